Background: an optimization exercise with open tools, aiming at small area. Do not read the settings as production practice. Where RTL was checked, it was by simulation tests only, not by an equivalence proof against the original. Runs are listed by start time; runs that overlapped did not see each other's results, and the first one shown may already differ from the original design. Not every run is shown, and edits may drop behaviour that the tests do not exercise. Function not checked in runs 2 to 8: the RTL went through the layout flow alone.

## flow/design.v

```verilog
module AHBDCD(
  input wire [31:0] HADDR,
  output wire HSEL_S0,
  output wire HSEL_S1,
  output wire HSEL_S2,
  output wire HSEL_S3,
  output wire HSEL_S4,
  output wire HSEL_S5,
  output wire HSEL_S6,
  output wire HSEL_S7,
  output wire HSEL_S8,
  output wire HSEL_S9,
  output wire HSEL_NOMAP,
  output reg [3:0] MUX_SEL
    );
reg [15:0] dec;
assign HSEL_S0 = dec[0];    
assign HSEL_S1 = dec[1];    
assign HSEL_S2 = dec[2];    
assign HSEL_S3 = dec[3];    
assign HSEL_S4 = dec[4];    
assign HSEL_S5 = dec[5];    
assign HSEL_S6 = dec[6];    
assign HSEL_S7 = dec[7];    
assign HSEL_S8 = dec[8];    
assign HSEL_S9 = dec[9];    
assign HSEL_NOMAP = dec[15];  
always@*
begin
  case(HADDR[31:24])
    8'h00: 						 
      begin
        dec = 16'b0000_0000_00000001;
        MUX_SEL = 4'b0000;
      end
    8'h50: 						 
      begin
        dec = 16'b0000_0000_0000_0010;
        MUX_SEL = 4'b0001;
      end
    8'h51: 						 
      begin
        dec =16'b0000_0000_0000_0100;
        MUX_SEL = 4'b0010;
      end   
    8'h52:  					 
      begin
        dec = 16'b0000_0000_0000_1000;
        MUX_SEL = 4'b0011;
      end
    8'h53: 						 
      begin
        dec = 16'b0000_0000_0001_0000;
        MUX_SEL = 4'b0100;
      end
    8'h54:						 
      begin
        dec = 16'b0000_0000_0010_0000;
        MUX_SEL = 4'b0101;
      end
    8'h55:						 
      begin
        dec = 16'b0000_0000_0100_0000;
        MUX_SEL = 4'b0110;
      end
    8'h56:						 
      begin
        dec = 16'b0000_0000_1000_0000;
        MUX_SEL = 4'b0111;
      end
    8'h57: 						 
      begin
        dec = 16'b0000_0001_0000_0000;
        MUX_SEL = 4'b1000;
      end
    8'h58:						 
      begin
        dec = 16'b0000_0010_0000_0000;
        MUX_SEL = 4'b1001;
      end
    default:  
      begin
        dec = 16'b1000_0000_00000000;
        MUX_SEL = 4'b1111;
      end
  endcase
end
endmodule
module AHBMUX(
  input wire HCLK,
  input wire HRESETn,
  input wire [3:0] MUX_SEL,
  input wire [31:0] HRDATA_S0,		
  input wire [31:0] HRDATA_S1,
  input wire [31:0] HRDATA_S2,
  input wire [31:0] HRDATA_S3,
  input wire [31:0] HRDATA_S4,
  input wire [31:0] HRDATA_S5,
  input wire [31:0] HRDATA_S6,
  input wire [31:0] HRDATA_S7,
  input wire [31:0] HRDATA_S8,
  input wire [31:0] HRDATA_S9,
  input wire [31:0] HRDATA_NOMAP,
  input wire HREADYOUT_S0,
  input wire HREADYOUT_S1,
  input wire HREADYOUT_S2,
  input wire HREADYOUT_S3,
  input wire HREADYOUT_S4,
  input wire HREADYOUT_S5,
  input wire HREADYOUT_S6,
  input wire HREADYOUT_S7,
  input wire HREADYOUT_S8,
  input wire HREADYOUT_S9,
  input wire HREADYOUT_NOMAP,
  output reg HREADY,
  output reg [31:0] HRDATA
);
  reg [3:0] APHASE_MUX_SEL;			 
  always@ (posedge HCLK or negedge HRESETn)
  begin
    if(!HRESETn)
      APHASE_MUX_SEL <= 4'h0;
    else if(HREADY)						 
      APHASE_MUX_SEL <= MUX_SEL;
  end
  always@*
  begin
    case(APHASE_MUX_SEL)
      4'b0000: begin						 
        HRDATA = HRDATA_S0;
        HREADY = HREADYOUT_S0;
      end
      4'b0001: begin
        HRDATA = HRDATA_S1;
        HREADY = HREADYOUT_S1;
      end
      4'b0010: begin
        HRDATA = HRDATA_S2;
        HREADY = HREADYOUT_S2;
      end
      4'b0011: begin
        HRDATA = HRDATA_S3;
        HREADY = HREADYOUT_S3;
      end
      4'b0100: begin
        HRDATA = HRDATA_S4;
        HREADY = HREADYOUT_S4;
      end
      4'b0101: begin
        HRDATA = HRDATA_S5;
        HREADY = HREADYOUT_S5;
      end
      4'b0110: begin
        HRDATA = HRDATA_S6;
        HREADY = HREADYOUT_S6;
      end
      4'b0111: begin
        HRDATA = HRDATA_S7;
        HREADY = HREADYOUT_S7;
      end
      4'b1000: begin
        HRDATA = HRDATA_S8;
        HREADY = HREADYOUT_S8;
      end
      4'b1001: begin
        HRDATA = HRDATA_S9;
        HREADY = HREADYOUT_S9;
      end
      default: begin            
        HRDATA = HRDATA_NOMAP;
        HREADY = HREADYOUT_NOMAP;
      end
    endcase
  end
endmodule
module BAUDGEN
(
  input wire clk,
  input wire resetn,
  input wire write_enable,
  input wire [15:0] divisor,
  output wire baudtick
);
reg [21:0] count_reg;
wire [21:0] count_next;
reg [15:0] count_div;
always @ (posedge clk, negedge resetn)
  begin
    if(!resetn) begin
      count_reg <= 0;
      count_div <= 16'd162;
    end 
    else if (write_enable) begin
      count_div <= (divisor == 16'd326) ? {16'd326} :
                   (divisor == 16'd162) ? {16'd162} :
                   (divisor == 16'd81) ?  {16'd81} :
                   (divisor == 16'd54) ?  {16'd54} :
                   (divisor == 16'd27) ?  {16'd27} :
                                          {16'd162} ;
      count_reg  <= 0;
    end                                         
    else
      count_reg <= count_next;
end
assign count_next = ((count_reg == count_div) ? 0 : count_reg + 1'b1);
assign baudtick = ((count_reg == count_div) ? 1'b1 : 1'b0);
endmodule
module FIFO #(parameter DWIDTH=8, AWIDTH=1)
(
  input wire clk,
  input wire resetn,
  input wire rd,
  input wire wr,
  input wire [DWIDTH-1:0] w_data,
  output wire empty,
  output wire full,
  output wire [DWIDTH-1:0] r_data
);
  reg [DWIDTH-1:0] array_reg [2**AWIDTH-1:0];
  reg [AWIDTH-1:0] w_ptr_reg;
  reg [AWIDTH-1:0] w_ptr_next;
  reg [AWIDTH-1:0] w_ptr_succ;
  reg [AWIDTH-1:0] r_ptr_reg;
  reg [AWIDTH-1:0] r_ptr_next;
  reg [AWIDTH-1:0] r_ptr_succ;
  reg full_reg;
  reg empty_reg;
  reg full_next;
  reg empty_next;
  wire w_en;
  always @ (posedge clk)
    if(w_en)
    begin
      array_reg[w_ptr_reg] <= w_data;
    end
  assign r_data = array_reg[r_ptr_reg];   
  assign w_en = wr & ~full_reg;           
  always @ (posedge clk, negedge resetn)
  begin
    if(!resetn)
      begin
        w_ptr_reg <= 0;
        r_ptr_reg <= 0;
        full_reg <= 1'b0;
        empty_reg <= 1'b1;
      end
    else
      begin
        w_ptr_reg <= w_ptr_next;
        r_ptr_reg <= r_ptr_next;
        full_reg <= full_next;
        empty_reg <= empty_next;
      end
  end
  always @*
  begin
    w_ptr_succ = w_ptr_reg + 1;
    r_ptr_succ = r_ptr_reg + 1;
    w_ptr_next = w_ptr_reg;
    r_ptr_next = r_ptr_reg;
    full_next = full_reg;
    empty_next = empty_reg;
    case({w_en,rd})
      2'b01:
        if(~empty_reg)
          begin
            r_ptr_next = r_ptr_succ;
            full_next = 1'b0;
            if (r_ptr_succ == w_ptr_reg)
              empty_next = 1'b1;
          end
      2'b10:
        if(~full_reg)
          begin
            w_ptr_next = w_ptr_succ;
            empty_next = 1'b0;
            if (w_ptr_succ == r_ptr_reg)
              full_next = 1'b1;
          end
      2'b11:
        begin
          w_ptr_next = w_ptr_succ;
          r_ptr_next = r_ptr_succ;
        end
    endcase
  end
  assign full = full_reg;
  assign empty = empty_reg;
endmodule
module UART_TX(
  input wire clk,
  input wire resetn,
  input wire tx_start,        
  input wire b_tick,           
  input wire [7:0] d_in,       
  input wire parity_en,
  input wire parity_odd,
  output reg tx_done,          
  output wire tx               
  );
  localparam [2:0] idle_st   = 3'b000;
  localparam [2:0] start_st  = 3'b001;
  localparam [2:0] data_st   = 3'b010;
  localparam [2:0] parity_st = 3'b011;
  localparam [2:0] stop_st   = 3'b100;
  reg [2:0] current_state;
  reg [2:0] next_state;
  reg [3:0] b_reg;           
  reg [3:0] b_next;
  reg [2:0] count_reg;       
  reg [2:0] count_next;
  reg [7:0] data_reg;        
  reg [7:0] data_next;
  reg tx_reg;                
  reg tx_next;
  reg parity_reg;
  reg parity_next;
  always @(posedge clk, negedge resetn)
  begin
    if(!resetn)
      begin
        current_state <= idle_st;
        b_reg <= 0;
        count_reg <= 0;
        data_reg <= 0;
        tx_reg <= 1'b1;
        parity_reg <= 1'b0;
      end
    else
      begin
        current_state <= next_state;
        b_reg <= b_next;
        count_reg <= count_next;
        data_reg <= data_next;
        tx_reg <= tx_next;
        parity_reg <= parity_next;
      end
  end
  always @*
  begin
    next_state = current_state;
    tx_done = 1'b0;
    b_next = b_reg;
    count_next = count_reg;
    data_next = data_reg;
    tx_next = tx_reg;
    parity_next = parity_reg;
    case(current_state)
      idle_st:
      begin
        tx_next = 1'b1;
        if(tx_start)
        begin
          next_state = start_st;
          b_next = 0;
          data_next = d_in;
          parity_next = parity_en ? (parity_odd ? ~(^d_in) : ^d_in) : 1'b0;
        end
      end
      start_st:  
      begin
        tx_next = 1'b0;
        if(b_tick)
          if(b_reg==15)
            begin
              next_state = data_st;
              b_next = 0;
              count_next = 0;
            end
          else
            b_next = b_reg + 1;
      end
      data_st:  
      begin
        tx_next = data_reg[0];
        if(b_tick)
          if(b_reg == 15)
            begin
              b_next = 0;
              data_next = data_reg >> 1;
              if(count_reg == 7)     
                next_state = parity_en ? parity_st : stop_st;
              else
                count_next = count_reg + 1;
            end
          else
            b_next = b_reg + 1;
      end
      parity_st:  
      begin
        tx_next = parity_reg;
        if(b_tick)
          if(b_reg == 15)
            begin
              next_state = stop_st;
              b_next = 0;
            end
          else
            b_next = b_reg + 1;
      end
      stop_st:  
      begin
        tx_next = 1'b1;
        if(b_tick)
          if(b_reg == 15)    
            begin
              next_state = idle_st;
              tx_done = 1'b1;
            end
          else
            b_next = b_reg + 1;
      end
    endcase
  end
  assign tx = tx_reg;
endmodule
module UART_RX(
  input wire clk,
  input wire resetn,
  input wire b_tick,         
  input wire rx,             
  input wire parity_en,
  input wire parity_odd,
  output reg parity_err,
  output reg rx_done,        
  output wire [7:0] dout     
  );
  localparam [2:0] idle_st   = 3'b000;
  localparam [2:0] start_st  = 3'b001;
  localparam [2:0] data_st   = 3'b010;
  localparam [2:0] parity_st = 3'b011;
  localparam [2:0] stop_st   = 3'b100;
  reg [2:0] current_state;
  reg [2:0] next_state;
  reg [3:0] b_reg;  
  reg [3:0] b_next;
  reg [2:0] count_reg;  
  reg [2:0] count_next;
  reg [7:0] data_reg;  
  reg [7:0] data_next;
  reg parity_err_next;
  always @ (posedge clk, negedge resetn)
  begin
    if(!resetn)
      begin
        current_state <= idle_st;
        b_reg <= 0;
        count_reg <= 0;
        data_reg <=0;
        parity_err <= 1'b0;
      end
    else
      begin
        current_state <= next_state;
        b_reg <= b_next;
        count_reg <= count_next;
        data_reg <= data_next;
        parity_err <= parity_err_next;
      end
  end
  always @*
  begin
    next_state = current_state;
    b_next = b_reg;
    count_next = count_reg;
    data_next = data_reg;
    rx_done = 1'b0;
    parity_err_next = parity_err;
    case(current_state)
      idle_st:
        if(~rx)
          begin
            next_state = start_st;
            b_next = 0;
          end
      start_st:
        if(b_tick)
          if(b_reg == 7)
            begin
              next_state = data_st;
              b_next = 0;
              count_next = 0;
            end
          else
            b_next = b_reg + 1'b1;
      data_st:
        if(b_tick)
          if(b_reg == 15)
            begin
              b_next = 0;
              data_next = {rx, data_reg [7:1]};
              if(count_next == 7)  
                next_state = parity_en ? parity_st : stop_st;
              else
                count_next = count_reg + 1'b1;
            end
          else
            b_next = b_reg + 1;
      parity_st:
        if (b_tick)
          if (b_reg == 15)
            begin
              b_next = 0;
              if (parity_odd)
              begin
                if (rx == ^data_reg)  
                  parity_err_next = 1'b1;
                else
                  parity_err_next = 1'b0;
              end 
              else
              begin
                if (rx == ^data_reg)
                  parity_err_next = 1'b0;
                else
                  parity_err_next = 1'b1;
              end
              next_state = stop_st;
            end 
          else 
            b_next = b_reg + 1;
      stop_st:
        if(b_tick)
          if(b_reg == 15)  
            begin
              next_state = idle_st;
              rx_done = 1'b1;
            end
          else
           b_next = b_reg + 1;
    endcase
  end
  assign dout = data_reg;
endmodule
module AHBUART(
  input wire         HCLK,
  input wire         HRESETn,
  input wire  [31:0] HADDR,
  input wire  [1:0]  HTRANS,
  input wire  [31:0] HWDATA,
  input wire         HWRITE,
  input wire         HREADY,
  output wire        HREADYOUT,
  output wire [31:0] HRDATA,
  input wire         HSEL,
  input wire         RsRx,   
  output wire        RsTx,   
  output wire uart_irq   
);
  localparam DATA_ADDR = 8'h00;
  localparam BAUD_ADDR = 8'h04;
  localparam PARITY_ADDR = 8'h08;
  localparam STATUS_ADDR = 8'h0C;
  wire [7:0] uart_wdata;  
  wire [7:0] uart_rdata;
  wire uart_wr;
  wire uart_rd;
  wire [7:0] tx_data;
  wire [7:0] rx_data;
  wire [7:0] status;
  wire tx_full;
  wire tx_empty;
  wire rx_full;
  wire rx_empty;
  wire tx_done;
  wire rx_done;
  wire b_tick;
  reg [1:0] last_HTRANS;
  reg [31:0] last_HADDR;
  reg last_HWRITE;
  reg last_HSEL;
  reg [15:0] BAUD_DIVISOR;
  reg w_baudgen;
  reg [7:0] PARITY_REGISTER;
  wire uart_parity_err;
  always@ (posedge HCLK)
  begin
    if(HREADY)
    begin
      last_HTRANS <= HTRANS;
      last_HWRITE <= HWRITE;
      last_HSEL <= HSEL;
      last_HADDR <= HADDR;
    end
  end
  assign HREADYOUT = ~tx_full;
  assign uart_wr = last_HTRANS[1] & last_HWRITE & last_HSEL & (last_HADDR[7:0]==8'h00);
  assign uart_rd = last_HTRANS[1] & ~last_HWRITE & last_HSEL & (last_HADDR[7:0]==8'h00);
  always @(posedge HCLK, negedge HRESETn)
  begin
    if(!HRESETn)
      begin
        BAUD_DIVISOR <= 16'd326;  
        PARITY_REGISTER <= 16'd0;
        w_baudgen <= 1'b0;
      end
    else if(last_HTRANS[1] & last_HWRITE & last_HSEL &  last_HADDR[7:0] == BAUD_ADDR & HREADYOUT)
      begin
        BAUD_DIVISOR <= HWDATA[15:0];
        w_baudgen <= 1'b1;
      end
    else if(last_HTRANS[1] & last_HWRITE & last_HSEL &  last_HADDR[7:0] == PARITY_ADDR)
      begin
        PARITY_REGISTER <= HWDATA[15:0];
      end
    else
      begin
        w_baudgen <= 1'b0;
      end
  end
  assign uart_wdata = HWDATA[7:0];
  assign HRDATA = (last_HADDR[7:0] == DATA_ADDR) ? {24'h000000, uart_rdata} :
                  (last_HADDR[7:0] == BAUD_ADDR) ? {16'h0000, BAUD_DIVISOR} :
                  (last_HADDR[7:0] == PARITY_ADDR) ? {16'h0000, PARITY_REGISTER} :
                  (last_HADDR[7:0] == STATUS_ADDR) ? {24'h000000, status} :
                  32'h00000000;
  assign status = {5'b00000, tx_full, rx_empty, uart_parity_err};  
  assign uart_irq = ~rx_empty; 
  BAUDGEN uBAUDGEN(
    .clk(HCLK),
    .resetn(HRESETn),
    .write_enable(w_baudgen),
    .divisor(BAUD_DIVISOR),
    .baudtick(b_tick)
  );
  FIFO  
   #(.DWIDTH(8), .AWIDTH(4))
	uFIFO_TX 
  (
    .clk(HCLK),
    .resetn(HRESETn),
    .rd(tx_done),
    .wr(uart_wr),
    .w_data(uart_wdata[7:0]),
    .empty(tx_empty),
    .full(tx_full),
    .r_data(tx_data[7:0])
  );
  FIFO 
   #(.DWIDTH(8), .AWIDTH(4))
	uFIFO_RX(
    .clk(HCLK),
    .resetn(HRESETn),
    .rd(uart_rd),
    .wr(rx_done),
    .w_data(rx_data[7:0]),
    .empty(rx_empty),
    .full(rx_full),
    .r_data(uart_rdata[7:0])
  );
  UART_RX uUART_RX(
    .clk(HCLK),
    .resetn(HRESETn),
    .b_tick(b_tick),
    .rx(RsRx),
    .parity_en(PARITY_REGISTER[1]),
    .parity_odd(PARITY_REGISTER[0]),
    .parity_err(uart_parity_err),
    .rx_done(rx_done),
    .dout(rx_data[7:0])
  );
  UART_TX uUART_TX(
    .clk(HCLK),
    .resetn(HRESETn),
    .tx_start(!tx_empty),
    .b_tick(b_tick),
    .d_in(tx_data[7:0]),
    .parity_en(PARITY_REGISTER[1]),
    .parity_odd(PARITY_REGISTER[0]),
    .tx_done(tx_done),
    .tx(RsTx)
  );
endmodule
module prescaler(
  input wire inclk,
  input wire resetn,
  output wire outclk
    );
reg [3:0] counter;
always @(posedge inclk, negedge resetn)
  if (!resetn)
    counter <= 4'b0000;
  else
    counter <= counter + 1'b1;
assign outclk = counter == 4'b1111;
endmodule
module AHBTIMER(
	input wire HCLK,
	input wire HRESETn,
  input wire [31:0] HADDR,
  input wire [31:0] HWDATA,
  input wire [1:0] HTRANS,
  input wire HWRITE,
  input wire HSEL,
  input wire HREADY,
  input wire capture_event,
  output wire [31:0] HRDATA,
	output wire HREADYOUT,
	output wire PWM_OUT,
  output reg timer_irq
);
  localparam [7:0] LDADDR = 8'h00;    
  localparam [7:0] VALADDR = 8'h04;   
  localparam [7:0] CTLADDR = 8'h08;   
  localparam [7:0] CLRADDR = 8'h0C;   
  localparam [7:0] CMPADDR = 8'h10;
  localparam [7:0] CAPTADDR = 8'h14; 
  localparam [2:0] FREE_RUN = 3'b000;
  localparam [2:0] PERIODIC = 3'b001;
  localparam [2:0] COMPARE  = 3'b010;
  localparam [2:0] PWM      = 3'b011;
  localparam [2:0] CAPTURE  = 3'b100;
  localparam st_idle = 1'b0;
  localparam st_count = 1'b1;
  reg current_state;
  reg next_state;
  reg [31:0] value_next;
  reg timer_irq_next;
  reg t_out_next;
  reg [31:0] cap_val_next;
  reg last_HWRITE;
  reg [31:0] last_HADDR;
  reg last_HSEL;
  reg [1:0] last_HTRANS;
  reg [4:0] control;
  reg [31:0] load;
  reg clear;
  reg [31:0] value;
  reg [31:0] cmp_val;
  reg [31:0] cap_val;
  reg t_out;
  wire enable;
  wire [2:0] mode;
  wire clk16;        
  wire timerclk;
  prescaler uprescaler16(
    .inclk(HCLK),
    .resetn(HRESETn),
    .outclk(clk16)
  );
  assign HREADYOUT = 1'b1;  
  always @(posedge HCLK)
    if(HREADY)
      begin
        last_HWRITE <= HWRITE;
        last_HSEL <= HSEL;
        last_HADDR <= HADDR;
        last_HTRANS <= HTRANS;
      end
  assign timerclk = ((control[4]) ? clk16 : 1'b1);   
  assign enable = control[0];
  assign mode = (control[3:1] == FREE_RUN) ? FREE_RUN :
                (control[3:1] == PERIODIC) ? PERIODIC :
                (control[3:1] == COMPARE)  ? COMPARE  :
                (control[3:1] == PWM)      ? PWM      :
                (control[3:1] == CAPTURE)  ? CAPTURE  :
                FREE_RUN;
  always @(posedge HCLK, negedge HRESETn)
    if(!HRESETn)
      control <= 5'b00000;
    else if(last_HWRITE & last_HSEL & last_HTRANS[1])
      if(last_HADDR[7:0] == CTLADDR)
        control <= HWDATA[4:0];
  always @(posedge HCLK, negedge HRESETn)
    if(!HRESETn)
      load <= 32'h0000_0000;
    else if(last_HWRITE & last_HSEL & last_HTRANS[1])
      if(last_HADDR[7:0] == LDADDR)
        load <= HWDATA;
  always @(posedge HCLK, negedge HRESETn)
    if(!HRESETn)
      cmp_val <= 32'h0000_0000;
    else if(last_HWRITE & last_HSEL & last_HTRANS[1])
      if(last_HADDR[7:0] == CMPADDR)
        cmp_val <= HWDATA;
  always @(posedge HCLK, negedge HRESETn)
    if(!HRESETn)
      clear <= 1'b0;
    else if(last_HWRITE & last_HSEL & last_HTRANS[1])
      if(last_HADDR[7:0] == CLRADDR)
        clear <= HWDATA[0];
  always @(posedge HCLK, negedge HRESETn)
    if(!HRESETn)
      timer_irq <= 1'b0;
    else
      timer_irq <= timer_irq_next;
  always @(posedge HCLK, negedge HRESETn)
    if(!HRESETn)
      begin
        current_state <= st_idle;
        value <= 32'h0000_0000;
        t_out <= 1'b1;
        cap_val <= 32'h0000_0000;
      end
    else
      begin
        value <= value_next;
        current_state <= next_state;
        t_out <= t_out_next;
        cap_val <= cap_val_next;
      end
  always @*
  begin
    next_state = current_state;
    value_next = value;
    t_out_next = t_out;
    cap_val_next = cap_val;
    timer_irq_next = (clear) ? 0 : timer_irq;
    case(current_state)
      st_idle:
        if(enable && timerclk)
            begin
              value_next = load;
              next_state = st_count;
              t_out_next = 1'b1;
            end
      st_count:
        if(enable && timerclk)
        begin
          case(mode)
            FREE_RUN: begin
                        if (value == 32'h0000_0000)
                          begin
                            timer_irq_next = 1;
                          end
                        value_next = value - 1;
                      end
            PERIODIC: begin
                        if (value == 32'h0000_0000)
                          begin
                            timer_irq_next = 1;
                            value_next = load;
                          end
                        else
                          value_next = value - 1;
                      end
            COMPARE: begin
                        if (value == cmp_val)
                          begin
                            timer_irq_next = 1;
                            value_next = load;
                          end
                        else
                          value_next = value - 1;
                      end
            PWM: begin
                   if (value == cmp_val)
                     begin
                       timer_irq_next = 1;
                       t_out_next = 1'b0;
                       value_next = value - 1;
                     end
                    else if (value == 32'h0000_0000)
                      begin
                        timer_irq_next = 1;
                        t_out_next = 1'b1;
                        value_next = load;
                      end
                   else
                     value_next = value - 1;
                 end
            CAPTURE: begin
                 if(capture_event)
                   begin
                     cap_val_next = value;
                     timer_irq_next = 1;
                   end
                   value_next = value - 1;
                end
            default: begin
                       value_next = value - 1;
                     end
          endcase
        end
    endcase
  end
  assign HRDATA = (last_HADDR[7:0] == LDADDR) ? load :
                  (last_HADDR[7:0] == VALADDR) ? value :
                  (last_HADDR[7:0] == CTLADDR) ? control :
                  (last_HADDR[7:0] == CMPADDR) ? cmp_val :
                  (last_HADDR[7:0] == CAPTADDR) ? cap_val :
                   32'h0000_0000;
  assign PWM_OUT = t_out;
endmodule
module AHBGPIO(
  input wire HCLK,
  input wire HRESETn,
  input wire [31:0] HADDR,
  input wire [1:0] HTRANS,
  input wire [31:0] HWDATA,
  input wire HWRITE,
  input wire HSEL,
  input wire HREADY,
  input wire [15:0] GPIOIN,
  output wire HREADYOUT,
  output wire [31:0] HRDATA,
  output wire [15:0] GPIOOUT,
  output wire gpio_irq   
  );
  localparam [7:0] gpio_data_addr = 8'h00;
  localparam [7:0] gpio_dir_addr  = 8'h04;
  localparam [7:0] gpio_mask_addr = 8'h08;
  reg [15:0] gpio_dataout;
  reg [15:0] gpio_datain;
  reg [15:0] gpio_dir;
  reg [15:0] gpio_data_next;
  reg [15:0] gpio_mask;
  reg [31:0] last_HADDR;
  reg [1:0] last_HTRANS;
  reg last_HWRITE;
  reg last_HSEL;
  integer i;
  assign HREADYOUT = 1'b1;
  always @(posedge HCLK)
  begin
    if(HREADY)
    begin
      last_HADDR <= HADDR;
      last_HTRANS <= HTRANS;
      last_HWRITE <= HWRITE;
      last_HSEL <= HSEL;
    end
  end
  always @(posedge HCLK, negedge HRESETn)
  begin
    if(!HRESETn)
    begin
      gpio_mask <= 16'h0000;
    end
    else if ((last_HADDR[7:0] == gpio_mask_addr) & last_HSEL & last_HWRITE & last_HTRANS[1])
      gpio_mask <= HWDATA[15:0];
  end
  always @(posedge HCLK, negedge HRESETn)
  begin
    if(!HRESETn)
    begin
      gpio_dir <= 16'h0000;
    end
    else if ((last_HADDR[7:0] == gpio_dir_addr) & last_HSEL & last_HWRITE & last_HTRANS[1])
      gpio_dir <= HWDATA[15:0];
  end
  always @(posedge HCLK, negedge HRESETn)
  begin
    if(!HRESETn)
    begin
      gpio_dataout <= 16'h0000;
    end
    else if ((last_HADDR[7:0] == gpio_data_addr) & last_HSEL & last_HWRITE & last_HTRANS[1])
      gpio_dataout <= ((gpio_dataout & ~(gpio_mask & gpio_dir)) | (HWDATA[15:0] & (gpio_mask & gpio_dir)));
  end
  always @(posedge HCLK, negedge HRESETn)
  begin
    if (!HRESETn)
      gpio_datain <= 16'h0000;
    else begin
      for(i=0; i<16; i=i+1)
      begin
        if(gpio_dir[i] == 1'b1)
          gpio_datain[i] <= gpio_dataout[i];
        else
          gpio_datain[i] <= GPIOIN[i];
      end
    end
  end  
  reg [15:0] prev_GPIOIN;
  reg        gpio_irq_reg;
  always @(posedge HCLK, negedge HRESETn)
  begin
    if (!HRESETn) begin
      prev_GPIOIN  <= 16'h0000;
      gpio_irq_reg <= 1'b0;
    end
    else begin
      if ((GPIOIN & ~gpio_dir) != (prev_GPIOIN & ~gpio_dir))
        gpio_irq_reg <= 1'b1;
      else
        gpio_irq_reg <= 1'b0;
      prev_GPIOIN <= GPIOIN;
    end
  end
  assign gpio_irq = gpio_irq_reg;
  assign HRDATA[31:16] = 16'h0000;
  assign HRDATA[15:0] = gpio_datain;  
  assign GPIOOUT = gpio_dataout;
endmodule
module AHB7SEGDEC(
  input wire HCLK,
  input wire HRESETn,
  input wire [31:0] HADDR,
  input wire [31:0] HWDATA,
  input wire [1:0] HTRANS,
  input wire HWRITE,
  input wire HSEL,
  input wire HREADY,
  output [31:0] HRDATA,
  output HREADYOUT,
  output [6:0] seg,
  output [3:0] an,
  output dp
  );
  localparam [7:0] DIGIT1_ADDR = 4'h0;
  localparam [7:0] DIGIT2_ADDR = 4'h4;
  localparam [7:0] DIGIT3_ADDR = 4'h8;
  localparam [7:0] DIGIT4_ADDR = 4'hC;
  localparam [7:0] DISP_ADDR = 8'h10;
  reg last_HWRITE;
  reg [31:0] last_HADDR;
  reg last_HSEL;
  reg [1:0] last_HTRANS;
  reg [7:0] DIGIT1;
  reg [7:0] DIGIT2;
  reg [7:0] DIGIT3; 
  reg [7:0] DIGIT4;
  reg DISP;
  assign HREADYOUT = 1'b1;  
  always @(posedge HCLK)
    if(HREADY)
      begin
        last_HWRITE <= HWRITE;
        last_HSEL <= HSEL;
        last_HADDR <= HADDR;
        last_HTRANS <= HTRANS;
      end
  always @(posedge HCLK, negedge HRESETn)
  begin
    if(!HRESETn)
	 begin
      DIGIT1 <= 7'b0_0101;
		DIGIT2 <= 7'b0_1110;
		DIGIT3 <= 7'b0_0000;
		DIGIT4 <= 7'b0_0001;
        DISP <= 1'b0;
	 end
    else if(last_HWRITE & last_HSEL & last_HTRANS[1])
	 begin
		if(last_HADDR[7:0] == DIGIT1_ADDR)
        	DIGIT1 <= HWDATA[7:0];
		else if(last_HADDR[7:0] == DIGIT2_ADDR)
			DIGIT2 <= HWDATA[7:0];
		else if(last_HADDR[7:0] == DIGIT3_ADDR)
			DIGIT3 <= HWDATA[7:0];
		else if(last_HADDR[7:0] == DIGIT4_ADDR)
			DIGIT4 <= HWDATA[7:0];
    else if(last_HADDR[7:0] == DISP_ADDR)
			DISP <= HWDATA[7:0];
	  end
	end
  assign HRDATA = (last_HADDR[7:0] == DIGIT1_ADDR) ? {24'h000_0000,DIGIT1} :
                  (last_HADDR[7:0] == DIGIT2_ADDR) ? {24'h000_0000,DIGIT2} :
                  (last_HADDR[7:0] == DIGIT3_ADDR) ? {24'h000_0000,DIGIT3} :
                  (last_HADDR[7:0] == DIGIT4_ADDR) ? {24'h000_0000,DIGIT4} :
                  (last_HADDR[7:0] == DISP_ADDR)   ? {31'h000_0000,DISP}   :
                   32'h0000_0000;
  reg [31:0] counter;
  reg [3:0] ring;
  wire [7:0] code;
  wire [6:0] seg_out;
  assign seg = ~seg_out;
  assign an = ~ring;
  always @(posedge HCLK or negedge HRESETn)
  begin
	if(!HRESETn)
		counter <= 32'h0000_0000;
	else
		counter <= counter + 1'b1;
  end
  always @(posedge HCLK or negedge HRESETn)
  begin
	if(!HRESETn)
		ring <= 4'b0001;
	else if (counter[15:0] == 16'h7FFF)
		ring <= {ring[2:0],ring[3]};
  end
  assign code =
	(ring == 4'b0001) ? DIGIT1[7:0] :
	(ring == 4'b0010) ? DIGIT2[7:0] :
	(ring == 4'b0100) ? DIGIT3[7:0] :
	(ring == 4'b1000) ? DIGIT4[7:0] :
		4'b1110;
	assign dp = ~code[7];
parameter A      = 7'b0000001;
parameter B      = 7'b0000010;
parameter C      = 7'b0000100;
parameter D      = 7'b0001000;
parameter E      = 7'b0010000;
parameter F      = 7'b0100000;
parameter G      = 7'b1000000;
wire [6:0] hex_decoded;
assign hex_decoded =
    (code[6:0] == 7'h0) ? (A|B|C|D|E|F) :
    (code[6:0] == 7'h1) ? (B|C) :
    (code[6:0] == 7'h2) ? (A|B|G|E|D) :
    (code[6:0] == 7'h3) ? (A|B|C|D|G) :
    (code[6:0] == 7'h4) ? (F|B|G|C) :
    (code[6:0] == 7'h5) ? (A|F|G|C|D) : 
    (code[6:0] == 7'h6) ? (A|F|G|C|D|E) :
    (code[6:0] == 7'h7) ? (A|B|C) :
    (code[6:0] == 7'h8) ? (A|B|C|D|E|F|G) :
    (code[6:0] == 7'h9) ? (A|B|C|D|F|G) :
    (code[6:0] == 7'ha) ? (A|F|B|G|E|C) :
    (code[6:0] == 7'hb) ? (F|G|C|D|E) :
    (code[6:0] == 7'hc) ? (A|F|E|D) :
    (code[6:0] == 7'hd) ? (B|C|D|E|G) :
    (code[6:0] == 7'he) ? (A|F|G|E|D) :
    (code[6:0] == 7'hf) ? (A|F|G|E) : 7'b000_0000;
wire [6:0] decimal_decoded;
assign decimal_decoded =
    (code[6:0] == 7'h0) ? (A|B|C|D|E|F) :
    (code[6:0] == 7'h1) ? (B|C) :
    (code[6:0] == 7'h2) ? (A|B|G|E|D) :
    (code[6:0] == 7'h3) ? (A|B|C|D|G) :
    (code[6:0] == 7'h4) ? (F|B|G|C) :
    (code[6:0] == 7'h5) ? (A|F|G|C|D) :
    (code[6:0] == 7'h6) ? (A|F|G|C|D|E) :
    (code[6:0] == 7'h7) ? (A|B|C) :
    (code[6:0] == 7'h8) ? (A|B|C|D|E|F|G) :
    (code[6:0] == 7'h9) ? (A|B|C|D|F|G) :
    7'b000_0000;    
assign seg_out = (DISP) ? decimal_decoded : hex_decoded;
endmodule
module AHBPERIPH(
  input  wire        HCLK,
  input  wire        HRESETn,
  input  wire [31:0] HADDR,
  input  wire [1:0]  HTRANS,
  input  wire        HWRITE,
  input  wire [31:0] HWDATA,
  output wire [31:0] HRDATA,
  output wire        HREADY,
  input  wire        RsRx,
  output wire        RsTx,
  input  wire        capture_event,
  output wire        PWM_OUT,
  input  wire [15:0] GPIOIN,
  output wire [15:0] GPIOOUT,
  output wire [6:0]  seg,
  output wire        dp,
  output wire [3:0]  an,
  output wire        uart_irq,
  output wire        timer_irq,
  output wire        gpio_irq
);
  wire [3:0]  mux_sel;
  wire        hsel_uart, hsel_timer, hsel_gpio, hsel_7seg;
  wire [31:0] hrdata_uart, hrdata_timer, hrdata_gpio, hrdata_7seg;
  wire        hready_uart, hready_timer, hready_gpio, hready_7seg;
  AHBDCD uAHBDCD (
    .HADDR(HADDR),
    .HSEL_S0(),
    .HSEL_S1(),
    .HSEL_S2(hsel_uart),
    .HSEL_S3(hsel_timer),
    .HSEL_S4(hsel_gpio),
    .HSEL_S5(hsel_7seg),
    .HSEL_S6(),
    .HSEL_S7(),
    .HSEL_S8(),
    .HSEL_S9(),
    .HSEL_NOMAP(),
    .MUX_SEL(mux_sel)
  );
  AHBMUX uAHBMUX (
    .HCLK(HCLK),
    .HRESETn(HRESETn),
    .MUX_SEL(mux_sel),
    .HRDATA_S0(32'h0000_0000),
    .HRDATA_S1(32'h0000_0000),
    .HRDATA_S2(hrdata_uart),
    .HRDATA_S3(hrdata_timer),
    .HRDATA_S4(hrdata_gpio),
    .HRDATA_S5(hrdata_7seg),
    .HRDATA_S6(32'h0000_0000),
    .HRDATA_S7(32'h0000_0000),
    .HRDATA_S8(32'h0000_0000),
    .HRDATA_S9(32'h0000_0000),
    .HRDATA_NOMAP(32'hDEADBEEF),
    .HREADYOUT_S0(1'b1),
    .HREADYOUT_S1(1'b1),
    .HREADYOUT_S2(hready_uart),
    .HREADYOUT_S3(hready_timer),
    .HREADYOUT_S4(hready_gpio),
    .HREADYOUT_S5(hready_7seg),
    .HREADYOUT_S6(1'b1),
    .HREADYOUT_S7(1'b1),
    .HREADYOUT_S8(1'b1),
    .HREADYOUT_S9(1'b1),
    .HREADYOUT_NOMAP(1'b1),
    .HRDATA(HRDATA),
    .HREADY(HREADY)
  );
  AHBUART uAHBUART (
    .HCLK(HCLK),
    .HRESETn(HRESETn),
    .HADDR(HADDR),
    .HTRANS(HTRANS),
    .HWDATA(HWDATA),
    .HWRITE(HWRITE),
    .HREADY(HREADY),
    .HREADYOUT(hready_uart),
    .HRDATA(hrdata_uart),
    .HSEL(hsel_uart),
    .RsRx(RsRx),
    .RsTx(RsTx),
    .uart_irq(uart_irq)
  );
  AHB7SEGDEC uAHB7SEGDEC (
    .HCLK(HCLK),
    .HRESETn(HRESETn),
    .HADDR(HADDR),
    .HTRANS(HTRANS),
    .HWDATA(HWDATA),
    .HWRITE(HWRITE),
    .HREADY(HREADY),
    .HREADYOUT(hready_7seg),
    .HRDATA(hrdata_7seg),
    .HSEL(hsel_7seg),
    .seg(seg),
    .an(an),
    .dp(dp)
  );
  AHBTIMER uAHBTIMER (
    .HCLK(HCLK),
    .HRESETn(HRESETn),
    .HADDR(HADDR),
    .HTRANS(HTRANS),
    .HWDATA(HWDATA),
    .HWRITE(HWRITE),
    .HREADY(HREADY),
    .HREADYOUT(hready_timer),
    .HRDATA(hrdata_timer),
    .PWM_OUT(PWM_OUT),
    .HSEL(hsel_timer),
    .capture_event(capture_event),
    .timer_irq(timer_irq)
  );
  AHBGPIO uAHBGPIO (
    .HCLK(HCLK),
    .HRESETn(HRESETn),
    .HADDR(HADDR),
    .HWRITE(HWRITE),
    .HWDATA(HWDATA),
    .HTRANS(HTRANS),
    .HSEL(hsel_gpio),
    .HREADY(HREADY),
    .GPIOIN(GPIOIN),
    .HREADYOUT(hready_gpio),
    .HRDATA(hrdata_gpio),
    .GPIOOUT(GPIOOUT),
    .gpio_irq(gpio_irq)
  );
endmodule
```

## flow/run.sh

```bash
#!/bin/bash
# synth_recipe.tcl (not shown) runs the flow's synth.tcl, then flattens the netlist and writes it again
# the make line also repeats each setting of config.mk as NAME=value (left out here)
make -C /OpenROAD-flow-scripts/flow DESIGN_CONFIG=/design/flow/config.mk WORK_HOME=/design/flow/orfs CLKGATE_MAP_FILE= SYNTH_SCRIPT=/design/flow/synth_recipe.tcl finish
```

## flow/config.mk

```make
export PLATFORM = sky130hd
export DESIGN_NAME = AHBPERIPH
export DESIGN_NICKNAME = AHBPERIPH
export VERILOG_FILES = /design/flow/design.v
export SDC_FILE = /design/flow/constraint.sdc
export NUM_CORES = 4
export LEC_CHECK = 0
export CAP_MARGIN = 20
export CORE_MARGIN = 2
export CORE_UTILIZATION = 40
export PLACE_DENSITY = 0.6
export SLEW_MARGIN = 20
```

## flow/constraint.sdc

```tcl
create_clock -name core_clock -period 10.0 [get_ports {HCLK}]
set_input_delay 2.0000 -clock core_clock [delete_from_list [all_inputs] [get_ports {HCLK}]]
set_output_delay 2.0000 -clock core_clock [all_outputs]
set_load 0.01 [all_outputs]
```

==> results of run 1 <==
==> through the flow <==
| step | util, % | setup slack [ns] |
|---|---|---|
| after floorplan | - | 5.41 |
| after global placement | 43.8 | 4.02 |
| after detailed placement | 43.8 | 3.96 |
| after CTS | 46.9 | 3.28 |
| after global routing | 47.0 | 2.86 |
| final | 47.0 | 3.25 |
==> cell type report <==
type                       count  area [µm²]
antenna                        1        2.50
clock buffer                 108        2130
clock inverter                22         214
fill                        6546       39600
inverter                      59         221
multi-input combinational   1436       11500
sequential                   664       18000
tap                          969        1210
timing repair buffer         186        1770
==> cell families (layout without fill, tap and decap cells) <==
| kind of cell | Yosys count | in the layout |
|---|---|---|
| flops | 664 | 664 |
| compound gates | 400 | 400 |
| buf+inv | 199 | 375 |
| xor+xnor | 142 | 142 |
| other cells | 0 | 1 |
| fa+ha+maj | 21 | 21 |
| simple gates | 541 | 541 |
| mux | 332 | 332 |
==> cell usage after synthesis (15+ instances only) <==
library cell	count
clkbuf_1	114
xor2_1	66
nand3_1	73
dfstp_2	18
o21ai_0	100
xnor2_1	75
and3_1	17
nor2_1	131
nor3_1	50
mux2_2	225
mux2i_1	31
o22ai_1	33
edfxtp_1	270
a22o_1	15
dfrtp_1	376
a221oi_1	35
mux4_2	76
inv_1	59
nand2_1	114
a22oi_1	28
nand4_1	29
a21oi_1	97
nor4_1	40
ha_1	21
==> worst max path at each step <==
stage,start,endpoint,slack (ns)
3_3_place_gp,uAHBGPIO.last_HADDR[7]$_DFFE_PP_,HRDATA[1],4.02
4_1_cts,uAHBGPIO.last_HADDR[7]$_DFFE_PP_,HRDATA[1],3.28
2_1_floorplan,uAHBUART.uFIFO_RX.r_ptr_reg[0]$_DFFE_PN0P_,HRDATA[4],5.41
6_report,uAHBGPIO.last_HADDR[6]$_DFFE_PP_,HRDATA[7],3.25
3_5_place_dp,uAHBGPIO.last_HADDR[7]$_DFFE_PP_,HRDATA[1],3.96
5_1_grt,uAHBGPIO.last_HADDR[7]$_DFFE_PP_,HRDATA[1],2.86
==> per-layer routing <==
metal	track usage, %	part of all wire [%]	vias up
met5	0	0.020	-
li1	-	-	8885
met2	31.5	47	579
met3	4.19	6.4	107
met4	7.31	2.9	4
met1	27.9	44	10200
==> flow_summary.yaml, run 1 <==
run_status:
  status: "timing/DRC/antenna clean"
timing:
  min_period_ns: 6.75
  hold_violations: 0
  period_share_pct: 67.5
  skew_ns: 0.0355
  rsz0062_at_grt: "no"
  slew_viol_final: 0
  setup_viol: 0
  tns_ns: 0
  worst_pin_slew_ns: 1.12
  slew_headroom_pct: 25.1
  fmax_mhz: 148
  hold_ws_ns: 0.451
setup_path:
  cp_max_fo: 13
  worstSetupEndpointType: "output port"
  max_stage_delay_ns: 0.88
  r2r_slack_ns: 5.63
  critPathKind: "flop to output port"
  cp.depth: 8
  cpMaxStageDelayCell: "nor2_1"
  worstPathCellList: "nor4_1 > nand3_1 > nor2_1 > a221oi_1 > nor3_1 > a2111oi_0 > o31ai_1 > clkdlybuf4s50_1"
  r2r-start: "uAHBUART.uBAUDGEN.count_reg[10]$_DFF_PN0_"
  worstRegToRegCells: 7
  cp_num_buf_inv: 1
  required_ns: 8.00
  cp_top_family: "simple AND/OR/NAND/NOR gates"
  arrival_ns: 4.75
  r2r_end: "uAHBUART.uFIFO_RX.array_reg[15][2]$_DFFE_PP_"
  start_kind: "flop"
clock_network:
  cts_buffers: 71
  cts_resized: 0
  clock_path_buffers: 3
  post_cts_buffers: 0
  cts_tree: "done"
  root_buffer: "clkbuf_16"
  insertion_delay_ns: 0.62
  clock-sinks: 664
  htreeDepth: 3
  cts_hold_buf: 0
  clk_pin_slew_ns: 0.06
route:
  wl_per_cell_um: 22.7
  ant_nets: 0
  drc: 0
  vias_per_cell: 5.74
  vias: 19800
  drt_iter0_drc: 1823
  dr.pass1.iters: 5
  wl_um: 78400
floorplanning:
  die_area_mm2: 0.0778
  ios: 153
  die_w_um: 279
  start_util_pct: 40.5
  die-height_um: 279
  std_cell_rows: 100
  core-area_mm2: 0.0746
synth:
  synthArstFlopShare_pct: 59.3
  synth_xor_area_share_pct: 4.16
  syn_inst: 2299
  synth_area_mm2: 0.0302
  synthAdderAreaFrac_pct: 0.870
  synth_top_area_share_pct: 31.1
  ys_seq_area_share_pct: 59.5
  synthSimpleGateAreaFrac_pct: 9.01
  synthTopCellsByArea: "dfrtp_1, edfxtp_1, mux2_2"
  synth_edf_count: 270
  syn-num-nets: 2407
  synth_mux_area_share_pct: 15.1
  synth_top_cell_by_area: "dfrtp_1"
  yosys_register_bits: 664
  synth_compound_area_share_pct: 8.76
  ys.flop_type: "dfrtp_1"
  yosys_warnings: 11
  synth_top_family_by_area: "multiplexers"
  avgSynthCellArea_um2: 13.1
  synth_cell_type_count: 78
global_routing:
  grt_overflow: 0
  first_global_vias: 19800
  grt_max_degree: 187
  track_usage_pct: 20.2
  antenna_found_initial: 8
  grt_pass1_wl_um: 120000
place:
  place_area_mm2: 0.0326
  gp_congestion: 0.844
  hpwlAfterDp_um: 51900
  dp.cells: 3313
  port-buffer-count: 135
layout:
  drive_above_1_share_pct: 20.4
  fin_cells: 3445
  stdcell_area_mm2: 0.0350
  mostFrequentLayoutCells: "dfrtp_1, edfxtp_1, mux2_2, clkdlybuf4s50_1, nor2_1"
  nets: 2526
  final_common_cell: "dfrtp_1"
  syn2layout_area_growth_pct: 15.9
hold_path:
  hp-start: "uAHBTIMER.uprescaler16.counter[0]$_DFF_PN0_"
  hold_path_depth: 1
  hold_class: "flop to flop"
  min_to: "uAHBTIMER.uprescaler16.counter[0]$_DFF_PN0_"
run:
  max_cap_violations: 0
Power of run 1 is not shown: the default activity estimate is doubtful for this run.
==> run 2, diff against run 1 <==
==> flow/design.v (replaced) <==
module FIFO (
  input  wire       clk,
  input  wire       resetn,
  input  wire       rd,
  input  wire       wr,
  input  wire [7:0] w_data,
  output wire       empty,
  output wire       full,
  output wire [3:0] r_ptr,
  output wire [127:0] mem_flat
);
  reg [7:0] mem [0:15];
  reg [3:0] w_ptr_reg, r_ptr_reg;
  reg       full_reg, empty_reg;
  wire      w_en = wr & ~full_reg;
  always @(posedge clk)
    if (w_en) mem[w_ptr_reg] <= w_data;
  genvar g;
  generate for (g = 0; g < 16; g = g + 1) begin : flat
    assign mem_flat[g*8 +: 8] = mem[g];
  end endgenerate
  wire [3:0] w_succ = w_ptr_reg + 1'b1;
  wire [3:0] r_succ = r_ptr_reg + 1'b1;
  always @(posedge clk or negedge resetn)
    if (!resetn) begin
      w_ptr_reg <= 4'd0;
      r_ptr_reg <= 4'd0;
      full_reg  <= 1'b0;
      empty_reg <= 1'b1;
    end else begin
      case ({w_en, rd})
        2'b01: if (~empty_reg) begin
                 r_ptr_reg <= r_succ;
                 full_reg  <= 1'b0;
                 if (r_succ == w_ptr_reg) empty_reg <= 1'b1;
               end
        2'b10: begin
                 w_ptr_reg <= w_succ;
                 empty_reg <= 1'b0;
                 if (w_succ == r_ptr_reg) full_reg <= 1'b1;
               end
        2'b11: begin
                 w_ptr_reg <= w_succ;
                 r_ptr_reg <= r_succ;
               end
        default: ;
      endcase
    end
  assign empty = empty_reg;
  assign full  = full_reg;
  assign r_ptr = r_ptr_reg;
endmodule
module AHBPERIPH(
  input  wire        HCLK,
  input  wire        HRESETn,
  input  wire [31:0] HADDR,
  input  wire [1:0]  HTRANS,
  input  wire        HWRITE,
  input  wire [31:0] HWDATA,
  output reg  [31:0] HRDATA,
  output wire        HREADY,
  input  wire        RsRx,
  output wire        RsTx,
  input  wire        capture_event,
  output wire        PWM_OUT,
  input  wire [15:0] GPIOIN,
  output wire [15:0] GPIOOUT,
  output wire [6:0]  seg,
  output wire        dp,
  output wire [3:0]  an,
  output wire        uart_irq,
  output wire        timer_irq,
  output wire        gpio_irq
);
  localparam [2:0] S_Z = 3'b000;    
  localparam [2:0] S_N = 3'b001;    
  localparam [2:0] S_U = 3'b100;
  localparam [2:0] S_T = 3'b101;
  localparam [2:0] S_G = 3'b110;
  localparam [2:0] S_S = 3'b111;
  reg [2:0] slot_n;
  always @* begin
    case (HADDR[31:24])
      8'h00, 8'h50, 8'h55, 8'h56, 8'h57, 8'h58: slot_n = S_Z;
      8'h51: slot_n = S_U;
      8'h52: slot_n = S_T;
      8'h53: slot_n = S_G;
      8'h54: slot_n = S_S;
      default: slot_n = S_N;
    endcase
  end
  reg [2:0] a_slot;
  reg [7:0] a_addr;
  reg       a_wr;
  reg       a_tr;
  always @(posedge HCLK)
    if (HREADY) begin
      a_slot <= slot_n;
      a_addr <= HADDR[7:0];
      a_wr   <= HWRITE;
      a_tr   <= HTRANS[1];
    end
  reg rflag;
  always @(posedge HCLK or negedge HRESETn)
    if (!HRESETn) rflag <= 1'b1;
    else          rflag <= 1'b0;
  wire [2:0] d_slot = rflag ? S_Z : a_slot;
  wire a_aligned = (a_addr[7:5] == 3'b000) & (a_addr[1:0] == 2'b00);
  wire [2:0] a_idx = a_addr[4:2];
  wire ra0 = a_aligned & (a_idx == 3'd0);
  wire ra1 = a_aligned & (a_idx == 3'd1);
  wire ra2 = a_aligned & (a_idx == 3'd2);
  wire ra3 = a_aligned & (a_idx == 3'd3);
  wire ra4 = a_aligned & (a_idx == 3'd4);
  wire ra5 = a_aligned & (a_idx == 3'd5);
  wire acc_w = a_tr & a_wr;
  wire sel_u = a_tr & (a_slot == S_U);
  wire wr_t  = acc_w & (a_slot == S_T);
  wire wr_g  = acc_w & (a_slot == S_G);
  wire wr_s  = acc_w & (a_slot == S_S);
  wire tx_full, tx_empty, rx_full, rx_empty;
  wire [3:0] tx_rptr, rx_rptr;
  wire [127:0] tx_mem, rx_mem;
  assign HREADY = ~((d_slot == S_U) & tx_full);
  wire uart_wr = sel_u &  a_wr & ra0;
  wire uart_rd = sel_u & ~a_wr & ra0;
  wire baud_wr = sel_u &  a_wr & ra1 & ~tx_full;
  wire par_wr  = sel_u &  a_wr & ra2;
  reg [15:0] BAUD;
  reg [7:0]  PARR;
  reg        w_baud;
  always @(posedge HCLK or negedge HRESETn)
    if (!HRESETn) begin
      BAUD   <= 16'd326;
      PARR   <= 8'd0;
      w_baud <= 1'b0;
    end else if (baud_wr) begin
      BAUD   <= HWDATA[15:0];
      w_baud <= 1'b1;
    end else if (par_wr) begin
      PARR   <= HWDATA[7:0];
    end else begin
      w_baud <= 1'b0;
    end
  wire baud_hi0 = (BAUD[15:9] == 7'd0);
  reg [2:0] fcode;
  always @* begin
    fcode = 3'd0;
    if (baud_hi0) begin
      if (BAUD[8:0] == 9'd326) fcode = 3'd1;
      if (BAUD[8:0] == 9'd81)  fcode = 3'd2;
      if (BAUD[8:0] == 9'd54)  fcode = 3'd3;
      if (BAUD[8:0] == 9'd27)  fcode = 3'd4;
    end
  end
  reg [2:0] dcode;
  reg [8:0] bcnt;
  reg [8:0] blim;
  always @* begin
    case (dcode)
      3'd1:    blim = 9'd326;
      3'd2:    blim = 9'd81;
      3'd3:    blim = 9'd54;
      3'd4:    blim = 9'd27;
      default: blim = 9'd162;
    endcase
  end
  wire btick = (bcnt == blim);
  always @(posedge HCLK or negedge HRESETn)
    if (!HRESETn) begin
      bcnt  <= 9'd0;
      dcode <= 3'd0;
    end else if (w_baud) begin
      bcnt  <= 9'd0;
      dcode <= fcode;
    end else begin
      bcnt  <= btick ? 9'd0 : bcnt + 1'b1;
    end
  localparam [2:0] ST_IDLE = 3'd0, ST_START = 3'd1, ST_DATA = 3'd2,
                   ST_PAR = 3'd3, ST_STOP = 3'd4;
  reg [2:0] tx_st;
  reg [3:0] tx_b;
  reg [2:0] tx_cnt;
  reg       tx_reg;
  reg       tx_p;       
  reg       tx_pen;     
  wire      tx_bend = btick & (tx_b == 4'd15);
  wire [7:0] tx_head = tx_mem[tx_rptr*8 +: 8];
  wire      tx_bit  = tx_head[tx_cnt];
  wire      tx_done = (tx_st == ST_STOP) & tx_bend;
  always @(posedge HCLK or negedge HRESETn)
    if (!HRESETn) begin
      tx_st  <= ST_IDLE;
      tx_reg <= 1'b1;
    end else begin
      case (tx_st)
        ST_IDLE:  begin
                    tx_reg <= 1'b1;
                    if (~tx_empty) tx_st <= ST_START;
                  end
        ST_START: begin
                    tx_reg <= 1'b0;
                    if (tx_bend) tx_st <= ST_DATA;
                  end
        ST_DATA:  begin
                    tx_reg <= tx_bit;
                    if (tx_bend & (tx_cnt == 3'd7))
                      tx_st <= PARR[1] ? ST_PAR : ST_STOP;
                  end
        ST_PAR:   begin
                    tx_reg <= tx_p;
                    if (tx_bend) tx_st <= ST_STOP;
                  end
        ST_STOP:  begin
                    tx_reg <= 1'b1;
                    if (tx_bend) tx_st <= ST_IDLE;
                  end
        default:  ;
      endcase
    end
  always @(posedge HCLK)
    case (tx_st)
      ST_IDLE: begin
        tx_b   <= 4'd0;
        tx_p   <= PARR[1] & PARR[0];
        tx_pen <= PARR[1];
      end
      ST_START: if (btick) begin
        tx_b   <= tx_b + 1'b1;
        if (tx_b == 4'd15) tx_cnt <= 3'd0;
      end
      ST_DATA: if (btick) begin
        tx_b <= tx_b + 1'b1;
        if (tx_b == 4'd15) begin
          tx_p <= tx_p ^ (tx_pen & tx_bit);
          if (tx_cnt != 3'd7) tx_cnt <= tx_cnt + 1'b1;
        end
      end
      ST_PAR: if (btick) tx_b <= tx_b + 1'b1;
      ST_STOP: if (btick & (tx_b != 4'd15)) tx_b <= tx_b + 1'b1;
      default: ;
    endcase
  assign RsTx = tx_reg;
  FIFO uFIFO_TX (
    .clk(HCLK), .resetn(HRESETn), .rd(tx_done), .wr(uart_wr),
    .w_data(HWDATA[7:0]), .empty(tx_empty), .full(tx_full),
    .r_ptr(tx_rptr), .mem_flat(tx_mem)
  );
  reg [2:0] rx_st;
  reg [3:0] rx_b;
  reg [2:0] rx_cnt;
  reg [7:0] rx_data;
  reg       rx_perr;
  wire      rx_bend = btick & (rx_b == 4'd15);
  wire      rx_done = (rx_st == ST_STOP) & rx_bend;
  always @(posedge HCLK or negedge HRESETn)
    if (!HRESETn) begin
      rx_st   <= ST_IDLE;
      rx_perr <= 1'b0;
    end else begin
      case (rx_st)
        ST_IDLE:  if (~RsRx) rx_st <= ST_START;
        ST_START: if (btick & (rx_b == 4'd7)) rx_st <= ST_DATA;
        ST_DATA:  if (rx_bend & (rx_cnt == 3'd7))
                    rx_st <= PARR[1] ? ST_PAR : ST_STOP;
        ST_PAR:   if (rx_bend) begin
                    rx_st   <= ST_STOP;
                    rx_perr <= RsRx ^ (^rx_data) ^ PARR[0];
                  end
        ST_STOP:  if (rx_bend) rx_st <= ST_IDLE;
        default:  ;
      endcase
    end
  always @(posedge HCLK)
    case (rx_st)
      ST_IDLE: rx_b <= 4'd0;
      ST_START: if (btick) begin
        if (rx_b == 4'd7) begin
          rx_b   <= 4'd0;
          rx_cnt <= 3'd0;
        end else
          rx_b <= rx_b + 1'b1;
      end
      ST_DATA: if (btick) begin
        rx_b <= rx_b + 1'b1;
        if (rx_b == 4'd15) begin
          rx_data <= {RsRx, rx_data[7:1]};
          if (rx_cnt != 3'd7) rx_cnt <= rx_cnt + 1'b1;
        end
      end
      ST_PAR: if (btick) rx_b <= rx_b + 1'b1;
      ST_STOP: if (btick & (rx_b != 4'd15)) rx_b <= rx_b + 1'b1;
      default: ;
    endcase
  FIFO uFIFO_RX (
    .clk(HCLK), .resetn(HRESETn), .rd(uart_rd), .wr(rx_done),
    .w_data(rx_data), .empty(rx_empty), .full(rx_full),
    .r_ptr(rx_rptr), .mem_flat(rx_mem)
  );
  wire [7:0] rx_head = rx_mem[rx_rptr*8 +: 8];
  assign uart_irq = ~rx_empty;
  reg [17:0] scan;
  always @(posedge HCLK or negedge HRESETn)
    if (!HRESETn) scan <= 18'h08000;
    else          scan <= scan + 1'b1;
  wire clk16 = &scan[3:0];
  wire [1:0] ring = scan[17:16];
  reg  [4:0]  control;
  reg  [31:0] load, cmp_val, value, cap_val;
  reg         clear, t_state, t_out, t_irq;
  always @(posedge HCLK or negedge HRESETn)
    if (!HRESETn) begin
      control <= 5'd0;
      load    <= 32'd0;
      cmp_val <= 32'd0;
      clear   <= 1'b0;
    end else if (wr_t) begin
      if (ra2) control <= HWDATA[4:0];
      if (ra0) load    <= HWDATA;
      if (ra4) cmp_val <= HWDATA;
      if (ra3) clear   <= HWDATA[0];
    end
  wire t_tick  = control[0] & (~control[4] | clk16);
  wire [2:0] t_mode = control[3:1];
  wire m_per = (t_mode == 3'd1);
  wire m_cmp = (t_mode == 3'd2);
  wire m_pwm = (t_mode == 3'd3);
  wire m_cap = (t_mode == 3'd4);
  wire m_free = ~(m_per | m_cmp | m_pwm | m_cap);
  wire v_zero = (value == 32'd0);
  wire v_eq   = (value == cmp_val);
  wire run    = t_tick & t_state;
  wire reload = ~t_state | (m_per & v_zero) | (m_cmp & v_eq) |
                (m_pwm & ~v_eq & v_zero);
  wire irq_set = ((m_free | m_per) & v_zero) | (m_cmp & v_eq) |
                 (m_pwm & (v_eq | v_zero)) | (m_cap & capture_event);
  always @(posedge HCLK or negedge HRESETn)
    if (!HRESETn) begin
      t_state <= 1'b0;
      value   <= 32'd0;
      t_out   <= 1'b1;
      cap_val <= 32'd0;
      t_irq   <= 1'b0;
    end else begin
      if (t_tick) begin
        t_state <= 1'b1;
        value   <= reload ? load : value - 1'b1;
      end
      if (t_tick & ~t_state)
        t_out <= 1'b1;
      else if (run & m_pwm & v_eq)
        t_out <= 1'b0;
      else if (run & m_pwm & v_zero)
        t_out <= 1'b1;
      if (run & m_cap & capture_event)
        cap_val <= value;
      t_irq <= (run & irq_set) | (t_irq & ~clear);
    end
  assign PWM_OUT   = t_out;
  assign timer_irq = t_irq;
  reg [15:0] g_out, g_dir, g_mask, g_in, g_prev;
  reg        g_irq;
  always @(posedge HCLK or negedge HRESETn)
    if (!HRESETn) begin
      g_out  <= 16'd0;
      g_dir  <= 16'd0;
      g_mask <= 16'd0;
    end else if (wr_g) begin
      if (a_addr == 8'h08) g_mask <= HWDATA[15:0];
      if (a_addr == 8'h04) g_dir  <= HWDATA[15:0];
      if (a_addr == 8'h00)
        g_out <= (g_out & ~(g_mask & g_dir)) | (HWDATA[15:0] & g_mask & g_dir);
    end
  always @(posedge HCLK)
    g_in <= (g_dir & g_out) | (~g_dir & GPIOIN);
  always @(posedge HCLK or negedge HRESETn)
    if (!HRESETn) begin
      g_prev <= 16'd0;
      g_irq  <= 1'b0;
    end else begin
      g_prev <= GPIOIN;
      g_irq  <= |((GPIOIN ^ g_prev) & ~g_dir);
    end
  assign GPIOOUT  = g_out;
  assign gpio_irq = g_irq;
  reg [7:0] DIG1, DIG2, DIG3, DIG4;
  reg       DISP;
  always @(posedge HCLK or negedge HRESETn)
    if (!HRESETn) begin
      DIG1 <= 8'h05;
      DIG2 <= 8'h0E;
      DIG3 <= 8'h00;
      DIG4 <= 8'h01;
      DISP <= 1'b0;
    end else if (wr_s) begin
      if (ra0) DIG1 <= HWDATA[7:0];
      if (ra1) DIG2 <= HWDATA[7:0];
      if (ra2) DIG3 <= HWDATA[7:0];
      if (ra3) DIG4 <= HWDATA[7:0];
      if (ra4) DISP <= HWDATA[0];
    end
  reg [7:0] code;
  always @* begin
    case (ring)
      2'd0: code = DIG1;
      2'd1: code = DIG2;
      2'd2: code = DIG3;
      default: code = DIG4;
    endcase
  end
  assign an = ~(4'b0001 << ring);
  assign dp = ~code[7];
  reg [6:0] seg_on;    
  always @* begin
    seg_on = 7'b0000000;
    if (code[6:4] == 3'b000) begin
      case (code[3:0])
        4'h0: seg_on = 7'b0111111;
        4'h1: seg_on = 7'b0000110;
        4'h2: seg_on = 7'b1011011;
        4'h3: seg_on = 7'b1001111;
        4'h4: seg_on = 7'b1100110;
        4'h5: seg_on = 7'b1101101;
        4'h6: seg_on = 7'b1111101;
        4'h7: seg_on = 7'b0000111;
        4'h8: seg_on = 7'b1111111;
        4'h9: seg_on = 7'b1101111;
        4'ha: seg_on = DISP ? 7'b0 : 7'b1110111;
        4'hb: seg_on = DISP ? 7'b0 : 7'b1111100;
        4'hc: seg_on = DISP ? 7'b0 : 7'b0111001;
        4'hd: seg_on = DISP ? 7'b0 : 7'b1011110;
        4'he: seg_on = DISP ? 7'b0 : 7'b1111001;
        default: seg_on = DISP ? 7'b0 : 7'b1110001;
      endcase
    end
  end
  assign seg = ~seg_on;
  always @* begin
    HRDATA = 32'd0;
    case (d_slot)
      S_N: HRDATA = 32'hDEADBEEF;
      S_U: begin
        if (ra0) HRDATA[7:0]  = rx_head;
        if (ra1) HRDATA[15:0] = BAUD;
        if (ra2) HRDATA[7:0]  = PARR;
        if (ra3) HRDATA[2:0]  = {tx_full, rx_empty, rx_perr};
      end
      S_T: begin
        if (ra0) HRDATA = load;
        if (ra1) HRDATA = value;
        if (ra2) HRDATA[4:0] = control;
        if (ra4) HRDATA = cmp_val;
        if (ra5) HRDATA = cap_val;
      end
      S_G: HRDATA[15:0] = g_in;
      S_S: begin
        if (ra0) HRDATA[7:0] = DIG1;
        if (ra1) HRDATA[7:0] = DIG2;
        if (ra2) HRDATA[7:0] = DIG3;
        if (ra3) HRDATA[7:0] = DIG4;
        if (ra4) HRDATA[0]   = DISP;
      end
      default: ;
    endcase
  end
endmodule
--- a/flow/config.mk
+++ b/flow/config.mk
@@ -7,6 +7,7 @@
 export LEC_CHECK = 0
 export CAP_MARGIN = 20
 export CORE_MARGIN = 2
-export CORE_UTILIZATION = 40
-export PLACE_DENSITY = 0.6
+export CORE_UTILIZATION = 60
+export CTS_BUF_LIST = sky130_fd_sc_hd__clkbuf_4
+export PLACE_DENSITY = 0.7
 export SLEW_MARGIN = 20
==> run 2 against run 1 <==
Net effect:
- still clean
- non-clock buffer count down 15
- sequential share of layout area grew 0.42 points
- count of clock-buffer cells in the layout rose by 150
- utilization up 22 points
- synthesized cell count is 7.0% lower
- area after synthesis is 4.2% lower
- cell area down 5.6%
- cell count down 10%
- via count is 3.1% lower
- clock skew is 0.010 ns higher
- register-to-register slack better by 0.39 ns
- global-route usage up 8.7 points
==> flow_summary.yaml, run 2 <==
run_status:
  status: "timing/DRC/antenna clean"
clock_network:
  post_cts_buffers: 0
  clk_pin_slew_ns: 0.07
  clock-sinks: 628
  cts_buffers: 161
  htreeDepth: 4
  cts_tree: "done"
  root_buffer: "clkbuf_4"
  insertion_delay_ns: 1.01
  cts_resized: 0
  clock_path_buffers: 3
  cts_hold_buf: 0
floorplanning:
  core-area_mm2: 0.0476
  die_w_um: 224
  ios: 153
  die-height_um: 224
  die_area_mm2: 0.0500
  start_util_pct: 60.8
  std_cell_rows: 80
timing:
  min_period_ns: 7.00
  slew_viol_final: 0
  hold_violations: 0
  fmax_mhz: 143
  skew_ns: 0.0458
  tns_ns: 0
  rsz0062_at_grt: "no"
  worst_pin_slew_ns: 1.05
  setup_viol: 0
  slew_headroom_pct: 29.5
  period_share_pct: 70.0
setup_path:
  r2r-start: "value[11]$_DFFE_PN0P_"
  crit_path_start: "a_addr[6]$_DFFE_PN_"
  endpoint: "HRDATA[7]"
  worstSetupEndpointType: "output port"
  cp_max_fo: 12
  r2r_end: "value[30]$_DFFE_PN0P_"
  start_kind: "flop"
  worstRegToRegCells: 8
  arrival_ns: 5.00
  critPathKind: "flop to output port"
  required_ns: 8.00
  r2r_slack_ns: 6.02
place:
  gp_congestion: 0.855
  hpwlAfterDp_um: 45500
  port-buffer-count: 135
global_routing:
  grt_max_degree: 154
  track_usage_pct: 28.9
  antenna_found_initial: 3
  grt_pass1_wl_um: 109000
  grt_overflow: 0
  first_global_vias: 19100
layout:
  nets: 2458
  syn2layout_area_growth_pct: 14.2
  fin_util_pct: 69.4
  final_common_cell: "dfrtp_1"
  drive_above_1_share_pct: 26.9
  mostFrequentLayoutCells: "dfrtp_1, edfxtp_1, clkbuf_4, mux2_2, clkdlybuf4s50_1"
route:
  ant_nets: 0
  vias: 19200
  wl_per_cell_um: 22.8
  wl_um: 70600
  drt_iter0_drc: 2085
  dr.pass1.iters: 7
  vias_per_cell: 6.19
  drc: 0
run:
  max_cap_violations: 0
hold_path:
  hold_class: "flop to flop"
synth:
  synth_area_mm2: 0.0290
  synthArstFlopShare_pct: 50.8
  yosysMostFrequentCell: "dfrtp_1"
  synth_top_cell_by_area: "edfxtp_1"
  synth_edf_count: 293
  yosys_register_bits: 628
  avgSynthCellArea_um2: 13.5
  syn-num-nets: 2251
  syn_inst: 2138
  ys_seq_area_share_pct: 59.1
  netlist_top_cells_count: "dfrtp_1, edfxtp_1, mux2_2, nor2_1, nand2_1"
  ys.flop_type: "dfrtp_1"
  synth_cell_type_count: 81
  synthTopCellsByArea: "edfxtp_1, dfrtp_1, mux2_2"
  synth_top_area_share_pct: 30.4
  yosys_warnings: 2
==> run 2: worst min-delay path by stage <==
stage / slack [ns] / to / cells after the start / start
after detailed placement: 0.45 / scan[0]$_DFF_PN0_ / 1 / scan[0]$_DFF_PN0_
after global placement: 0.44 / scan[0]$_DFF_PN0_ / 1 / scan[0]$_DFF_PN0_
after floorplan: 0.42 / scan[0]$_DFF_PN0_ / 1 / scan[0]$_DFF_PN0_
after global routing: 0.47 / scan[0]$_DFF_PN0_ / 1 / scan[0]$_DFF_PN0_
after CTS: 0.46 / scan[0]$_DFF_PN0_ / 1 / scan[0]$_DFF_PN0_
final: 0.46 / scan[0]$_DFF_PN0_ / 1 / scan[0]$_DFF_PN0_
==> run 2: cell type report <==
cell class | instances | area [µm²]
Antenna cell | 4 | 10.0
Clock buffer | 258 | 1940
Clock inverter | 35 | 246
Fill cell | 3438 | 14600
Inverter | 59 | 221
Multi-Input combinational cell | 1324 | 11100
Sequential cell | 628 | 17100
Tap cell | 615 | 769
Timing Repair Buffer | 171 | 1650
==> run 2: per-stage QoR <==
stage / std cells / hold WS (ns) / instance area [µm²] / worst slack, ns
floorplan: 2138 / 0.422 / 29000 / 5.09
global placement: 2796 / 0.438 / 30800 / 3.72
detailed placement: 2796 / 0.448 / 30800 / 3.75
CTS: 3089 / 0.457 / 33000 / 2.61
global route: 3093 / 0.469 / 33100 / 2.81
finish: 3094 / 0.460 / 33100 / 3.00
==> run 2: critical path, cell delays in order (launching register included) <==
cell             delay (ns)
edfxtp_1               0.35
or4_1                  0.69
nor3_2                 0.58
nand3_1                0.67
nor2_1                 0.26
nor3_1                 0.13
a211oi_1               0.42
o221ai_1               0.30
clkdlybuf4s50_1        0.57
==> run 2: cell families after synthesis <==
logic type               count (synthesis)  synth area share [%]
AO/OA/AOI/OAI                          292                  6.96
XOR/XNOR                               119                  3.60
adder cells (fa/ha/maj)                 26                  1.12
buffers and inverters                  186                  2.66
flip-flops                             628                  59.1
multiplexers                           377                  17.5
other                                    1                0.0130
AND/OR/NAND/NOR                        509                  8.97
==> run 2: metal layers <==
metal | vias to the layer above | wire (µm) | share of wire (%) | track usage, %
li1 | 8575 | - | - | -
met5 | - | 0 | 0 | 0
met4 | 0 | 1450 | 2.1 | 10.2
met1 | 9726 | 31600 | 45 | 41.6
met3 | 121 | 4720 | 6.7 | 6.27
met2 | 737 | 32900 | 47 | 43.8
Power of run 2 is not shown: the default activity estimate is doubtful for this run.
==> run 3, diff against run 2 <==
--- a/flow/config.mk
+++ b/flow/config.mk
@@ -7,7 +7,6 @@
 export LEC_CHECK = 0
 export CAP_MARGIN = 20
 export CORE_MARGIN = 2
-export CORE_UTILIZATION = 60
-export CTS_BUF_LIST = sky130_fd_sc_hd__clkbuf_4
-export PLACE_DENSITY = 0.7
+export CORE_UTILIZATION = 40
+export PLACE_DENSITY = 0.6
 export SLEW_MARGIN = 20
==> run 3 against run 2 <==
Net effect:
- flip-flop and latch count unchanged
- highest routed layer unchanged
- worst hold slack worse by 0.0040 ns
- non-clock buffer count up 2
- clock skew down 0.013 ns
- via count decreased by 3.7%
- count of clock-buffer cells in the layout down 149
- register-to-register slack got worse by 0.06 ns
- critical path depth shrank 2
- cell count is 5.5% higher
- worst setup slack better by 0.41 ns
- global-route usage fell by 9.4 points
==> flow_summary.yaml, run 3 <==
timing:
  skew_ns: 0.0326
  setup_viol: 0
  slew_headroom_pct: 28.4
  slew_viol_final: 0
  fmax_mhz: 152
  hold_violations: 0
  tns_ns: 0
  rsz0062_at_grt: "no"
  worst_pin_slew_ns: 1.07
  min_period_ns: 6.59
  period_share_pct: 65.9
clock_network:
  cts_hold_buf: 0
  htreeDepth: 3
  clock_path_buffers: 3
  clk_pin_slew_ns: 0.06
  insertion_delay_ns: 0.63
  root_buffer: "clkbuf_16"
  cts_tree: "done"
  post_cts_buffers: 0
  clock-sinks: 628
  cts_buffers: 70
  cts_resized: 0
floorplanning:
  die_w_um: 273
  start_util_pct: 40.4
  die_area_mm2: 0.0746
  ios: 153
  core-area_mm2: 0.0716
  die-height_um: 273
  std_cell_rows: 98
layout:
  mostFrequentLayoutCells: "dfrtp_1, edfxtp_1, mux2_2, clkdlybuf4s50_1, nor2_1"
  syn2layout_area_growth_pct: 16.0
  antenna_cells: 0
  final_common_cell: "dfrtp_1"
  nets: 2369
  fill_cells: 6311
  drive_above_1_share_pct: 21.7
route:
  wl_per_cell_um: 22.2
  wl_met2_um: 33600
  drt_iter0_drc: 1533
  dr.pass1.iters: 5
  ant_nets: 0
  vias_per_cell: 5.65
  drc: 0
  vias: 18400
  wl_um: 72400
  met1_length_um: 33600
  routed.top_layer: "met4"
  dr_wl_met3_um: 3720
synth:
  synth_cell_type_count: 81
  synth_xor_area_share_pct: 3.60
  synth_compound_area_share_pct: 6.96
  netlist_top_cells_count: "dfrtp_1, edfxtp_1, mux2_2, nor2_1, nand2_1"
  synthSimpleGateAreaFrac_pct: 8.97
  avgSynthCellArea_um2: 13.5
  yosys_register_bits: 628
  synth_mux_area_share_pct: 17.5
  ys_seq_area_share_pct: 59.1
  synth_top_cell_by_area: "edfxtp_1"
  yosys_warnings: 2
  synth_top_family_by_area: "multiplexers"
  yosysMostFrequentCell: "dfrtp_1"
  syn-num-nets: 2251
  synthAdderAreaFrac_pct: 1.12
  synth_edf_count: 293
  synthTopCellsByArea: "edfxtp_1, dfrtp_1, mux2_2"
  synthArstFlopShare_pct: 50.8
  ys.flop_type: "dfrtp_1"
  synth_area_mm2: 0.0290
  synth_top_area_share_pct: 30.4
  syn_inst: 2138
setup_path:
  worstSetupEndpointType: "output port"
  worstRegToRegCells: 5
  critPathKind: "flop to output port"
  cp.depth: 6
  cp_num_buf_inv: 1
  start_kind: "flop"
  worstPathCellList: "or4_1 > or4_1 > nor2_1 > a222oi_1 > o221ai_1 > clkdlybuf4s50_1"
  required_ns: 8.00
  max_stage_delay_ns: 0.89
  cp_top_family: "simple AND/OR/NAND/NOR gates"
  arrival_ns: 4.59
  cp_common_cell: "or4_1"
  cp_max_fo: 12
  cpMaxStageDelayCell: "nor2_1"
place:
  port-buffer-count: 135
  gp_congestion: 0.840
  hpwlAfterDp_um: 47600
global_routing:
  antenna_found_initial: 1
  track_usage_pct: 19.4
  first_global_vias: 18500
  grt_overflow: 0
  grt_max_degree: 142
  grt_pass1_wl_um: 112000
run_status:
  status: "timing/DRC/antenna clean"
hold_path:
  hold_class: "flop to flop"
  hold_path_depth: 1
run:
  max_cap_violations: 0
run 3: cell counts after synthesis:
Identical to the previous run, type by type.
run 3: layout make-up:
cell class / count / area (µm²) / area share, %
Clock inverter: 20 / 204 / 0.607
Timing Repair Buffer: 173 / 1650 / 4.92
Inverter: 59 / 221 / 0.659
Tap cell: 950 / 1190 / 3.54
Sequential cell: 628 / 17100 / 51.0
Multi-Input combinational cell: 1324 / 11100 / 33.1
Clock buffer: 109 / 2100 / 6.26
run 3: path summary, 6_finish.rpt:
| kind | slack (ns) | start | to |
|---|---|---|---|
| setup / recovery | 3.41 | a_addr[6]$_DFFE_PN_ | HRDATA[5] |
| hold / removal | 0.46 | scan[0]$_DFF_PN0_ | scan[0]$_DFF_PN0_ |
| setup reg to reg | 5.96 | a_addr[6]$_DFFE_PN_ | g_mask[9]$_DFFE_PN0P_ |
| hold reg to reg | 0.46 | scan[0]$_DFF_PN0_ | scan[0]$_DFF_PN0_ |
| max in group asynchronous | 7.14 | HRESETn | cap_val[11]$_DFFE_PN0P_ |
| min in group asynchronous | 1.43 | HRESETn | cmp_val[28]$_DFFE_PN0P_ |
run 3: kinds of logic (layout without fill, tap and decap cells):
kind of cell	Yosys count	count (layout)
multiplexers	377	377
other	1	1
adder cells (fa/ha/maj)	26	26
flip-flops	628	628
buffers and inverters	186	361
AO/OA/AOI/OAI	292	292
AND/OR/NAND/NOR	509	509
XOR/XNOR	119	119
run 3: per-stage QoR:
step	hold WS (ns)	instances	cell area, µm²	setup slack (ns)	util (%)
6_report	0.456	3263	33600	3.41	46.9
3_3_place_gp	0.440	3133	31300	4.12	43.7
5_1_grt	0.468	3263	33600	3.19	46.9
3_5_place_dp	0.450	3133	31300	4.14	43.7
2_1_floorplan	0.422	2138	29000	5.09	-
4_1_cts	0.456	3262	33600	3.44	46.9
run 3: routing by layer:
metal / vias up / global-route usage, %
li1: 8301 / -
met1: 9556 / 28.1
met2: 494 / 30.3
met3: 96 / 2.91
met4: 0 / 6.00
met5: - / 0
Power of run 3 is not shown: the default activity estimate is doubtful for this run.
==> run 4, diff against run 3 <==
--- a/flow/design.v
+++ b/flow/design.v
@@ -126,16 +126,20 @@
   wire uart_rd = sel_u & ~a_wr & ra0;
   wire baud_wr = sel_u &  a_wr & ra1 & ~tx_full;
   wire par_wr  = sel_u &  a_wr & ra2;
-  reg [15:0] BAUD;
+  reg [15:0] BAUD_r;
+  reg        baud_v;
   reg [7:0]  PARR;
   reg        w_baud;
+  wire [15:0] BAUD = baud_v ? BAUD_r : 16'd326;
+  always @(posedge HCLK)
+    if (baud_wr) BAUD_r <= HWDATA[15:0];
   always @(posedge HCLK or negedge HRESETn)
     if (!HRESETn) begin
-      BAUD   <= 16'd326;
+      baud_v <= 1'b0;
       PARR   <= 8'd0;
       w_baud <= 1'b0;
     end else if (baud_wr) begin
-      BAUD   <= HWDATA[15:0];
+      baud_v <= 1'b1;
       w_baud <= 1'b1;
     end else if (par_wr) begin
       PARR   <= HWDATA[7:0];
@@ -307,18 +311,24 @@
   wire [1:0] ring = scan[17:16];
   reg  [4:0]  control;
   reg  [31:0] load, cmp_val, value, cap_val;
+  reg         load_v, cmp_v, cap_v;
   reg         clear, t_state, t_out, t_irq;
   always @(posedge HCLK or negedge HRESETn)
     if (!HRESETn) begin
       control <= 5'd0;
-      load    <= 32'd0;
-      cmp_val <= 32'd0;
       clear   <= 1'b0;
+      load_v  <= 1'b0;
+      cmp_v   <= 1'b0;
     end else if (wr_t) begin
       if (ra2) control <= HWDATA[4:0];
+      if (ra3) clear   <= HWDATA[0];
+      if (ra0) load_v  <= 1'b1;
+      if (ra4) cmp_v   <= 1'b1;
+    end
+  always @(posedge HCLK)
+    if (wr_t) begin
       if (ra0) load    <= HWDATA;
       if (ra4) cmp_val <= HWDATA;
-      if (ra3) clear   <= HWDATA[0];
     end
   wire t_tick  = control[0] & (~control[4] | clk16);
   wire [2:0] t_mode = control[3:1];
@@ -328,50 +338,55 @@
   wire m_cap = (t_mode == 3'd4);
   wire m_free = ~(m_per | m_cmp | m_pwm | m_cap);
   wire v_zero = (value == 32'd0);
-  wire v_eq   = (value == cmp_val);
+  wire v_eq   = cmp_v ? (value == cmp_val) : v_zero;
   wire run    = t_tick & t_state;
   wire reload = ~t_state | (m_per & v_zero) | (m_cmp & v_eq) |
                 (m_pwm & ~v_eq & v_zero);
   wire irq_set = ((m_free | m_per) & v_zero) | (m_cmp & v_eq) |
                  (m_pwm & (v_eq | v_zero)) | (m_cap & capture_event);
+  wire cap_now = run & m_cap & capture_event;
+  always @(posedge HCLK)
+    if (t_tick)
+      value <= reload ? (load_v ? load : 32'd0) : value - 1'b1;
+  always @(posedge HCLK)
+    if (cap_now) cap_val <= value;
   always @(posedge HCLK or negedge HRESETn)
     if (!HRESETn) begin
       t_state <= 1'b0;
-      value   <= 32'd0;
       t_out   <= 1'b1;
-      cap_val <= 32'd0;
+      cap_v   <= 1'b0;
       t_irq   <= 1'b0;
     end else begin
-      if (t_tick) begin
-        t_state <= 1'b1;
-        value   <= reload ? load : value - 1'b1;
-      end
+      if (t_tick) t_state <= 1'b1;
       if (t_tick & ~t_state)
         t_out <= 1'b1;
       else if (run & m_pwm & v_eq)
         t_out <= 1'b0;
       else if (run & m_pwm & v_zero)
         t_out <= 1'b1;
-      if (run & m_cap & capture_event)
-        cap_val <= value;
+      if (cap_now) cap_v <= 1'b1;
       t_irq <= (run & irq_set) | (t_irq & ~clear);
     end
   assign PWM_OUT   = t_out;
   assign timer_irq = t_irq;
   reg [15:0] g_out, g_dir, g_mask, g_in, g_prev;
+  reg        g_mask_v;
   reg        g_irq;
+  wire [15:0] g_wmask = g_mask & g_dir & {16{g_mask_v}};
   always @(posedge HCLK or negedge HRESETn)
     if (!HRESETn) begin
-      g_out  <= 16'd0;
-      g_dir  <= 16'd0;
-      g_mask <= 16'd0;
+      g_out    <= 16'd0;
+      g_dir    <= 16'd0;
+      g_mask_v <= 1'b0;
     end else if (wr_g) begin
-      if (a_addr == 8'h08) g_mask <= HWDATA[15:0];
+      if (a_addr == 8'h08) g_mask_v <= 1'b1;
       if (a_addr == 8'h04) g_dir  <= HWDATA[15:0];
       if (a_addr == 8'h00)
-        g_out <= (g_out & ~(g_mask & g_dir)) | (HWDATA[15:0] & g_mask & g_dir);
+        g_out <= (g_out & ~g_wmask) | (HWDATA[15:0] & g_wmask);
     end
   always @(posedge HCLK)
+    if (wr_g & (a_addr == 8'h08)) g_mask <= HWDATA[15:0];
+  always @(posedge HCLK)
     g_in <= (g_dir & g_out) | (~g_dir & GPIOIN);
   always @(posedge HCLK or negedge HRESETn)
     if (!HRESETn) begin
@@ -446,11 +461,11 @@
         if (ra3) HRDATA[2:0]  = {tx_full, rx_empty, rx_perr};
       end
       S_T: begin
-        if (ra0) HRDATA = load;
-        if (ra1) HRDATA = value;
+        if (ra0 & load_v)  HRDATA = load;
+        if (ra1 & t_state) HRDATA = value;
         if (ra2) HRDATA[4:0] = control;
-        if (ra4) HRDATA = cmp_val;
-        if (ra5) HRDATA = cap_val;
+        if (ra4 & cmp_v)   HRDATA = cmp_val;
+        if (ra5 & cap_v)   HRDATA = cap_val;
       end
       S_G: HRDATA[15:0] = g_in;
       S_S: begin
==> flow/flow/run.sh (new file) <==
#!/bin/bash
set -e
cp standard.sh standard.sh.copy.txt
export BUFFER_PORTS_ARGS="-buffer_cell sky130_fd_sc_hd__buf_1"
export CTS_ARGS="-sink_clustering_enable -repair_clock_nets -dont_use_dummy_load -buf_list sky130_fd_sc_hd__clkbuf_4"
bash standard.sh > standard.log 2>&1
==> flow/standard.sh (new file) <==
#!/bin/bash
# synth_recipe.tcl (not shown) runs the flow's synth.tcl, then flattens the netlist and writes it again
# the make line also repeats each setting of config.mk as NAME=value (left out here)
make -C /OpenROAD-flow-scripts/flow DESIGN_CONFIG=/design/flow/config.mk WORK_HOME=/design/flow/orfs CLKGATE_MAP_FILE= SYNTH_SCRIPT=/design/flow/synth_recipe.tcl "${@:-finish}"
removed: flow/run.sh
==> run 4 against run 3 <==
Net effect:
- fmax rose by 6.8%
- worst setup slack improved by 0.42 ns
- routed wire length fell by 4.9%
- flip-flop and latch count rose by 5
- highest routed layer unchanged
- clock skew rose by 0.077 ns
- die area fell by 2.5%
- non-clock buffer count fell by 3
- cell count fell by 4.4%
- critical path depth rose by 2
- cell area fell by 7.6%
==> flow_summary.yaml, run 4 <==
setup_path:
  cp_top_family: "simple AND/OR/NAND/NOR gates"
  max_stage_delay_ns: 0.75
  cp_num_buf_inv: 2
  cp_max_fo: 32
  worstPathCellList: "or4_1 > nor4b_2 > buf_4 > and2_2 > a22o_1 > a221oi_1 > o221ai_1 > buf_1"
  worstSetupEndpointType: "output port"
  required_ns: 8.00
  critPathKind: "flop to output port"
  cpMaxStageDelayCell: "and2_2"
  start_kind: "flop"
  arrival_ns: 4.17
synth:
  synth_top_area_share_pct: 48.2
  yosysMostFrequentCell: "edfxtp_1"
  syn_inst: 1948
  synthTopCellsByArea: "edfxtp_1, dfrtp_1, mux4_2"
  synth_edf_count: 453
  yosys_register_bits: 633
  yosys_warnings: 2
  netlist_top_cells_count: "edfxtp_1, dfrtp_1, nand2_1, xnor2_1, mux2_2"
  synthArstFlopShare_pct: 25.9
  ys.flop_type: "edfxtp_1"
  synth_area_mm2: 0.0282
  synth_top_cell_by_area: "edfxtp_1"
  synth_cell_type_count: 89
  avgSynthCellArea_um2: 14.5
  syn-num-nets: 2061
  ys_seq_area_share_pct: 63.9
layout:
  nets: 2293
  drive_above_1_share_pct: 20.4
  syn2layout_area_growth_pct: 10.0
  final_common_cell: "edfxtp_1"
  mostFrequentLayoutCells: "edfxtp_1, clkbuf_4, dfrtp_1, buf_1, nand2_1"
timing:
  slew_viol_final: 0
  tns_ns: 0
  slew_headroom_pct: 30.0
  fmax_mhz: 162
  hold_violations: 0
  period_share_pct: 61.7
  hold_ws_ns: 0.460
  worst_pin_slew_ns: 1.05
  skew_ns: 0.109
  rsz0062_at_grt: "no"
  min_period_ns: 6.17
  setup_viol: 0
clock_network:
  root_buffer: "clkbuf_4"
  cts_buffers: 166
  htreeDepth: 4
  cts_resized: 0
  clock-sinks: 633
  cts_tree: "done"
  insertion_delay_ns: 0.95
  clock_path_buffers: 3
  cts_hold_buf: 0
  post_cts_buffers: 0
  clk_pin_slew_ns: 0.05
floorplanning:
  die_w_um: 270
  die_area_mm2: 0.0727
  ios: 153
  start_util_pct: 40.4
  core-area_mm2: 0.0699
  std_cell_rows: 97
  die-height_um: 270
route:
  vias: 17500
  wl_um: 68900
  wl_per_cell_um: 22.1
  dr.pass1.iters: 5
  vias_per_cell: 5.61
  drc: 0
  drt_iter0_drc: 1516
  ant_nets: 0
place:
  port-buffer-count: 135
  gp_congestion: 0.842
  hpwlAfterDp_um: 44100
run:
  max_cap_violations: 0
global_routing:
  first_global_vias: 17900
  antenna_found_initial: 2
  track_usage_pct: 18.9
  grt_overflow: 0
  grt_max_degree: 165
  grt_pass1_wl_um: 106000
run_status:
  status: "timing/DRC/antenna clean"
hold_path:
  hold_class: "flop to flop"
[run 4: cell count changes after synthesis, moves of 20 or more]
cell	previous run	this run
nor2_1	125	88
mux2_2	234	105
dfrtp_1	303	152
o2bb2ai_1	20	0
inv_1	59	38
a22oi_1	9	54
xnor2_1	96	118
edfxtp_1	293	453
o21ai_0	65	43
[run 4: metal layers]
layer | up-vias | track usage [%] | share of wire [%]
met4 | 0 | 6.29 | 2.1
met3 | 106 | 4.27 | 5.7
li1 | 7936 | - | -
met1 | 8891 | 25.6 | 44
met2 | 555 | 30.2 | 48
met5 | - | 0 | 0
[run 4: worst reg2reg max path: cells and delay by family, from the launching register on]
family | cells | cell delay, ns
AND/OR/NAND/NOR | 6 | 3.21
flip-flops | 1 | 0.35
[run 4: metrics by stage]
| step | cell area [µm²] | setup WS [ns] | util, % | cells |
|---|---|---|---|---|
| 3_3_place_gp | 29800 | 4.82 | 42.6 | 2951 |
| 6_report | 31100 | 3.83 | 44.4 | 3120 |
| 2_1_floorplan | 28200 | 3.55 | - | 1948 |
| 4_1_cts | 31100 | 3.71 | 44.4 | 3118 |
| 5_1_grt | 31100 | 3.58 | 44.4 | 3120 |
| 3_5_place_dp | 29800 | 4.79 | 42.6 | 2952 |
[run 4: path summary, 6_finish.rpt]
check	from	slack [ns]	end	cells after the start
setup / recovery	a_addr[5]$_DFFE_PN_	3.83	HRDATA[6]	8
hold / removal	scan[10]$_DFF_PN0_	0.46	scan[10]$_DFF_PN0_	1
setup reg to reg	a_addr[5]$_DFFE_PN_	6.02	uFIFO_TX.mem[15][5]$_DFFE_PP_	6
hold reg to reg	scan[10]$_DFF_PN0_	0.46	scan[10]$_DFF_PN0_	1
max in group asynchronous	HRESETn	7.87	uFIFO_RX.r_ptr_reg[0]$_DFFE_PN0P_	2
min in group asynchronous	HRESETn	1.16	g_prev[10]$_DFF_PN0_	2
[run 4: cells by family (layout without fill, tap and decap cells)]
group / after synthesis / count (layout) / share of synthesized area [%]
fa+ha+maj: 27 / 27 / 1.19
simple gates: 494 / 494 / 9.38
buf+inv: 145 / 375 / 2.12
xor+xnor: 148 / 148 / 4.59
other cells: 1 / 3 / 0.0133
mux: 230 / 230 / 12.0
flops: 633 / 633 / 63.9
compound gates: 270 / 270 / 6.74
[run 4: layout make-up]
| type | instances | area, µm² |
|---|---|---|
| fillers | 6384 | 38800 |
| flip-flops and latches | 633 | 18000 |
| multi-input cells | 1170 | 9630 |
| clock buffers | 166 | 1250 |
| well taps | 940 | 1180 |
| repair buffers | 170 | 807 |
| inverters | 39 | 146 |
| diodes | 2 | 5.00 |
Power of run 4 is not shown: the default activity estimate is doubtful for this run.
==> run 5, diff against run 4 <==
==> flow/flow/run.sh (replaced) <==
#!/bin/bash
set -euo pipefail
W=$PWD
# Synthesis script: synth_recipe.tcl with abc's -script argument replaced.
{
  echo "proc abc {args} {"
  echo "  set i [lsearch -exact \$args -script]"
  echo "  if {\$i >= 0} { lset args [expr {\$i + 1}] $W/flow/area.abc }"
  echo "  yosys abc {*}\$args"
  echo "}"
  cat synth_recipe.tcl
} > my_synth.tcl
sed "s|SYNTH_SCRIPT=[^ ]*|SYNTH_SCRIPT=$W/my_synth.tcl|" standard.sh > my_standard.sh
grep -q "SYNTH_SCRIPT=$W/my_synth.tcl" my_standard.sh
export BUFFER_PORTS_ARGS="-buffer_cell sky130_fd_sc_hd__buf_1"
export CTS_ARGS="-sink_clustering_enable -repair_clock_nets -dont_use_dummy_load -buf_list sky130_fd_sc_hd__clkbuf_4 -root_buf sky130_fd_sc_hd__clkbuf_16 -sink_clustering_size 8 -sink_clustering_max_diameter 40"
bash my_standard.sh > standard.log 2>&1
==> flow/flow/area.abc (new file) <==
strash
dc2
dch -f
amap -m -F 4 -A 8
==> run 5 against run 4 <==
Net effect:
- area after synthesis decreased by 4.1%
- die area decreased by 4.0%
- synthesized cell count increased by 17%
- cell count increased by 9.8%
- cell area decreased by 3.5%
- first-iteration DRC count increased by 58%
- global-route usage increased by 3.1 points
- routed wire length increased by 12%
- critical path depth increased by 5
==> flow_summary.yaml, run 5 <==
run_status:
  status: "timing/DRC/antenna clean"
setup_path:
  required_ns: 8.00
  start_kind: "flop"
  r2r_slack_ns: 4.83
  worstPathCellList: "nor3_1 > nand3b_1 > nor3_1 > clkinv_1 > nor2_1 > buf_4 > clkinv_1 > buf_4 > o221ai_1 > o221ai_1 > o2111a_1 > o21ai_0 > buf_1"
  cp_max_fo: 18
  r2r-start: "value[28]$_DFFE_PP_"
  cp.depth: 13
  critPathKind: "flop to output port"
  max_stage_delay_ns: 0.80
  r2r_end: "value[11]$_DFFE_PP_"
  arrival_ns: 5.63
  cpMaxStageDelayCell: "clkinv_1"
  worstRegToRegCells: 14
  worstSetupEndpointType: "output port"
  cp_num_buf_inv: 5
  cp_top_family: "buffers and inverters"
synth:
  synth_cell_type_count: 58
  ys.flop_type: "edfxtp_1"
  yosys_register_bits: 633
  synthArstFlopShare_pct: 25.9
  syn-num-nets: 2390
  synth_area_mm2: 0.0271
  ys_seq_area_share_pct: 66.6
  yosysMostFrequentCell: "edfxtp_1"
  yosys_warnings: 2
  synth_top_cell_by_area: "edfxtp_1"
  netlist_top_cells_count: "edfxtp_1, clkinv_1, nor2_1, o22ai_1"
  synth_top_area_share_pct: 50.2
  avgSynthCellArea_um2: 11.9
  syn_inst: 2277
  synthTopCellsByArea: "edfxtp_1, dfrtp_1, o22ai_1"
  synth_edf_count: 453
floorplanning:
  std_cell_rows: 95
  start_util_pct: 40.4
  die-height_um: 264
  core-area_mm2: 0.0670
  die_w_um: 264
  ios: 153
  die_area_mm2: 0.0698
layout:
  antenna_cells: 0
  fill_cells: 6183
  mostFrequentLayoutCells: "edfxtp_1, clkinv_1, o22ai_1, nor2_1, o21ai_0"
  final_common_cell: "edfxtp_1"
  syn2layout_area_growth_pct: 10.7
  nets: 2669
  fin_util_pct: 44.7
  drive_above_1_share_pct: 6.30
timing:
  worst_pin_slew_ns: 1.03
  period_share_pct: 76.3
  skew_ns: 0.0808
  min_period_ns: 7.63
  hold_violations: 0
  setup_viol: 0
  tns_ns: 0
  rsz0062_at_grt: "no"
  slew_headroom_pct: 30.2
  fmax_mhz: 131
  slew_viol_final: 0
route:
  ant_nets: 0
  wl_per_cell_um: 22.6
  drc: 0
  vias: 20500
  dr.pass1.iters: 8
  drt_iter0_drc: 2391
  vias_per_cell: 5.98
  wl_um: 77400
clock_network:
  cts_hold_buf: 0
  insertion_delay_ns: 0.60
  root_buffer: "clkbuf_16"
  clock_path_buffers: 3
  cts_buffers: 105
  htreeDepth: 3
  cts_tree: "done"
  clock-sinks: 633
  clk_pin_slew_ns: 0.08
  post_cts_buffers: 0
  cts_resized: 0
place:
  gp_congestion: 0.889
  hpwlAfterDp_um: 51700
  port-buffer-count: 135
global_routing:
  grt_max_degree: 165
  grt_pass1_wl_um: 119000
  grt_overflow: 0
  track_usage_pct: 22.0
  antenna_found_initial: 1
  first_global_vias: 20000
hold_path:
  min_to: "cap_val[19]$_DFFE_PP_"
  hp-start: "value[19]$_DFFE_PP_"
  hold_class: "flop to flop"
  hold_path_depth: 0
run:
  max_cap_violations: 0
## run 5: through the flow
stage	instances	hold WS, ns	cell area [µm²]	setup WS, ns
finish	3427	0.471	30000	2.37
global route	3427	0.478	30000	2.04
CTS	3427	0.472	30000	2.39
detailed placement	3322	0.454	29000	3.03
global placement	3319	0.451	29000	3.09
floorplan	2277	0.434	27100	3.05
## run 5: metal layers
layer	vias to the layer above	track usage [%]	share of wire [%]
li1	9388	-	-
met1	10100	31.2	43
met2	915	34.1	46
met3	110	4.81	9.2
met4	0	6.14	1.9
met5	-	0	0
## run 5: cell families after synthesis
kind of cell	after synthesis	share of synthesized area [%]
AOI/OAI and AO/OA	786	19.4
DFF	633	66.6
and+or+nand+nor	534	8.55
buffers and inverters	295	4.09
adders and majority gates	26	1.20
xor gates and xnor gates	2	0.0647
other	1	0.0139
## run 5: final cells by class
cell class / instances / area [µm²] / area share [%]
inverter: 295 / 1110 / 3.69
tap: 873 / 1090 / 3.64
clock buffer: 105 / 946 / 3.15
sequential: 633 / 18000 / 60.2
timing repair buffer: 172 / 838 / 2.80
multi-input combinational: 1349 / 7950 / 26.5
## run 5: how the worst max path moves through the flow
stage                 to  slack [ns]                start
3_3_place_gp   HRDATA[0]        3.09  a_addr[5]$_DFFE_PN_
3_5_place_dp   HRDATA[0]        3.03  a_addr[5]$_DFFE_PN_
2_1_floorplan  HRDATA[0]        3.05  a_addr[5]$_DFFE_PN_
5_1_grt        HRDATA[1]        2.04  a_addr[5]$_DFFE_PN_
6_report       HRDATA[0]        2.37  a_addr[5]$_DFFE_PN_
4_1_cts        HRDATA[0]        2.39  a_addr[5]$_DFFE_PN_
Power of run 5 is not shown: the default activity estimate is doubtful for this run.
==> run 6, diff against run 5 <==
--- a/flow/flow/run.sh
+++ b/flow/flow/run.sh
@@ -13,5 +13,5 @@
 sed "s|SYNTH_SCRIPT=[^ ]*|SYNTH_SCRIPT=$W/my_synth.tcl|" standard.sh > my_standard.sh
 grep -q "SYNTH_SCRIPT=$W/my_synth.tcl" my_standard.sh
 export BUFFER_PORTS_ARGS="-buffer_cell sky130_fd_sc_hd__buf_1"
-export CTS_ARGS="-sink_clustering_enable -repair_clock_nets -dont_use_dummy_load -buf_list sky130_fd_sc_hd__clkbuf_4 -root_buf sky130_fd_sc_hd__clkbuf_16 -sink_clustering_size 8 -sink_clustering_max_diameter 40"
+export CTS_ARGS="-sink_clustering_enable -repair_clock_nets -dont_use_dummy_load -buf_list sky130_fd_sc_hd__clkbuf_8 -sink_clustering_size 14 -sink_clustering_max_diameter 50"
 bash my_standard.sh > standard.log 2>&1
==> run 6 against run 5 <==
Net effect:
- global-route usage down 0.054 points
- routed wire length up 0.17%
- synthesized cell count unchanged
- sequential share of layout area down 0.15 points
- fmax down 0.31%
- utilization up 0.11 points
==> flow_summary.yaml, run 6 <==
floorplanning:
  die-height_um: 264
  die_area_mm2: 0.0698
  ios: 153
  start_util_pct: 40.4
  die_w_um: 264
  core-area_mm2: 0.0670
  std_cell_rows: 95
route:
  dr.pass1.iters: 9
  ant_nets: 0
  drc: 0
  wl_um: 77500
  drt_iter0_drc: 2415
  wl_per_cell_um: 22.8
  vias: 20400
  vias_per_cell: 6.00
synth:
  synth_cell_type_count: 58
  netlist_top_cells_count: "edfxtp_1, clkinv_1, nor2_1, o22ai_1"
  yosysMostFrequentCell: "edfxtp_1"
  yosys_warnings: 2
  synthArstFlopShare_pct: 25.9
  syn_inst: 2277
  synth_top_cell_by_area: "edfxtp_1"
  synth_edf_count: 453
  avgSynthCellArea_um2: 11.9
  syn-num-nets: 2390
  yosys_register_bits: 633
  ys.flop_type: "edfxtp_1"
  synth_top_area_share_pct: 50.2
  synthTopCellsByArea: "edfxtp_1, dfrtp_1, o22ai_1"
  synth_area_mm2: 0.0271
  ys_seq_area_share_pct: 66.6
clock_network:
  clk_pin_slew_ns: 0.09
  root_buffer: "clkbuf_8"
  post_cts_buffers: 0
  cts_resized: 0
  cts_buffers: 74
  insertion_delay_ns: 0.71
  cts_hold_buf: 0
  htreeDepth: 3
  cts_tree: "done"
  clock_path_buffers: 3
  clock-sinks: 633
setup_path:
  max_stage_delay_ns: 0.79
  arrival_ns: 5.65
  cpMaxStageDelayCell: "clkinv_1"
  cp_num_buf_inv: 5
  worstSetupEndpointType: "output port"
  worstPathCellList: "nor3_1 > nand3b_1 > nor3_1 > clkinv_1 > nor2_1 > buf_4 > clkinv_1 > buf_4 > o221ai_1 > o221ai_1 > o2111a_1 > o21ai_0 > buf_1"
  required_ns: 8.00
  critPathKind: "flop to output port"
  start_kind: "flop"
  cp_max_fo: 18
  cp_top_family: "buffers and inverters"
layout:
  syn2layout_area_growth_pct: 11.0
  mostFrequentLayoutCells: "edfxtp_1, clkinv_1, o22ai_1, nor2_1, o21ai_0"
  fill_cells: 6171
  drive_above_1_share_pct: 5.15
  nets: 2638
  final_common_cell: "edfxtp_1"
  regArea_mm2: 0.0180
  multiInputGateArea_mm2: 0.00795
timing:
  fmax_mhz: 131
  hold_ws_ns: 0.465
  slew_headroom_pct: 29.0
  tns_ns: 0
  rsz0062_at_grt: "no"
  skew_ns: 0.0964
  min_period_ns: 7.65
  slew_viol_final: 0
  worst_pin_slew_ns: 1.05
  hold_violations: 0
  period_share_pct: 76.5
  setup_viol: 0
place:
  port-buffer-count: 135
  gp_congestion: 0.889
  hpwlAfterDp_um: 51700
global_routing:
  antenna_found_initial: 2
  track_usage_pct: 21.9
  first_global_vias: 19800
  grt_overflow: 0
  grt_pass1_wl_um: 118000
  grt_max_degree: 165
run:
  max_cap_violations: 0
hold_path:
  hold_class: "flop to flop"
run_status:
  status: "timing/DRC/antenna clean"
==> run 6: cell types whose count changed in the layout (fill, tap and decap cells not counted), sizes merged <==
cell,change
clkbuf,-31
diode,+1
==> run 6: final cells by class <==
cell class              count  share of cell area (%)
flip-flops and latches    633                    60.0
multi-input cells        1349                    26.5
inverters                 295                    3.68
well taps                 873                    3.63
clock buffers              74                    3.39
repair buffers            172                    2.79
diodes                      1                 0.00833
==> run 6: final timing paths <==
kind / start / endpoint / slack (ns) / cells past startpoint
worst max-delay path: a_addr[5]$_DFFE_PN_ / HRDATA[0] / 2.35 / 13
worst min-delay path: value[7]$_DFFE_PP_ / cap_val[7]$_DFFE_PP_ / 0.46 / 0
worst max register to register: value[28]$_DFFE_PP_ / value[11]$_DFFE_PP_ / 4.86 / 14
worst min register to register: value[7]$_DFFE_PP_ / cap_val[7]$_DFFE_PP_ / 0.46 / 0
max in group asynchronous: HRESETn / uFIFO_RX.r_ptr_reg[2]$_DFFE_PN0P_ / 7.66 / 2
min in group asynchronous: HRESETn / async pin / 1.39 / 2
==> run 6: metal layers <==
layer | global-route usage [%] | routed length (µm) | up-vias
li1 | - | - | 9283
met1 | 31.4 | 33400 | 10100
met2 | 34.2 | 35500 | 930
met3 | 4.42 | 7050 | 115
met4 | 5.68 | 1520 | 0
met5 | 0 | 0 | -
==> run 6: logic make-up (layout without fill, tap and decap cells) <==
kind of cell / count (synthesis) / count (layout) / synth area share (%)
AO/OA/AOI/OAI: 786 / 786 / 19.4
flip-flops: 633 / 633 / 66.6
AND/OR/NAND/NOR: 534 / 534 / 8.55
buffers and inverters: 295 / 541 / 4.09
adder cells (fa/ha/maj): 26 / 26 / 1.20
XOR/XNOR: 2 / 2 / 0.0647
other: 1 / 2 / 0.0139
==> run 6: per-stage QoR <==
step,cells,utilization [%],worst slack [ns],area (µm²)
2_1_floorplan,2277,-,3.05,27100
4_1_cts,3396,44.8,2.30,30100
3_3_place_gp,3319,43.2,3.09,29000
6_report,3397,44.8,2.35,30100
3_5_place_dp,3322,43.3,3.03,29000
5_1_grt,3397,44.8,2.00,30100
==> run 6: worst register-to-register path, cell delays in order (launching register included) <==
cell and delay (ns):
edfxtp_1 0.52, nor2_1 0.22, nand2_1 0.15, or4_1 0.48, nor4_1 0.66, clkinv_1 0.28, o21a_1 0.28, nor2_1 0.10
nor4_1 0.05, nor3_1 0.17, buf_4 0.22, clkinv_1 0.82, nand2_1 0.29, buf_4 0.41, o22ai_1 0.17
Power of run 6 is not shown: the default activity estimate is doubtful for this run.
==> run 7, diff against run 6 <==
--- a/flow/flow/run.sh
+++ b/flow/flow/run.sh
@@ -13,5 +13,5 @@
 sed "s|SYNTH_SCRIPT=[^ ]*|SYNTH_SCRIPT=$W/my_synth.tcl|" standard.sh > my_standard.sh
 grep -q "SYNTH_SCRIPT=$W/my_synth.tcl" my_standard.sh
 export BUFFER_PORTS_ARGS="-buffer_cell sky130_fd_sc_hd__buf_1"
-export CTS_ARGS="-sink_clustering_enable -repair_clock_nets -dont_use_dummy_load -buf_list sky130_fd_sc_hd__clkbuf_8 -sink_clustering_size 14 -sink_clustering_max_diameter 50"
+export CTS_ARGS="-sink_clustering_enable -repair_clock_nets -dont_use_dummy_load -buf_list sky130_fd_sc_hd__clkbuf_4 -root_buf sky130_fd_sc_hd__clkbuf_16 -sink_clustering_size 8 -sink_clustering_max_diameter 40"
 bash my_standard.sh > standard.log 2>&1
--- a/flow/config.mk
+++ b/flow/config.mk
@@ -7,6 +7,6 @@
 export LEC_CHECK = 0
 export CAP_MARGIN = 20
 export CORE_MARGIN = 2
-export CORE_UTILIZATION = 40
-export PLACE_DENSITY = 0.6
+export CORE_UTILIZATION = 55
+export PLACE_DENSITY = 0.7
 export SLEW_MARGIN = 20
==> run 7 against run 6 <==
Net effect:
- still clean
- die area is 27% lower
- first-iteration DRC count is 0.79% lower
- cell area decreased by 1.2%
- register-to-register slack improved by 0.08 ns
- routed wire length fell by 3.5%
- critical endpoint is now HRDATA[2]
==> flow_summary.yaml, run 7 <==
floorplanning:
  std_cell_rows: 81
  die-height_um: 226
  core-area_mm2: 0.0487
  ios: 153
  start_util_pct: 55.5
  die_area_mm2: 0.0510
  die_w_um: 226
route:
  drc: 0
  vias: 20700
  drt_iter0_drc: 2396
  vias_per_cell: 6.46
  ant_nets: 0
  dr.pass1.iters: 6
  wl_um: 74800
  wl_per_cell_um: 23.3
clock_network:
  root_buffer: "clkbuf_16"
  clock_path_buffers: 3
  cts_buffers: 99
  insertion_delay_ns: 0.61
  cts_tree: "done"
  clock-sinks: 633
  cts_resized: 0
  post_cts_buffers: 0
  htreeDepth: 3
  clk_pin_slew_ns: 0.08
  cts_hold_buf: 0
timing:
  tns_ns: 0
  min_period_ns: 7.62
  hold_violations: 0
  slew_headroom_pct: 30.5
  setup_viol: 0
  skew_ns: 0.0531
  period_share_pct: 76.2
  worst_pin_slew_ns: 1.04
  slew_viol_final: 0
  worst_slack_ns: 2.38
  fmax_mhz: 131
  rsz0062_at_grt: "no"
synth:
  yosys_warnings: 2
  synth_top_area_share_pct: 50.2
  yosys_register_bits: 633
  synth_area_mm2: 0.0271
  syn-num-nets: 2390
  synth_edf_count: 453
  netlist_top_cells_count: "edfxtp_1, clkinv_1, nor2_1, o22ai_1"
  ys.flop_type: "edfxtp_1"
  syn_inst: 2277
  avgSynthCellArea_um2: 11.9
  synthArstFlopShare_pct: 25.9
  synthTopCellsByArea: "edfxtp_1, dfrtp_1, o22ai_1"
  yosysMostFrequentCell: "edfxtp_1"
  synth_top_cell_by_area: "edfxtp_1"
  synth_cell_type_count: 58
  ys_seq_area_share_pct: 66.6
setup_path:
  arrival_ns: 5.62
  worstSetupEndpointType: "output port"
  required_ns: 8.00
  cp_num_buf_inv: 4
  cp_max_fo: 27
  start_kind: "flop"
  cp_top_family: "buffers and inverters"
  cpMaxStageDelayCell: "clkinv_1"
  critPathKind: "flop to output port"
  crit_path_start: "a_addr[5]$_DFFE_PN_"
  worstPathCellList: "nor3_1 > nand3b_1 > nor3_1 > clkinv_1 > nor2_1 > buf_4 > clkinv_1 > o21ai_0 > o22ai_1 > o221ai_1 > nand3_1 > buf_1"
  max_stage_delay_ns: 0.81
  r2r-start: "value[15]$_DFFE_PP_"
global_routing:
  antenna_found_initial: 1
  grt_overflow: 0
  track_usage_pct: 29.4
  grt_max_degree: 76
  grt_pass1_wl_um: 114000
  first_global_vias: 19600
place:
  port-buffer-count: 135
  pre_cts_slack_ns: 3.25
  hpwlAfterDp_um: 49500
  gp_congestion: 0.948
layout:
  final_common_cell: "edfxtp_1"
  drive_above_1_share_pct: 6.12
  fill_cells: 4006
  syn2layout_area_growth_pct: 9.70
  nets: 2663
  mostFrequentLayoutCells: "edfxtp_1, clkinv_1, o22ai_1, nor2_1, o21ai_0"
hold_path:
  hp-start: "value[19]$_DFFE_PP_"
  hold_class: "flop to flop"
run_status:
  status: "timing/DRC/antenna clean"
run:
  max_cap_violations: 0
[run 7: final timing paths]
path	cells past startpoint	slack [ns]	endpoint
setup / recovery	12	2.38	HRDATA[2]
hold / removal	0	0.47	cap_val[19]$_DFFE_PP_
setup reg to reg	17	4.94	value[9]$_DFFE_PP_
hold reg to reg	0	0.47	cap_val[19]$_DFFE_PP_
max in group asynchronous	3	6.44	uFIFO_TX.r_ptr_reg[2]$_DFFE_PN0P_
min in group asynchronous	1	1.48	async pin
[run 7: worst register-to-register path, stage by stage (launching register included)]
cell and delay, ns:
edfxtp_1 0.37, clkinv_1 0.20, nand2_1 0.11, o21ai_0 0.10, a211o_1 0.28, nor3b_1 0.20
o2111ai_1 0.13, or4_1 0.43, or4_1 0.49, o21a_1 0.18, nor2_1 0.11, nor4_1 0.06
nor3_1 0.19, buf_4 0.22, clkinv_1 0.80, nand2_1 0.30, buf_4 0.41, o22ai_1 0.15
[run 7: cells by family after synthesis]
logic type	Yosys count	synth area share [%]
buffers and inverters	295	4.09
adder cells (fa/ha/maj)	26	1.20
flip-flops	633	66.6
AND/OR/NAND/NOR	534	8.55
AO/OA/AOI/OAI	786	19.4
other	1	0.0139
XOR/XNOR	2	0.0647
[run 7: area by class of cell]
type	count	area, µm²	area share [%]
Timing Repair Buffer	172	856	2.88
Antenna cell	1	2.50	0.00842
Sequential cell	633	18000	60.8
Clock buffer	99	901	3.03
Tap cell	664	831	2.80
Inverter	295	1110	3.73
Multi-Input combinational cell	1349	7960	26.8
[run 7: per-layer routing]
layer | global-route usage (%) | vias to the layer above | routed length, µm
met4 | 10.8 | 0 | 2250
met5 | 0 | - | 0
met3 | 6.47 | 151 | 7960
met2 | 44.7 | 1172 | 34200
met1 | 41.9 | 10000 | 30400
li1 | - | 9392 | -
[run 7: metrics by stage]
step | util, % | cell area (µm²) | std cells | hold WS (ns)
6_report | 60.9 | 29700 | 3213 | 0.470
5_1_grt | 60.9 | 29700 | 3213 | 0.489
4_1_cts | 60.8 | 29600 | 3209 | 0.469
3_5_place_dp | 58.9 | 28700 | 3110 | 0.448
3_3_place_gp | 58.9 | 28700 | 3109 | 0.438
2_1_floorplan | - | 27100 | 2277 | 0.434
Power of run 7 is not shown: the default activity estimate is doubtful for this run.
==> run 8, diff against run 7 <==
--- a/flow/flow/run.sh
+++ b/flow/flow/run.sh
@@ -13,5 +13,5 @@
 sed "s|SYNTH_SCRIPT=[^ ]*|SYNTH_SCRIPT=$W/my_synth.tcl|" standard.sh > my_standard.sh
 grep -q "SYNTH_SCRIPT=$W/my_synth.tcl" my_standard.sh
 export BUFFER_PORTS_ARGS="-buffer_cell sky130_fd_sc_hd__buf_1"
-export CTS_ARGS="-sink_clustering_enable -repair_clock_nets -dont_use_dummy_load -buf_list sky130_fd_sc_hd__clkbuf_4 -root_buf sky130_fd_sc_hd__clkbuf_16 -sink_clustering_size 8 -sink_clustering_max_diameter 40"
+export CTS_ARGS="-sink_clustering_enable -repair_clock_nets -dont_use_dummy_load -buf_list sky130_fd_sc_hd__clkbuf_4 -root_buf sky130_fd_sc_hd__clkbuf_16 -sink_clustering_size 11 -sink_clustering_max_diameter 45"
 bash my_standard.sh > standard.log 2>&1
--- a/flow/config.mk
+++ b/flow/config.mk
@@ -7,6 +7,6 @@
 export LEC_CHECK = 0
 export CAP_MARGIN = 20
 export CORE_MARGIN = 2
-export CORE_UTILIZATION = 55
-export PLACE_DENSITY = 0.7
+export CORE_UTILIZATION = 40
+export PLACE_DENSITY = 0.6
 export SLEW_MARGIN = 20
==> run 8 against run 7 <==
Net effect:
- still clean on timing, DRC and antenna
- fmax down 0.52%
- via count decreased by 1.7%
- sequential share of layout area down 0.31 points
- routed wire length grew 3.6%
==> flow_summary.yaml, run 8 <==
layout:
  mostFrequentLayoutCells: "edfxtp_1, clkinv_1, o22ai_1, nor2_1, o21ai_0"
  stdcell_area_mm2: 0.0299
  final_common_cell: "edfxtp_1"
  nets: 2651
  syn2layout_area_growth_pct: 10.3
  drive_above_1_share_pct: 5.64
timing:
  tns_ns: 0
  rsz0062_at_grt: "no"
  min_period_ns: 7.66
  slew_viol_final: 0
  hold_violations: 0
  setup_viol: 0
  fmax_mhz: 131
  slew_headroom_pct: 28.9
  skew_ns: 0.0833
  worst_pin_slew_ns: 1.06
  period_share_pct: 76.6
clock_network:
  post_cts_buffers: 0
  cts_hold_buf: 0
  cts_tree: "done"
  root_buffer: "clkbuf_16"
  clock-sinks: 633
  clock_path_buffers: 3
  cts_resized: 0
  cts_buffers: 87
  clk_pin_slew_ns: 0.11
  htreeDepth: 3
  insertion_delay_ns: 0.63
setup_path:
  required_ns: 8.00
  worstSetupEndpointType: "output port"
  cp_max_fo: 18
  arrival_ns: 5.66
  critPathKind: "flop to output port"
  start_kind: "flop"
synth:
  synth_top_cell_by_area: "edfxtp_1"
  ys.flop_type: "edfxtp_1"
  synth_area_mm2: 0.0271
  synth_xor_area_share_pct: 0.0647
  avgSynthCellArea_um2: 11.9
  yosysMostFrequentCell: "edfxtp_1"
  synthTopCellsByArea: "edfxtp_1, dfrtp_1, o22ai_1"
  synth_edf_count: 453
  synthSimpleGateAreaFrac_pct: 8.55
  synth_compound_area_share_pct: 19.4
  synthAdderAreaFrac_pct: 1.20
  syn-num-nets: 2390
  syn_inst: 2277
  synth_top_area_share_pct: 50.2
  netlist_top_cells_count: "edfxtp_1, clkinv_1, nor2_1, o22ai_1"
  yosys_warnings: 2
  synth_top_family_by_area: "compound AO/OA/AOI/OAI gates"
  synth_cell_type_count: 58
  yosys_register_bits: 633
  ys_seq_area_share_pct: 66.6
  synthArstFlopShare_pct: 25.9
  synth_mux_area_share_pct: 0
place:
  hpwlAfterDp_um: 51700
  place_area_mm2: 0.0290
  port-buffer-count: 135
  gp_congestion: 0.889
route:
  drc: 0
  dr.pass1.iters: 6
  ant_nets: 0
  vias: 20400
  drt_iter0_drc: 2355
  wl_um: 77500
  wl_per_cell_um: 22.7
  vias_per_cell: 5.98
global_routing:
  busiest_layer: "met2"
  first_global_vias: 19900
  use_met3_pct: 4.77
  grt_pass1_wl_um: 119000
  track_usage_pct: 22.0
  grt_use_met1_pct: 31.2
  antenna_found_initial: 2
  grt_overflow: 0
  met2_usage_pct: 34.1
  grt_max_degree: 165
floorplanning:
  std_cell_rows: 95
  start_util_pct: 40.4
  ios: 153
  die_w_um: 264
  die_area_mm2: 0.0698
  die-height_um: 264
  core-area_mm2: 0.0670
run:
  max_cap_violations: 0
run_status:
  status: "timing/DRC/antenna clean"
hold_path:
  hold_class: "flop to flop"
## run 8: logic make-up after synthesis
family / Yosys count
buffers and inverters: 295
AO/OA/AOI/OAI: 786
XOR/XNOR: 2
flip-flops: 633
adder cells (fa/ha/maj): 26
AND/OR/NAND/NOR: 534
other: 1
## run 8: per-stage QoR
stage | utilization [%] | hold slack [ns] | instances | worst slack, ns
floorplan | - | 0.434 | 2277 | 3.05
global placement | 43.2 | 0.451 | 3319 | 3.09
detailed placement | 43.3 | 0.454 | 3322 | 3.03
CTS | 44.5 | 0.457 | 3409 | 2.37
global route | 44.5 | 0.457 | 3410 | 2.05
finish | 44.5 | 0.467 | 3411 | 2.34
## run 8: area by class of cell
type,instances,area (µm²)
diodes,2,5.00
clock buffers,87,811
fillers,6199,37200
inverters,295,1110
multi-input cells,1349,7950
flip-flops and latches,633,18000
well taps,873,1090
repair buffers,172,838
## run 8: critical path, cell delays in order, from the launching register on
cell and delay [ns]:
edfxtp_1 0.38, nor3_1 0.52, nand3b_1 0.23, nor3_1 0.65
clkinv_1 0.80, nor2_1 0.25, buf_4 0.26, clkinv_1 0.47
buf_4 0.39, o221ai_1 0.16, o221ai_1 0.25, o2111a_1 0.20
o21ai_0 0.28, buf_1 0.21
## run 8: metal layers
layer	vias up	part of all wire, %
met5	-	0
met4	0	1.9
met3	109	9.2
met2	892	46
met1	10100	43
li1	9345	-
## run 8: final timing paths
path / from / to / slack (ns) / cells past startpoint
setup / recovery: a_addr[5]$_DFFE_PN_ / HRDATA[0] / 2.34 / 13
setup reg to reg: value[28]$_DFFE_PP_ / value[14]$_DFFE_PP_ / 4.93 / 14
min in group asynchronous: HRESETn / async pin / 1.50 / 2
hold / removal: value[23]$_DFFE_PP_ / cap_val[23]$_DFFE_PP_ / 0.47 / 0
max in group asynchronous: HRESETn / cmp_v$_DFFE_PN0P_ / 7.64 / 2
hold reg to reg: value[23]$_DFFE_PP_ / cap_val[23]$_DFFE_PP_ / 0.47 / 0
Power of run 8 is not shown: the default activity estimate is doubtful for this run.
==> run 9, diff against run 8 <==
--- a/flow/design.v
+++ b/flow/design.v
@@ -72,31 +72,34 @@
   output wire        timer_irq,
   output wire        gpio_irq
 );
-  localparam [2:0] S_Z = 3'b000;    
-  localparam [2:0] S_N = 3'b001;    
-  localparam [2:0] S_U = 3'b100;
-  localparam [2:0] S_T = 3'b101;
-  localparam [2:0] S_G = 3'b110;
-  localparam [2:0] S_S = 3'b111;
+  localparam [2:0] S_Z  = 3'b001;   
+  localparam [2:0] S_N  = 3'b011;   
+  localparam [2:0] S_UU = 3'b000;   
+  localparam [2:0] S_GU = 3'b010;   
+  localparam [2:0] S_U  = 3'b100;
+  localparam [2:0] S_T  = 3'b101;
+  localparam [2:0] S_G  = 3'b110;
+  localparam [2:0] S_S  = 3'b111;
+  wire h_aligned = (HADDR[7:5] == 3'b000) & (HADDR[1:0] == 2'b00);
   reg [2:0] slot_n;
   always @* begin
     case (HADDR[31:24])
+      8'h51: slot_n = h_aligned ? S_U : S_UU;
+      8'h52: slot_n = h_aligned ? S_T : S_Z;
+      8'h53: slot_n = h_aligned ? S_G : S_GU;
+      8'h54: slot_n = h_aligned ? S_S : S_Z;
       8'h00, 8'h50, 8'h55, 8'h56, 8'h57, 8'h58: slot_n = S_Z;
-      8'h51: slot_n = S_U;
-      8'h52: slot_n = S_T;
-      8'h53: slot_n = S_G;
-      8'h54: slot_n = S_S;
       default: slot_n = S_N;
     endcase
   end
   reg [2:0] a_slot;
-  reg [7:0] a_addr;
+  reg [2:0] a_idx;      
   reg       a_wr;
   reg       a_tr;
   always @(posedge HCLK)
     if (HREADY) begin
       a_slot <= slot_n;
-      a_addr <= HADDR[7:0];
+      a_idx  <= HADDR[4:2];
       a_wr   <= HWRITE;
       a_tr   <= HTRANS[1];
     end
@@ -105,14 +108,12 @@
     if (!HRESETn) rflag <= 1'b1;
     else          rflag <= 1'b0;
   wire [2:0] d_slot = rflag ? S_Z : a_slot;
-  wire a_aligned = (a_addr[7:5] == 3'b000) & (a_addr[1:0] == 2'b00);
-  wire [2:0] a_idx = a_addr[4:2];
-  wire ra0 = a_aligned & (a_idx == 3'd0);
-  wire ra1 = a_aligned & (a_idx == 3'd1);
-  wire ra2 = a_aligned & (a_idx == 3'd2);
-  wire ra3 = a_aligned & (a_idx == 3'd3);
-  wire ra4 = a_aligned & (a_idx == 3'd4);
-  wire ra5 = a_aligned & (a_idx == 3'd5);
+  wire ra0 = (a_idx == 3'd0);
+  wire ra1 = (a_idx == 3'd1);
+  wire ra2 = (a_idx == 3'd2);
+  wire ra3 = (a_idx == 3'd3);
+  wire ra4 = (a_idx == 3'd4);
+  wire ra5 = (a_idx == 3'd5);
   wire acc_w = a_tr & a_wr;
   wire sel_u = a_tr & (a_slot == S_U);
   wire wr_t  = acc_w & (a_slot == S_T);
@@ -121,7 +122,7 @@
   wire tx_full, tx_empty, rx_full, rx_empty;
   wire [3:0] tx_rptr, rx_rptr;
   wire [127:0] tx_mem, rx_mem;
-  assign HREADY = ~((d_slot == S_U) & tx_full);
+  assign HREADY = ~((d_slot[1:0] == 2'b00) & tx_full);
   wire uart_wr = sel_u &  a_wr & ra0;
   wire uart_rd = sel_u & ~a_wr & ra0;
   wire baud_wr = sel_u &  a_wr & ra1 & ~tx_full;
@@ -310,7 +311,8 @@
   wire clk16 = &scan[3:0];
   wire [1:0] ring = scan[17:16];
   reg  [4:0]  control;
-  reg  [31:0] load, cmp_val, value, cap_val;
+  reg  [31:0] load, cmp_val, nvalue, cap_val;
+  wire [31:0] value = ~nvalue;    
   reg         load_v, cmp_v, cap_v;
   reg         clear, t_state, t_out, t_irq;
   always @(posedge HCLK or negedge HRESETn)
@@ -347,7 +349,7 @@
   wire cap_now = run & m_cap & capture_event;
   always @(posedge HCLK)
     if (t_tick)
-      value <= reload ? (load_v ? load : 32'd0) : value - 1'b1;
+      nvalue <= reload ? ~(load_v ? load : 32'd0) : nvalue + 1'b1;
   always @(posedge HCLK)
     if (cap_now) cap_val <= value;
   always @(posedge HCLK or negedge HRESETn)
@@ -375,17 +377,22 @@
   wire [15:0] g_wmask = g_mask & g_dir & {16{g_mask_v}};
   always @(posedge HCLK or negedge HRESETn)
     if (!HRESETn) begin
-      g_out    <= 16'd0;
       g_dir    <= 16'd0;
       g_mask_v <= 1'b0;
     end else if (wr_g) begin
-      if (a_addr == 8'h08) g_mask_v <= 1'b1;
-      if (a_addr == 8'h04) g_dir  <= HWDATA[15:0];
-      if (a_addr == 8'h00)
-        g_out <= (g_out & ~g_wmask) | (HWDATA[15:0] & g_wmask);
+      if (ra2) g_mask_v <= 1'b1;
+      if (ra1) g_dir  <= HWDATA[15:0];
     end
+  genvar gi;
+  generate for (gi = 0; gi < 16; gi = gi + 1) begin : gpio_out
+    always @(posedge HCLK or negedge HRESETn)
+      if (!HRESETn)
+        g_out[gi] <= 1'b0;
+      else if (wr_g & ra0 & g_wmask[gi])
+        g_out[gi] <= HWDATA[gi];
+  end endgenerate
   always @(posedge HCLK)
-    if (wr_g & (a_addr == 8'h08)) g_mask <= HWDATA[15:0];
+    if (wr_g & ra2) g_mask <= HWDATA[15:0];
   always @(posedge HCLK)
     g_in <= (g_dir & g_out) | (~g_dir & GPIOIN);
   always @(posedge HCLK or negedge HRESETn)
@@ -467,7 +474,7 @@
         if (ra4 & cmp_v)   HRDATA = cmp_val;
         if (ra5 & cap_v)   HRDATA = cap_val;
       end
-      S_G: HRDATA[15:0] = g_in;
+      S_G, S_GU: HRDATA[15:0] = g_in;
       S_S: begin
         if (ra0) HRDATA[7:0] = DIG1;
         if (ra1) HRDATA[7:0] = DIG2;
--- a/flow/flow/run.sh
+++ b/flow/flow/run.sh
@@ -13,5 +13,5 @@
 sed "s|SYNTH_SCRIPT=[^ ]*|SYNTH_SCRIPT=$W/my_synth.tcl|" standard.sh > my_standard.sh
 grep -q "SYNTH_SCRIPT=$W/my_synth.tcl" my_standard.sh
 export BUFFER_PORTS_ARGS="-buffer_cell sky130_fd_sc_hd__buf_1"
-export CTS_ARGS="-sink_clustering_enable -repair_clock_nets -dont_use_dummy_load -buf_list sky130_fd_sc_hd__clkbuf_4 -root_buf sky130_fd_sc_hd__clkbuf_16 -sink_clustering_size 11 -sink_clustering_max_diameter 45"
+export CTS_ARGS="-sink_clustering_enable -repair_clock_nets -dont_use_dummy_load -buf_list sky130_fd_sc_hd__clkbuf_4 -root_buf sky130_fd_sc_hd__clkbuf_16 -sink_clustering_size 8 -sink_clustering_max_diameter 40"
 bash my_standard.sh > standard.log 2>&1
==> flow/flow/area.abc (replaced) <==
strash
dc2
&get -n
&deepsyn -T 30
&put
dc2
dch -f
amap -m -F 4 -A 8
==> run 9 against run 8 <==
Net effect:
- worst hold slack worse by 0.011 ns
- sequential share of layout area grew 0.83 points
- global-route usage up 0.33 points
- routed wire length decreased by 1.3%
- via count shrank 3.8%
- count of clock-buffer cells in the layout grew 18
==> flow_summary.yaml, run 9 <==
clock_network:
  cts_hold_buf: 0
  root_buffer: "clkbuf_16"
  cts_buffers: 105
  cts_resized: 0
  clock-sinks: 628
  htreeDepth: 3
  insertion_delay_ns: 0.60
  post_cts_buffers: 0
  clock_path_buffers: 3
  cts_tree: "done"
  clk_pin_slew_ns: 0.08
synth:
  synth_cell_type_count: 57
  synth_edf_count: 448
  netlist_top_cells_count: "edfxtp_1, clkinv_1, nor2_1, dfrtp_1, o21ai_0"
  synth_top_cell_by_area: "edfxtp_1"
  ys.flop_type: "edfxtp_1"
  ys_seq_area_share_pct: 68.0
  synth_area_mm2: 0.0263
  avgSynthCellArea_um2: 12.1
  yosysMostFrequentCell: "edfxtp_1"
  synthArstFlopShare_pct: 26.1
  yosys_warnings: 2
  yosys_register_bits: 628
  synth_top_area_share_pct: 51.2
  synthTopCellsByArea: "edfxtp_1, dfrtp_1, clkinv_1"
  syn_inst: 2179
  syn-num-nets: 2292
layout:
  syn2layout_area_growth_pct: 11.0
  drive_above_1_share_pct: 6.48
  antenna_cells: 0
  final_common_cell: "edfxtp_1"
  fill_cells: 6074
  nets: 2569
  mostFrequentLayoutCells: "edfxtp_1, clkinv_1, nor2_1, dfrtp_1, o21ai_0"
floorplanning:
  ios: 153
  std_cell_rows: 94
  die-height_um: 260
  die_w_um: 260
  start_util_pct: 40.2
  die_area_mm2: 0.0678
  core-area_mm2: 0.0654
setup_path:
  cpMaxStageDelayCell: "edfxtp_1"
  critPathKind: "flop to flop"
  cp_max_fo: 54
  required_ns: 10.28
  worstSetupEndpointType: "flop"
  max_stage_delay_ns: 0.45
  arrival_ns: 8.65
  start_kind: "flop"
route:
  wl_um: 76400
  vias: 19600
  dr.pass1.iters: 7
  drc: 0
  drt_iter0_drc: 2137
  vias_per_cell: 5.91
  wl_per_cell_um: 23.0
  ant_nets: 0
global_routing:
  grt_overflow: 0
  first_global_vias: 19300
  grt_pass1_wl_um: 115000
  track_usage_pct: 22.3
  grt_max_degree: 165
  antenna_found_initial: 0
timing:
  slew_headroom_pct: 23.4
  worst_pin_slew_ns: 1.14
  skew_ns: 0.0602
  setup_viol: 0
  fmax_mhz: 119
  rsz0062_at_grt: "no"
  period_share_pct: 83.8
  slew_viol_final: 0
  hold_violations: 0
  tns_ns: 0
  min_period_ns: 8.38
hold_path:
  hold_class: "flop to flop"
place:
  gp_congestion: 0.925
  port-buffer-count: 135
  hpwlAfterDp_um: 51700
run_status:
  status: "timing/DRC/antenna clean"
run:
  max_cap_violations: 0
## run 9: changes by cell type after synthesis, sizes merged, moves of 14 or more
cell | previous run | this run
nand3 | 44 | 29
nor3 | 49 | 68
nand2 | 135 | 104
a21oi | 111 | 94
a222oi | 9 | 53
a31oi | 14 | 33
nor2 | 238 | 279
o221ai | 66 | 18
a22oi | 14 | 39
o21ai | 152 | 138
o22ai | 237 | 128
## run 9: per-stage QoR
step	worst slack (ns)	util, %	area [µm²]	instances	hold slack [ns]
3_5_place_dp	1.82	43.1	28200	3210	0.445
3_3_place_gp	1.90	43.1	28200	3210	0.438
5_1_grt	0.813	44.7	29200	3318	0.469
2_1_floorplan	0.223	-	26300	2179	0.430
6_report	1.62	44.7	29200	3318	0.457
4_1_cts	1.78	44.5	29100	3315	0.452
## run 9: cell type report
type                            count  area (µm²)  area share, %
Inverter                          307        1150           3.95
Timing Repair Buffer              170         838           2.87
Clock buffer                      105         946           3.24
Sequential cell                   628       17900           61.3
Multi-Input combinational cell   1244        7290           25.0
Tap cell                          864        1080           3.70
## run 9: cell families after synthesis
group	Yosys count	synth area share [%]
other	1	0.0143
xor gates and xnor gates	1	0.0333
adders and majority gates	26	1.24
and+or+nand+nor	551	9.07
buffers and inverters	307	4.38
DFF	628	68.0
AOI/OAI and AO/OA	664	17.2
muxes	1	0.0428
## run 9: critical path: cells and delay by family, from the launching register on
family | cells | cell delay, ns
AO/OA/AOI/OAI | 6 | 1.19
adder cells (fa/ha/maj) | 1 | 0.22
buffers and inverters | 14 | 2.00
flip-flops | 1 | 0.45
AND/OR/NAND/NOR | 17 | 4.17
## run 9: path summary, 6_finish.rpt
kind	startpoint	to	slack, ns	cells past startpoint
max reg2reg	nvalue[1]$_DFFE_PP_	nvalue[29]$_DFFE_PP_	1.62	38
min in group asynchronous	HRESETn	g_prev[12]$_DFF_PN0_	1.52	2
min reg2reg	g_mask[4]$_DFFE_PP_	g_out[4]$_DFFE_PN0P_	0.46	1
min	g_mask[4]$_DFFE_PP_	g_out[4]$_DFFE_PN0P_	0.46	1
max in group asynchronous	HRESETn	uFIFO_RX.r_ptr_reg[1]$_DFFE_PN0P_	7.64	2
max	nvalue[1]$_DFFE_PP_	nvalue[29]$_DFFE_PP_	1.62	38
## run 9: layer usage
layer	track usage (%)	share of wire [%]	vias to the layer above
li1	-	-	8898
met1	29.0	41	9592
met2	36.4	47	936
met3	4.50	8.1	185
met4	9.90	4.1	0
met5	0	0	-
Power of run 9 is not shown: the default activity estimate is doubtful for this run.
==> run 10, diff against run 9 <==
--- a/flow/design.v
+++ b/flow/design.v
@@ -57,7 +57,7 @@
   input  wire [1:0]  HTRANS,
   input  wire        HWRITE,
   input  wire [31:0] HWDATA,
-  output reg  [31:0] HRDATA,
+  output wire [31:0] HRDATA,
   output wire        HREADY,
   input  wire        RsRx,
   output wire        RsTx,
@@ -421,16 +421,10 @@
       if (ra3) DIG4 <= HWDATA[7:0];
       if (ra4) DISP <= HWDATA[0];
     end
-  reg [7:0] code;
-  always @* begin
-    case (ring)
-      2'd0: code = DIG1;
-      2'd1: code = DIG2;
-      2'd2: code = DIG3;
-      default: code = DIG4;
-    endcase
-  end
-  assign an = ~(4'b0001 << ring);
+  wire [3:0] ring_oh = 4'b0001 << ring;
+  wire [7:0] code = ({8{ring_oh[0]}} & DIG1) | ({8{ring_oh[1]}} & DIG2) |
+                    ({8{ring_oh[2]}} & DIG3) | ({8{ring_oh[3]}} & DIG4);
+  assign an = ~ring_oh;
   assign dp = ~code[7];
   reg [6:0] seg_on;    
   always @* begin
@@ -457,32 +451,29 @@
     end
   end
   assign seg = ~seg_on;
-  always @* begin
-    HRDATA = 32'd0;
-    case (d_slot)
-      S_N: HRDATA = 32'hDEADBEEF;
-      S_U: begin
-        if (ra0) HRDATA[7:0]  = rx_head;
-        if (ra1) HRDATA[15:0] = BAUD;
-        if (ra2) HRDATA[7:0]  = PARR;
-        if (ra3) HRDATA[2:0]  = {tx_full, rx_empty, rx_perr};
-      end
-      S_T: begin
-        if (ra0 & load_v)  HRDATA = load;
-        if (ra1 & t_state) HRDATA = value;
-        if (ra2) HRDATA[4:0] = control;
-        if (ra4 & cmp_v)   HRDATA = cmp_val;
-        if (ra5 & cap_v)   HRDATA = cap_val;
-      end
-      S_G, S_GU: HRDATA[15:0] = g_in;
-      S_S: begin
-        if (ra0) HRDATA[7:0] = DIG1;
-        if (ra1) HRDATA[7:0] = DIG2;
-        if (ra2) HRDATA[7:0] = DIG3;
-        if (ra3) HRDATA[7:0] = DIG4;
-        if (ra4) HRDATA[0]   = DISP;
-      end
-      default: ;
-    endcase
-  end
+  wire dU = (d_slot == S_U);
+  wire dT = (d_slot == S_T);
+  wire dS = (d_slot == S_S);
+  wire dG = (d_slot[1:0] == 2'b10);
+  wire dN = (d_slot == S_N);
+  wire sU0 = dU & ra0, sU1 = dU & ra1, sU2 = dU & ra2, sU3 = dU & ra3;
+  wire sT0 = dT & ra0 & load_v, sT1 = dT & ra1 & t_state, sT2 = dT & ra2;
+  wire sT4 = dT & ra4 & cmp_v, sT5 = dT & ra5 & cap_v;
+  wire sS0 = dS & ra0, sS1 = dS & ra1, sS2 = dS & ra2, sS3 = dS & ra3;
+  wire sS4 = dS & ra4;
+  assign HRDATA = ({32{sU0}} & {24'd0, rx_head}) |
+                  ({32{sU1}} & {16'd0, BAUD}) |
+                  ({32{sU2}} & {24'd0, PARR}) |
+                  ({32{sU3}} & {29'd0, tx_full, rx_empty, rx_perr}) |
+                  ({32{sT0}} & load) |
+                  ({32{sT1}} & value) |
+                  ({32{sT2}} & {27'd0, control}) |
+                  ({32{sT4}} & cmp_val) |
+                  ({32{sT5}} & cap_val) |
+                  ({32{sS0}} & {24'd0, DIG1}) |
+                  ({32{sS1}} & {24'd0, DIG2}) |
+                  ({32{sS2}} & {24'd0, DIG3}) |
+                  ({32{sS3}} & {24'd0, DIG4}) |
+                  ({32{sS4}} & {31'd0, DISP}) |
+                  ({32{dG}} & {16'd0, g_in}) | ({32{dN}} & 32'hDEADBEEF);
 endmodule
--- a/flow/flow/run.sh
+++ b/flow/flow/run.sh
@@ -13,5 +13,5 @@
 sed "s|SYNTH_SCRIPT=[^ ]*|SYNTH_SCRIPT=$W/my_synth.tcl|" standard.sh > my_standard.sh
 grep -q "SYNTH_SCRIPT=$W/my_synth.tcl" my_standard.sh
 export BUFFER_PORTS_ARGS="-buffer_cell sky130_fd_sc_hd__buf_1"
-export CTS_ARGS="-sink_clustering_enable -repair_clock_nets -dont_use_dummy_load -buf_list sky130_fd_sc_hd__clkbuf_4 -root_buf sky130_fd_sc_hd__clkbuf_16 -sink_clustering_size 8 -sink_clustering_max_diameter 40"
+export CTS_ARGS="-sink_clustering_enable -repair_clock_nets -dont_use_dummy_load -buf_list sky130_fd_sc_hd__clkbuf_4 -root_buf sky130_fd_sc_hd__clkbuf_16 -sink_clustering_size 10 -sink_clustering_max_diameter 40"
 bash my_standard.sh > standard.log 2>&1
==> run 10 against run 9 <==
Net effect:
- area after synthesis down 0.60%
- register-to-register slack improved by 0.18 ns
- cell count fell by 1.7%
- fmax increased by 2.2%
- via count fell by 1.1%
- routed wire length decreased by 1.3%
- count of clock-buffer cells in the layout is 9 lower
- highest routed layer unchanged
==> flow_summary.yaml, run 10 <==
run_status:
  status: "timing/DRC/antenna clean"
place:
  pre_cts_slack_ns: 1.97
  port-buffer-count: 135
  gp_congestion: 0.925
  place_area_mm2: 0.0280
  hpwlAfterDp_um: 52500
global_routing:
  grt_max_degree: 61
  antenna_found_initial: 3
  first_global_vias: 18800
  grt_overflow: 0
  track_usage_pct: 22.2
  grt_pass1_wl_um: 114000
timing:
  worst_pin_slew_ns: 1.02
  period_share_pct: 82.0
  rsz0062_at_grt: "no"
  slew_viol_final: 0
  tns_ns: 0
  worst_slack_ns: 1.80
  setup_viol: 0
  fmax_mhz: 122
  min_period_ns: 8.20
  slew_headroom_pct: 31.3
  hold_violations: 0
  skew_ns: 0.0730
route:
  vias: 19400
  drc: 0
  drt_iter0_drc: 2156
  wl_um: 75400
  dr.pass1.iters: 6
  wl_per_cell_um: 23.1
  ant_nets: 0
  vias_per_cell: 5.94
synth:
  syn_inst: 2138
  synthTopCellsByArea: "edfxtp_1, dfrtp_1, clkinv_1"
  synth_area_mm2: 0.0261
  netlist_top_cells_count: "edfxtp_1, clkinv_1, nor2_1, dfrtp_1, o22ai_1"
  synth_edf_count: 448
  yosysMostFrequentCell: "edfxtp_1"
  syn-num-nets: 2250
  synth_top_cell_by_area: "edfxtp_1"
  ys_seq_area_share_pct: 68.5
  synth_cell_type_count: 55
  avgSynthCellArea_um2: 12.2
  synthArstFlopShare_pct: 26.1
  synth_top_area_share_pct: 51.5
  yosys_warnings: 2
  ys.flop_type: "edfxtp_1"
  yosys_register_bits: 628
hold_path:
  hold_class: "flop to flop"
layout:
  syn2layout_area_growth_pct: 10.9
  multiInputGateArea_mm2: 0.00721
  drive_above_1_share_pct: 6.41
  mostFrequentLayoutCells: "edfxtp_1, clkinv_1, nor2_1, dfrtp_1, o22ai_1"
  regArea_mm2: 0.0179
  nets: 2518
  fill_cells: 5980
  final_common_cell: "edfxtp_1"
  stdcell_area_mm2: 0.0290
clock_network:
  cts_tree: "done"
  clock-sinks: 628
  clock_path_buffers: 3
  clk_pin_slew_ns: 0.10
  htreeDepth: 3
  cts_buffers: 96
  root_buffer: "clkbuf_16"
  cts_hold_buf: 0
  post_cts_buffers: 0
  cts_resized: 0
  insertion_delay_ns: 0.62
floorplanning:
  die-height_um: 260
  std_cell_rows: 93
  die_area_mm2: 0.0674
  die_w_um: 260
  ios: 153
  core-area_mm2: 0.0646
  start_util_pct: 40.5
setup_path:
  start_kind: "flop"
  arrival_ns: 8.62
  required_ns: 10.43
  cp_max_fo: 29
  critPathKind: "flop to flop"
  max_stage_delay_ns: 0.72
  cpMaxStageDelayCell: "o221ai_4"
  worstSetupEndpointType: "flop"
run:
  max_cap_violations: 0
run 10: cell count changes after synthesis, sizes merged, moves of 10 or more:
cell / previous run / this run
a31oi: 33 / 47
clkinv: 307 / 295
nor2: 279 / 260
o21ai: 138 / 101
o22a: 26 / 16
o22ai: 128 / 151
run 10: through the flow:
step                std cells  utilization, %  hold WS [ns]
finish                   3262            44.9         0.423
global route             3262            44.9         0.459
CTS                      3257            44.8         0.417
detailed placement       3161            43.4         0.444
global placement         3161            43.4         0.436
floorplan                2138               -         0.430
run 10: routing by layer:
layer / up-vias / global-route usage [%] / wire length, µm
met5: - / 0 / 0
met4: 0 / 7.63 / 2270
met3: 150 / 4.49 / 6450
met2: 911 / 34.9 / 35100
met1: 9557 / 30.8 / 31600
li1: 8770 / - / -
run 10: path summary, 6_finish.rpt:
path / startpoint / endpoint / slack, ns / depth (start not counted)
worst min-delay path: g_mask[3]$_DFFE_PP_ / g_out[3]$_DFFE_PN0P_ / 0.42 / 1
min in group asynchronous: HRESETn / uFIFO_RX.r_ptr_reg[3]$_DFFE_PN0P_ / 1.44 / 1
worst min register to register: g_mask[3]$_DFFE_PP_ / g_out[3]$_DFFE_PN0P_ / 0.42 / 1
max in group asynchronous: HRESETn / g_out[10]$_DFFE_PN0P_ / 6.50 / 3
worst max-delay path: nvalue[0]$_DFFE_PP_ / nvalue[12]$_DFFE_PP_ / 1.80 / 31
worst max register to register: nvalue[0]$_DFFE_PP_ / nvalue[12]$_DFFE_PP_ / 1.80 / 31
run 10: logic make-up after synthesis:
group	after synthesis	share of synthesized area, %
flops	628	68.5
fa+ha+maj	25	1.20
buf+inv	295	4.24
xor+xnor	2	0.0670
simple gates	537	8.97
other cells	1	0.0143
compound gates	650	17.1
run 10: critical path: cells and delay by family (launching register included):
family	cells	cell delay, ns
buffers and inverters	11	1.73
adders and majority gates	1	0.19
DFF	1	0.40
AOI/OAI and AO/OA	2	0.89
and+or+nand+nor	17	4.83
run 10: final cells by class:
cell class	instances	area share, %
sequential	628	61.7
multi-input combinational	1215	24.9
inverter	295	3.82
tap	855	3.69
clock buffer	96	3.03
timing repair buffer	170	2.81
antenna	3	0.0259
Power of run 10 is not shown: the default activity estimate is doubtful for this run.
==> run 11, diff against run 10 <==
--- a/flow/flow/run.sh
+++ b/flow/flow/run.sh
@@ -13,5 +13,5 @@
 sed "s|SYNTH_SCRIPT=[^ ]*|SYNTH_SCRIPT=$W/my_synth.tcl|" standard.sh > my_standard.sh
 grep -q "SYNTH_SCRIPT=$W/my_synth.tcl" my_standard.sh
 export BUFFER_PORTS_ARGS="-buffer_cell sky130_fd_sc_hd__buf_1"
-export CTS_ARGS="-sink_clustering_enable -repair_clock_nets -dont_use_dummy_load -buf_list sky130_fd_sc_hd__clkbuf_4 -root_buf sky130_fd_sc_hd__clkbuf_16 -sink_clustering_size 10 -sink_clustering_max_diameter 40"
+export CTS_ARGS="-sink_clustering_enable -repair_clock_nets -dont_use_dummy_load -buf_list sky130_fd_sc_hd__clkbuf_4 -root_buf sky130_fd_sc_hd__clkbuf_16 -sink_clustering_size 8 -sink_clustering_max_diameter 40"
 bash my_standard.sh > standard.log 2>&1
==> run 11 against run 10 <==
Net effect:
- still clean
- area after synthesis is 0.27% lower
- cell area is 0.26% lower
- first-iteration DRC count is 3.7% higher
- register-to-register slack better by 0.35 ns
- worst hold slack better by 0.026 ns
- cell count is 0.21% lower
- clock skew is 0.0037 ns higher
- utilization hardly changed
- flip-flop and latch count stayed put
- worst setup slack better by 0.35 ns
- synthesized cell count is 0.19% lower
- count of clock-buffer cells in the layout is 5 higher
- critical path type unchanged
- highest routed layer is now met5
==> flow_summary.yaml, run 11 <==
run_status:
  status: "timing/DRC/antenna clean"
hold_path:
  min_to: "g_out[6]$_DFFE_PN0P_"
  hp-start: "g_mask[6]$_DFFE_PP_"
  hold_class: "flop to flop"
  hold_path_depth: 1
route:
  vias: 19300
  ant_nets: 0
  dr.pass1.iters: 9
  wl_um: 76600
  vias_per_cell: 5.93
  drt_iter0_drc: 2236
  wl_per_cell_um: 23.5
  drc: 0
floorplanning:
  die_w_um: 259
  core-area_mm2: 0.0645
  start_util_pct: 40.4
  die_area_mm2: 0.0672
  ios: 153
  die-height_um: 259
  std_cell_rows: 93
layout:
  mostFrequentLayoutCells: "edfxtp_1, clkinv_1, nor2_1, dfrtp_1, o22ai_1"
  drive_above_1_share_pct: 6.42
  final_common_cell: "edfxtp_1"
  syn2layout_area_growth_pct: 10.9
  antenna_cells: 0
  stdcell_area_mm2: 0.0289
  nets: 2514
place:
  port-buffer-count: 135
  gp_congestion: 0.947
  hpwlAfterDp_um: 53400
  place_area_mm2: 0.0280
global_routing:
  first_global_vias: 18900
  track_usage_pct: 22.5
  use_met3_pct: 4.42
  grt_max_degree: 69
  met2_usage_pct: 36.0
  grt_overflow: 0
  antenna_found_initial: 1
  grt_pass1_wl_um: 115000
  grt_use_met1_pct: 31.0
  busiest_layer: "met2"
clock_network:
  cts_hold_buf: 0
  cts_buffers: 101
  clock_path_buffers: 3
  clock-sinks: 628
  cts_tree: "done"
  root_buffer: "clkbuf_16"
  htreeDepth: 3
  cts_resized: 0
  insertion_delay_ns: 0.59
  post_cts_buffers: 0
  clk_pin_slew_ns: 0.09
timing:
  period_share_pct: 78.4
  hold_violations: 0
  slew_viol_final: 0
  skew_ns: 0.0767
  tns_ns: 0
  worst_pin_slew_ns: 1.13
  min_period_ns: 7.84
  fmax_mhz: 128
  setup_viol: 0
  slew_headroom_pct: 24.4
  rsz0062_at_grt: "no"
synth:
  synth_edf_count: 448
  synth_top_area_share_pct: 51.6
  yosys_register_bits: 628
  yosysMostFrequentCell: "edfxtp_1"
  synthTopCellsByArea: "edfxtp_1, dfrtp_1, clkinv_1"
  synth_top_cell_by_area: "edfxtp_1"
  synth_area_mm2: 0.0261
  ys.flop_type: "edfxtp_1"
  avgSynthCellArea_um2: 12.2
  synthArstFlopShare_pct: 26.1
  syn_inst: 2134
  synth_cell_type_count: 56
  yosys_warnings: 2
  netlist_top_cells_count: "edfxtp_1, clkinv_1, nor2_1, dfrtp_1, o22ai_1"
  ys_seq_area_share_pct: 68.6
  syn-num-nets: 2246
setup_path:
  r2r_slack_ns: 2.16
  max_stage_delay_ns: 0.48
  cpMaxStageDelayCell: "o21ai_4"
  critPathKind: "flop to flop"
  r2r_end: "nvalue[6]$_DFFE_PP_"
  cp_max_fo: 20
  r2r-start: "nvalue[0]$_DFFE_PP_"
  start_kind: "flop"
  worstSetupEndpointType: "flop"
  required_ns: 10.33
  arrival_ns: 8.17
  cp_common_cell: "nor3_1"
  worstRegToRegCells: 34
run:
  max_cap_violations: 0
run 11: changes by cell type in the layout (fill, tap and decap cells not counted), moves of 5 or more:
cell,change
a21oi_1,+10
a222oi_1,+9
a31oi_1,-5
buf_4,-6
clkbuf_4,+5
nor2_1,+5
o21a_1,-6
o21ai_0,+12
o221ai_1,+6
o22ai_1,-9
run 11: worst max-delay path by stage:
stage,to,slack (ns),startpoint
detailed placement,nvalue[12]$_DFFE_PP_,2.39,nvalue[0]$_DFFE_PP_
global placement,nvalue[6]$_DFFE_PP_,2.40,nvalue[0]$_DFFE_PP_
finish,nvalue[6]$_DFFE_PP_,2.16,nvalue[0]$_DFFE_PP_
global route,nvalue[6]$_DFFE_PP_,1.15,nvalue[0]$_DFFE_PP_
CTS,nvalue[6]$_DFFE_PP_,2.30,nvalue[0]$_DFFE_PP_
floorplan,nvalue[24]$_DFFE_PP_,0.94,nvalue[0]$_DFFE_PP_
run 11: cells by family (layout without fill, tap and decap cells):
kind of cell / count (synthesis) / in the layout / synth area share (%)
AOI/OAI and AO/OA: 648 / 648 / 16.9
xor gates and xnor gates: 1 / 1 / 0.0336
adders and majority gates: 25 / 25 / 1.20
buffers and inverters: 291 / 557 / 4.19
DFF: 628 / 628 / 68.6
other: 1 / 1 / 0.0144
and+or+nand+nor: 540 / 540 / 9.00
run 11: worst max-delay path: cells and delay by family, from the launching register on:
family                   cells  cell delay [ns]
AO/OA/AOI/OAI                2             0.76
adder cells (fa/ha/maj)      1             0.23
buffers and inverters       11             1.78
flip-flops                   1             0.47
AND/OR/NAND/NOR             20             4.33
run 11: layer usage:
metal	up-vias	wire (µm)
li1	8726	-
met1	9520	32400
met5	-	13
met4	2	2110
met2	923	35800
met3	143	6340
run 11: per-stage QoR:
step                setup slack [ns]  util (%)  cells  hold slack (ns)
finish                          2.16      44.8   3255            0.449
global route                    1.15      44.8   3255            0.474
CTS                             2.30      44.8   3255            0.458
detailed placement              2.39      43.4   3154            0.445
global placement                2.40      43.3   3151            0.437
floorplan                      0.935         -   2134            0.430
run 11: layout make-up:
type,count,area [µm²]
Clock buffer,101,916
Fill cell,5949,35600
Inverter,291,1090
Multi-Input combinational cell,1215,7140
Sequential cell,628,17900
Tap cell,855,1070
Timing Repair Buffer,165,788
Power of run 11 is not shown: the default activity estimate is doubtful for this run.
==> run 12, diff against run 11 <==
--- a/flow/config.mk
+++ b/flow/config.mk
@@ -5,8 +5,8 @@
 export SDC_FILE = /design/flow/constraint.sdc
 export NUM_CORES = 4
 export LEC_CHECK = 0
-export CAP_MARGIN = 20
+export CAP_MARGIN = 5
 export CORE_MARGIN = 2
 export CORE_UTILIZATION = 40
 export PLACE_DENSITY = 0.6
-export SLEW_MARGIN = 20
+export SLEW_MARGIN = 5
==> run 12 against run 11 <==
Net effect:
- register-to-register slack worse by 0.28 ns
- flip-flop and latch count is the same
- critical endpoint is now nvalue[12]$_DFFE_PP_
- worst hold slack worse by 0.0045 ns
- first-iteration DRC count fell by 7.5%
- via count increased by 0.50%
- global-route usage decreased by 0.20 points
==> flow_summary.yaml, run 12 <==
route:
  dr.pass1.iters: 8
  vias: 19400
  drt_iter0_drc: 2069
  wl_um: 75600
  drc: 0
  wl_per_cell_um: 23.1
  ant_nets: 0
  vias_per_cell: 5.94
place:
  hpwlAfterDp_um: 52500
  port-buffer-count: 135
  gp_congestion: 0.925
layout:
  mostFrequentLayoutCells: "edfxtp_1, clkinv_1, nor2_1, dfrtp_1, o22ai_1"
  nets: 2525
  drive_above_1_share_pct: 6.68
  syn2layout_area_growth_pct: 10.9
  final_common_cell: "edfxtp_1"
timing:
  slew_headroom_pct: 22.3
  slew_viol_final: 0
  worst_pin_slew_ns: 1.16
  setup_viol: 0
  rsz0062_at_grt: "no"
  hold_violations: 0
  fmax_mhz: 123
  skew_ns: 0.0858
  period_share_pct: 81.2
  min_period_ns: 8.12
  tns_ns: 0
floorplanning:
  die-height_um: 260
  start_util_pct: 40.5
  std_cell_rows: 93
  ios: 153
  core-area_mm2: 0.0646
  die_area_mm2: 0.0674
  die_w_um: 260
global_routing:
  antenna_found_initial: 3
  grt_overflow: 0
  grt_max_degree: 61
  first_global_vias: 19000
  grt_pass1_wl_um: 115000
  track_usage_pct: 22.3
setup_path:
  start_kind: "flop"
  cp_max_fo: 29
  cp_top_family: "simple AND/OR/NAND/NOR gates"
  cp.depth: 31
  endpoint: "nvalue[12]$_DFFE_PP_"
  crit_path_start: "nvalue[0]$_DFFE_PP_"
  required_ns: 10.42
  worstSetupEndpointType: "flop"
  worstRegToRegCells: 31
  r2r_end: "nvalue[12]$_DFFE_PP_"
  cpMaxStageDelayCell: "o221ai_4"
  r2r_slack_ns: 1.88
  cp_num_buf_inv: 11
  arrival_ns: 8.54
  r2r-start: "nvalue[0]$_DFFE_PP_"
  critPathKind: "flop to flop"
  max_stage_delay_ns: 0.72
synth:
  synth_cell_type_count: 55
  synthSimpleGateAreaFrac_pct: 8.97
  yosysMostFrequentCell: "edfxtp_1"
  synth_top_family_by_area: "compound AO/OA/AOI/OAI gates"
  synth_xor_area_share_pct: 0.0670
  ys_seq_area_share_pct: 68.5
  yosys_warnings: 2
  synth_top_cell_by_area: "edfxtp_1"
  synthAdderAreaFrac_pct: 1.20
  ys.flop_type: "edfxtp_1"
  synth_mux_area_share_pct: 0
  netlist_top_cells_count: "edfxtp_1, clkinv_1, nor2_1, dfrtp_1, o22ai_1"
  synth_top_area_share_pct: 51.5
  synth_edf_count: 448
  synth_compound_area_share_pct: 17.1
  synthTopCellsByArea: "edfxtp_1, dfrtp_1, clkinv_1"
  synthArstFlopShare_pct: 26.1
  syn-num-nets: 2250
  avgSynthCellArea_um2: 12.2
  yosys_register_bits: 628
  syn_inst: 2138
  synth_area_mm2: 0.0261
clock_network:
  clock_path_buffers: 3
  post_cts_buffers: 0
  insertion_delay_ns: 0.61
  cts_hold_buf: 0
  root_buffer: "clkbuf_16"
  htreeDepth: 3
  clk_pin_slew_ns: 0.08
  clock-sinks: 628
  cts_buffers: 105
  cts_resized: 0
  cts_tree: "done"
run:
  max_cap_violations: 0
hold_path:
  hp-start: "g_mask[3]$_DFFE_PP_"
  hold_class: "flop to flop"
run_status:
  status: "timing/DRC/antenna clean"
[run 12: changes by cell type after synthesis, moves of 5 or more]
cell and change:
a21oi_1 -10, a222oi_1 -9, a31oi_1 +5, nor2_1 -8, nor4_1 +5, o21a_1 +6, o21ai_0 -14, o221ai_1 -5
o22ai_1 +9
[run 12: how the worst min path moves through the flow]
stage,end,slack (ns),cells past startpoint
3_3_place_gp,g_out[0]$_DFFE_PN0P_,0.44,1
5_1_grt,g_out[7]$_DFFE_PN0P_,0.47,1
4_1_cts,g_out[3]$_DFFE_PN0P_,0.44,1
2_1_floorplan,g_out[0]$_DFFE_PN0P_,0.43,1
6_report,g_out[3]$_DFFE_PN0P_,0.44,1
3_5_place_dp,g_out[0]$_DFFE_PN0P_,0.44,1
[run 12: cell type report]
class | count | area, µm²
diodes | 3 | 7.51
inverters | 295 | 1110
repair buffers | 168 | 758
multi-input cells | 1215 | 7210
clock buffers | 105 | 946
fillers | 5987 | 35600
well taps | 855 | 1070
flip-flops and latches | 628 | 17900
[run 12: routing by layer]
metal  global-route usage (%)  wire length, µm  vias to the layer above
li1                         -                -                     8772
met5                        0                0                        -
met1                     30.8            31600                     9555
met3                     4.70             6370                      185
met2                     34.9            35000                      899
met4                     8.19             2600                        0
[run 12: cells by family after synthesis]
logic type	after synthesis
buffers and inverters	295
DFF	628
and+or+nand+nor	537
xor gates and xnor gates	2
other	1
adders and majority gates	25
AOI/OAI and AO/OA	650
[run 12: per-stage QoR]
stage	instance area [µm²]	setup slack (ns)	utilization, %	hold slack (ns)	std cells
4_1_cts	29000	1.95	44.9	0.438	3266
5_1_grt	29000	0.843	44.9	0.474	3269
3_3_place_gp	28000	2.13	43.4	0.436	3161
3_5_place_dp	28000	1.97	43.4	0.444	3161
6_report	29000	1.88	44.9	0.444	3269
2_1_floorplan	26100	1.65	-	0.430	2138
Power of run 12 is not shown: the default activity estimate is doubtful for this run.
==> run 13, diff against run 12 <==
--- a/flow/config.mk
+++ b/flow/config.mk
@@ -5,8 +5,9 @@
 export SDC_FILE = /design/flow/constraint.sdc
 export NUM_CORES = 4
 export LEC_CHECK = 0
-export CAP_MARGIN = 5
+export CAP_MARGIN = 20
 export CORE_MARGIN = 2
 export CORE_UTILIZATION = 40
+export GPL_TIMING_DRIVEN = 0
 export PLACE_DENSITY = 0.6
-export SLEW_MARGIN = 5
+export SLEW_MARGIN = 20
==> run 13 against run 12 <==
Net effect:
- die area decreased by 0.31%
- clock skew decreased by 0.0098 ns
- via count increased by 1.3%
- sequential share of layout area hardly changed
- flip-flop and latch count unchanged
- critical endpoint is now nvalue[28]$_DFFE_PP_
==> flow_summary.yaml, run 13 <==
setup_path:
  r2r-start: "nvalue[0]$_DFFE_PP_"
  r2r_slack_ns: 2.35
  critPathKind: "flop to flop"
  worstSetupEndpointType: "flop"
  arrival_ns: 8.07
  required_ns: 10.42
  worstRegToRegCells: 26
  cp_max_fo: 49
  r2r_end: "nvalue[28]$_DFFE_PP_"
  start_kind: "flop"
route:
  vias_per_cell: 6.05
  vias: 19700
  ant_nets: 0
  wl_met2_um: 34200
  drc: 0
  routed.top_layer: "met4"
  dr.pass1.iters: 9
  wl_per_cell_um: 23.5
  wl_um: 76400
  drt_iter0_drc: 2686
  met1_length_um: 32400
  dr_wl_met3_um: 8170
timing:
  hold_violations: 0
  rsz0062_at_grt: "no"
  slew_headroom_pct: 25.5
  period_share_pct: 76.5
  setup_viol: 0
  skew_ns: 0.0760
  tns_ns: 0
  min_period_ns: 7.65
  worst_pin_slew_ns: 1.11
  fmax_mhz: 131
  slew_viol_final: 0
place:
  dp.cells: 3145
  gp_congestion: 0.929
  port-buffer-count: 135
  hpwlAfterDp_um: 53800
synth:
  netlist_top_cells_count: "edfxtp_1, clkinv_1, nor2_1, dfrtp_1, o21ai_0"
  syn-num-nets: 2240
  synth_edf_count: 448
  synth_top_area_share_pct: 51.6
  yosys_register_bits: 628
  ys.flop_type: "edfxtp_1"
  synth_area_mm2: 0.0261
  ys_seq_area_share_pct: 68.7
  syn_inst: 2128
  synth_cell_type_count: 49
  avgSynthCellArea_um2: 12.2
  synthArstFlopShare_pct: 26.1
  synth_top_cell_by_area: "edfxtp_1"
  yosys_warnings: 2
  yosysMostFrequentCell: "edfxtp_1"
  synthTopCellsByArea: "edfxtp_1, dfrtp_1, clkinv_1"
hold_path:
  hp-start: "g_mask[5]$_DFFE_PP_"
  hold_class: "flop to flop"
  min_to: "g_out[5]$_DFFE_PN0P_"
  hold_path_depth: 1
layout:
  nets: 2505
  final_common_cell: "edfxtp_1"
  drive_above_1_share_pct: 6.86
  mostFrequentLayoutCells: "edfxtp_1, clkinv_1, nor2_1, dfrtp_1, o21ai_0"
  fin_cells: 3247
  fill_cells: 5949
  syn2layout_area_growth_pct: 11.3
floorplanning:
  die_area_mm2: 0.0672
  ios: 153
  die_w_um: 259
  std_cell_rows: 93
  die-height_um: 259
  start_util_pct: 40.4
  core-area_mm2: 0.0645
global_routing:
  first_global_vias: 18700
  grt_pass1_wl_um: 116000
  grt_max_degree: 50
  track_usage_pct: 22.6
  antenna_found_initial: 1
  grt_overflow: 0
clock_network:
  htreeDepth: 3
  clock_path_buffers: 3
  root_buffer: "clkbuf_16"
  cts_buffers: 101
  insertion_delay_ns: 0.59
  clock-sinks: 628
  cts_resized: 0
  cts_hold_buf: 0
  clk_pin_slew_ns: 0.09
  post_cts_buffers: 0
  cts_tree: "done"
run:
  max_cap_violations: 0
run_status:
  status: "timing/DRC/antenna clean"
==> run 13: cell count changes in the layout (fill, tap and decap cells not counted), moves of 7 or more <==
cell / previous run / this run
clkinv_1: 295 / 276
buf_2: 0 / 8
o22ai_1: 151 / 113
o221ai_1: 22 / 38
a222oi_1: 46 / 74
nor2_1: 258 / 247
a31oi_1: 47 / 38
a221oi_1: 26 / 11
a221o_1: 7 / 0
buf_4: 33 / 9
nand2_1: 101 / 124
o21ai_0: 101 / 136
a21oi_1: 87 / 96
==> run 13: critical path: stages, from the launching register on <==
cell and delay [ns]:
edfxtp_1 0.45, ha_1 0.21, clkinv_1 0.08, nor3_1 0.26
clkinv_1 0.13, nor3_1 0.23, nand2_1 0.17, nor3_1 0.27
nand2_1 0.13, nor2_1 0.16, nand2_1 0.10, nor2_1 0.14
clkinv_1 0.12, nor3_1 0.31, nand2_1 0.16, nor4_1 0.37
clkinv_1 0.16, nor3_1 0.33, nand2_1 0.17, nor3_1 0.32
nand2_1 0.09, a21oi_1 0.24, o21ai_0 0.14, a31oi_1 0.81
clkinv_2 0.95, nand2_1 0.74, o22a_1 0.21
==> run 13: cells by family after synthesis <==
logic type	Yosys count	synth area share, %
AO/OA/AOI/OAI	650	17.1
adder cells (fa/ha/maj)	25	1.20
buffers and inverters	278	4.00
flip-flops	628	68.7
other	1	0.0144
AND/OR/NAND/NOR	546	9.02
==> run 13: cell type report <==
type,instances,area (µm²),share of cell area [%]
antenna,1,2.50,0.00863
tap,855,1070,3.69
timing repair buffer,162,880,3.03
clock buffer,101,916,3.16
inverter,278,1050,3.61
sequential,628,17900,61.7
multi-input combinational,1222,7190,24.8
==> run 13: worst max path at each step <==
stage                                   start              endpoint  slack [ns]  cells after the start
after floorplan           a_slot[2]$_DFFE_PN_             HRDATA[4]        3.69                      5
after global placement                HRESETn   g_prev[7]$_DFF_PN0_       -1.51                      1
after detailed placement  nvalue[0]$_DFFE_PP_  nvalue[19]$_DFFE_PP_        2.57                     26
after CTS                 a_slot[2]$_DFFE_PN_             HRDATA[2]        2.48                      8
after global routing      nvalue[0]$_DFFE_PP_  nvalue[28]$_DFFE_PP_        1.60                     26
final                     nvalue[0]$_DFFE_PP_  nvalue[28]$_DFFE_PP_        2.35                     26
==> run 13: metal layers <==
| layer | vias up | GRT usage, % |
|---|---|---|
| li1 | 8759 | - |
| met1 | 9664 | 32.5 |
| met2 | 1095 | 34.5 |
| met3 | 140 | 5.19 |
| met4 | 0 | 6.03 |
| met5 | - | 0 |
==> run 13: metrics by stage <==
step,util (%),instance area (µm²),setup WS [ns],hold WS (ns)
6_report,45.0,29000,2.35,0.459
3_3_place_gp,42.9,27600,-1.51,0.434
5_1_grt,45.0,29000,1.60,0.479
3_5_place_dp,43.5,28100,2.57,0.445
2_1_floorplan,-,26100,3.69,0.430
4_1_cts,45.0,29000,2.48,0.457
Power of run 13 is not shown: the default activity estimate is doubtful for this run.
==> run 14, diff against run 13 <==
--- a/flow/flow/run.sh
+++ b/flow/flow/run.sh
@@ -13,5 +13,5 @@
 sed "s|SYNTH_SCRIPT=[^ ]*|SYNTH_SCRIPT=$W/my_synth.tcl|" standard.sh > my_standard.sh
 grep -q "SYNTH_SCRIPT=$W/my_synth.tcl" my_standard.sh
 export BUFFER_PORTS_ARGS="-buffer_cell sky130_fd_sc_hd__buf_1"
-export CTS_ARGS="-sink_clustering_enable -repair_clock_nets -dont_use_dummy_load -buf_list sky130_fd_sc_hd__clkbuf_4 -root_buf sky130_fd_sc_hd__clkbuf_16 -sink_clustering_size 8 -sink_clustering_max_diameter 40"
+export CTS_ARGS="-sink_clustering_enable -repair_clock_nets -dont_use_dummy_load -buf_list sky130_fd_sc_hd__clkbuf_4 -root_buf sky130_fd_sc_hd__clkbuf_16 -sink_clustering_size 9 -sink_clustering_max_diameter 60"
 bash my_standard.sh > standard.log 2>&1
--- a/flow/config.mk
+++ b/flow/config.mk
@@ -8,6 +8,5 @@
 export CAP_MARGIN = 20
 export CORE_MARGIN = 2
 export CORE_UTILIZATION = 40
-export GPL_TIMING_DRIVEN = 0
 export PLACE_DENSITY = 0.6
 export SLEW_MARGIN = 20
==> run 14 against run 13 <==
Net effect:
- routed wire length barely moved
- non-clock buffer count increased by 4
- clock skew decreased by 0.010 ns
- register-to-register slack better by 0.68 ns
- count of clock-buffer cells in the layout is 21 lower
- first-iteration DRC count is 7.6% lower
==> flow_summary.yaml, run 14 <==
run_status:
  status: "timing/DRC/antenna clean"
layout:
  mostFrequentLayoutCells: "edfxtp_1, clkinv_1, nor2_1, dfrtp_1, o21ai_0"
  final_common_cell: "edfxtp_1"
  multiInputGateArea_mm2: 0.00718
  drive_above_1_share_pct: 5.64
  syn2layout_area_growth_pct: 10.3
  nets: 2488
  fin_cells: 3232
  regArea_mm2: 0.0179
  fill_cells: 5951
setup_path:
  max_stage_delay_ns: 1.02
  cp_num_buf_inv: 4
  start_kind: "flop"
  cpMaxStageDelayCell: "or4_1"
  arrival_ns: 5.25
  cp_max_fo: 20
  worstPathCellList: "clkinv_1 > or4_1 > nor3_2 > buf_4 > clkinv_1 > o21ai_0 > a2111oi_0 > o21ai_0 > buf_1"
  required_ns: 8.00
  critPathKind: "flop to output port"
  cp_top_family: "buffers and inverters"
  worstSetupEndpointType: "output port"
route:
  vias_per_cell: 6.03
  vias: 19500
  ant_nets: 0
  dr.pass1.iters: 6
  drc: 0
  drt_iter0_drc: 2483
  wl_um: 76300
  wl_per_cell_um: 23.6
synth:
  yosys_register_bits: 628
  synthTopCellsByArea: "edfxtp_1, dfrtp_1, clkinv_1"
  synth_edf_count: 448
  netlist_top_cells_count: "edfxtp_1, clkinv_1, nor2_1, dfrtp_1, o21ai_0"
  synth_top_cell_by_area: "edfxtp_1"
  ys_seq_area_share_pct: 68.7
  synth_top_area_share_pct: 51.6
  yosys_warnings: 2
  synthArstFlopShare_pct: 26.1
  synth_area_mm2: 0.0261
  avgSynthCellArea_um2: 12.2
  synth_cell_type_count: 49
  yosysMostFrequentCell: "edfxtp_1"
  ys.flop_type: "edfxtp_1"
  syn_inst: 2128
  syn-num-nets: 2240
floorplanning:
  die_w_um: 259
  ios: 153
  die_area_mm2: 0.0672
  start_util_pct: 40.4
  die-height_um: 259
  core-area_mm2: 0.0645
  std_cell_rows: 93
timing:
  hold_ws_ns: 0.464
  rsz0062_at_grt: "no"
  setup_viol: 0
  slew_headroom_pct: 28.4
  worst_pin_slew_ns: 1.07
  hold_violations: 0
  period_share_pct: 72.5
  tns_ns: 0
  slew_viol_final: 0
  min_period_ns: 7.25
  fmax_mhz: 138
  skew_ns: 0.0659
clock_network:
  cts_buffers: 80
  htreeDepth: 3
  insertion_delay_ns: 0.61
  cts_tree: "done"
  root_buffer: "clkbuf_16"
  clock_path_buffers: 3
  post_cts_buffers: 0
  cts_resized: 0
  clock-sinks: 628
  cts_hold_buf: 0
  clk_pin_slew_ns: 0.10
run:
  max_cap_violations: 0
place:
  port-buffer-count: 135
  gp_congestion: 0.953
  hpwlAfterDp_um: 52800
  dp.cells: 3146
hold_path:
  hold_class: "flop to flop"
global_routing:
  antenna_found_initial: 3
  grt_pass1_wl_um: 113000
  grt_max_degree: 75
  first_global_vias: 18500
  grt_overflow: 0
  track_usage_pct: 22.3
-- run 14: cell counts after synthesis --
Identical to the previous run, type by type.
-- run 14: stage by stage --
step           instance area [µm²]  utilization, %  worst slack (ns)
4_1_cts                      28700            44.5              2.86
6_report                     28700            44.6              2.75
5_1_grt                      28700            44.6              2.31
2_1_floorplan                26100               -              3.69
3_3_place_gp                 27900            43.3              3.42
3_5_place_dp                 27900            43.3              3.24
-- run 14: cell type report --
type,count,share of cell area (%)
diodes,3,0.0261
clock buffers,80,2.64
inverters,278,3.63
multi-input cells,1222,25.0
flip-flops and latches,628,62.2
well taps,855,3.72
repair buffers,166,2.77
-- run 14: layer usage --
| layer | part of all wire (%) | global-route usage (%) | wire length, µm | vias up |
|---|---|---|---|---|
| met2 | 45 | 34.3 | 34600 | 1079 |
| met4 | 2.1 | 5.78 | 1600 | 2 |
| met5 | 0.017 | 0 | 13 | - |
| li1 | - | - | - | 8685 |
| met3 | 10 | 4.74 | 7770 | 116 |
| met1 | 42 | 32.1 | 32300 | 9617 |
-- run 14: logic make-up (layout without fill, tap and decap cells) --
group	after synthesis	after routing	share of synthesized area (%)
compound gates	650	650	17.1
flops	628	628	68.7
simple gates	546	546	9.02
buf+inv	278	524	4.00
fa+ha+maj	25	25	1.20
other cells	1	4	0.0144
-- run 14: final timing paths --
| kind | endpoint | startpoint | cells after the start | slack, ns |
|---|---|---|---|---|
| max | HRDATA[2] | a_slot[2]$_DFFE_PN_ | 9 | 2.75 |
| min | g_out[2]$_DFFE_PN0P_ | g_mask[2]$_DFFE_PP_ | 1 | 0.46 |
| max reg2reg | nvalue[28]$_DFFE_PP_ | nvalue[0]$_DFFE_PP_ | 27 | 3.03 |
| min reg2reg | g_out[2]$_DFFE_PN0P_ | g_mask[2]$_DFFE_PP_ | 1 | 0.46 |
| max in group asynchronous | g_dir[7]$_DFFE_PN0P_ | HRESETn | 3 | 6.53 |
| min in group asynchronous | uFIFO_RX.r_ptr_reg[0]$_DFFE_PN0P_ | HRESETn | 1 | 1.34 |
Power of run 14 is not shown: the default activity estimate is doubtful for this run.
==> run 15, diff against run 14 <==
--- a/flow/design.v
+++ b/flow/design.v
@@ -395,14 +395,13 @@
     if (wr_g & ra2) g_mask <= HWDATA[15:0];
   always @(posedge HCLK)
     g_in <= (g_dir & g_out) | (~g_dir & GPIOIN);
+  always @(posedge HCLK)
+    g_prev <= GPIOIN;
   always @(posedge HCLK or negedge HRESETn)
-    if (!HRESETn) begin
-      g_prev <= 16'd0;
-      g_irq  <= 1'b0;
-    end else begin
-      g_prev <= GPIOIN;
-      g_irq  <= |((GPIOIN ^ g_prev) & ~g_dir);
-    end
+    if (!HRESETn)
+      g_irq <= 1'b0;
+    else
+      g_irq <= rflag ? |GPIOIN : |((GPIOIN ^ g_prev) & ~g_dir);
   assign GPIOOUT  = g_out;
   assign gpio_irq = g_irq;
   reg [7:0] DIG1, DIG2, DIG3, DIG4;
--- a/flow/flow/run.sh
+++ b/flow/flow/run.sh
@@ -13,5 +13,5 @@
 sed "s|SYNTH_SCRIPT=[^ ]*|SYNTH_SCRIPT=$W/my_synth.tcl|" standard.sh > my_standard.sh
 grep -q "SYNTH_SCRIPT=$W/my_synth.tcl" my_standard.sh
 export BUFFER_PORTS_ARGS="-buffer_cell sky130_fd_sc_hd__buf_1"
-export CTS_ARGS="-sink_clustering_enable -repair_clock_nets -dont_use_dummy_load -buf_list sky130_fd_sc_hd__clkbuf_4 -root_buf sky130_fd_sc_hd__clkbuf_16 -sink_clustering_size 9 -sink_clustering_max_diameter 60"
+export CTS_ARGS="-sink_clustering_enable -repair_clock_nets -dont_use_dummy_load -buf_list sky130_fd_sc_hd__clkbuf_4 -root_buf sky130_fd_sc_hd__clkbuf_16 -sink_clustering_size 9 -sink_clustering_max_diameter 40"
 bash my_standard.sh > standard.log 2>&1
==> run 15 against run 14 <==
Net effect:
- still clean on timing, DRC and antenna
- fmax fell by 19%
- cell count increased by 0.80%
- flip-flop and latch count unchanged
- non-clock buffer count up 3
- worst setup slack worse by 1.7 ns
- worst hold slack worse by 0.012 ns
- critical path depth rose by 28
- cell area rose by 0.62%
- area after synthesis about the same
- largest cell class unchanged
==> flow_summary.yaml, run 15 <==
clock_network:
  clk_pin_slew_ns: 0.10
  insertion_delay_ns: 0.59
  root_buffer: "clkbuf_16"
  clock_path_buffers: 3
  clock-sinks: 628
  htreeDepth: 3
  cts_buffers: 100
  cts_tree: "done"
layout:
  mostFrequentLayoutCells: "edfxtp_1, clkinv_1, nor2_1, o22ai_1, dfrtp_1"
  fin_cells: 3258
  antenna_cells: 0
  drive_above_1_share_pct: 6.70
  syn2layout_area_growth_pct: 11.1
  nets: 2517
  stdcell_area_mm2: 0.0289
  final_common_cell: "edfxtp_1"
  fill_cells: 5964
route:
  wl_um: 77600
  wl_met2_um: 36700
  dr_wl_met3_um: 5950
  drt_iter0_drc: 2259
  ant_nets: 0
  wl_per_cell_um: 23.8
  vias_per_cell: 5.95
  vias: 19400
  dr.pass1.iters: 8
  met1_length_um: 32300
  routed.top_layer: "met4"
  drc: 0
synth:
  synth_edf_count: 448
  netlist_top_cells_count: "edfxtp_1, clkinv_1, nor2_1, o22ai_1, dfrtp_1"
  syn-num-nets: 2245
  yosys_register_bits: 628
  synth_area_mm2: 0.0260
  synth_top_area_share_pct: 51.7
  ys.flop_type: "edfxtp_1"
  synthTopCellsByArea: "edfxtp_1, dfrtp_1, clkinv_1"
  synthArstFlopShare_pct: 23.6
  yosys_warnings: 2
  synth_cell_type_count: 55
  synth_top_cell_by_area: "edfxtp_1"
  yosysMostFrequentCell: "edfxtp_1"
  avgSynthCellArea_um2: 12.2
  syn_inst: 2133
  ys_seq_area_share_pct: 68.4
floorplanning:
  start_util_pct: 40.4
  std_cell_rows: 93
  die-height_um: 259
  die_w_um: 259
  core-area_mm2: 0.0645
  ios: 153
  die_area_mm2: 0.0672
setup_path:
  cp_common_cell: "clkinv_1"
  start_kind: "flop"
  arrival_ns: 9.41
  worstSetupEndpointType: "flop"
  required_ns: 10.42
  cp_max_fo: 38
  critPathKind: "flop to flop"
  cpMaxStageDelayCell: "o21ai_4"
  max_stage_delay_ns: 0.47
place:
  gp_congestion: 0.946
  pre_cts_slack_ns: 0.868
  port-buffer-count: 135
  dp.cells: 3155
  hpwlAfterDp_um: 53700
  place_area_mm2: 0.0279
global_routing:
  grt_max_degree: 75
  antenna_found_initial: 1
  grt_pass1_wl_um: 117000
  grt_overflow: 0
  first_global_vias: 19100
  track_usage_pct: 22.9
timing:
  slew_viol_final: 0
  setup_viol: 0
  rsz0062_at_grt: "no"
  worst_slack_ns: 1.01
  skew_ns: 0.0831
  hold_violations: 0
  slew_headroom_pct: 20.2
  min_period_ns: 8.99
  period_share_pct: 89.9
  fmax_mhz: 111
  tns_ns: 0
  worst_pin_slew_ns: 1.19
run_status:
  status: "timing/DRC/antenna clean"
hold_path:
  hold_class: "flop to flop"
run:
  max_cap_violations: 0
-- run 15: cell types whose count changed in the layout (fill, tap and decap cells not counted), moves of 17 or more --
cell,delta
o21ai_0,-30
a21oi_1,-17
clkbuf_4,+20
o22ai_1,+34
nand2_1,-25
clkinv_1,+26
-- run 15: cells by family (layout without fill, tap and decap cells) --
group | count (synthesis) | in the layout | synth area share (%)
flip-flops | 628 | 628 | 68.4
adder cells (fa/ha/maj) | 25 | 25 | 1.20
buffers and inverters | 304 | 573 | 4.38
XOR/XNOR | 2 | 2 | 0.0673
AO/OA/AOI/OAI | 640 | 641 | 17.0
other | 1 | 1 | 0.0144
AND/OR/NAND/NOR | 533 | 533 | 8.89
-- run 15: cell type report --
type / count / area (µm²) / share of cell area [%]
sequential: 628 / 17800 / 61.6
multi-input combinational: 1202 / 7180 / 24.8
inverter: 304 / 1140 / 3.94
tap: 855 / 1070 / 3.70
clock buffer: 100 / 908 / 3.14
timing repair buffer: 169 / 813 / 2.81
-- run 15: path summary, 6_finish.rpt --
| path | startpoint | endpoint | slack, ns | cells past startpoint |
|---|---|---|---|---|
| setup / recovery | nvalue[1]$_DFFE_PP_ | nvalue[0]$_DFFE_PP_ | 1.01 | 37 |
| max in group asynchronous | HRESETn | bcnt[8]$_DFF_PN0_ | 6.71 | 3 |
| min in group asynchronous | HRESETn | g_out[12]$_DFFE_PN0P_ | 1.44 | 1 |
| hold reg to reg | g_mask[7]$_DFFE_PP_ | g_out[7]$_DFFE_PN0P_ | 0.45 | 1 |
| hold / removal | g_mask[7]$_DFFE_PP_ | g_out[7]$_DFFE_PN0P_ | 0.45 | 1 |
| setup reg to reg | nvalue[1]$_DFFE_PP_ | nvalue[0]$_DFFE_PP_ | 1.01 | 37 |
-- run 15: worst max-delay path: cells and delay by family, from the launching register on --
kind	cells	cell delay, ns
DFF	1	0.45
and+or+nand+nor	15	4.39
adders and majority gates	1	0.21
AOI/OAI and AO/OA	4	1.23
buffers and inverters	17	2.54
-- run 15: layer usage --
layer / global-route usage [%] / up-vias
met5: 0 / -
met4: 7.71 / 0
met3: 3.98 / 180
met2: 37.6 / 933
met1: 30.9 / 9461
li1: - / 8798
-- run 15: timing repair --
| item | in CTS | in global routing |
|---|---|---|
| setup buffers | 0 | 1 |
| endpoints found under the setup margin | 0 | 27 |
| resized for setup | 0 | 3 |
| hold buffers | 0 | 0 |
-- run 15: through the flow --
step | hold WS, ns | utilization (%)
3_5_place_dp | 0.445 | 43.4
2_1_floorplan | 0.430 | -
5_1_grt | 0.476 | 44.9
3_3_place_gp | 0.436 | 43.3
4_1_cts | 0.450 | 44.8
6_report | 0.452 | 44.9
Power of run 15 is not shown: the default activity estimate is doubtful for this run.
==> run 16, diff against run 15 <==
--- a/flow/flow/run.sh
+++ b/flow/flow/run.sh
@@ -13,5 +13,5 @@
 sed "s|SYNTH_SCRIPT=[^ ]*|SYNTH_SCRIPT=$W/my_synth.tcl|" standard.sh > my_standard.sh
 grep -q "SYNTH_SCRIPT=$W/my_synth.tcl" my_standard.sh
 export BUFFER_PORTS_ARGS="-buffer_cell sky130_fd_sc_hd__buf_1"
-export CTS_ARGS="-sink_clustering_enable -repair_clock_nets -dont_use_dummy_load -buf_list sky130_fd_sc_hd__clkbuf_4 -root_buf sky130_fd_sc_hd__clkbuf_16 -sink_clustering_size 9 -sink_clustering_max_diameter 40"
+export CTS_ARGS="-sink_clustering_enable -repair_clock_nets -dont_use_dummy_load -buf_list {sky130_fd_sc_hd__clkbuf_2 sky130_fd_sc_hd__clkbuf_4 sky130_fd_sc_hd__clkbuf_8} -root_buf sky130_fd_sc_hd__clkbuf_16 -sink_clustering_size 9 -sink_clustering_max_diameter 40"
 bash my_standard.sh > standard.log 2>&1
==> run 16 against run 15 <==
Net effect:
- routed wire length is essentially flat
- clock skew decreased by 0.0051 ns
- worst hold slack improved by 0.0042 ns
- utilization is 0.88 points higher
- cell count is the same
- non-clock buffer count unchanged
- worst setup slack worse by 0.048 ns
- register-to-register slack lost 0.05 ns
- cell area is 2.0% higher
- area after synthesis stayed put
- critical endpoint unchanged
==> flow_summary.yaml, run 16 <==
hold_path:
  hold_class: "flop to flop"
  hold_path_depth: 1
synth:
  ys_seq_area_share_pct: 68.4
  synthAdderAreaFrac_pct: 1.20
  synth_area_mm2: 0.0260
  synth_compound_area_share_pct: 17.0
  syn_inst: 2133
  synth_xor_area_share_pct: 0.0673
  yosys_warnings: 2
  synth_top_family_by_area: "compound AO/OA/AOI/OAI gates"
  avgSynthCellArea_um2: 12.2
  synth_cell_type_count: 55
  synth_top_area_share_pct: 51.7
  netlist_top_cells_count: "edfxtp_1, clkinv_1, nor2_1, o22ai_1, dfrtp_1"
  yosysMostFrequentCell: "edfxtp_1"
  synthTopCellsByArea: "edfxtp_1, dfrtp_1, clkinv_1"
  ys.flop_type: "edfxtp_1"
  yosys_register_bits: 628
  synth_edf_count: 448
  synthArstFlopShare_pct: 23.6
  synthSimpleGateAreaFrac_pct: 8.89
  syn-num-nets: 2245
  synth_mux_area_share_pct: 0
  synth_top_cell_by_area: "edfxtp_1"
setup_path:
  arrival_ns: 9.46
  worstSetupEndpointType: "flop"
  cpMaxStageDelayCell: "o21ai_4"
  worstRegToRegCells: 37
  max_stage_delay_ns: 0.47
  cp_common_cell: "clkinv_1"
  start_kind: "flop"
  cp_max_fo: 38
  critPathKind: "flop to flop"
  required_ns: 10.42
timing:
  skew_ns: 0.0780
  setup_viol: 0
  fmax_mhz: 111
  tns_ns: 0
  hold_violations: 0
  slew_viol_final: 0
  worst_pin_slew_ns: 1.16
  slew_headroom_pct: 22.2
  min_period_ns: 9.04
  period_share_pct: 90.4
  rsz0062_at_grt: "no"
floorplanning:
  ios: 153
  die_w_um: 259
  die_area_mm2: 0.0672
  core-area_mm2: 0.0645
  start_util_pct: 40.4
  die-height_um: 259
  std_cell_rows: 93
route:
  vias_per_cell: 5.94
  ant_nets: 0
  drc: 0
  wl_per_cell_um: 23.8
  drt_iter0_drc: 2250
  wl_um: 77600
  vias: 19300
  dr.pass1.iters: 6
clock_network:
  clock-sinks: 628
  clk_pin_slew_ns: 0.07
  insertion_delay_ns: 0.59
  htreeDepth: 3
  cts_hold_buf: 0
  cts_buffers: 100
  cts_tree: "done"
  root_buffer: "clkbuf_16"
  clock_path_buffers: 3
place:
  port-buffer-count: 135
  gp_congestion: 0.946
  place_area_mm2: 0.0279
  hpwlAfterDp_um: 53700
global_routing:
  track_usage_pct: 22.9
  grt_max_degree: 75
  antenna_found_initial: 2
  first_global_vias: 19100
  grt_pass1_wl_um: 117000
  grt_overflow: 0
layout:
  antenna_cells: 0
  mostFrequentLayoutCells: "edfxtp_1, clkinv_1, nor2_1, o22ai_1, dfrtp_1"
  nets: 2517
  stdcell_area_mm2: 0.0295
  final_common_cell: "edfxtp_1"
  drive_above_1_share_pct: 6.70
  syn2layout_area_growth_pct: 13.3
run_status:
  status: "timing/DRC/antenna clean"
run:
  max_cap_violations: 0
-- run 16: cell counts after synthesis --
Identical to the previous run, type by type.
-- run 16: timing repair --
item	4_1_cts	5_1_grt
endpoints found under the hold margin	0	0
buffers inserted	0	1
setup endpoints to repair	0	27
resized for setup	0	3
-- run 16: layer usage --
metal	part of all wire [%]	global-route usage (%)	up-vias
met2	47	37.5	981
met4	3.5	8.22	0
li1	-	-	8748
met5	0	0	-
met1	41	30.7	9432
met3	8.2	4.13	178
-- run 16: worst max-delay path, delay by kind of cell, from the launching register on --
kind / cells / cell delay, ns
flops: 1 / 0.43
fa+ha+maj: 1 / 0.20
simple gates: 15 / 4.44
compound gates: 4 / 1.21
buf+inv: 17 / 2.57
-- run 16: per-stage QoR --
step                setup WS (ns)  hold WS, ns  util [%]  std cells
finish                      0.961        0.456      45.8       3258
global route               0.0288        0.464      45.8       3258
CTS                         0.807        0.443      45.6       3255
detailed placement          0.868        0.445      43.4       3155
global placement             1.07        0.436      43.3       3154
floorplan                    1.02        0.430         -       2133
-- run 16: final timing paths --
kind                                           from  slack (ns)                    end
worst max register to register  nvalue[1]$_DFFE_PP_        0.96    nvalue[0]$_DFFE_PP_
min in group asynchronous                   HRESETn        1.46  g_dir[12]$_DFFE_PN0P_
worst min-delay path            g_mask[4]$_DFFE_PP_        0.46   g_out[4]$_DFFE_PN0P_
worst min register to register  g_mask[4]$_DFFE_PP_        0.46   g_out[4]$_DFFE_PN0P_
max in group asynchronous                   HRESETn        6.68      bcnt[8]$_DFF_PN0_
worst max-delay path            nvalue[1]$_DFFE_PP_        0.96    nvalue[0]$_DFFE_PP_
-- run 16: layout make-up --
cell class                      count  area, µm²
Timing Repair Buffer              169        813
Fill cell                        5883      35000
Clock buffer                      100       1480
Tap cell                          855       1070
Sequential cell                   628      17800
Inverter                          304       1140
Multi-Input combinational cell   1202       7180
-- run 16: kinds of logic after synthesis --
kind of cell | Yosys count
AOI/OAI and AO/OA | 640
xor gates and xnor gates | 2
adders and majority gates | 25
buffers and inverters | 304
DFF | 628
other | 1
and+or+nand+nor | 533
Power of run 16 is not shown: the default activity estimate is doubtful for this run.
==> run 17, diff against run 16 <==
--- a/flow/flow/run.sh
+++ b/flow/flow/run.sh
@@ -13,5 +13,5 @@
 sed "s|SYNTH_SCRIPT=[^ ]*|SYNTH_SCRIPT=$W/my_synth.tcl|" standard.sh > my_standard.sh
 grep -q "SYNTH_SCRIPT=$W/my_synth.tcl" my_standard.sh
 export BUFFER_PORTS_ARGS="-buffer_cell sky130_fd_sc_hd__buf_1"
-export CTS_ARGS="-sink_clustering_enable -repair_clock_nets -dont_use_dummy_load -buf_list {sky130_fd_sc_hd__clkbuf_2 sky130_fd_sc_hd__clkbuf_4 sky130_fd_sc_hd__clkbuf_8} -root_buf sky130_fd_sc_hd__clkbuf_16 -sink_clustering_size 9 -sink_clustering_max_diameter 40"
+export CTS_ARGS="-sink_clustering_enable -repair_clock_nets -dont_use_dummy_load -buf_list sky130_fd_sc_hd__clkbuf_4 -root_buf sky130_fd_sc_hd__clkbuf_16 -sink_clustering_size 9 -sink_clustering_max_diameter 40"
 bash my_standard.sh > standard.log 2>&1
--- a/flow/config.mk
+++ b/flow/config.mk
@@ -7,6 +7,6 @@
 export LEC_CHECK = 0
 export CAP_MARGIN = 20
 export CORE_MARGIN = 2
-export CORE_UTILIZATION = 40
-export PLACE_DENSITY = 0.6
+export CORE_UTILIZATION = 65
+export PLACE_DENSITY = 0.8
 export SLEW_MARGIN = 20
==> run 17 against run 16 <==
Net effect:
- die area decreased by 38%
- cell count decreased by 10%
- critical path depth unchanged
- critical endpoint is now nvalue[23]$_DFFE_PP_
==> flow_summary.yaml, run 17 <==
setup_path:
  worstRegToRegCells: 37
  max_stage_delay_ns: 0.46
  arrival_ns: 9.35
  cp_common_cell: "clkinv_1"
  start_kind: "flop"
  required_ns: 10.31
  cpMaxStageDelayCell: "edfxtp_1"
  critPathKind: "flop to flop"
  cp_max_fo: 34
  r2r_end: "nvalue[23]$_DFFE_PP_"
  r2r-start: "nvalue[1]$_DFFE_PP_"
  r2r_slack_ns: 0.96
  worstSetupEndpointType: "flop"
synth:
  synthArstFlopShare_pct: 23.6
  ys_seq_area_share_pct: 68.4
  synth_area_mm2: 0.0260
  syn_inst: 2133
  netlist_top_cells_count: "edfxtp_1, clkinv_1, nor2_1, o22ai_1, dfrtp_1"
  syn-num-nets: 2245
  synth_top_cell_by_area: "edfxtp_1"
  synthTopCellsByArea: "edfxtp_1, dfrtp_1, clkinv_1"
  synth_edf_count: 448
  synth_top_area_share_pct: 51.7
  ys.flop_type: "edfxtp_1"
  yosysMostFrequentCell: "edfxtp_1"
  yosys_register_bits: 628
  avgSynthCellArea_um2: 12.2
  yosys_warnings: 2
  synth_cell_type_count: 55
route:
  dr.pass1.iters: 10
  vias_per_cell: 6.85
  wl_um: 73000
  wl_per_cell_um: 25.0
  ant_nets: 0
  drt_iter0_drc: 3244
  vias: 20000
  drc: 0
global_routing:
  grt_max_degree: 76
  first_global_vias: 19100
  track_usage_pct: 35.0
  antenna_found_initial: 1
  grt_pass1_wl_um: 109000
  grt_overflow: 0
floorplanning:
  die_area_mm2: 0.0417
  die_w_um: 204
  std_cell_rows: 73
  die-height_um: 204
  ios: 153
  core-area_mm2: 0.0396
  start_util_pct: 65.7
hold_path:
  hp-start: "g_dir[14]$_DFFE_PN0P_"
  hold_path_depth: 1
  min_to: "g_in[14]$_DFF_P_"
  hold_class: "flop to flop"
timing:
  hold_ws_ns: 0.461
  min_period_ns: 9.04
  period_share_pct: 90.4
  setup_viol: 0
  worst_pin_slew_ns: 1.06
  hold_violations: 0
  tns_ns: 0
  slew_viol_final: 0
  skew_ns: 0.0534
  rsz0062_at_grt: "no"
  fmax_mhz: 111
  worst_slack_ns: 0.960
  slew_headroom_pct: 27.7
layout:
  nets: 2507
  antenna_cells: 0
  mostFrequentLayoutCells: "edfxtp_1, clkinv_1, nor2_1, o22ai_1, dfrtp_1"
  syn2layout_area_growth_pct: 9.19
  final_common_cell: "edfxtp_1"
  drive_above_1_share_pct: 6.35
clock_network:
  post_cts_buffers: 0
  clk_pin_slew_ns: 0.10
  clock_path_buffers: 3
  insertion_delay_ns: 0.58
  clock-sinks: 628
  htreeDepth: 3
  cts_buffers: 92
  cts_tree: "done"
  root_buffer: "clkbuf_16"
place:
  port-buffer-count: 135
  gp_congestion: 0.976
  pre_cts_slack_ns: 1.02
  hpwlAfterDp_um: 49700
run_status:
  status: "timing/DRC/antenna clean"
run:
  max_cap_violations: 0
[run 17: changes by cell type in the layout (fill, tap and decap cells not counted), sizes merged]
cell,before,now
clkbuf,101,93
buf,168,166
[run 17: critical path: cells and delay by family (launching register included)]
kind	cells	cell delay (ns)
simple gates	15	4.29
fa+ha+maj	1	0.23
flops	1	0.46
buf+inv	16	2.32
compound gates	5	1.46
[run 17: cell families after synthesis]
| logic type | count (synthesis) | share of synthesized area, % |
|---|---|---|
| buffers and inverters | 304 | 4.38 |
| and+or+nand+nor | 533 | 8.89 |
| adders and majority gates | 25 | 1.20 |
| xor gates and xnor gates | 2 | 0.0673 |
| AOI/OAI and AO/OA | 640 | 17.0 |
| other | 1 | 0.0144 |
| DFF | 628 | 68.4 |
[run 17: cell type report]
type | count | area, µm²
clock buffer | 92 | 848
fill | 2686 | 11200
inverter | 304 | 1140
multi-input combinational | 1202 | 7180
sequential | 628 | 17800
tap | 525 | 657
timing repair buffer | 167 | 798
[run 17: metal layers]
| metal | global-route usage [%] | vias to the layer above | routed length (µm) |
|---|---|---|---|
| met3 | 7.67 | 267 | 8170 |
| li1 | - | 8754 | - |
| met4 | 15.5 | 0 | 3530 |
| met5 | 0 | - | 0 |
| met2 | 55.3 | 1394 | 34200 |
| met1 | 47.1 | 9575 | 27100 |
[run 17: timing repair]
| item | 4_1_cts | 5_1_grt |
|---|---|---|
| endpoints found under the setup margin | 0 | 22 |
| hold buffers | 0 | 0 |
| resized for setup | 0 | 2 |
[run 17: worst max-delay path by stage]
stage / from / endpoint / slack (ns) / cells past startpoint
3_3_place_gp: nvalue[1]$_DFFE_PP_ / nvalue[31]$_DFFE_PP_ / 1.31 / 36
2_1_floorplan: nvalue[0]$_DFFE_PP_ / nvalue[31]$_DFFE_PP_ / 1.02 / 36
4_1_cts: nvalue[1]$_DFFE_PP_ / nvalue[31]$_DFFE_PP_ / 0.95 / 36
5_1_grt: nvalue[1]$_DFFE_PP_ / nvalue[23]$_DFFE_PP_ / 0.08 / 37
6_report: nvalue[1]$_DFFE_PP_ / nvalue[23]$_DFFE_PP_ / 0.96 / 37
3_5_place_dp: nvalue[1]$_DFFE_PP_ / nvalue[31]$_DFFE_PP_ / 1.02 / 36
[run 17: through the flow]
stage | std cells | utilization [%] | instance area [µm²]
after floorplan | 2133 | - | 26000
after global placement | 2821 | 69.3 | 27500
after detailed placement | 2822 | 69.3 | 27500
after CTS | 2914 | 71.5 | 28300
after global routing | 2918 | 71.7 | 28400
final | 2918 | 71.7 | 28400
Power of run 17 is not shown: the default activity estimate is doubtful for this run.
==> run 18, diff against run 17 <==
--- a/flow/flow/run.sh
+++ b/flow/flow/run.sh
@@ -13,5 +13,5 @@
 sed "s|SYNTH_SCRIPT=[^ ]*|SYNTH_SCRIPT=$W/my_synth.tcl|" standard.sh > my_standard.sh
 grep -q "SYNTH_SCRIPT=$W/my_synth.tcl" my_standard.sh
 export BUFFER_PORTS_ARGS="-buffer_cell sky130_fd_sc_hd__buf_1"
-export CTS_ARGS="-sink_clustering_enable -repair_clock_nets -dont_use_dummy_load -buf_list sky130_fd_sc_hd__clkbuf_4 -root_buf sky130_fd_sc_hd__clkbuf_16 -sink_clustering_size 9 -sink_clustering_max_diameter 40"
+export CTS_ARGS="-sink_clustering_enable -repair_clock_nets -dont_use_dummy_load -buf_list sky130_fd_sc_hd__clkbuf_4 -root_buf sky130_fd_sc_hd__clkbuf_16 -sink_clustering_size 10 -sink_clustering_max_diameter 40"
 bash my_standard.sh > standard.log 2>&1
==> run 18 against run 17 <==
Net effect:
- still clean
- fmax shrank 0.11%
- synthesized cell count is the same
- via count shrank 0.59%
- routed wire length shrank 0.37%
- non-clock buffer count is the same
- cell count shrank 0.21%
- worst hold slack gained 0.0014 ns
- critical path type unchanged
- largest cell class unchanged
==> flow_summary.yaml, run 18 <==
run_status:
  status: "timing/DRC/antenna clean"
clock_network:
  htreeDepth: 3
  cts_buffers: 87
  clock_path_buffers: 3
  clk_pin_slew_ns: 0.11
  cts_hold_buf: 0
  clock-sinks: 628
  insertion_delay_ns: 0.58
  root_buffer: "clkbuf_16"
  cts_tree: "done"
timing:
  worst_pin_slew_ns: 1.17
  period_share_pct: 90.5
  slew_headroom_pct: 20.3
  slew_viol_final: 0
  fmax_mhz: 110
  min_period_ns: 9.05
  hold_violations: 0
  setup_viol: 0
  rsz0062_at_grt: "no"
  tns_ns: 0
  skew_ns: 0.0600
synth:
  synth_top_cell_by_area: "edfxtp_1"
  yosys_warnings: 2
  synth_cell_type_count: 55
  yosys_register_bits: 628
  ys_seq_area_share_pct: 68.4
  syn_inst: 2133
  synth_area_mm2: 0.0260
  synthTopCellsByArea: "edfxtp_1, dfrtp_1, clkinv_1"
  synth_edf_count: 448
  yosysMostFrequentCell: "edfxtp_1"
  synthArstFlopShare_pct: 23.6
  avgSynthCellArea_um2: 12.2
  synth_top_area_share_pct: 51.7
  netlist_top_cells_count: "edfxtp_1, clkinv_1, nor2_1, o22ai_1, dfrtp_1"
  ys.flop_type: "edfxtp_1"
  syn-num-nets: 2245
global_routing:
  grt_overflow: 0
  grt_pass1_wl_um: 109000
  grt_max_degree: 76
  track_usage_pct: 35.0
  first_global_vias: 19000
  antenna_found_initial: 0
layout:
  syn2layout_area_growth_pct: 9.00
  antenna_cells: 0
  nets: 2501
  drive_above_1_share_pct: 6.03
  mostFrequentLayoutCells: "edfxtp_1, clkinv_1, nor2_1, o22ai_1, dfrtp_1"
  stdcell_area_mm2: 0.0284
  final_common_cell: "edfxtp_1"
route:
  vias: 19900
  wl_um: 72800
  dr.pass1.iters: 7
  drt_iter0_drc: 3040
  ant_nets: 0
  drc: 0
  vias_per_cell: 6.82
  wl_per_cell_um: 25.0
setup_path:
  cp_max_fo: 34
  worstSetupEndpointType: "flop"
  worstRegToRegCells: 37
  r2r-start: "nvalue[1]$_DFFE_PP_"
  required_ns: 10.32
  r2r_slack_ns: 0.95
  arrival_ns: 9.37
  max_stage_delay_ns: 0.45
  start_kind: "flop"
  cp_common_cell: "clkinv_1"
  cpMaxStageDelayCell: "edfxtp_1"
  critPathKind: "flop to flop"
  r2r_end: "nvalue[27]$_DFFE_PP_"
floorplanning:
  start_util_pct: 65.7
  core-area_mm2: 0.0396
  std_cell_rows: 73
  die_area_mm2: 0.0417
  die-height_um: 204
  die_w_um: 204
  ios: 153
place:
  place_area_mm2: 0.0275
  gp_congestion: 0.976
  hpwlAfterDp_um: 49700
  port-buffer-count: 135
hold_path:
  min_to: "g_in[14]$_DFF_P_"
  hp-start: "g_dir[14]$_DFFE_PN0P_"
  hold_path_depth: 1
  hold_class: "flop to flop"
run:
  max_cap_violations: 0
run 18: cell counts after synthesis:
No cell type changed its count.
run 18: worst max-delay path: cells and delay by family (launching register included):
kind / cells / cell delay, ns
AND/OR/NAND/NOR: 15 / 4.28
buffers and inverters: 16 / 2.35
flip-flops: 1 / 0.45
AO/OA/AOI/OAI: 5 / 1.44
adder cells (fa/ha/maj): 1 / 0.22
run 18: kinds of logic (layout without fill, tap and decap cells):
kind of cell / Yosys count / in the layout / share of synthesized area, %
buffers and inverters: 304 / 558 / 4.38
AOI/OAI and AO/OA: 640 / 640 / 17.0
other: 1 / 1 / 0.0144
xor gates and xnor gates: 2 / 2 / 0.0673
and+or+nand+nor: 533 / 533 / 8.89
adders and majority gates: 25 / 25 / 1.20
DFF: 628 / 628 / 68.4
run 18: area by class of cell:
| class | instances | area [µm²] |
|---|---|---|
| clock buffers | 87 | 811 |
| flip-flops and latches | 628 | 17800 |
| inverters | 304 | 1140 |
| repair buffers | 167 | 806 |
| well taps | 525 | 657 |
| fillers | 2705 | 11300 |
| multi-input cells | 1201 | 7160 |
run 18: what timing repair did:
item | in CTS | in global routing
buffers inserted | 0 | 0
endpoints found under the setup margin | 0 | 22
resized for setup | 0 | 1
run 18: how the worst max path moves through the flow:
stage                              from                   end  slack [ns]  cells after the start
floorplan           nvalue[0]$_DFFE_PP_  nvalue[31]$_DFFE_PP_        1.02                     36
global placement    nvalue[1]$_DFFE_PP_  nvalue[31]$_DFFE_PP_        1.31                     36
detailed placement  nvalue[1]$_DFFE_PP_  nvalue[31]$_DFFE_PP_        1.02                     36
CTS                 nvalue[1]$_DFFE_PP_  nvalue[31]$_DFFE_PP_        0.87                     36
global route        nvalue[1]$_DFFE_PP_  nvalue[23]$_DFFE_PP_        0.02                     37
finish              nvalue[1]$_DFFE_PP_  nvalue[27]$_DFFE_PP_        0.95                     37
run 18: stage by stage:
step	util, %	worst slack (ns)	std cells	hold slack, ns
floorplan	-	1.02	2133	0.430
global placement	69.3	1.31	2821	0.435
detailed placement	69.3	1.02	2822	0.449
CTS	71.4	0.868	2909	0.457
global route	71.6	0.0245	2912	0.471
finish	71.6	0.950	2912	0.462
run 18: per-layer routing:
layer,routed length [µm],share of wire [%],vias to the layer above,track usage [%]
met3,8420,12,241,7.46
met4,3300,4.5,0,15.2
met2,34100,47,1408,55.6
li1,-,-,8747,-
met1,26900,37,9476,47.3
met5,0,0,-,0
Power of run 18 is not shown: the default activity estimate is doubtful for this run.

-- port drivers added, routing unchanged --
No port has a modelled driver above. Below, the same layouts with a new extraction and two added sets of constraints. Step 1: set_driving_cell puts a clkbuf_16 on HCLK and a buf_2 on each other input, an assumption about the parent block. Step 2 times the ports against the registers' clock, not the clock port: input delays grow and output delays shrink by t, the midpoint of the rising clock arrivals with the driver on. a / b / c = no drivers / after step 1 / after step 2; a / b = the first two.
| run | shift t [ns] | setup WS [ns] | worst setup path at the end | latest minus earliest clock arrival (ns) | slew at the worst register clock pin (ns) |
|---|---|---|---|---|---|
| run 1 | 0.663 | 3.249 / 3.185 / 3.848 | register to output | 0.036 / 0.036 | 0.06 / 0.06 |
| run 2 | 1.039 | 3.003 / 2.947 / 3.986 | register to output | 0.046 / 0.046 | 0.07 / 0.07 |
| run 3 | 0.680 | 3.410 / 3.345 / 4.025 | register to output | 0.037 / 0.037 | 0.06 / 0.06 |
| run 4 | 0.962 | 3.828 / 3.766 / 4.727 | register to output | 0.118 / 0.119 | 0.07 / 0.07 |
| run 5 | 0.618 | 2.372 / 2.314 / 2.932 | register to output | 0.082 / 0.082 | 0.09 / 0.09 |
| run 6 | 0.710 | 2.348 / 2.294 / 3.003 | register to output | 0.104 / 0.103 | 0.09 / 0.09 |
| run 7 | 0.635 | 2.385 / 2.326 / 2.961 | register to output | 0.059 / 0.059 | 0.10 / 0.10 |
| run 8 | 0.639 | 2.345 / 2.287 / 2.927 | register to output | 0.094 / 0.093 | 0.12 / 0.12 |
| run 9 | 0.631 | 1.624 / 1.624 / 1.624 | register to register | 0.077 / 0.076 | 0.10 / 0.10 |
| run 10 | 0.624 | 1.804 / 1.804 / 1.804 | register to register | 0.103 / 0.102 | 0.12 / 0.12 |
| run 11 | 0.610 | 2.159 / 2.159 / 2.159 | register to register | 0.084 / 0.084 | 0.10 / 0.10 |
| run 12 | 0.627 | 1.877 / 1.877 / 1.877 | register to register | 0.090 / 0.091 | 0.10 / 0.10 |
| run 13 | 0.625 | 2.355 / 2.307 / 2.355 | register to register | 0.087 / 0.087 | 0.11 / 0.11 |
| run 14 | 0.637 | 2.748 / 2.684 / 3.028 | register to register | 0.067 / 0.066 | 0.12 / 0.12 |
| run 15 | 0.619 | 1.009 / 1.009 / 1.009 | register to register | 0.086 / 0.087 | 0.11 / 0.11 |
| run 16 | 0.618 | 0.961 / 0.961 / 0.961 | register to register | 0.078 / 0.078 | 0.07 / 0.07 |
| run 17 | 0.613 | 0.960 / 0.960 / 0.960 | register to register | 0.063 / 0.063 | 0.11 / 0.11 |
| run 18 | 0.619 | 0.950 / 0.950 / 0.950 | register to register | 0.074 / 0.074 | 0.12 / 0.12 |
After both steps setup and hold are still met in every run listed.
